This design comes from an exercise in tuning for small area, a short achievable clock period and few clock cycles per item on the open sky130 flow, not from production work.
Where RTL was checked, it was by simulation tests only, not by an equivalence proof against the original.
The runs stand in the order in which they began. Some may have run side by side, so a run need not build on the results above it, and the first need not be the original design.
The series may have gaps, and a smaller design here may also do less where the tests do not look.
The RTL of runs 4 to 7 and 16 was laid out without a check of its function.

===== flow/design.v =====
module NoekeonGammaSbox(
	input wire	[3:0] inData,
	output wire	[3:0]	outData
);
assign outData =
	(inData == 4'h0) ? 4'h7:
	(inData == 4'h1) ? 4'hA:
	(inData == 4'h2) ? 4'h2:
	(inData == 4'h3) ? 4'hC:
	(inData == 4'h4) ? 4'h4:
	(inData == 4'h5) ? 4'h8:
	(inData == 4'h6) ? 4'hF:
	(inData == 4'h7) ? 4'h0:
	(inData == 4'h8) ? 4'h5:
	(inData == 4'h9) ? 4'h9:
	(inData == 4'hA) ? 4'h1:
	(inData == 4'hB) ? 4'hE:
	(inData == 4'hC) ? 4'h3:
	(inData == 4'hD) ? 4'hD:
	(inData == 4'hE) ? 4'hB:
	4'h6;	
endmodule
module NoekeonGamma(
	input wire	[127:0]	inData,
	output wire	[127:0]	outData
);
NoekeonGammaSbox sbox00(.inData({inData[096], inData[064], inData[032], inData[000]}), .outData({outData[096], outData[064], outData[032], outData[000]}));
NoekeonGammaSbox sbox01(.inData({inData[097], inData[065], inData[033], inData[001]}), .outData({outData[097], outData[065], outData[033], outData[001]}));
NoekeonGammaSbox sbox02(.inData({inData[098], inData[066], inData[034], inData[002]}), .outData({outData[098], outData[066], outData[034], outData[002]}));
NoekeonGammaSbox sbox03(.inData({inData[099], inData[067], inData[035], inData[003]}), .outData({outData[099], outData[067], outData[035], outData[003]}));
NoekeonGammaSbox sbox04(.inData({inData[100], inData[068], inData[036], inData[004]}), .outData({outData[100], outData[068], outData[036], outData[004]}));
NoekeonGammaSbox sbox05(.inData({inData[101], inData[069], inData[037], inData[005]}), .outData({outData[101], outData[069], outData[037], outData[005]}));
NoekeonGammaSbox sbox06(.inData({inData[102], inData[070], inData[038], inData[006]}), .outData({outData[102], outData[070], outData[038], outData[006]}));
NoekeonGammaSbox sbox07(.inData({inData[103], inData[071], inData[039], inData[007]}), .outData({outData[103], outData[071], outData[039], outData[007]}));
NoekeonGammaSbox sbox08(.inData({inData[104], inData[072], inData[040], inData[008]}), .outData({outData[104], outData[072], outData[040], outData[008]}));
NoekeonGammaSbox sbox09(.inData({inData[105], inData[073], inData[041], inData[009]}), .outData({outData[105], outData[073], outData[041], outData[009]}));
NoekeonGammaSbox sbox10(.inData({inData[106], inData[074], inData[042], inData[010]}), .outData({outData[106], outData[074], outData[042], outData[010]}));
NoekeonGammaSbox sbox11(.inData({inData[107], inData[075], inData[043], inData[011]}), .outData({outData[107], outData[075], outData[043], outData[011]}));
NoekeonGammaSbox sbox12(.inData({inData[108], inData[076], inData[044], inData[012]}), .outData({outData[108], outData[076], outData[044], outData[012]}));
NoekeonGammaSbox sbox13(.inData({inData[109], inData[077], inData[045], inData[013]}), .outData({outData[109], outData[077], outData[045], outData[013]}));
NoekeonGammaSbox sbox14(.inData({inData[110], inData[078], inData[046], inData[014]}), .outData({outData[110], outData[078], outData[046], outData[014]}));
NoekeonGammaSbox sbox15(.inData({inData[111], inData[079], inData[047], inData[015]}), .outData({outData[111], outData[079], outData[047], outData[015]}));
NoekeonGammaSbox sbox16(.inData({inData[112], inData[080], inData[048], inData[016]}), .outData({outData[112], outData[080], outData[048], outData[016]}));
NoekeonGammaSbox sbox17(.inData({inData[113], inData[081], inData[049], inData[017]}), .outData({outData[113], outData[081], outData[049], outData[017]}));
NoekeonGammaSbox sbox18(.inData({inData[114], inData[082], inData[050], inData[018]}), .outData({outData[114], outData[082], outData[050], outData[018]}));
NoekeonGammaSbox sbox19(.inData({inData[115], inData[083], inData[051], inData[019]}), .outData({outData[115], outData[083], outData[051], outData[019]}));
NoekeonGammaSbox sbox20(.inData({inData[116], inData[084], inData[052], inData[020]}), .outData({outData[116], outData[084], outData[052], outData[020]}));
NoekeonGammaSbox sbox21(.inData({inData[117], inData[085], inData[053], inData[021]}), .outData({outData[117], outData[085], outData[053], outData[021]}));
NoekeonGammaSbox sbox22(.inData({inData[118], inData[086], inData[054], inData[022]}), .outData({outData[118], outData[086], outData[054], outData[022]}));
NoekeonGammaSbox sbox23(.inData({inData[119], inData[087], inData[055], inData[023]}), .outData({outData[119], outData[087], outData[055], outData[023]}));
NoekeonGammaSbox sbox24(.inData({inData[120], inData[088], inData[056], inData[024]}), .outData({outData[120], outData[088], outData[056], outData[024]}));
NoekeonGammaSbox sbox25(.inData({inData[121], inData[089], inData[057], inData[025]}), .outData({outData[121], outData[089], outData[057], outData[025]}));
NoekeonGammaSbox sbox26(.inData({inData[122], inData[090], inData[058], inData[026]}), .outData({outData[122], outData[090], outData[058], outData[026]}));
NoekeonGammaSbox sbox27(.inData({inData[123], inData[091], inData[059], inData[027]}), .outData({outData[123], outData[091], outData[059], outData[027]}));
NoekeonGammaSbox sbox28(.inData({inData[124], inData[092], inData[060], inData[028]}), .outData({outData[124], outData[092], outData[060], outData[028]}));
NoekeonGammaSbox sbox29(.inData({inData[125], inData[093], inData[061], inData[029]}), .outData({outData[125], outData[093], outData[061], outData[029]}));
NoekeonGammaSbox sbox30(.inData({inData[126], inData[094], inData[062], inData[030]}), .outData({outData[126], outData[094], outData[062], outData[030]}));
NoekeonGammaSbox sbox31(.inData({inData[127], inData[095], inData[063], inData[031]}), .outData({outData[127], outData[095], outData[063], outData[031]}));
endmodule
module NoekeonPi1(
	input wire	[127:0]	inData,
	output wire	[127:0]	outData
);
assign outData[31:0]		= inData[31:0];
assign outData[63:32]	= {inData[62:32],inData[63]};
assign outData[95:64]	= {inData[90:64],inData[95:91]};
assign outData[127:96]	= {inData[125:96],inData[127:126]};
endmodule
module NoekeonPi2(
	input wire	[127:0]	inData,
	output wire	[127:0]	outData
);
assign outData[31:0]		= inData[31:0];
assign outData[63:32]	= {inData[32],inData[63:33]};
assign outData[95:64]	= {inData[68:64],inData[95:69]};
assign outData[127:96]	= {inData[97:96],inData[127:98]};
endmodule
module NoekeonTheta(
	input wire	[127:0]	inData,
	input wire	[127:0]	inKey,
	output wire	[127:0]	outData
);
assign outData[007:000] = inKey[007:000] ^ inData[039:032] ^ inKey[039:032] ^ inData[103:096] ^ inKey[103:096] ^ inData[047:040] ^ inKey[047:040] ^ inData[111:104] ^ inKey[111:104] ^ inData[063:056] ^ inKey[063:056] ^ inData[127:120] ^ inData[007:000] ^ inKey[127:120];
assign outData[015:008] = inKey[015:008] ^ inData[047:040] ^ inKey[047:040] ^ inData[111:104] ^ inKey[111:104] ^ inData[055:048] ^ inKey[055:048] ^ inData[119:112] ^ inKey[119:112] ^ inData[039:032] ^ inKey[039:032] ^ inData[103:096] ^ inData[015:008] ^ inKey[103:096];
assign outData[023:016] = inKey[023:016] ^ inData[055:048] ^ inKey[055:048] ^ inData[119:112] ^ inKey[119:112] ^ inData[063:056] ^ inKey[063:056] ^ inData[127:120] ^ inKey[127:120] ^ inData[047:040] ^ inKey[047:040] ^ inData[111:104] ^ inData[023:016] ^ inKey[111:104];
assign outData[031:024] = inKey[031:024] ^ inData[063:056] ^ inKey[063:056] ^ inData[127:120] ^ inKey[127:120] ^ inData[039:032] ^ inKey[039:032] ^ inData[103:096] ^ inKey[103:096] ^ inData[055:048] ^ inKey[055:048] ^ inData[119:112] ^ inData[031:024] ^ inKey[119:112];
assign outData[039:032] = inData[039:032] ^ inData[007:000] ^ inData[071:064] ^ inData[015:008] ^ inData[079:072] ^ inData[031:024] ^ inData[095:088] ^ inKey[039:032];
assign outData[047:040] = inData[047:040] ^ inData[015:008] ^ inData[079:072] ^ inData[023:016] ^ inData[087:080] ^ inData[007:000] ^ inData[071:064] ^ inKey[047:040];
assign outData[055:048] = inData[055:048] ^ inData[023:016] ^ inData[087:080] ^ inData[031:024] ^ inData[095:088] ^ inData[015:008] ^ inData[079:072] ^ inKey[055:048];
assign outData[063:056] = inData[063:056] ^ inData[031:024] ^ inData[095:088] ^ inData[007:000] ^ inData[071:064] ^ inData[023:016] ^ inData[087:080] ^ inKey[063:056];
assign outData[071:064] = inKey[071:064] ^ inData[039:032] ^ inKey[039:032] ^ inData[103:096] ^ inKey[103:096] ^ inData[047:040] ^ inKey[047:040] ^ inData[111:104] ^ inKey[111:104] ^ inData[063:056] ^ inKey[063:056] ^ inData[127:120] ^ inData[071:064] ^ inKey[127:120];
assign outData[079:072] = inKey[079:072] ^ inData[047:040] ^ inKey[047:040] ^ inData[111:104] ^ inKey[111:104] ^ inData[055:048] ^ inKey[055:048] ^ inData[119:112] ^ inKey[119:112] ^ inData[039:032] ^ inKey[039:032] ^ inData[103:096] ^ inData[079:072] ^ inKey[103:096];
assign outData[087:080] = inKey[087:080] ^ inData[055:048] ^ inKey[055:048] ^ inData[119:112] ^ inKey[119:112] ^ inData[063:056] ^ inKey[063:056] ^ inData[127:120] ^ inKey[127:120] ^ inData[047:040] ^ inKey[047:040] ^ inData[111:104] ^ inData[087:080] ^ inKey[111:104];
assign outData[095:088] = inKey[095:088] ^ inData[063:056] ^ inKey[063:056] ^ inData[127:120] ^ inKey[127:120] ^ inData[039:032] ^ inKey[039:032] ^ inData[103:096] ^ inKey[103:096] ^ inData[055:048] ^ inKey[055:048] ^ inData[119:112] ^ inData[095:088] ^ inKey[119:112];
assign outData[103:096] = inData[103:096] ^ inData[007:000] ^ inData[071:064] ^ inData[015:008] ^ inData[079:072] ^ inData[031:024] ^ inData[095:088] ^ inKey[103:096];
assign outData[111:104] = inData[111:104] ^ inData[015:008] ^ inData[079:072] ^ inData[023:016] ^ inData[087:080] ^ inData[007:000] ^ inData[071:064] ^ inKey[111:104];
assign outData[119:112] = inData[119:112] ^ inData[023:016] ^ inData[087:080] ^ inData[031:024] ^ inData[095:088] ^ inData[015:008] ^ inData[079:072] ^ inKey[119:112];
assign outData[127:120] = inData[127:120] ^ inData[031:024] ^ inData[095:088] ^ inData[007:000] ^ inData[071:064] ^ inData[023:016] ^ inData[087:080] ^ inKey[127:120];
endmodule
module NoekeonKeyTheta(
	input wire	[127:0]	inKey,
	input wire				inDecipher,  
	output wire	[127:0]	outKey
);
wire	[127:0]	outTheta;
NoekeonTheta noekeon_Theta(
		.inData(inKey),
		.inKey(128'h0),
		.outData(outTheta)
);
assign outKey = (inDecipher == 1'b1) ? outTheta : inKey;
endmodule
module NoekeonRoundSh(
	input wire	[127:0]	inData,
	input wire	[127:0]	inKey,
	input wire	[7:0]		inRoundconst,
	input wire				inDecipher,			 
	output wire	[127:0]	outData
);
wire	[127:0]	temp1;
wire	[127:0]	temp2;
wire	[127:0]	temp3;
wire	[127:0]	temp4;
wire	[127:0]	temp5;
assign temp1 = (inDecipher == 1'b1) ? inData: {inData[127:8],inData[7:0]^inRoundconst};
NoekeonTheta noekeon_theta(.inKey(inKey), .inData(temp1), .outData(temp2));
assign temp3 = (inDecipher == 1'b0) ? temp2: {temp2[127:8],temp2[7:0]^inRoundconst};
NoekeonPi1 noekeon_Pi1(.inData(temp3), .outData(temp4));
NoekeonGamma noekeon_gamma(.inData(temp4), .outData(temp5));
NoekeonPi2 noekeon_Pi2(.inData(temp5), .outData(outData));
endmodule
module NoekeonLastRoundSh(
	input wire	[127:0]	inData,
	input wire	[127:0]	inKey,
	input wire	[7:0]		inRoundconst,
	input wire				inDecipher,		 
	output wire	[127:0]	outData
);
wire	[127:0]	temp1;
wire	[127:0]	temp2;
assign temp1 = (inDecipher == 1'b1) ? inData: {inData[127:8],inData[7:0]^inRoundconst};
NoekeonTheta noekeon_theta(.inKey(inKey), .inData(temp1), .outData(temp2));
assign outData = (inDecipher == 1'b0) ? temp2: {temp2[127:8],temp2[7:0]^inRoundconst};
endmodule
module NoekeonConstatBox(
	input wire	[4:0]		inRoundNum,
	output wire	[7:0]		outRoundConst
);
assign outRoundConst =
	(inRoundNum == 5'd00) ? 8'h80:
	(inRoundNum == 5'd01) ? 8'h1B:
	(inRoundNum == 5'd02) ? 8'h36:
	(inRoundNum == 5'd03) ? 8'h6C:
	(inRoundNum == 5'd04) ? 8'hD8:
	(inRoundNum == 5'd05) ? 8'hAB:
	(inRoundNum == 5'd06) ? 8'h4D:
	(inRoundNum == 5'd07) ? 8'h9A:
	(inRoundNum == 5'd08) ? 8'h2F:
	(inRoundNum == 5'd09) ? 8'h5E:
	(inRoundNum == 5'd10) ? 8'hBC:
	(inRoundNum == 5'd11) ? 8'h63:
	(inRoundNum == 5'd12) ? 8'hC6:
	(inRoundNum == 5'd13) ? 8'h97:
	(inRoundNum == 5'd14) ? 8'h35:
	(inRoundNum == 5'd15) ? 8'h6A:
	8'hD4;
endmodule
module NoekeonDataReg(
	input wire				inClk,
	input wire				inReset,
	input wire				inDataWrKey,		 
	input wire	[127:0]	inDataDataKey,
	input wire				inDataWrExt,		 
	input wire	[127:0]	inDataDataExt,
	input wire	 			inDatawrInt,		 
	input wire	[127:0]	inDataDataInt,
	output wire	[127:0]	outData
);
reg [127:0]		DataReg;
always @(posedge(inClk) or posedge(inReset))
begin
	if(inReset == 1'b1) begin
		DataReg <= 128'b0;
	end else begin
		if(inDataWrKey == 1'b1) begin
			DataReg <= inDataDataKey;
		end else begin
			if (inDataWrExt == 1'b1) begin
				DataReg <= inDataDataExt;
			end else begin
				if (inDatawrInt == 1'b1) begin
					DataReg <= inDataDataInt;
				end
			end
		end
	end
end
assign outData = DataReg;
endmodule
module NoekeonDataOutReg(
	input wire 				inClk,
	input wire				inReset,
	input wire	[127:0]	inData,
	input wire				inWr,
	output wire [127:0]	outData
);
reg [127:0]		DataOutReg;
always @(posedge(inClk) or posedge(inReset))
begin
	if(inReset == 1'b1) begin
		DataOutReg <= 128'b0;
	end else begin
		if(inWr == 1'b1) begin
			DataOutReg <= inData;
		end
	end
end
assign outData = DataOutReg;
endmodule
module NoekeonKeyReg(
	input wire				inClk,
	input wire				inReset,
	input wire				inClear,		 
	input wire				inKeyWrExt,		 
	input wire	[127:0]	inKeyDataExt,
	input wire	 			inKeywrInt,		 
	input wire	[127:0]	inKeyDataInt,
	output wire	[127:0]	outKey
);
reg [127:0]		KeyReg;
always @(posedge(inClk) or posedge(inReset))
begin
	if(inReset == 1'b1) begin
		KeyReg <= 128'b0;
	end else begin
		if(inClear == 1'b1) begin
			KeyReg <= 128'b0;
		end else if(inKeyWrExt == 1'b1) begin
			KeyReg <= inKeyDataExt;
		end else begin
			if (inKeywrInt == 1'b1) begin
				KeyReg <= inKeyDataInt;
			end
		end
	end
end
assign outKey = KeyReg;
endmodule
module NoekeonControl(
	input wire				inClk,
	input wire				inReset,
	input wire				inMode,			 
	input wire				inDecipher,		 
	input wire				inDataWr,
	input wire				inKeyWr,
	output wire				outBusy,
	output wire				outKeyWrCipher,	 
	output wire				outKeyWrExt,		 
	output wire				outDataWrKey,		 
	output wire				outDataWrExt,		 
	output wire 			outDatawrInt,		 
	output wire	[4:0]		outRoundNumber,	 
	output wire				outRegOutDataWr,	 
	output wire				outIntDecipher,
	output wire				outResetKey			 
);
reg	[4:0]		regRoundNum; 
reg	[2:0]		regState;
reg				regMode;
reg				regDecipher;
always @(posedge(inClk) or posedge(inReset)) begin
	if(inReset == 1'b1) begin
		regRoundNum <= 5'b0; 
		regState <= 3'd0;
		regMode <= 1'd0;
		regDecipher <= 1'd0;
	end else begin
		case(regState)
			3'd0 :	begin
							if((inKeyWr == 1'b1) & (inMode == 1'b1)) begin
								regState <= 3'd1;
								regRoundNum <= 5'b0;
								regDecipher <= 1'b0;
								regMode <= 1'b1;
							end else begin
								if(inDataWr == 1'b1) begin
									regMode <= 1'b0;
									if(inDecipher == 1'b0) begin
										regState <= 3'd1;
										regDecipher <= 1'b0;
										regRoundNum <= 5'b0;
									end else begin
										regState <= 3'd4;
										regDecipher <= 1'b1;
										regRoundNum <= 5'd16;
									end
								end
							end
						end
			3'd1 :	begin
							if(regRoundNum < 5'd15) begin
								regRoundNum <= regRoundNum + 5'd1;
							end else begin
								if(regMode == 1'b1) begin
									regState <= 3'd2;
									regRoundNum <= regRoundNum + 5'd1;
								end else begin
									regState <= 3'd3;
									regRoundNum <= regRoundNum + 5'd1;
								end
							end
						end
			3'd2 :	begin
							regState <= 3'd0;
						end
			3'd3 :	begin
							regState <= 3'd0;
						end
			3'd4 :	begin
							if(regRoundNum > 5'd1) begin
								regRoundNum <= regRoundNum - 5'd1;
							end else begin
								regState <= 3'd5;
								regRoundNum <= regRoundNum - 5'd1;
							end
						end
			3'd5 :	begin
							regState <= 3'd0;
						end
		endcase
	end
end
assign outRoundNumber = regRoundNum;
assign outKeyWrExt = ((regState == 3'd0) & (inKeyWr==1'b1) & (inMode==1'b0)) ? 1'b1 : 1'b0;
assign outDataWrKey = ((regState == 3'd0) & (inKeyWr==1'b1) & (inMode==1'b1)) ? 1'b1 : 1'b0;
assign outKeyWrCipher = (regState == 3'd2) ? 1'b1 : 1'b0;
assign outRegOutDataWr = ((regState == 3'd3) | (regState == 3'd5)) ? 1'b1 : 1'b0;
assign outDatawrInt = ((regState == 3'd1) | (regState == 3'd4)) ? 1'b1 : 1'b0;
assign outIntDecipher = regDecipher;
assign outDataWrExt = ((regState == 3'd0) & (inDataWr==1'b1)) ? 1'b1 : 1'b0;
assign outBusy = (regState == 3'd0) ? 1'b0 : 1'b1;
assign outResetKey = ((regState == 3'd0) & (inKeyWr == 1'b1) & (inMode == 1'b1)) ? 1'b1 : 1'b0;
endmodule
module Noekeon(
	input wire				inClk,
	input wire				inReset,
	input wire				inMode,			 
	input wire				inDecipher,		 
	input wire				inDataWr,
	input wire	[127:0]	inDataData,
	input wire				inKeyWr,
	input wire	[127:0]	inKeyData,
	output wire				outBusy,
	output wire	[127:0]	outData
);
wire			controlOutKeyWrCipher;	 
wire			controlOutKeyWrExt;		 
wire			controlOutDataWrKey;		 
wire			controlOutDataWrExt;		 
wire			controlOutDatawrInt;		 
wire			controlOutRegOutDataWr;	 
wire			controlOutResetKey;		 
wire				controlOutIntDecipher;
wire	[127:0]	keyBeforeTheta;
wire	[127:0]	keyAfterTheta;
wire	[4:0]		controlOutRoundNumber;   
wire	[7:0]		roundConstant;
wire	[127:0]	regDataData;
wire	[127:0]	LastRoundData;
wire	[127:0]	RoundData;
NoekeonControl noekeon_Control(
	.inClk(inClk),
	.inReset(inReset),
	.inMode(inMode),
	.inDecipher(inDecipher),
	.inDataWr(inDataWr),
	.inKeyWr(inKeyWr),
	.outBusy(outBusy),
	.outKeyWrCipher(controlOutKeyWrCipher),	
	.outKeyWrExt(controlOutKeyWrExt),		
	.outDataWrKey(controlOutDataWrKey),
	.outDataWrExt(controlOutDataWrExt),
	.outDatawrInt(controlOutDatawrInt),
	.outRoundNumber(controlOutRoundNumber),
	.outRegOutDataWr(controlOutRegOutDataWr),
	.outIntDecipher(controlOutIntDecipher),
	.outResetKey(controlOutResetKey)
);
NoekeonKeyReg noekeon_KeyReg(
 	.inClk(inClk),
 	.inReset(inReset),
 	.inClear(controlOutResetKey),
 	.inKeyWrExt(controlOutKeyWrExt),
 	.inKeyDataExt(inKeyData),
  	.inKeywrInt(controlOutKeyWrCipher),
 	.inKeyDataInt(LastRoundData),
 	.outKey(keyBeforeTheta)
);
NoekeonDataReg noekeon_DataReg(
 	.inClk(inClk),
 	.inReset(inReset),
 	.inDataWrKey(controlOutDataWrKey),
 	.inDataDataKey(inKeyData),
 	.inDataWrExt(controlOutDataWrExt),
 	.inDataDataExt(inDataData),
  	.inDatawrInt(controlOutDatawrInt),
 	.inDataDataInt(RoundData),
 	.outData(regDataData)
);
NoekeonRoundSh noekeon_RoundSh(
 	.inData(regDataData),
 	.inKey(keyAfterTheta),
 	.inRoundconst(roundConstant),
 	.inDecipher(controlOutIntDecipher),
 	.outData(RoundData)
);
NoekeonLastRoundSh noekeon_LastRoundSh(
 	.inData(regDataData),
 	.inKey(keyAfterTheta),
 	.inRoundconst(roundConstant),
 	.inDecipher(controlOutIntDecipher),
 	.outData(LastRoundData)
);
NoekeonDataOutReg noekeon_DataOutReg(
	.inClk(inClk),
 	.inReset(inReset),
 	.inData(LastRoundData),
 	.inWr(controlOutRegOutDataWr),
	.outData(outData)
);
NoekeonConstatBox noekeon_ConstatBox(
 	.inRoundNum(controlOutRoundNumber),
	.outRoundConst(roundConstant)
);
NoekeonKeyTheta noekeon_KeyTheta(
 	.inKey(keyBeforeTheta),
 	.inDecipher(controlOutIntDecipher),
 	.outKey(keyAfterTheta)
);
endmodule

===== flow/run.sh =====
#!/bin/bash
# synth_recipe.tcl (not shown) runs the flow's synth.tcl, then flattens the netlist and writes it again
# the make line also repeats each setting of config.mk as NAME=value (left out here)
make -C /OpenROAD-flow-scripts/flow DESIGN_CONFIG=/design/flow/config.mk WORK_HOME=/design/flow/orfs CLKGATE_MAP_FILE= SYNTH_SCRIPT=/design/flow/synth_recipe.tcl finish

===== flow/config.mk =====
export PLATFORM = sky130hd
export DESIGN_NAME = Noekeon
export DESIGN_NICKNAME = Noekeon
export VERILOG_FILES = /design/flow/design.v
export SDC_FILE = /design/flow/constraint.sdc
export NUM_CORES = 4
export LEC_CHECK = 0
export CAP_MARGIN = 20
export CORE_MARGIN = 2
export CORE_UTILIZATION = 40
export SLEW_MARGIN = 20

===== flow/constraint.sdc =====
create_clock -name core_clock -period 5.0 [get_ports {inClk}]
set_input_delay 1.0000 -clock core_clock [delete_from_list [all_inputs] [get_ports {inClk}]]
set_output_delay 1.0000 -clock core_clock [all_outputs]
set_load 0.01 [all_outputs]

==> flow_metrics.tcl, run 1 <==
set metrics [dict create \
    hold_viol 0 \
    die_w_um 271 \
    worstSetupStartpoint "noekeon_Control.regRoundNum[1]$_DFFE_PP0P_" \
    maxCapViolCount 0 \
    netlist_area_mm2 0.0285 \
    cts_num_sinks 394 \
    rows 97 \
    slew_violations 0 \
    startpoint_type "register" \
    cts_tree "yes" \
    dieHeight_um 271 \
    root_buffer "clkbuf_16" \
    status "no timing/DRC/antenna violations" \
    cts.reportedPaths.clkPinSlew_ns 0.06 \
    clock_latency_ns 0.61 \
    ios 391 \
    yosysUniqueCellTypes 84 \
    hold_path_startpoint "noekeon_DataOutReg.DataOutReg[0]$_DFFE_PP0P_" \
    routabilityCongestion 0.967 \
    cp.arrival_ns 5.10 \
    vias 26200 \
    vias_per_cell 5.80 \
    postCtsHoldBufs 0 \
    min_period_over_period_pct 91.7 \
    post_dp_cell_area_mm2 0.0341 \
    min_path_type "register to register" \
    final_cell_count_no_fill 4518 \
    dieArea_mm2 0.0734 \
    max_freq_mhz 218 \
    post-route-cell-area_mm2 0.0356 \
    whs_ns 0.478 \
    ys_seq_elements 394 \
    fin_setup_tns_ns 0 \
    yosysWarnings 4 \
    io_buffers 390 \
    ys_seq_area_share_pct 34.6 \
    syn_avg_cell_area_um2 9.00 \
    critical_path_class "register to register" \
    dp_cells 4432 \
    drive_gt1_share_pct 7.80 \
    synth_top_area_share_pct 34.6 \
    slew_headroom_pct 26.2 \
    critPathSlowestCell "xnor2_1" \
    crit_required_ns 5.52 \
    grt_max_degree 135 \
    cts.repair.resized 0 \
    crit_chain "inv_1, ha_1, nor2_1, a2111oi_0, or4_1, nand3_1, xnor2_1, xnor2_1, nor2_1, xor2_1, nand2_1, a21oi_1" \
    initial_utilization_pct 40.6 \
    synthFlopType "dfrtp_1" \
    grt_usage_pct 32.5 \
    drtAntennaViolNets 0 \
    first_global_vias 24600 \
    seq_area_mm2 0.00986 \
    yosys.area.top_type "dfrtp_1" \
    yosys-top-cells-count "xnor2_1 (512), dfrtp_1 (394), nand2_1 (380)" \
    layout_min_cycle_time_ns 4.58 \
    cts_buffers 47 \
    worstMarginPinSlew_ns 1.10 \
    antenna_found_initial 3 \
    drt-initial-drc-count 2973 \
    grt_pass1_wl_mm 176 \
    yosys-top-cells-area "dfrtp_1 (35%), xnor2_1 (16%), o21ai_0 (6.1%), xnor3_1 (5.3%), xor2_1 (5.0%)" \
    async_reset_ff_share_pct 100 \
    antenna_cells 0 \
    wl_per_cell_um 27.0 \
    post-synth-top-count-cell "xnor2_1" \
    rsz0062_at_grt "no" \
    routed_wl_mm 122 \
    postCtsSetupBuffers 0 \
    cp.buffers_inverters 1 \
    multi_input_area_mm2 0.0180 \
    htreeDepth 2 \
    syn_nets 3437 \
    slowest_delay_ns 0.74 \
    hpwl_mm 92.1 \
    setup_violations 0 \
    r2r_start "noekeon_Control.regRoundNum[1]$_DFFE_PP0P_" \
    crit_path_max_fanout 18 \
    dr.pass1.iters 6 \
    synth_edf_count 0 \
    fill_cells 6645 \
    syn_to_final_growth_pct 25.0 \
    overflow 0 \
    critPathTopFamily "XOR/XNOR gates" \
    fin_skew_ns 0.0239 \
    drc 0 \
    end_kind "register" \
    cts_buffer_depth 3 \
    core_area_mm2 0.0703 \
    netlist_instances 3169 \
    nNetsFinal 3809 \
]
==> logic make-up (layout without fill, tap and decap cells) <==
group	count (synthesis)	count (layout)	share of synthesized area [%]
fa+ha+maj	6	6	0.263
buf+inv	204	613	2.76
compound gates	874	874	18.4
simple gates	821	821	12.2
flops	394	394	34.6
mux	99	99	3.62
xor+xnor	771	771	28.2
==> worst min-delay path: cells and delay by family, from the launching register on <==
kind,cells,cell delay (ns)
AND/OR/NAND/NOR,1,0.05
flip-flops,1,0.33
AO/OA/AOI/OAI,1,0.06
==> registers in the layout, indices dropped and copies added, names as in the netlist <==
signal / cells
noekeon_Control.regDecipher: 1
noekeon_Control.regMode: 1
noekeon_Control.regRoundNum: 5
noekeon_Control.regState: 3
noekeon_DataOutReg.DataOutReg: 128
noekeon_DataReg.DataReg: 128
noekeon_KeyReg.KeyReg: 128
==> final timing paths <==
kind	slack [ns]	cells past startpoint	to
max	0.42	12	noekeon_DataReg.DataReg[101]$_DFFE_PP0P_
min	0.48	2	noekeon_DataOutReg.DataOutReg[0]$_DFFE_PP0P_
max reg2reg	0.42	12	noekeon_DataReg.DataReg[101]$_DFFE_PP0P_
min reg2reg	0.48	2	noekeon_DataOutReg.DataOutReg[0]$_DFFE_PP0P_
max in group asynchronous	3.05	3	noekeon_DataOutReg.DataOutReg[75]$_DFFE_PP0P_
min in group asynchronous	0.86	2	noekeon_DataOutReg.DataOutReg[3]$_DFFE_PP0P_
==> cell type report <==
class,instances,area share (%)
clock buffer,75,4.00
clock inverter,11,0.337
inverter,23,0.253
multi-input combinational,2571,50.4
sequential,394,27.7
tap,940,3.30
timing repair buffer,504,14.0
==> per-layer routing <==
layer / track usage (%) / share of wire, % / vias to the layer above / wire [um]
met5: 0 / 0 / - / 0
met4: 13.9 / 4.8 / 0 / 5860
met3: 4.57 / 8.3 / 200 / 10100
met2: 49.9 / 45 / 1381 / 54300
met1: 45.5 / 42 / 12900 / 51600
li1: - / - / 11700 / -
==> through the flow <==
stage,util (%),setup slack (ns)
after CTS,50.7,0.608
after global routing,50.7,0.195
after floorplan,-,-1.30
after detailed placement,48.5,0.639
after global placement,48.5,0.644
final,50.7,0.415
==> layout by cell type, fill, tap and decap left out, types with 30 or more instances in the layout <==
| cell type | synthesis | final |
|---|---|---|
| nor2_1 | 284 | 278 |
| buf_4 | 1 | 95 |
| xnor2_1 | 512 | 512 |
| mux2i_1 | 66 | 66 |
| a21oi_1 | 222 | 221 |
| nand2_1 | 380 | 376 |
| a221oi_1 | 58 | 58 |
| o21ai_0 | 350 | 350 |
| o22ai_1 | 70 | 70 |
| nand2b_1 | 30 | 30 |
| xor2_1 | 163 | 163 |
| dfrtp_1 | 394 | 393 |
| clkdlybuf4s50_1 | 0 | 390 |
| clkbuf_16 | 0 | 49 |
| mux2_2 | 33 | 33 |
| xnor3_1 | 67 | 67 |
Testbench counts, summed over its fixed seeds: cycles 6,912, items 368.
Power of run 1 is left out: the tool's default activity adds up to more than one toggle a clock period on the data nets, which glitch-free logic cannot reach.
==> run 2, diff against run 1 <==
==> flow/design.v (replaced) <==
module NoekeonGammaSbox(
	input wire	[3:0]	inData,
	output reg	[3:0]	outData
);
always @(*) begin
	case (inData)
		4'h0: outData = 4'h7;
		4'h1: outData = 4'hA;
		4'h2: outData = 4'h2;
		4'h3: outData = 4'hC;
		4'h4: outData = 4'h4;
		4'h5: outData = 4'h8;
		4'h6: outData = 4'hF;
		4'h7: outData = 4'h0;
		4'h8: outData = 4'h5;
		4'h9: outData = 4'h9;
		4'hA: outData = 4'h1;
		4'hB: outData = 4'hE;
		4'hC: outData = 4'h3;
		4'hD: outData = 4'hD;
		4'hE: outData = 4'hB;
		default: outData = 4'h6;
	endcase
end
endmodule
module NoekeonGamma(
	input wire	[127:0]	inData,
	output wire	[127:0]	outData
);
genvar i;
generate
	for (i = 0; i < 32; i = i + 1) begin : sbox
		NoekeonGammaSbox s(
			.inData({inData[96+i], inData[64+i], inData[32+i], inData[i]}),
			.outData({outData[96+i], outData[64+i], outData[32+i], outData[i]})
		);
	end
endgenerate
endmodule
module NoekeonPi1(
	input wire	[127:0]	inData,
	output wire	[127:0]	outData
);
assign outData[31:0]		= inData[31:0];
assign outData[63:32]	= {inData[62:32],inData[63]};
assign outData[95:64]	= {inData[90:64],inData[95:91]};
assign outData[127:96]	= {inData[125:96],inData[127:126]};
endmodule
module NoekeonPi2(
	input wire	[127:0]	inData,
	output wire	[127:0]	outData
);
assign outData[31:0]		= inData[31:0];
assign outData[63:32]	= {inData[32],inData[63:33]};
assign outData[95:64]	= {inData[68:64],inData[95:69]};
assign outData[127:96]	= {inData[97:96],inData[127:98]};
endmodule
module NoekeonTheta(
	input wire	[127:0]	inData,
	output wire	[127:0]	outData
);
wire	[31:0]	m02;
wire	[31:0]	m13;
NoekeonMix mix02(.inData(inData[31:0] ^ inData[95:64]), .outData(m02));
NoekeonMix mix13(.inData(inData[63:32] ^ inData[127:96]), .outData(m13));
assign outData[31:0]   = inData[31:0]   ^ m13;
assign outData[63:32]  = inData[63:32]  ^ m02;
assign outData[95:64]  = inData[95:64]  ^ m13;
assign outData[127:96] = inData[127:96] ^ m02;
endmodule
module NoekeonKeyTheta(
	input wire	[127:0]	inKey,
	input wire				inUseK,
	input wire				inUseU,
	input wire				inUseT,
	output wire	[127:0]	outKey
);
wire	[31:0]	u;
wire	[31:0]	t;
NoekeonMix mixU(.inData(inKey[63:32] ^ inKey[127:96]), .outData(u));
NoekeonMix mixT(.inData(inKey[31:0] ^ inKey[95:64]), .outData(t));
wire	[31:0]	uu = u & {32{inUseU}};
wire	[31:0]	tt = t & {32{inUseT}};
wire	[127:0]	kk = inKey & {128{inUseK}};
assign outKey = kk ^ {tt, uu, tt, uu};
endmodule
module NoekeonRoundSh(
	input wire	[127:0]	inData,
	input wire				inFirst,
	input wire				inZero,
	input wire	[127:0]	inVec,
	output wire	[127:0]	outData
);
wire	[127:0]	p1;
wire	[127:0]	g;
wire	[127:0]	p2;
wire	[127:0]	src;
wire	[127:0]	th;
NoekeonPi1 noekeon_Pi1(.inData(inData), .outData(p1));
NoekeonGamma noekeon_Gamma(.inData(p1), .outData(g));
NoekeonPi2 noekeon_Pi2(.inData(g), .outData(p2));
assign src = inFirst ? (inData & {128{~inZero}}) : p2;
NoekeonTheta noekeon_Theta(.inData(src), .outData(th));
assign outData = th ^ inVec;
endmodule
module NoekeonMix(
	input wire	[31:0]	inData,
	output wire	[31:0]	outData
);
assign outData = inData ^ {inData[23:0], inData[31:24]} ^ {inData[7:0], inData[31:8]};
endmodule
module NoekeonConstatBox(
	input wire	[7:0]		inRc,
	input wire				inDecipher,
	output wire	[7:0]		outRcNext,
	output wire	[127:0]	outConst
);
wire	[7:0]	fwd = {inRc[6:0], 1'b0} ^ (inRc[7] ? 8'h1B : 8'h00);
wire	[7:0]	rc1 = inRc ^ (inRc[0] ? 8'h1B : 8'h00);
wire	[7:0]	bwd = {inRc[0], rc1[7:1]};
assign outRcNext = inDecipher ? bwd : fwd;
wire	[7:0]	e = inDecipher ? 8'h00 : inRc;
wire	[31:0]	w13 = {e, 8'h00, e, e};
assign outConst = {w13, 32'h0, w13, 24'h0, inRc};
endmodule
module NoekeonDataReg(
	input wire				inClk,
	input wire				inBusy,
	input wire				inLoad,
	input wire	[127:0]	inDataExt,
	input wire	[127:0]	inDataInt,
	output wire	[127:0]	outData
);
reg [127:0]		DataReg;
always @(posedge inClk) begin
	if (inBusy == 1'b1)
		DataReg <= inDataInt;
	else if (inLoad == 1'b1)
		DataReg <= inDataExt;
end
assign outData = DataReg;
endmodule
module NoekeonDataOutReg(
	input wire	[127:0]	inData,
	output wire	[127:0]	outData
);
assign outData = inData;
endmodule
module NoekeonKeyReg(
	input wire				inClk,
	input wire				inReset,
	input wire				inKeyWrExt,
	input wire	[127:0]	inKeyDataExt,
	input wire				inKeyWrInt,
	input wire	[127:0]	inKeyDataInt,
	output wire	[127:0]	outKey
);
reg [127:0]		KeyReg;
always @(posedge inClk or posedge inReset) begin
	if (inReset == 1'b1)
		KeyReg <= 128'b0;
	else if (inKeyWrExt == 1'b1)
		KeyReg <= inKeyDataExt;
	else if (inKeyWrInt == 1'b1)
		KeyReg <= inKeyDataInt;
end
assign outKey = KeyReg;
endmodule
module NoekeonControl(
	input wire				inClk,
	input wire				inReset,
	input wire				inMode,
	input wire				inDecipher,
	input wire				inDataWr,
	input wire				inKeyWr,
	input wire	[7:0]		inRcNext,
	output wire				outBusy,
	output wire				outFirst,
	output wire				outMode,
	output wire				outDecipher,
	output wire	[7:0]		outRc,
	output wire				outDataLoad,	 
	output wire				outKeyWrExt,	 
	output wire				outKeyWrInt,	 
	output wire				outUseK,
	output wire				outUseU,
	output wire				outUseT
);
reg				regBusy;
reg				regFirst;
reg				regMode;
reg				regDecipher;
reg	[7:0]		regRc;
wire	startKey  = ~regBusy & inKeyWr & inMode;
wire	startData = ~regBusy & inDataWr & ~(inKeyWr & inMode);
wire	last      = ~regFirst & (regRc == (regDecipher ? 8'h80 : 8'hD4));
always @(posedge inClk or posedge inReset) begin
	if (inReset == 1'b1)
		regBusy <= 1'b0;
	else if (regBusy == 1'b0)
		regBusy <= startKey | startData;
	else if (last == 1'b1)
		regBusy <= 1'b0;
end
always @(posedge inClk) begin
	regFirst <= ~regBusy;
	if (regBusy == 1'b0) begin
		regMode <= inKeyWr & inMode;
		regDecipher <= inDecipher & ~(inKeyWr & inMode);
		regRc <= (inDecipher & ~(inKeyWr & inMode)) ? 8'hD4 : 8'h80;
	end else begin
		regRc <= inRcNext;
	end
end
assign outBusy = regBusy;
assign outFirst = regFirst;
assign outMode = regMode;
assign outDecipher = regDecipher;
assign outRc = regRc;
assign outDataLoad = startData;
assign outKeyWrExt = ~regBusy & inKeyWr;
assign outKeyWrInt = regBusy & regMode & last;
assign outUseK = ~regMode | regFirst;
assign outUseU = ~regDecipher & (~regMode | regFirst);
assign outUseT = regDecipher | (regMode & regFirst);
endmodule
module Noekeon(
	input wire				inClk,
	input wire				inReset,
	input wire				inMode,			 
	input wire				inDecipher,		 
	input wire				inDataWr,
	input wire	[127:0]	inDataData,
	input wire				inKeyWr,
	input wire	[127:0]	inKeyData,
	output wire				outBusy,
	output wire	[127:0]	outData
);
wire			busy;
wire			first;
wire			mode;
wire			decipher;
wire	[7:0]	rc;
wire	[7:0]	rcNext;
wire			dataLoad;
wire			keyWrExt;
wire			keyWrInt;
wire			useK;
wire			useU;
wire			useT;
wire	[127:0]	key;
wire	[127:0]	keyVec;
wire	[127:0]	constVec;
wire	[127:0]	state;
wire	[127:0]	roundData;
NoekeonControl noekeon_Control(
	.inClk(inClk),
	.inReset(inReset),
	.inMode(inMode),
	.inDecipher(inDecipher),
	.inDataWr(inDataWr),
	.inKeyWr(inKeyWr),
	.inRcNext(rcNext),
	.outBusy(busy),
	.outFirst(first),
	.outMode(mode),
	.outDecipher(decipher),
	.outRc(rc),
	.outDataLoad(dataLoad),
	.outKeyWrExt(keyWrExt),
	.outKeyWrInt(keyWrInt),
	.outUseK(useK),
	.outUseU(useU),
	.outUseT(useT)
);
NoekeonKeyReg noekeon_KeyReg(
	.inClk(inClk),
	.inReset(inReset),
	.inKeyWrExt(keyWrExt),
	.inKeyDataExt(inKeyData),
	.inKeyWrInt(keyWrInt),
	.inKeyDataInt(roundData),
	.outKey(key)
);
NoekeonKeyTheta noekeon_KeyTheta(
	.inKey(key),
	.inUseK(useK),
	.inUseU(useU),
	.inUseT(useT),
	.outKey(keyVec)
);
NoekeonConstatBox noekeon_ConstatBox(
	.inRc(rc),
	.inDecipher(decipher),
	.outRcNext(rcNext),
	.outConst(constVec)
);
NoekeonRoundSh noekeon_RoundSh(
	.inData(state),
	.inFirst(first),
	.inZero(mode),
	.inVec(keyVec ^ constVec),
	.outData(roundData)
);
NoekeonDataReg noekeon_DataReg(
	.inClk(inClk),
	.inBusy(busy),
	.inLoad(dataLoad),
	.inDataExt(inDataData),
	.inDataInt(roundData),
	.outData(state)
);
NoekeonDataOutReg noekeon_DataOutReg(
	.inData(state),
	.outData(outData)
);
assign outBusy = busy;
endmodule
==> flow_metrics.tcl, run 2 <==
set metrics [dict create \
    crit_path_max_fanout 24 \
    post-route-cell-area_mm2 0.0393 \
    overflow 0 \
    dieHeight_um 290 \
    post_dp_cell_area_mm2 0.0377 \
    yosysWarnings 4 \
    hold_viol 0 \
    cts_num_sinks 396 \
    yosys-top-cells-area "edfxtp_1 (12%), xnor2_1 (10%), dfrtp_1 (9.9%), dfxtp_1 (8.4%), mux2i_1 (6.5%)" \
    cts.repair.resized 0 \
    root_buffer "clkbuf_16" \
    dr.pass1.iters 6 \
    ys_seq_area_share_pct 30.2 \
    dp_cells 4731 \
    final_cell_mix "clkdlybuf4s50_1 (390), xnor2_1 (383), nand2_1 (302)" \
    drtAntennaViolNets 0 \
    layout_min_cycle_time_ns 3.99 \
    critical_path_class "register to register" \
    drive_gt1_share_pct 10.8 \
    slew_headroom_pct 28.0 \
    rows 104 \
    initial_utilization_pct 40.5 \
    synth_top_area_share_pct 11.9 \
    yosysUniqueCellTypes 76 \
    vias_per_cell 5.84 \
    hpwl_mm 102 \
    slew_violations 0 \
    io_buffers 390 \
    cts_tree "yes" \
    worstMarginPinSlew_ns 1.08 \
    fin_setup_tns_ns 0 \
    synthFlopType "dfxtp_1" \
    maxCapViolCount 0 \
    min_path_cells 2 \
    end_kind "register" \
    grt_usage_pct 31.1 \
    fin_skew_ns 0.0217 \
    first_global_vias 26600 \
    netlist_instances 3397 \
    vias 28200 \
    antenna_found_initial 4 \
    status "no timing/DRC/antenna violations" \
    ios 391 \
    routabilityCongestion 0.996 \
    rsz0062_at_grt "no" \
    critPathSlowestCell "xnor3_1" \
    cts.reportedPaths.clkPinSlew_ns 0.06 \
    dieArea_mm2 0.0841 \
    slowest_delay_ns 0.49 \
    postCtsHoldBufs 0 \
    netlist_area_mm2 0.0327 \
    min_period_over_period_pct 79.7 \
    nNetsFinal 4089 \
    syn_to_final_growth_pct 20.2 \
    crit_chain "nand2b_4, buf_12, o22ai_2, xor2_2, xnor3_1, xnor2_1, nand2_1, o21ai_2, inv_1, ha_1, o311ai_0, o21ai_0" \
    startpoint_type "register" \
    async_reset_ff_share_pct 32.6 \
    whs_ns 0.558 \
    routed_wl_mm 135 \
    final_cell_count_no_fill 4830 \
    die_w_um 290 \
    drc 0 \
    ys_seq_elements 396 \
    postCtsSetupBuffers 0 \
    synth_edf_count 130 \
    min_path_type "register to register" \
    grt_pass1_wl_mm 192 \
    cts_buffers 51 \
    crit_required_ns 5.50 \
    drt-initial-drc-count 3237 \
    wl_per_cell_um 27.9 \
    cp.arrival_ns 4.49 \
    yosys.area.top_type "edfxtp_1" \
    yosys-top-cells-count "xnor2_1 (383), nand2_1 (305), nor2_1 (274)" \
    syn_avg_cell_area_um2 9.63 \
    max_freq_mhz 251 \
    final_common_cell "clkdlybuf4s50_1" \
    syn_nets 3761 \
    reg2reg_depth 12 \
    setup_violations 0 \
    clock_latency_ns 0.63 \
    core_area_mm2 0.0808 \
    cts_buffer_depth 3 \
    htreeDepth 2 \
    fill_cells 7515 \
    grt_max_degree 147 \
    post-synth-top-count-cell "xnor2_1" \
]
-- run 2: cell count changes after synthesis, sizes merged, moves of 89 or more --
| cell | delta |
|---|---|
| a21oi | -95 |
| edfxtp | +130 |
| xnor2 | -137 |
| dfrtp | -265 |
| a22oi | +174 |
| mux2i | +146 |
| inv | +89 |
| o21ai | -100 |
| dfxtp | +137 |
| ha | +96 |
-- run 2: cells by family (layout without fill, tap and decap cells) --
family | Yosys count | after routing | share of synthesized area (%)
compound gates | 830 | 830 | 18.2
xor+xnor | 634 | 634 | 21.9
fa+ha+maj | 102 | 102 | 3.90
buf+inv | 304 | 675 | 4.53
flops | 396 | 396 | 30.2
mux | 316 | 316 | 10.1
other cells | 0 | 2 | 0
simple gates | 815 | 815 | 11.3
-- run 2: path summary, 6_finish.rpt --
path / startpoint / to / slack (ns)
max: noekeon_Control.regMode$_DFFE_PN_ / noekeon_RoundSh.noekeon_Gamma.sbox[5].s.outData[2]$_DFF_P_ / 1.01
max reg2reg: noekeon_Control.regMode$_DFFE_PN_ / noekeon_RoundSh.noekeon_Gamma.sbox[5].s.outData[2]$_DFF_P_ / 1.01
min in group asynchronous: inReset / noekeon_KeyReg.KeyReg[51]$_DFFE_PP0P_ / 0.93
min: noekeon_Control.regRc[2]$_DFF_P_ / noekeon_Control.regRc[1]$_SDFF_PN0_ / 0.56
min reg2reg: noekeon_Control.regRc[2]$_DFF_P_ / noekeon_Control.regRc[1]$_SDFF_PN0_ / 0.56
max in group asynchronous: inReset / noekeon_Control.regBusy$_DFF_PP0_ / 3.04
-- run 2: final cells by class --
class                   count  area [um2]  area share [%]
clock inverters             8        55.1           0.140
repair buffers            467        4650            11.8
clock buffers              88        1560            3.96
flip-flops and latches    396        9880            25.1
diodes                      2        5.00          0.0127
multi-input cells        2697       21400            54.5
well taps                1060        1330            3.37
inverters                 112         427            1.08
-- run 2: critical path: cells and delay by family (launching register included) --
family | cells | cell delay [ns]
simple gates | 2 | 0.61
fa+ha+maj | 1 | 0.20
compound gates | 4 | 1.09
buf+inv | 2 | 0.40
flops | 1 | 0.45
xor+xnor | 3 | 1.08
-- run 2: through the flow --
stage                     setup WS (ns)  utilization [%]
after floorplan                   0.559                -
after detailed placement          0.955             46.6
after CTS                          1.06             48.6
after global placement            0.972             46.6
after global routing              0.828             48.7
final                              1.01             48.7
-- run 2: routing by layer --
layer  track usage [%]  vias up  part of all wire (%)
li1                  -    12700                     -
met1              42.8    13800                    42
met2              47.4     1473                    44
met3              7.25      219                    10
met4              11.7        4                   4.0
met5                 0        -                 0.019
Testbench counts for the RTL of run 2, summed over its fixed seeds: cycles 6,912, items 368.
Power of run 2 is left out for the same reason.
==> run 3, diff against run 2 <==
--- a/flow/design.v
+++ b/flow/design.v
@@ -1,27 +1,15 @@
 module NoekeonGammaSbox(
 	input wire	[3:0]	inData,
-	output reg	[3:0]	outData
+	output wire	[3:0]	outData
 );
-always @(*) begin
-	case (inData)
-		4'h0: outData = 4'h7;
-		4'h1: outData = 4'hA;
-		4'h2: outData = 4'h2;
-		4'h3: outData = 4'hC;
-		4'h4: outData = 4'h4;
-		4'h5: outData = 4'h8;
-		4'h6: outData = 4'hF;
-		4'h7: outData = 4'h0;
-		4'h8: outData = 4'h5;
-		4'h9: outData = 4'h9;
-		4'hA: outData = 4'h1;
-		4'hB: outData = 4'hE;
-		4'hC: outData = 4'h3;
-		4'hD: outData = 4'hD;
-		4'hE: outData = 4'hB;
-		default: outData = 4'h6;
-	endcase
-end
+wire	a1a = inData[1] ^ (~inData[3] & ~inData[2]);
+wire	a0a = inData[0] ^ (inData[2] & a1a);
+wire	b0  = inData[3];
+wire	b3  = a0a;
+wire	b2  = inData[2] ^ b0 ^ a1a ^ b3;
+wire	b1  = a1a ^ (~b3 & ~b2);
+wire	c0  = b0 ^ (b2 & b1);
+assign outData = {b3, b2, b1, c0};
 endmodule
 module NoekeonGamma(
 	input wire	[127:0]	inData,
==> flow_metrics.tcl, run 3 <==
set metrics [dict create \
    cts.reportedPaths.clkPinSlew_ns 0.06 \
    hold_path_startpoint "noekeon_Control.regRc[2]$_DFF_P_" \
    postCtsSetupBuffers 0 \
    yosys.area.top_type "xnor2_1" \
    end_kind "register" \
    io_buffers 390 \
    hpwl_mm 86.1 \
    final_cell_count_no_fill 4216 \
    post-synth-top-count-cell "xnor2_1" \
    vias 24500 \
    maxCapViolCount 0 \
    cts_tree "yes" \
    grt_pass1_wl_mm 163 \
    seq_area_mm2 0.00732 \
    nNetsFinal 3639 \
    reg2reg_depth 11 \
    grt_max_degree 90 \
    yosysUniqueCellTypes 76 \
    worstMarginPinSlew_ns 1.14 \
    min_period_over_period_pct 83.9 \
    vias_per_cell 5.80 \
    r2r_start "noekeon_DataReg.DataReg[84]$_DFFE_PP_" \
    fin_skew_ns 0.0152 \
    slew_headroom_pct 23.5 \
    finalWorstSetupSlack_ns 0.803 \
    antenna_found_initial 0 \
    final_common_cell "xnor2_1" \
    fin_setup_tns_ns 0 \
    final_cell_mix "xnor2_1 (557), clkdlybuf4s50_1 (390), nor2_1 (353)" \
    syn_to_final_growth_pct 26.7 \
    ios 391 \
    multi_input_area_mm2 0.0170 \
    syn_avg_cell_area_um2 8.56 \
    grt_usage_pct 33.9 \
    antenna_cells 0 \
    ys_seq_elements 268 \
    dieArea_mm2 0.0653 \
    netlist_instances 2957 \
    dr.pass1.iters 6 \
    routed_wl_mm 115 \
    die_w_um 256 \
    wl_met1_mm 47.7 \
    overflow 0 \
    htreeDepth 2 \
    critical_path_class "register to register" \
    dr.max_layer_used "met4" \
    worstHoldEndpoint "noekeon_Control.regRc[1]$_SDFF_PN0_" \
    postCtsHoldBufs 0 \
    synthFlopType "edfxtp_1" \
    hold_viol 0 \
    rows 92 \
    cts_num_sinks 268 \
    async_reset_ff_share_pct 48.1 \
    dpl_worst_slack_ns 0.886 \
    synth_top_area_share_pct 19.3 \
    routabilityCongestion 0.974 \
    wl_met2_mm 51.2 \
    cts.repair.resized 0 \
    yosysWarnings 3 \
    crit_path_max_fanout 6 \
    initial_utilization_pct 40.3 \
    wl_per_cell_um 27.2 \
    cts_buffers 37 \
    max_freq_mhz 238 \
    drt-initial-drc-count 2515 \
    drc 0 \
    dp_cells 4147 \
    min_path_cells 2 \
    synth_edf_count 130 \
    fill_cells 5915 \
    first_global_vias 23600 \
    layout_min_cycle_time_ns 4.20 \
    clock_latency_ns 0.57 \
    syn_nets 3255 \
    wl_met3_mm 9.59 \
    status "no timing/DRC/antenna violations" \
    netlist_area_mm2 0.0253 \
    rr_endpoint "noekeon_DataReg.DataReg[121]$_DFFE_PP_" \
    yosys-top-cells-count "xnor2_1 (557), nor2_1 (356), a21oi_1 (264)" \
    reg2reg_setup_slack_ns 0.80 \
    startpoint_type "register" \
    crit_required_ns 5.32 \
    ys_seq_area_share_pct 28.9 \
    drive_gt1_share_pct 7.66 \
    setup_violations 0 \
    root_buffer "clkbuf_16" \
    yosys-top-cells-area "xnor2_1 (19%), edfxtp_1 (15%), dfrtp_1 (13%), xor2_1 (7.5%), nor2_1 (5.3%)" \
    min_path_type "register to register" \
    drtAntennaViolNets 0 \
    cts_buffer_depth 3 \
    cp.arrival_ns 4.51 \
    core_area_mm2 0.0629 \
    dieHeight_um 256 \
    slew_violations 0 \
    rsz0062_at_grt "no" \
]
==> run 3: cell types whose count changed in the layout (fill, tap and decap cells not counted), moves of 44 or more <==
cell      before  now
mux2_2       101   23
a22oi_1      182   68
a221oi_1      57   10
buf_4         64  123
xnor3_1       93   32
nor2b_1       50    6
ha_1         102   36
xor2_1       129  218
nor2_1       273  353
nand2_1      302  193
xnor2_1      383  557
dfxtp_1      136    8
mux2i_1      212   33
a21oi_1      110  263
==> run 3: kinds of logic after synthesis <==
family	count (synthesis)	synth area share, %
buf+inv	278	4.39
flops	268	28.9
compound gates	806	19.3
xor+xnor	834	32.0
fa+ha+maj	36	1.78
mux	56	2.33
simple gates	679	11.3
==> run 3: routing by layer <==
metal | up-vias | global-route usage [%]
li1 | 11000 | -
met1 | 12000 | 45.6
met2 | 1291 | 53.4
met3 | 221 | 5.16
met4 | 0 | 16.4
met5 | - | 0
==> run 3: worst max path at each step <==
| stage | start | endpoint | slack, ns | depth (start not counted) |
|---|---|---|---|---|
| detailed placement | noekeon_DataReg.DataReg[84]$_DFFE_PP_ | noekeon_DataReg.DataReg[121]$_DFFE_PP_ | 0.89 | 11 |
| floorplan | noekeon_Control.regBusy$_DFF_PP0_ | noekeon_DataReg.DataReg[0]$_DFFE_PP_ | 0.52 | 5 |
| CTS | noekeon_DataReg.DataReg[84]$_DFFE_PP_ | noekeon_DataReg.DataReg[121]$_DFFE_PP_ | 0.86 | 11 |
| global placement | noekeon_DataReg.DataReg[119]$_DFFE_PP_ | noekeon_DataReg.DataReg[49]$_DFFE_PP_ | 0.88 | 12 |
| global route | noekeon_DataReg.DataReg[84]$_DFFE_PP_ | noekeon_DataReg.DataReg[33]$_DFFE_PP_ | 0.63 | 12 |
| finish | noekeon_DataReg.DataReg[84]$_DFFE_PP_ | noekeon_DataReg.DataReg[121]$_DFFE_PP_ | 0.80 | 11 |
==> run 3: layout make-up <==
| cell class | instances | area share (%) |
|---|---|---|
| clock inverter | 21 | 0.885 |
| inverter | 99 | 1.19 |
| sequential | 268 | 22.8 |
| clock buffer | 47 | 3.20 |
| tap | 846 | 3.30 |
| timing repair buffer | 524 | 15.8 |
| multi-input combinational | 2411 | 52.9 |
==> run 3: worst max-delay path: stages, from the launching register on <==
cell	delay, ns
edfxtp_1	0.48
inv_1	0.10
ha_1	0.35
xor3_1	0.43
or3_1	0.31
a31oi_1	0.66
xnor2_1	0.33
xnor2_1	0.23
xnor2_1	0.37
buf_4	0.22
xnor2_1	0.15
mux2_2	0.29
==> run 3: through the flow <==
| step | cell area [um2] | hold slack, ns | util [%] |
|---|---|---|---|
| after floorplan | 25300 | 0.494 | - |
| after global placement | 30700 | 0.521 | 48.9 |
| after detailed placement | 30700 | 0.529 | 48.9 |
| after CTS | 32100 | 0.537 | 51.0 |
| after global routing | 32100 | 0.561 | 51.0 |
| final | 32100 | 0.537 | 51.0 |
Testbench counts for the RTL of run 3, summed over its fixed seeds: cycles 6,912, items 368.
Power of run 3 is left out for the same reason.
==> run 4, diff against run 3 <==
--- a/flow/design.v
+++ b/flow/design.v
@@ -56,6 +56,12 @@
 assign outData[95:64]  = inData[95:64]  ^ m13;
 assign outData[127:96] = inData[127:96] ^ m02;
 endmodule
+module NoekeonMix(
+	input wire	[31:0]	inData,
+	output wire	[31:0]	outData
+);
+assign outData = inData ^ {inData[23:0], inData[31:24]} ^ {inData[7:0], inData[31:8]};
+endmodule
 module NoekeonKeyTheta(
 	input wire	[127:0]	inKey,
 	input wire				inUseK,
@@ -74,28 +80,28 @@
 endmodule
 module NoekeonRoundSh(
 	input wire	[127:0]	inData,
-	input wire				inFirst,
-	input wire				inZero,
 	input wire	[127:0]	inVec,
 	output wire	[127:0]	outData
 );
 wire	[127:0]	p1;
 wire	[127:0]	g;
 wire	[127:0]	p2;
-wire	[127:0]	src;
 wire	[127:0]	th;
 NoekeonPi1 noekeon_Pi1(.inData(inData), .outData(p1));
 NoekeonGamma noekeon_Gamma(.inData(p1), .outData(g));
 NoekeonPi2 noekeon_Pi2(.inData(g), .outData(p2));
-assign src = inFirst ? (inData & {128{~inZero}}) : p2;
-NoekeonTheta noekeon_Theta(.inData(src), .outData(th));
+NoekeonTheta noekeon_Theta(.inData(p2), .outData(th));
 assign outData = th ^ inVec;
 endmodule
-module NoekeonMix(
-	input wire	[31:0]	inData,
-	output wire	[31:0]	outData
+module NoekeonLastRoundSh(
+	input wire	[127:0]	inData,
+	output wire	[127:0]	outData
 );
-assign outData = inData ^ {inData[23:0], inData[31:24]} ^ {inData[7:0], inData[31:8]};
+wire	[127:0]	p1;
+wire	[127:0]	g;
+NoekeonPi1 noekeon_Pi1(.inData(inData), .outData(p1));
+NoekeonGamma noekeon_Gamma(.inData(p1), .outData(g));
+NoekeonPi2 noekeon_Pi2(.inData(g), .outData(outData));
 endmodule
 module NoekeonConstatBox(
 	input wire	[7:0]		inRc,
@@ -115,16 +121,22 @@
 	input wire				inClk,
 	input wire				inBusy,
 	input wire				inLoad,
+	input wire				inLoadZero,
 	input wire	[127:0]	inDataExt,
 	input wire	[127:0]	inDataInt,
 	output wire	[127:0]	outData
 );
 reg [127:0]		DataReg;
+wire	[127:0]	preRound;
+NoekeonLastRoundSh noekeon_PreRound(.inData(inDataExt), .outData(preRound));
+localparam [127:0] PRE_ZERO = {32'h0, {96{1'b1}}};
 always @(posedge inClk) begin
 	if (inBusy == 1'b1)
 		DataReg <= inDataInt;
 	else if (inLoad == 1'b1)
-		DataReg <= inDataExt;
+		DataReg <= preRound;
+	else if (inLoadZero == 1'b1)
+		DataReg <= PRE_ZERO;
 end
 assign outData = DataReg;
 endmodule
@@ -141,18 +153,25 @@
 	input wire	[127:0]	inKeyDataExt,
 	input wire				inKeyWrInt,
 	input wire	[127:0]	inKeyDataInt,
-	output wire	[127:0]	outKey
+	output wire	[127:0]	outKey,
+	output wire				outValid
 );
 reg [127:0]		KeyReg;
-always @(posedge inClk or posedge inReset) begin
-	if (inReset == 1'b1)
-		KeyReg <= 128'b0;
-	else if (inKeyWrExt == 1'b1)
+reg				regValid;
+always @(posedge inClk) begin
+	if (inKeyWrExt == 1'b1)
 		KeyReg <= inKeyDataExt;
 	else if (inKeyWrInt == 1'b1)
 		KeyReg <= inKeyDataInt;
 end
+always @(posedge inClk or posedge inReset) begin
+	if (inReset == 1'b1)
+		regValid <= 1'b0;
+	else if (inKeyWrExt == 1'b1)
+		regValid <= 1'b1;
+end
 assign outKey = KeyReg;
+assign outValid = regValid;
 endmodule
 module NoekeonControl(
 	input wire				inClk,
@@ -161,13 +180,13 @@
 	input wire				inDecipher,
 	input wire				inDataWr,
 	input wire				inKeyWr,
+	input wire				inKeyValid,
 	input wire	[7:0]		inRcNext,
 	output wire				outBusy,
-	output wire				outFirst,
-	output wire				outMode,
 	output wire				outDecipher,
 	output wire	[7:0]		outRc,
 	output wire				outDataLoad,	 
+	output wire				outZeroLoad,	 
 	output wire				outKeyWrExt,	 
 	output wire				outKeyWrInt,	 
 	output wire				outUseK,
@@ -200,17 +219,17 @@
 		regRc <= inRcNext;
 	end
 end
+wire	useFirstKey = regMode & regFirst;
 assign outBusy = regBusy;
-assign outFirst = regFirst;
-assign outMode = regMode;
 assign outDecipher = regDecipher;
 assign outRc = regRc;
 assign outDataLoad = startData;
+assign outZeroLoad = startKey;
 assign outKeyWrExt = ~regBusy & inKeyWr;
 assign outKeyWrInt = regBusy & regMode & last;
-assign outUseK = ~regMode | regFirst;
-assign outUseU = ~regDecipher & (~regMode | regFirst);
-assign outUseT = regDecipher | (regMode & regFirst);
+assign outUseK = inKeyValid & (~regMode | regFirst);
+assign outUseU = inKeyValid & ((~regDecipher & ~regMode) | useFirstKey);
+assign outUseT = inKeyValid & ((regDecipher & ~regMode) | useFirstKey);
 endmodule
 module Noekeon(
 	input wire				inClk,
@@ -225,14 +244,14 @@
 	output wire	[127:0]	outData
 );
 wire			busy;
-wire			first;
-wire			mode;
 wire			decipher;
 wire	[7:0]	rc;
 wire	[7:0]	rcNext;
 wire			dataLoad;
+wire			zeroLoad;
 wire			keyWrExt;
 wire			keyWrInt;
+wire			keyValid;
 wire			useK;
 wire			useU;
 wire			useT;
@@ -248,13 +267,13 @@
 	.inDecipher(inDecipher),
 	.inDataWr(inDataWr),
 	.inKeyWr(inKeyWr),
+	.inKeyValid(keyValid),
 	.inRcNext(rcNext),
 	.outBusy(busy),
-	.outFirst(first),
-	.outMode(mode),
 	.outDecipher(decipher),
 	.outRc(rc),
 	.outDataLoad(dataLoad),
+	.outZeroLoad(zeroLoad),
 	.outKeyWrExt(keyWrExt),
 	.outKeyWrInt(keyWrInt),
 	.outUseK(useK),
@@ -268,7 +287,8 @@
 	.inKeyDataExt(inKeyData),
 	.inKeyWrInt(keyWrInt),
 	.inKeyDataInt(roundData),
-	.outKey(key)
+	.outKey(key),
+	.outValid(keyValid)
 );
 NoekeonKeyTheta noekeon_KeyTheta(
 	.inKey(key),
@@ -285,8 +305,6 @@
 );
 NoekeonRoundSh noekeon_RoundSh(
 	.inData(state),
-	.inFirst(first),
-	.inZero(mode),
 	.inVec(keyVec ^ constVec),
 	.outData(roundData)
 );
@@ -294,6 +312,7 @@
 	.inClk(inClk),
 	.inBusy(busy),
 	.inLoad(dataLoad),
+	.inLoadZero(zeroLoad),
 	.inDataExt(inDataData),
 	.inDataInt(roundData),
 	.outData(state)
--- a/flow/config.mk
+++ b/flow/config.mk
@@ -8,4 +8,5 @@
 export CAP_MARGIN = 20
 export CORE_MARGIN = 2
 export CORE_UTILIZATION = 40
+export SETUP_SLACK_MARGIN = 1.5
 export SLEW_MARGIN = 20
==> flow_metrics.tcl, run 4 <==
set metrics [dict create \
    crit_required_ns 5.29 \
    status "no timing/DRC/antenna violations" \
    cp.arrival_ns 3.72 \
    dp_cells 3834 \
    min_path_type "register to register" \
    antenna_found_initial 0 \
    netlist_area_mm2 0.0273 \
    post-synth-top-count-cell "xnor2_1" \
    rsz0062_at_grt "yes" \
    dieHeight_um 265 \
    post_dp_cell_area_mm2 0.0322 \
    synthXorXnorAreaFrac_pct 42.6 \
    cts_num_sinks 269 \
    vias 21100 \
    netlist_instances 2647 \
    yosys.area.top_type "edfxtp_1" \
    setup_violations 0 \
    cts.reportedPaths.clkPinSlew_ns 0.06 \
    hold_viol 0 \
    yosys-top-cells-count "xnor2_1 (537), nand2_1 (274), edfxtp_1 (258)" \
    max_freq_mhz 291 \
    critical_path_class "register to register" \
    synth-compound-area-share_pct 8.75 \
    fin_skew_ns 0.0388 \
    core_area_mm2 0.0674 \
    grt_max_degree 141 \
    vias_per_cell 5.40 \
    end_kind "register" \
    syn_to_final_growth_pct 23.8 \
    fin_setup_tns_ns 0 \
    drt-initial-drc-count 1677 \
    wl_per_cell_um 25.7 \
    drtAntennaViolNets 0 \
    cts_buffer_depth 3 \
    fill_cells 5975 \
    antenna_cells 0 \
    synth-simple-area-share_pct 8.56 \
    yosysWarnings 3 \
    finalWorstSetupSlack_ns 1.57 \
    dpl_worst_slack_ns 0.982 \
    post-route-cell-area_mm2 0.0338 \
    ios 391 \
    final_cell_mix "xnor2_1 (499), clkdlybuf4s50_1 (390), nand2_1 (270)" \
    io_buffers 390 \
    startpoint_type "register" \
    syn_nets 2977 \
    rows 95 \
    yosys-top-cells-area "edfxtp_1 (28%), xnor2_1 (17%), xnor3_1 (13%), xor2_1 (6.6%), nand2_1 (3.8%)" \
    nNetsFinal 3332 \
    drc 0 \
    routabilityCongestion 0.953 \
    final_cell_count_no_fill 3903 \
    die_w_um 265 \
    worstMarginPinSlew_ns 1.09 \
    drive_gt1_share_pct 7.10 \
    synth_top_area_share_pct 28.3 \
    reg2reg_setup_slack_ns 1.57 \
    htreeDepth 2 \
    slew_headroom_pct 26.8 \
    synthAdderAreaFrac_pct 3.11 \
    cts_buffers 36 \
    min_period_over_period_pct 68.7 \
    ys_seq_elements 269 \
    synth_top_family_by_area "XOR/XNOR gates" \
    synthFlopType "edfxtp_1" \
    routed_wl_mm 100 \
    initial_utilization_pct 40.6 \
    dr.pass1.iters 5 \
    cts_tree "yes" \
    grt_pass1_wl_mm 142 \
    final_common_cell "xnor2_1" \
    layout_min_cycle_time_ns 3.43 \
    clock_latency_ns 0.58 \
    synth_edf_count 258 \
    first_global_vias 21300 \
    crit_path_max_fanout 5 \
    yosysUniqueCellTypes 44 \
    synth.area.mux_share_pct 4.33 \
    slew_violations 0 \
    maxCapViolCount 0 \
    ys_seq_area_share_pct 29.2 \
    root_buffer "clkbuf_16" \
    syn_avg_cell_area_um2 10.3 \
    dieArea_mm2 0.0704 \
    hpwl_mm 79.6 \
    overflow 0 \
    async_reset_ff_share_pct 0.743 \
    grt_usage_pct 27.8 \
]
## run 4: metrics by stage
step / hold slack, ns / utilization (%)
floorplan: 0.472 / -
global placement: 0.582 / 47.8
detailed placement: 0.599 / 47.8
CTS: 0.585 / 49.7
global route: 0.605 / 50.2
finish: 0.602 / 50.2
## run 4: final cells by class
cell class | count | area (um2) | share of cell area [%]
clock buffers | 48 | 988 | 2.92
clock inverters | 18 | 204 | 0.603
inverters | 145 | 544 | 1.61
multi-input cells | 2134 | 18900 | 55.8
flip-flops and latches | 269 | 7980 | 23.6
well taps | 873 | 1090 | 3.23
repair buffers | 416 | 4160 | 12.3
## run 4: cell families (layout without fill, tap and decap cells)
group | count (synthesis) | after routing
xor+xnor | 980 | 980
simple gates | 574 | 574
compound gates | 397 | 397
flops | 269 | 269
buf+inv | 244 | 627
mux | 115 | 115
fa+ha+maj | 68 | 68
## run 4: metal layers
layer,wire length (um),GRT usage [%],vias up
li1,-,-,9708
met1,40700,35.4,10500
met2,49900,48.9,759
met3,6560,3.97,123
met4,3000,8.41,0
met5,0,0,-
## run 4: worst max-delay path, cell delays in order, from the launching register on
cell and delay (ns):
edfxtp_1 0.45, inv_1 0.10, ha_1 0.22, xor2_1 0.40
nand2_1 0.18, xor3_1 0.57, xnor2_1 0.22, xnor2_1 0.56
xnor2_1 0.33, o21ai_0 0.13
## run 4: worst paths after layout
kind	start	endpoint	depth (start not counted)
max	noekeon_DataReg.DataReg[70]$_DFFE_PP_	noekeon_KeyReg.KeyReg[1]$_DFFE_PP_	9
min	noekeon_Control.regRc[6]$_DFF_P_	noekeon_Control.regRc[5]$_SDFF_PN0_	2
max reg2reg	noekeon_DataReg.DataReg[70]$_DFFE_PP_	noekeon_KeyReg.KeyReg[1]$_DFFE_PP_	9
min reg2reg	noekeon_Control.regRc[6]$_DFF_P_	noekeon_Control.regRc[5]$_SDFF_PN0_	2
max in group asynchronous	inReset	noekeon_Control.regBusy$_DFF_PP0_	2
min in group asynchronous	inReset	noekeon_KeyReg.regValid$_DFFE_PP0P_	2
## run 4: what timing repair did
action                     CTS  global route
hold buffers                 0             0
gates resized for setup     13            36
setup buffers                2             0
pin swaps                    0             2
setup endpoints to repair   67            75
Power of run 4 is left out for the same reason.
==> run 5, diff against run 4 <==
--- a/flow/config.mk
+++ b/flow/config.mk
@@ -8,5 +8,5 @@
 export CAP_MARGIN = 20
 export CORE_MARGIN = 2
 export CORE_UTILIZATION = 40
-export SETUP_SLACK_MARGIN = 1.5
+export SETUP_SLACK_MARGIN = 2.2
 export SLEW_MARGIN = 20
==> flow_metrics.tcl, run 5 <==
set metrics [dict create \
    grt_usage_pct 29.9 \
    critPathSlowestCell "xor3_2" \
    reg2reg_setup_slack_ns 2.00 \
    dieArea_mm2 0.0704 \
    cpMostUsedCell "xor2_4" \
    layout_min_cycle_time_ns 3.00 \
    drt-initial-drc-count 1780 \
    drive_gt1_share_pct 37.0 \
    synth_top_area_share_pct 28.3 \
    crit_required_ns 5.28 \
    reg2reg_depth 9 \
    yosys.area.top_type "edfxtp_1" \
    overflow 0 \
    startpoint_type "register" \
    rows 95 \
    syn_avg_cell_area_um2 10.3 \
    max_freq_mhz 333 \
    cts_buffers 35 \
    endpoint "noekeon_DataReg.DataReg[79]$_DFFE_PP_" \
    dieHeight_um 265 \
    final_util_pct 64.2 \
    hpwl_mm 78.1 \
    fin_setup_tns_ns 0 \
    yosys-top-cells-area "edfxtp_1 (28%), xnor2_1 (17%), xnor3_1 (13%), xor2_1 (6.6%), nand2_1 (3.8%)" \
    maxCapViolCount 0 \
    vias_per_cell 5.43 \
    min_period_over_period_pct 60.0 \
    cts_num_sinks 269 \
    vias 23400 \
    ios 391 \
    min_path_type "register to register" \
    crit_chain "inv_2, ha_4, xor2_4, nand2_2, xnor2_4, xor3_2, xor2_4, xor2_2, a22oi_2" \
    drtAntennaViolNets 0 \
    crit_path_max_fanout 6 \
    ys_seq_area_share_pct 29.2 \
    cts_buffer_depth 3 \
    ys_seq_elements 269 \
    setup_violations 0 \
    slew_headroom_pct 41.4 \
    routabilityCongestion 0.957 \
    routed_wl_mm 111 \
    clock_latency_ns 0.57 \
    io_buffers 390 \
    cts_tree "yes" \
    rsz0062_at_grt "yes" \
    drc 0 \
    hold_viol 0 \
    synthFlopType "edfxtp_1" \
    dr.pass1.iters 5 \
    end_kind "register" \
    status "no timing/DRC/antenna violations" \
    rr_endpoint "noekeon_DataReg.DataReg[79]$_DFFE_PP_" \
    slew_violations 0 \
    critical_path_class "register to register" \
    syn_nets 2977 \
    first_global_vias 23600 \
    htreeDepth 2 \
    initial_utilization_pct 40.6 \
    post-synth-top-count-cell "xnor2_1" \
    final_common_cell "clkdlybuf4s50_1" \
    syn_to_final_growth_pct 58.3 \
    root_buffer "clkbuf_16" \
    async_reset_ff_share_pct 0.743 \
    yosysUniqueCellTypes 44 \
    postCtsHoldBufs 0 \
    worstMarginPinSlew_ns 0.879 \
    die_w_um 265 \
    slowest_delay_ns 0.60 \
    r2r_start "noekeon_DataReg.DataReg[68]$_DFFE_PP_" \
    nNetsFinal 3753 \
    yosys-top-cells-count "xnor2_1 (537), nand2_1 (274), edfxtp_1 (258)" \
    netlist_instances 2647 \
    grt_max_degree 129 \
    cp.arrival_ns 3.28 \
    cts.reportedPaths.clkPinSlew_ns 0.06 \
    synth_edf_count 258 \
    wl_per_cell_um 25.6 \
    worstSetupStartpoint "noekeon_DataReg.DataReg[68]$_DFFE_PP_" \
    yosysWarnings 3 \
    fin_skew_ns 0.0219 \
    netlist_area_mm2 0.0273 \
    antenna_found_initial 1 \
    core_area_mm2 0.0674 \
    final_cell_mix "clkdlybuf4s50_1 (386), buf_4 (354), xnor2_1 (298)" \
    grt_pass1_wl_mm 153 \
]
==> run 5: area by class of cell <==
cell class	count	area, um2
Tap cell	873	1090
Fill cell	4894	24100
Multi-Input combinational cell	2137	24600
Sequential cell	269	7980
Clock inverter	20	188
Timing Repair Buffer	835	7970
Clock buffer	41	898
Antenna cell	1	2.50
Inverter	145	547
==> run 5: kinds of logic (layout without fill, tap and decap cells) <==
group / count (synthesis) / count (layout) / share of synthesized area (%)
simple gates: 574 / 576 / 8.56
compound gates: 397 / 398 / 8.75
other cells: 0 / 1 / 0
buf+inv: 244 / 1041 / 3.50
flops: 269 / 269 / 29.2
fa+ha+maj: 68 / 68 / 3.11
mux: 115 / 115 / 4.33
xor+xnor: 980 / 980 / 42.6
==> run 5: per-stage QoR <==
| step | std cells | hold WS (ns) | instance area, um2 | worst slack (ns) |
|---|---|---|---|---|
| global placement | 3831 | 0.527 | 32400 | 1.42 |
| CTS | 4147 | 0.539 | 40000 | 2.01 |
| global route | 4321 | 0.591 | 43300 | 1.92 |
| detailed placement | 3831 | 0.534 | 32400 | 1.36 |
| floorplan | 2647 | 0.472 | 27600 | 2.15 |
| finish | 4321 | 0.534 | 43300 | 2.00 |
==> run 5: worst max-delay path, delay by kind of cell, from the launching register on <==
| family | cells | cell delay [ns] |
|---|---|---|
| AOI/OAI and AO/OA | 1 | 0.12 |
| xor gates and xnor gates | 5 | 1.74 |
| buffers and inverters | 1 | 0.11 |
| and+or+nand+nor | 1 | 0.15 |
| adders and majority gates | 1 | 0.17 |
| DFF | 1 | 0.42 |
==> run 5: timing repair <==
| action | in CTS | in global routing |
|---|---|---|
| setup endpoints to repair | 510 | 381 |
| cloned | 6 | 0 |
| pin swaps | 253 | 267 |
| buffers inserted | 249 | 172 |
| gates resized for setup | 665 | 321 |
==> run 5: how the worst min path moves through the flow <==
| stage | depth (start not counted) | startpoint | end | slack, ns |
|---|---|---|---|---|
| 6_report | 2 | noekeon_Control.regRc[2]$_DFF_P_ | noekeon_Control.regRc[1]$_SDFF_PN0_ | 0.53 |
| 5_1_grt | 2 | noekeon_Control.regRc[2]$_DFF_P_ | noekeon_Control.regRc[1]$_SDFF_PN0_ | 0.59 |
| 3_3_place_gp | 2 | noekeon_Control.regRc[2]$_DFF_P_ | noekeon_Control.regRc[1]$_SDFF_PN0_ | 0.53 |
| 2_1_floorplan | 1 | noekeon_KeyReg.regValid$_DFFE_PP0P_ | noekeon_KeyReg.regValid$_DFFE_PP0P_ | 0.47 |
| 3_5_place_dp | 2 | noekeon_Control.regRc[2]$_DFF_P_ | noekeon_Control.regRc[1]$_SDFF_PN0_ | 0.53 |
| 4_1_cts | 2 | noekeon_Control.regRc[2]$_DFF_P_ | noekeon_Control.regRc[1]$_SDFF_PN0_ | 0.54 |
==> run 5: metal layers <==
layer	vias to the layer above	global-route usage, %	part of all wire, %
li1	10500	-	-
met5	-	0	0
met2	964	52.5	50
met1	11800	36.3	38
met4	0	11.8	4.7
met3	215	5.27	7.5
Power of run 5 is left out for the same reason.
==> run 6, diff against run 5 <==
--- a/flow/design.v
+++ b/flow/design.v
@@ -45,16 +45,18 @@
 endmodule
 module NoekeonTheta(
 	input wire	[127:0]	inData,
+	input wire	[127:0]	inVec,
 	output wire	[127:0]	outData
 );
 wire	[31:0]	m02;
 wire	[31:0]	m13;
 NoekeonMix mix02(.inData(inData[31:0] ^ inData[95:64]), .outData(m02));
 NoekeonMix mix13(.inData(inData[63:32] ^ inData[127:96]), .outData(m13));
-assign outData[31:0]   = inData[31:0]   ^ m13;
-assign outData[63:32]  = inData[63:32]  ^ m02;
-assign outData[95:64]  = inData[95:64]  ^ m13;
-assign outData[127:96] = inData[127:96] ^ m02;
+wire	[127:0]	a = inData ^ inVec;
+assign outData[31:0]   = a[31:0]   ^ m13;
+assign outData[63:32]  = a[63:32]  ^ m02;
+assign outData[95:64]  = a[95:64]  ^ m13;
+assign outData[127:96] = a[127:96] ^ m02;
 endmodule
 module NoekeonMix(
 	input wire	[31:0]	inData,
@@ -86,12 +88,10 @@
 wire	[127:0]	p1;
 wire	[127:0]	g;
 wire	[127:0]	p2;
-wire	[127:0]	th;
 NoekeonPi1 noekeon_Pi1(.inData(inData), .outData(p1));
 NoekeonGamma noekeon_Gamma(.inData(p1), .outData(g));
 NoekeonPi2 noekeon_Pi2(.inData(g), .outData(p2));
-NoekeonTheta noekeon_Theta(.inData(p2), .outData(th));
-assign outData = th ^ inVec;
+NoekeonTheta noekeon_Theta(.inData(p2), .inVec(inVec), .outData(outData));
 endmodule
 module NoekeonLastRoundSh(
 	input wire	[127:0]	inData,
==> flow/flow/run.sh (new file) <==
#!/bin/bash
# The standard ORFS layout, with each port's buffer made with the
# smallest buffer cell instead of the one buffer_ports picks by default.
# Every input and output port still gets its own buffer.
set -euo pipefail
export BUFFER_PORTS_ARGS="-buffer_cell sky130_fd_sc_hd__buf_1"
bash standard.sh finish > flow_standard.log 2>&1
==> flow/standard.sh (new file) <==
#!/bin/bash
# synth_recipe.tcl (not shown) runs the flow's synth.tcl, then flattens the netlist and writes it again
# the make line also repeats each setting of config.mk as NAME=value (left out here)
make -C /OpenROAD-flow-scripts/flow DESIGN_CONFIG=/design/flow/config.mk WORK_HOME=/design/flow/orfs CLKGATE_MAP_FILE= SYNTH_SCRIPT=/design/flow/synth_recipe.tcl "${@:-finish}"
--- a/flow/config.mk
+++ b/flow/config.mk
@@ -8,5 +8,4 @@
 export CAP_MARGIN = 20
 export CORE_MARGIN = 2
 export CORE_UTILIZATION = 40
-export SETUP_SLACK_MARGIN = 2.2
 export SLEW_MARGIN = 20
removed: flow/run.sh
==> flow_metrics.tcl, run 6 <==
set metrics [dict create \
    yosys-top-cells-count "xnor2_1 (559), nand2_1 (284), edfxtp_1 (258)" \
    crit_required_ns 5.31 \
    slew_headroom_pct 24.6 \
    drc 0 \
    end_kind "register" \
    dr.max_layer_used "met4" \
    core_area_mm2 0.0672 \
    netlist_instances 2652 \
    critPathSlowestCell "xnor2_1" \
    yosys-top-cells-area "edfxtp_1 (29%), xnor2_1 (18%), xnor3_1 (14%), xor2_1 (6.9%), nand2_1 (3.9%)" \
    drtAntennaViolNets 0 \
    cts.repair.resized 0 \
    fin_setup_tns_ns 0 \
    maxCapViolCount 0 \
    yosysWarnings 3 \
    vias_per_cell 5.44 \
    critical_path_class "register to register" \
    reg2reg_depth 9 \
    min_path_type "input pin to async pin" \
    initial_utilization_pct 40.3 \
    ys_seq_elements 269 \
    startpoint_type "register" \
    overflow 0 \
    syn_avg_cell_area_um2 10.2 \
    routabilityCongestion 0.974 \
    io_buffers 390 \
    drt-initial-drc-count 1963 \
    slew_violations 0 \
    critPathTopFamily "XOR/XNOR gates" \
    ys_seq_area_share_pct 29.5 \
    cp.arrival_ns 4.17 \
    wl_met1_mm 41.1 \
    dieArea_mm2 0.0698 \
    rsz0062_at_grt "no" \
    max_freq_mhz 259 \
    dieHeight_um 264 \
    routed_wl_mm 99.6 \
    grt_usage_pct 27.9 \
    clock_latency_ns 0.56 \
    status "no timing/DRC/antenna violations" \
    wl_per_cell_um 25.5 \
    die_w_um 264 \
    cts_buffers 35 \
    netlist_area_mm2 0.0271 \
    final_util_pct 45.7 \
    syn_to_final_growth_pct 13.4 \
    crit_chain "inv_1, ha_1, xor2_1, nand2_1, xnor2_1, xnor2_1, xnor3_1, xor2_1, mux2_2" \
    wl_met2_mm 48.3 \
    worstMarginPinSlew_ns 1.12 \
    cts_num_sinks 269 \
    cts_tree "yes" \
    synthFlopType "edfxtp_1" \
    fin_skew_ns 0.0178 \
    rows 95 \
    root_buffer "clkbuf_16" \
    post-synth-top-count-cell "xnor2_1" \
    wl_met3_mm 6.49 \
    hold_viol 0 \
    antenna_found_initial 1 \
    final_common_cell "xnor2_1" \
    postCtsSetupBuffers 0 \
    htreeDepth 2 \
    min_period_over_period_pct 77.2 \
    hpwl_mm 80.2 \
    slowest_delay_ns 0.89 \
    syn_nets 2982 \
    yosysUniqueCellTypes 41 \
    cp.buffers_inverters 1 \
    grt_pass1_wl_mm 143 \
    yosys.area.top_type "edfxtp_1" \
    ios 391 \
    postCtsHoldBufs 0 \
    grt_max_degree 140 \
    layout_min_cycle_time_ns 3.86 \
    cts.reportedPaths.clkPinSlew_ns 0.06 \
    final_cell_mix "xnor2_1 (558), buf_1 (390), nand2_1 (280)" \
    dr.pass1.iters 5 \
    crit_path_max_fanout 5 \
    async_reset_ff_share_pct 0.743 \
    path_depth 9 \
    nNetsFinal 3335 \
    setup_violations 0 \
    synth_edf_count 258 \
    drive_gt1_share_pct 4.32 \
    first_global_vias 21400 \
    cts_buffer_depth 3 \
    synth_top_area_share_pct 28.6 \
    vias 21200 \
]
[run 6: final cells by class]
| type | count | area [um2] |
|---|---|---|
| Antenna cell | 1 | 2.50 |
| Clock buffer | 48 | 977 |
| Clock inverter | 13 | 165 |
| Fill cell | 6303 | 36400 |
| Inverter | 148 | 556 |
| Multi-Input combinational cell | 2136 | 18200 |
| Sequential cell | 269 | 7980 |
| Tap cell | 873 | 1090 |
| Timing Repair Buffer | 415 | 1710 |
[run 6: logic make-up after synthesis]
family          count (synthesis)  synth area share, %
compound gates                397                 8.82
xor+xnor                      981                 42.1
mux                           116                 4.40
simple gates                  574                 8.56
flops                         269                 29.5
fa+ha+maj                      68                 3.14
buf+inv                       247                 3.53
[run 6: routing by layer]
layer | GRT usage (%) | vias to the layer above
met5 | 0 | -
met4 | 10.0 | 0
met3 | 3.94 | 140
met2 | 47.4 | 875
met1 | 36.2 | 10500
li1 | - | 9719
[run 6: final timing paths]
| path | start | endpoint | slack [ns] |
|---|---|---|---|
| worst min register to register | noekeon_Control.regRc[2]$_DFF_P_ | noekeon_Control.regRc[1]$_SDFF_PN0_ | 0.57 |
| worst max-delay path | noekeon_DataReg.DataReg[83]$_DFFE_PP_ | noekeon_KeyReg.KeyReg[123]$_DFFE_PP_ | 1.14 |
| min in group core_clock | noekeon_Control.regRc[2]$_DFF_P_ | noekeon_Control.regRc[1]$_SDFF_PN0_ | 0.57 |
| worst max register to register | noekeon_DataReg.DataReg[83]$_DFFE_PP_ | noekeon_KeyReg.KeyReg[123]$_DFFE_PP_ | 1.14 |
| max in group asynchronous | inReset | noekeon_Control.regBusy$_DFF_PP0_ | 4.54 |
| worst min-delay path | inReset | noekeon_Control.regBusy$_DFF_PP0_ | 0.29 |
[run 6: per-stage QoR]
step	area, um2	setup slack [ns]	hold WS [ns]	cells
final	30700	1.14	0.295	3903
after global routing	30700	1.05	0.296	3903
after CTS	30700	1.21	0.276	3902
after detailed placement	29600	1.23	0.552	3841
after global placement	29600	1.28	0.543	3841
after floorplan	27100	0.411	0.472	2652
[run 6: worst register-to-register path: stages (launching register included)]
cell,delay (ns)
edfxtp_1,0.47
inv_1,0.10
ha_1,0.22
xor2_1,0.31
nand2_1,0.12
xnor2_1,0.28
xnor2_1,0.89
xnor3_1,0.70
xor2_1,0.24
mux2_2,0.28
Power of run 6 is left out for the same reason.
==> run 7, diff against run 6 <==
==> flow/run.sh (new file) <==
#!/bin/bash
# synth_recipe.tcl (not shown) runs the flow's synth.tcl, then flattens the netlist and writes it again
# the make line also repeats each setting of config.mk as NAME=value (left out here)
make -C /OpenROAD-flow-scripts/flow DESIGN_CONFIG=/design/flow/config.mk WORK_HOME=/design/flow/orfs CLKGATE_MAP_FILE= SYNTH_SCRIPT=/design/flow/synth_recipe.tcl finish
--- a/flow/config.mk
+++ b/flow/config.mk
@@ -7,5 +7,6 @@
 export LEC_CHECK = 0
 export CAP_MARGIN = 20
 export CORE_MARGIN = 2
-export CORE_UTILIZATION = 40
+export CORE_UTILIZATION = 60
+export SETUP_SLACK_MARGIN = 1.5
 export SLEW_MARGIN = 20
removed: flow/flow/run.sh
removed: flow/standard.sh
==> flow_metrics.tcl, run 7 <==
set metrics [dict create \
    synthFlopType "edfxtp_1" \
    rr_endpoint "noekeon_DataReg.DataReg[96]$_DFFE_PP_" \
    core_area_mm2 0.0444 \
    dieHeight_um 216 \
    end_kind "register" \
    io_buffers 390 \
    cts.reportedPaths.clkPinSlew_ns 0.06 \
    slew_headroom_pct 17.6 \
    synth_top_family_by_area "XOR/XNOR gates" \
    rsz0062_at_grt "yes" \
    synthAdderAreaFrac_pct 3.14 \
    min_path_cells 2 \
    finalWorstSetupSlack_ns 1.54 \
    drtAntennaViolNets 0 \
    antenna_cells 0 \
    yosys.area.top_type "edfxtp_1" \
    reg2reg_depth 9 \
    r2r_start "noekeon_DataReg.DataReg[83]$_DFFE_PP_" \
    hold_path_startpoint "noekeon_Control.regRc[2]$_DFF_P_" \
    syn_nets 2982 \
    worstSetupStartpoint "noekeon_DataReg.DataReg[83]$_DFFE_PP_" \
    min_path_type "register to register" \
    final_cell_mix "xnor2_1 (523), clkdlybuf4s50_1 (390), nand2_1 (280)" \
    cts_buffers 34 \
    setup_violations 0 \
    nNetsFinal 3332 \
    antenna_found_initial 0 \
    routed_wl_mm 91.3 \
    fin_skew_ns 0.0145 \
    layout_min_cycle_time_ns 3.46 \
    drc 0 \
    hpwl_mm 71.7 \
    cts_buffer_depth 3 \
    final_common_cell "xnor2_1" \
    rows 77 \
    fin_setup_tns_ns 0 \
    clock_latency_ns 0.56 \
    ios 391 \
    overflow 0 \
    status "no timing/DRC/antenna violations" \
    yosysWarnings 3 \
    first_global_vias 21500 \
    syn_avg_cell_area_um2 10.2 \
    critical_path_class "register to register" \
    seq_area_mm2 0.00798 \
    syn_to_final_growth_pct 22.8 \
    worstMarginPinSlew_ns 1.23 \
    yosys-top-cells-area "edfxtp_1 (29%), xnor2_1 (18%), xnor3_1 (14%), xor2_1 (6.9%), nand2_1 (3.9%)" \
    worstHoldEndpoint "noekeon_Control.regRc[1]$_SDFF_PN0_" \
    reg2reg_setup_slack_ns 1.54 \
    max_freq_mhz 289 \
    startpoint_type "register" \
    synth-compound-area-share_pct 8.82 \
    synth_edf_count 258 \
    postCtsHoldBufs 0 \
    async_reset_ff_share_pct 0.743 \
    synth.area.mux_share_pct 4.40 \
    htreeDepth 2 \
    hold_viol 0 \
    slew_violations 0 \
    root_buffer "clkbuf_16" \
    dpl_worst_slack_ns 1.09 \
    die_w_um 216 \
    wl_per_cell_um 25.2 \
    netlist_instances 2652 \
    yosys-top-cells-count "xnor2_1 (559), nand2_1 (284), edfxtp_1 (258)" \
    crit_path_max_fanout 5 \
    whs_ns 0.558 \
    vias_per_cell 6.03 \
    netlist_area_mm2 0.0271 \
    maxCapViolCount 0 \
    post-synth-top-count-cell "xnor2_1" \
    drt-initial-drc-count 2623 \
    multi_input_area_mm2 0.0187 \
    dieArea_mm2 0.0469 \
    synth-simple-area-share_pct 8.56 \
    final_util_pct 74.9 \
    cp.arrival_ns 3.73 \
    cts_tree "yes" \
    grt_usage_pct 38.3 \
    yosysUniqueCellTypes 41 \
    cts_num_sinks 269 \
    synth_top_area_share_pct 28.6 \
    fill_cells 3101 \
    grt_pass1_wl_mm 133 \
    min_period_over_period_pct 69.2 \
    initial_utilization_pct 61.0 \
    vias 21800 \
    ys_seq_area_share_pct 29.5 \
    crit_required_ns 5.27 \
    ys_seq_elements 269 \
    synthXorXnorAreaFrac_pct 42.1 \
    grt_max_degree 129 \
    dr.pass1.iters 7 \
    drive_gt1_share_pct 5.98 \
    routabilityCongestion 0.967 \
]
==> run 7: cell counts after synthesis <==
No cell type changed its count.
==> run 7: per-layer routing <==
metal	GRT usage, %	share of wire, %
met5	0	0
met4	15.7	4.5
met3	5.96	9.6
met2	63.6	47
met1	50.4	38
==> run 7: worst max path at each step <==
stage,end,slack [ns],depth (start not counted)
final,noekeon_DataReg.DataReg[96]$_DFFE_PP_,1.54,9
after global routing,noekeon_DataReg.DataReg[126]$_DFFE_PP_,1.45,9
after CTS,noekeon_KeyReg.KeyReg[37]$_DFFE_PP_,1.37,9
after detailed placement,noekeon_KeyReg.KeyReg[37]$_DFFE_PP_,1.09,9
after global placement,noekeon_KeyReg.KeyReg[37]$_DFFE_PP_,1.14,9
after floorplan,noekeon_DataReg.DataReg[0]$_DFFE_PP_,1.70,3
==> run 7: cell type report <==
| type | count | area share, % |
|---|---|---|
| Clock buffer | 44 | 2.86 |
| Clock inverter | 16 | 0.636 |
| Inverter | 148 | 1.67 |
| Multi-Input combinational cell | 2136 | 56.1 |
| Sequential cell | 269 | 24.0 |
| Tap cell | 592 | 2.23 |
| Timing Repair Buffer | 413 | 12.5 |
==> run 7: critical path, cell delays in order, from the launching register on <==
cell and delay, ns:
edfxtp_1 0.49, inv_1 0.12, ha_1 0.37, xnor3_1 0.39, nand2_1 0.06, xnor2_1 0.20
xnor2_2 0.60, xnor3_1 0.53, xnor2_1 0.28, o22ai_1 0.12
==> run 7: logic make-up after synthesis <==
| family | after synthesis |
|---|---|
| muxes | 116 |
| buffers and inverters | 247 |
| and+or+nand+nor | 574 |
| xor gates and xnor gates | 981 |
| AOI/OAI and AO/OA | 397 |
| adders and majority gates | 68 |
| DFF | 269 |
==> run 7: through the flow <==
stage               instance area [um2]  std cells
finish                            33300       3618
global route                      33300       3618
CTS                               32900       3614
detailed placement                31600       3551
global placement                  31600       3551
floorplan                         27100       2652
==> run 7: what timing repair did <==
| item | in CTS | in global routing |
|---|---|---|
| gates resized for setup | 17 | 40 |
| endpoints found under the setup margin | 172 | 110 |
| pin swaps | 0 | 4 |
| buffers inserted | 3 | 4 |
Power of run 7 is left out for the same reason.
==> run 8, diff against run 7 <==
--- a/flow/design.v
+++ b/flow/design.v
@@ -48,15 +48,17 @@
 	input wire	[127:0]	inVec,
 	output wire	[127:0]	outData
 );
-wire	[31:0]	m02;
-wire	[31:0]	m13;
-NoekeonMix mix02(.inData(inData[31:0] ^ inData[95:64]), .outData(m02));
-NoekeonMix mix13(.inData(inData[63:32] ^ inData[127:96]), .outData(m13));
+wire	[31:0]	p02 = inData[31:0] ^ inData[95:64];
+wire	[31:0]	p13 = inData[63:32] ^ inData[127:96];
+wire	[31:0]	q02 = p02 ^ {p02[23:0], p02[31:24]};
+wire	[31:0]	q13 = p13 ^ {p13[23:0], p13[31:24]};
+wire	[31:0]	r02 = {p02[7:0], p02[31:8]};
+wire	[31:0]	r13 = {p13[7:0], p13[31:8]};
 wire	[127:0]	a = inData ^ inVec;
-assign outData[31:0]   = a[31:0]   ^ m13;
-assign outData[63:32]  = a[63:32]  ^ m02;
-assign outData[95:64]  = a[95:64]  ^ m13;
-assign outData[127:96] = a[127:96] ^ m02;
+assign outData[31:0]   = (a[31:0]   ^ r13) ^ q13;
+assign outData[63:32]  = (a[63:32]  ^ r02) ^ q02;
+assign outData[95:64]  = (a[95:64]  ^ r13) ^ q13;
+assign outData[127:96] = (a[127:96] ^ r02) ^ q02;
 endmodule
 module NoekeonMix(
 	input wire	[31:0]	inData,
==> flow/flow/run.sh (new file) <==
#!/bin/bash
# The standard ORFS layout, with each port's buffer made with the
# smallest buffer cell instead of the one buffer_ports picks by default.
# Every input and output port still gets its own buffer.
set -euo pipefail
export BUFFER_PORTS_ARGS="-buffer_cell sky130_fd_sc_hd__buf_1"
bash standard.sh finish > flow_standard.log 2>&1
==> flow/standard.sh (new file) <==
#!/bin/bash
# synth_recipe.tcl (not shown) runs the flow's synth.tcl, then flattens the netlist and writes it again
# the make line also repeats each setting of config.mk as NAME=value (left out here)
make -C /OpenROAD-flow-scripts/flow DESIGN_CONFIG=/design/flow/config.mk WORK_HOME=/design/flow/orfs CLKGATE_MAP_FILE= SYNTH_SCRIPT=/design/flow/synth_recipe.tcl "${@:-finish}"
--- a/flow/config.mk
+++ b/flow/config.mk
@@ -7,6 +7,6 @@
 export LEC_CHECK = 0
 export CAP_MARGIN = 20
 export CORE_MARGIN = 2
-export CORE_UTILIZATION = 60
+export CORE_UTILIZATION = 40
 export SETUP_SLACK_MARGIN = 1.5
 export SLEW_MARGIN = 20
removed: flow/run.sh
==> flow_metrics.tcl, run 8 <==
set metrics [dict create \
    grt_usage_pct 27.6 \
    drt-initial-drc-count 1817 \
    routabilityCongestion 0.951 \
    layout_min_cycle_time_ns 3.56 \
    antenna_found_initial 1 \
    synthFlopType "edfxtp_1" \
    cpMostUsedCell "xnor2_2" \
    slowest_delay_ns 0.54 \
    critPathSlowestCell "xor3_2" \
    hpwl_mm 78.8 \
    maxCapViolCount 0 \
    critical_path_class "register to register" \
    post-synth-top-count-cell "xnor2_1" \
    clock_latency_ns 0.57 \
    nNetsFinal 3318 \
    htreeDepth 2 \
    ys_seq_area_share_pct 29.4 \
    crit_path_max_fanout 4 \
    cts_buffer_depth 3 \
    crit_required_ns 5.36 \
    status "no timing/DRC/antenna violations" \
    cp.arrival_ns 3.91 \
    yosys.area.top_type "edfxtp_1" \
    dr.pass1.iters 5 \
    root_buffer "clkbuf_16" \
    dieHeight_um 265 \
    grt_max_degree 129 \
    netlist_instances 2642 \
    vias_per_cell 5.43 \
    ys_seq_elements 269 \
    multi_input_area_mm2 0.0188 \
    netlist_area_mm2 0.0272 \
    drc 0 \
    min_period_over_period_pct 71.1 \
    syn_avg_cell_area_um2 10.3 \
    cts_buffers 37 \
    syn_to_final_growth_pct 15.4 \
    cts_tree "yes" \
    startpoint_type "register" \
    routed_wl_mm 99.5 \
    yosysUniqueCellTypes 38 \
    slew_violations 0 \
    cts.reportedPaths.clkPinSlew_ns 0.06 \
    setup_violations 0 \
    final_common_cell "xnor2_1" \
    worstMarginPinSlew_ns 1.01 \
    rows 95 \
    fin_setup_tns_ns 0 \
    cts_num_sinks 269 \
    fill_cells 6259 \
    hold_viol 0 \
    slew_headroom_pct 32.4 \
    seq_area_mm2 0.00798 \
    min_path_type "input pin to async pin" \
    core_area_mm2 0.0672 \
    die_w_um 265 \
    final_cell_mix "xnor2_1 (502), buf_1 (390), nand2_1 (274)" \
    yosys-top-cells-count "xnor2_1 (537), nand2_1 (278), edfxtp_1 (258)" \
    synth_edf_count 258 \
    overflow 0 \
    vias 21100 \
    dieArea_mm2 0.0700 \
    grt_pass1_wl_mm 141 \
    synth_top_area_share_pct 28.5 \
    initial_utilization_pct 40.5 \
    ios 391 \
    rsz0062_at_grt "yes" \
    async_reset_ff_share_pct 0.743 \
    wl_per_cell_um 25.6 \
    first_global_vias 21100 \
    drtAntennaViolNets 0 \
    drive_gt1_share_pct 6.43 \
    yosysWarnings 3 \
    yosys-top-cells-area "edfxtp_1 (29%), xnor2_1 (17%), xnor3_1 (14%), xor2_1 (7.2%), nand2_1 (3.8%)" \
    max_freq_mhz 281 \
    crit_chain "inv_1, ha_1, nor2_1, o2bb2ai_1, xor3_2, xnor3_2, xnor2_2, xnor2_2, a21oi_1" \
    io_buffers 390 \
    syn_nets 2972 \
    fin_skew_ns 0.0217 \
    end_kind "register" \
]
[run 8: cell count changes after synthesis, sizes merged, moves of 3 or more]
| cell | previous run | this run |
|---|---|---|
| mux2i | 95 | 88 |
| a21oi | 142 | 138 |
| o22ai | 19 | 14 |
| nand2 | 284 | 280 |
| xnor3 | 164 | 168 |
| inv | 148 | 137 |
| buf | 28 | 36 |
| o2bb2ai | 41 | 44 |
| a21boi | 4 | 1 |
| xnor2 | 581 | 564 |
| and2 | 7 | 20 |
| a22oi | 38 | 34 |
| xor2 | 213 | 228 |
[run 8: final cells by class]
| type | instances | area share (%) |
|---|---|---|
| clock buffer | 44 | 3.24 |
| timing repair buffer | 414 | 5.53 |
| inverter | 137 | 1.64 |
| antenna | 1 | 0.00798 |
| tap | 873 | 3.48 |
| sequential | 269 | 25.5 |
| clock inverter | 23 | 0.694 |
| multi-input combinational | 2129 | 60.0 |
[run 8: layer usage]
layer | global-route usage, % | share of wire [%]
met5 | 0 | 0
met4 | 9.15 | 3.2
met3 | 4.25 | 7.2
met2 | 47.3 | 49
met1 | 35.7 | 41
[run 8: cell families after synthesis]
family                   after synthesis  synth area share, %
buffers and inverters                245                 3.52
adder cells (fa/ha/maj)               68                 3.13
multiplexers                         108                 4.07
AO/OA/AOI/OAI                        382                 8.47
XOR/XNOR                             985                 42.6
flip-flops                           269                 29.4
AND/OR/NAND/NOR                      585                 8.81
[run 8: what timing repair did]
item                                   in CTS  in global routing
resized for setup                          25                 34
hold buffers                                0                  0
gates cloned                                0                  1
setup buffers                               4                  4
endpoints found under the hold margin       0                  0
setup endpoints to repair                 188                 70
pin swaps                                   0                  3
[run 8: path summary, 6_finish.rpt]
kind                                                       end  cells after the start                                    from  slack, ns
hold reg to reg            noekeon_Control.regRc[7]$_SDFF_PN1_                      2        noekeon_Control.regRc[6]$_DFF_P_       0.59
setup / recovery           noekeon_KeyReg.KeyReg[31]$_DFFE_PP_                      9  noekeon_DataReg.DataReg[126]$_DFFE_PP_       1.44
hold / removal             noekeon_KeyReg.regValid$_DFFE_PP0P_                      2                                 inReset       0.26
setup reg to reg           noekeon_KeyReg.KeyReg[31]$_DFFE_PP_                      9  noekeon_DataReg.DataReg[126]$_DFFE_PP_       1.44
max in group asynchronous    noekeon_Control.regBusy$_DFF_PP0_                      2                                 inReset       4.60
min in group core_clock    noekeon_Control.regRc[7]$_SDFF_PN1_                      2        noekeon_Control.regRc[6]$_DFF_P_       0.59
[run 8: critical path: cells and delay by family (launching register included)]
kind | cells | cell delay (ns)
adder cells (fa/ha/maj) | 1 | 0.37
AND/OR/NAND/NOR | 1 | 0.06
AO/OA/AOI/OAI | 2 | 0.64
buffers and inverters | 1 | 0.13
flip-flops | 1 | 0.45
XOR/XNOR | 4 | 1.69
[run 8: through the flow]
stage / util, % / setup slack [ns] / cells / hold slack, ns / area (um2)
floorplan: - / 1.70 / 2642 / 0.472 / 27200
global placement: 44.0 / 1.22 / 3812 / 0.589 / 29600
detailed placement: 44.0 / 1.24 / 3812 / 0.577 / 29600
CTS: 46.2 / 1.51 / 3883 / 0.239 / 31000
global route: 46.7 / 1.47 / 3890 / 0.277 / 31400
finish: 46.7 / 1.44 / 3890 / 0.260 / 31400
Testbench counts for the RTL of run 8, summed over its fixed seeds: cycles 6,912, items 368.
Power of run 8 is left out for the same reason.
==> run 9, diff against run 8 <==
--- a/flow/config.mk
+++ b/flow/config.mk
@@ -8,5 +8,6 @@
 export CAP_MARGIN = 20
 export CORE_MARGIN = 2
 export CORE_UTILIZATION = 40
+export PLACE_DENSITY = 0.85
 export SETUP_SLACK_MARGIN = 1.5
 export SLEW_MARGIN = 20
==> flow_metrics.tcl, run 9 <==
set metrics [dict create \
    grt_usage_pct 26.0 \
    slew_headroom_pct 26.1 \
    crit_path_max_fanout 5 \
    status "no timing/DRC/antenna violations" \
    yosysUniqueCellTypes 38 \
    wl_met2_mm 44.0 \
    layout_min_cycle_time_ns 3.50 \
    setup_violations 0 \
    end_kind "register" \
    slew_violations 0 \
    nNetsFinal 3310 \
    first_global_vias 20400 \
    drt-initial-drc-count 2353 \
    fin_skew_ns 0.0303 \
    dieArea_mm2 0.0700 \
    antenna_found_initial 5 \
    cts_buffers 31 \
    dieHeight_um 265 \
    synthFlopType "edfxtp_1" \
    drive_gt1_share_pct 5.03 \
    rows 95 \
    dr.max_layer_used "met4" \
    post-synth-top-count-cell "xnor2_1" \
    root_buffer "clkbuf_16" \
    hold_viol 0 \
    seq_area_mm2 0.00798 \
    synth_edf_count 258 \
    netlist_area_mm2 0.0272 \
    grt_pass1_wl_mm 133 \
    grt_max_degree 139 \
    core_area_mm2 0.0672 \
    netlist_instances 2642 \
    critical_path_class "register to register" \
    wl_met3_mm 9.97 \
    drtAntennaViolNets 0 \
    htreeDepth 1 \
    max_freq_mhz 286 \
    routed_wl_mm 94.6 \
    postCtsHoldBufs 0 \
    syn_to_final_growth_pct 13.3 \
    hpwl_mm 76.0 \
    initial_utilization_pct 40.5 \
    die_w_um 265 \
    cts.reportedPaths.clkPinSlew_ns 0.06 \
    io_buffers 390 \
    dr.pass1.iters 6 \
    routabilityCongestion 1.03 \
    wl_met1_mm 35.3 \
    ys_seq_elements 269 \
    final_cell_mix "xnor2_1 (521), buf_1 (390), nand2_1 (274)" \
    async_reset_ff_share_pct 0.743 \
    startpoint_type "register" \
    yosysWarnings 3 \
    drc 0 \
    clock_latency_ns 0.60 \
    rsz0062_at_grt "yes" \
    ys_seq_area_share_pct 29.4 \
    wl_per_cell_um 24.4 \
    cts_tree "yes" \
    syn_nets 2972 \
    syn_avg_cell_area_um2 10.3 \
    crit_required_ns 5.39 \
    worstMarginPinSlew_ns 1.11 \
    vias_per_cell 5.52 \
    overflow 0 \
    cts_buffer_depth 3 \
    cts_num_sinks 269 \
    fin_setup_tns_ns 0 \
    multi_input_area_mm2 0.0185 \
    ios 391 \
    vias 21400 \
    yosys.area.top_type "edfxtp_1" \
    min_path_type "input pin to async pin" \
    min_period_over_period_pct 70.0 \
    cp.arrival_ns 3.89 \
    yosys-top-cells-area "edfxtp_1 (29%), xnor2_1 (17%), xnor3_1 (14%), xor2_1 (7.2%), nand2_1 (3.8%)" \
    fill_cells 6118 \
    final_common_cell "xnor2_1" \
    synth_top_area_share_pct 28.5 \
    yosys-top-cells-count "xnor2_1 (537), nand2_1 (278), edfxtp_1 (258)" \
    maxCapViolCount 0 \
]
==> run 9: worst max-delay path: stages, from the launching register on <==
cell and delay [ns]:
edfxtp_1 0.44, inv_1 0.08, ha_1 0.36, xnor3_1 0.39, nand2_1 0.07, xnor2_1 0.53
xor2_1 0.21, xnor2_2 0.53, xnor3_1 0.51, o22ai_1 0.17
==> run 9: per-layer routing <==
layer,vias up,track usage (%)
met4,0,13.3
met5,-,0
met2,1287,42.4
li1,9637,-
met1,10300,32.9
met3,227,5.03
==> run 9: worst paths after layout <==
path,start,endpoint,slack (ns),cells after the start
min in group core_clock,noekeon_Control.regRc[2]$_DFF_P_,noekeon_Control.regRc[1]$_SDFF_PN0_,0.57,2
min reg2reg,noekeon_Control.regRc[2]$_DFF_P_,noekeon_Control.regRc[1]$_SDFF_PN0_,0.57,2
max,noekeon_DataReg.DataReg[91]$_DFFE_PP_,noekeon_DataReg.DataReg[120]$_DFFE_PP_,1.50,9
max reg2reg,noekeon_DataReg.DataReg[91]$_DFFE_PP_,noekeon_DataReg.DataReg[120]$_DFFE_PP_,1.50,9
max in group asynchronous,inReset,noekeon_Control.regBusy$_DFF_PP0_,4.62,2
min,inReset,noekeon_Control.regBusy$_DFF_PP0_,0.23,2
==> run 9: final cells by class <==
| cell class | instances | area share (%) |
|---|---|---|
| multi-input combinational | 2128 | 60.2 |
| sequential | 269 | 25.9 |
| timing repair buffer | 413 | 5.57 |
| tap | 873 | 3.55 |
| clock buffer | 51 | 2.96 |
| inverter | 137 | 1.67 |
| clock inverter | 6 | 0.102 |
| antenna | 5 | 0.0406 |
==> run 9: logic make-up (layout without fill, tap and decap cells) <==
family	Yosys count	count (layout)	synth area share, %
buffers and inverters	245	607	3.52
adder cells (fa/ha/maj)	68	68	3.13
AO/OA/AOI/OAI	382	382	8.47
flip-flops	269	269	29.4
other	0	5	0
XOR/XNOR	985	985	42.6
AND/OR/NAND/NOR	585	585	8.81
multiplexers	108	108	4.07
==> run 9: timing repair <==
| item | in CTS | in global routing |
|---|---|---|
| gates resized for setup | 8 | 21 |
| setup endpoints to repair | 38 | 144 |
| buffers inserted | 0 | 5 |
| pin swaps | 0 | 1 |
==> run 9: through the flow <==
stage / setup slack, ns / hold slack [ns] / util (%) / cells / instance area [um2]
4_1_cts: 1.50 / 0.228 / 45.5 / 3872 / 30600
5_1_grt: 1.44 / 0.235 / 45.9 / 3882 / 30800
6_report: 1.50 / 0.230 / 45.9 / 3882 / 30800
2_1_floorplan: 1.70 / 0.472 / - / 2642 / 27200
3_5_place_dp: 1.31 / 0.562 / 44.0 / 3815 / 29600
3_3_place_gp: 1.39 / 0.553 / 44.0 / 3815 / 29600
Power of run 9 is left out for the same reason.
==> run 10, diff against run 9 <==
--- a/flow/config.mk
+++ b/flow/config.mk
@@ -8,6 +8,5 @@
 export CAP_MARGIN = 20
 export CORE_MARGIN = 2
 export CORE_UTILIZATION = 40
-export PLACE_DENSITY = 0.85
-export SETUP_SLACK_MARGIN = 1.5
+export SETUP_SLACK_MARGIN = 1.8
 export SLEW_MARGIN = 20
==> flow_metrics.tcl, run 10 <==
set metrics [dict create \
    cts_tree "yes" \
    overflow 0 \
    setup_violations 0 \
    dr.pass1.iters 6 \
    status "no timing/DRC/antenna violations" \
    clock_latency_ns 0.57 \
    dp_cells 3813 \
    yosysWarnings 3 \
    drtAntennaViolNets 0 \
    yosysUniqueCellTypes 38 \
    worstMarginPinSlew_ns 1.03 \
    yosys.area.top_type "edfxtp_1" \
    slew_violations 0 \
    syn_to_final_growth_pct 24.8 \
    max_freq_mhz 313 \
    reg2reg_depth 10 \
    maxCapViolCount 0 \
    fin_setup_tns_ns 0 \
    postCtsHoldBufs 0 \
    final_common_cell "xnor2_1" \
    min_path_type "input pin to async pin" \
    routed_wl_mm 102 \
    async_reset_ff_share_pct 0.743 \
    grt_usage_pct 28.3 \
    cts.reportedPaths.clkPinSlew_ns 0.06 \
    vias 21600 \
    cts_buffers 35 \
    layout_min_cycle_time_ns 3.19 \
    post-synth-top-count-cell "xnor2_1" \
    reg2reg_setup_slack_ns 1.81 \
    initial_utilization_pct 40.5 \
    yosys-top-cells-count "xnor2_1 (537), nand2_1 (278), edfxtp_1 (258)" \
    cts_num_sinks 269 \
    antenna_found_initial 0 \
    netlist_area_mm2 0.0272 \
    syn_nets 2972 \
    synth_edf_count 258 \
    r2r_start "noekeon_DataReg.DataReg[88]$_DFFE_PP_" \
    netlist_instances 2642 \
    wl_per_cell_um 25.7 \
    hpwl_mm 79.1 \
    crit_required_ns 5.28 \
    final_cell_count_no_fill 3979 \
    root_buffer "clkbuf_16" \
    nNetsFinal 3412 \
    syn_avg_cell_area_um2 10.3 \
    drt-initial-drc-count 1910 \
    synthFlopType "edfxtp_1" \
    cp.arrival_ns 3.48 \
    rows 95 \
    synth_top_area_share_pct 28.5 \
    end_kind "register" \
    post_dp_cell_area_mm2 0.0296 \
    dieArea_mm2 0.0700 \
    drive_gt1_share_pct 16.3 \
    crit_path_max_fanout 5 \
    worstSetupStartpoint "noekeon_DataReg.DataReg[88]$_DFFE_PP_" \
    grt_pass1_wl_mm 144 \
    post-route-cell-area_mm2 0.0339 \
    grt_max_degree 140 \
    vias_per_cell 5.44 \
    htreeDepth 2 \
    ios 391 \
    core_area_mm2 0.0672 \
    routabilityCongestion 0.938 \
    slew_headroom_pct 31.1 \
    cts_buffer_depth 3 \
    ys_seq_area_share_pct 29.4 \
    io_buffers 390 \
    dieHeight_um 265 \
    min_period_over_period_pct 63.9 \
    drc 0 \
    hold_viol 0 \
    antenna_cells 0 \
    final_util_pct 50.5 \
    startpoint_type "register" \
    yosys-top-cells-area "edfxtp_1 (29%), xnor2_1 (17%), xnor3_1 (14%), xor2_1 (7.2%), nand2_1 (3.8%)" \
    rsz0062_at_grt "yes" \
    critical_path_class "register to register" \
    ys_seq_elements 269 \
    endpoint "noekeon_DataReg.DataReg[83]$_DFFE_PP_" \
    final_cell_mix "xnor2_1 (406), buf_1 (390), nand2_1 (272)" \
    die_w_um 265 \
    fin_skew_ns 0.0220 \
    first_global_vias 21500 \
    rr_endpoint "noekeon_DataReg.DataReg[83]$_DFFE_PP_" \
]
==> run 10: through the flow <==
stage                     setup WS, ns  hold slack (ns)
after floorplan                   2.01            0.472
after global placement            1.22            0.570
after detailed placement          1.16            0.566
after CTS                         1.67            0.260
after global routing              1.68            0.277
final                             1.81            0.269
==> run 10: routing by layer <==
metal  share of wire (%)  up-vias  track usage, %
li1                    -     9809               -
met1                  40    10800            36.4
met2                  49      884            48.5
met3                 7.4      155            4.12
met4                 4.1        0            10.4
met5                   0        -               0
==> run 10: logic make-up after synthesis <==
group / count (synthesis) / share of synthesized area (%)
buf+inv: 245 / 3.52
mux: 108 / 4.07
xor+xnor: 985 / 42.6
compound gates: 382 / 8.47
simple gates: 585 / 8.81
fa+ha+maj: 68 / 3.13
flops: 269 / 29.4
==> run 10: timing repair <==
| action | in CTS | in global routing |
|---|---|---|
| hold endpoints to repair | 0 | 0 |
| gates resized for setup | 156 | 190 |
| pin swaps | 31 | 71 |
| setup buffers | 33 | 71 |
| cloned | 1 | 0 |
| setup endpoints to repair | 325 | 207 |
==> run 10: final cells by class <==
class / count / area, um2
inverter: 137 / 514
clock buffer: 46 / 981
timing repair buffer: 510 / 2540
clock inverter: 15 / 143
tap: 873 / 1090
multi-input combinational: 2129 / 20600
sequential: 269 / 7980
fill: 6059 / 33300
==> run 10: worst max-delay path, cell delays in order, from the launching register on <==
cell and delay, ns:
edfxtp_1 0.47, inv_1 0.13, ha_2 0.20, xor2_2 0.23, and2_1 0.24, xor3_2 0.43
xor3_2 0.53, xnor2_4 0.21, buf_12 0.15, xor2_4 0.21, a22oi_1 0.12
==> run 10: worst min-delay path by stage <==
stage	start	endpoint	slack [ns]	cells past startpoint
after floorplan	noekeon_KeyReg.regValid$_DFFE_PP0P_	noekeon_KeyReg.regValid$_DFFE_PP0P_	0.47	1
after global placement	noekeon_Control.regRc[2]$_DFF_P_	noekeon_Control.regRc[1]$_SDFF_PN0_	0.57	2
after detailed placement	noekeon_Control.regRc[2]$_DFF_P_	noekeon_Control.regRc[1]$_SDFF_PN0_	0.57	2
after CTS	inReset	noekeon_Control.regBusy$_DFF_PP0_	0.26	2
after global routing	inReset	noekeon_Control.regBusy$_DFF_PP0_	0.28	2
final	inReset	noekeon_KeyReg.regValid$_DFFE_PP0P_	0.27	2
Power of run 10 is left out for the same reason.
==> run 11, diff against run 10 <==
--- a/flow/config.mk
+++ b/flow/config.mk
@@ -8,5 +8,6 @@
 export CAP_MARGIN = 20
 export CORE_MARGIN = 2
 export CORE_UTILIZATION = 40
-export SETUP_SLACK_MARGIN = 1.8
+export PLACE_DENSITY = 0.95
+export SETUP_SLACK_MARGIN = 1.5
 export SLEW_MARGIN = 20
==> flow_metrics.tcl, run 11 <==
set metrics [dict create \
    cts.reportedPaths.clkPinSlew_ns 0.06 \
    ios 391 \
    drtAntennaViolNets 0 \
    drive_gt1_share_pct 5.72 \
    nNetsFinal 3314 \
    overflow 0 \
    setup_violations 0 \
    slowest_delay_ns 0.48 \
    status "no timing/DRC/antenna violations" \
    startpoint_type "register" \
    hold_viol 0 \
    syn_avg_cell_area_um2 10.3 \
    synth_edf_count 258 \
    root_buffer "clkbuf_16" \
    crit_path_max_fanout 5 \
    slew_violations 0 \
    final_util_pct 46.2 \
    ys_seq_elements 269 \
    hpwl_mm 78.1 \
    dieHeight_um 265 \
    rows 95 \
    cts_tree "yes" \
    critPathSlowestCell "xnor2_1" \
    wl_per_cell_um 25.2 \
    crit_required_ns 5.27 \
    vias 21900 \
    rsz0062_at_grt "yes" \
    grt_usage_pct 27.3 \
    routed_wl_mm 98.0 \
    crit_chain "inv_1, ha_1, nor2_1, o2bb2ai_1, xor3_1, xor2_1, xnor2_1, xnor2_1, o21ai_1" \
    end_kind "register" \
    fin_setup_tns_ns 0 \
    max_freq_mhz 289 \
    maxCapViolCount 0 \
    synthFlopType "edfxtp_1" \
    dp_cells 3812 \
    yosys.area.top_type "edfxtp_1" \
    cp.buffers_inverters 1 \
    layout_min_cycle_time_ns 3.46 \
    cts_buffer_depth 3 \
    cts_num_sinks 269 \
    antenna_found_initial 10 \
    drc 0 \
    syn_nets 2972 \
    yosysWarnings 3 \
    slew_headroom_pct 35.3 \
    async_reset_ff_share_pct 0.743 \
    cts_buffers 34 \
    dieArea_mm2 0.0700 \
    grt_pass1_wl_mm 140 \
    min_period_over_period_pct 69.2 \
    netlist_instances 2642 \
    vias_per_cell 5.65 \
    io_buffers 390 \
    critPathTopFamily "XOR/XNOR gates" \
    clock_latency_ns 0.56 \
    critical_path_class "register to register" \
    final_common_cell "xnor2_1" \
    initial_utilization_pct 40.5 \
    netlist_area_mm2 0.0272 \
    yosys-top-cells-count "xnor2_1 (537), nand2_1 (278), edfxtp_1 (258)" \
    dr.pass1.iters 6 \
    drt-initial-drc-count 2548 \
    final_cell_mix "xnor2_1 (511), buf_1 (390), nand2_1 (274)" \
    final_cell_count_no_fill 3886 \
    worstMarginPinSlew_ns 0.964 \
    first_global_vias 21700 \
    grt_max_degree 139 \
    cpMostUsedCell "xnor2_1" \
    die_w_um 265 \
    core_area_mm2 0.0672 \
    yosysUniqueCellTypes 38 \
    whs_ns 0.278 \
    path_depth 9 \
    post-synth-top-count-cell "xnor2_1" \
    syn_to_final_growth_pct 14.2 \
    ys_seq_area_share_pct 29.4 \
    reg2reg_depth 9 \
    fin_skew_ns 0.0158 \
    htreeDepth 2 \
    min_path_type "input pin to async pin" \
    cp.arrival_ns 3.73 \
    routabilityCongestion 1.02 \
    synth_top_area_share_pct 28.5 \
    yosys-top-cells-area "edfxtp_1 (29%), xnor2_1 (17%), xnor3_1 (14%), xor2_1 (7.2%), nand2_1 (3.8%)" \
]
==> run 11: cell type report <==
| class | count | area (um2) |
|---|---|---|
| repair buffers | 414 | 1700 |
| well taps | 873 | 1090 |
| inverters | 137 | 514 |
| clock inverters | 16 | 161 |
| flip-flops and latches | 269 | 7980 |
| diodes | 7 | 17.5 |
| clock buffers | 42 | 902 |
| fillers | 5986 | 36100 |
| multi-input cells | 2128 | 18700 |
==> run 11: per-stage QoR <==
stage / instance area, um2 / worst slack, ns
2_1_floorplan: 27200 / 1.70
3_3_place_gp: 29500 / 1.31
3_5_place_dp: 29500 / 1.29
4_1_cts: 30700 / 1.51
5_1_grt: 31000 / 1.45
6_report: 31000 / 1.54
==> run 11: kinds of logic after synthesis <==
kind of cell               count (synthesis)  synth area share, %
AOI/OAI and AO/OA                        382                 8.47
xor gates and xnor gates                 985                 42.6
adders and majority gates                 68                 3.13
buffers and inverters                    245                 3.52
DFF                                      269                 29.4
muxes                                    108                 4.07
and+or+nand+nor                          585                 8.81
==> run 11: timing repair <==
action,4_1_cts,5_1_grt
hold buffers,0,0
setup buffers,2,6
resized for setup,9,35
endpoints found under the setup margin,80,169
pin swaps,1,2
==> run 11: final timing paths <==
check                                                            from  slack, ns                             endpoint
worst max-delay path            noekeon_DataReg.DataReg[67]$_DFFE_PP_       1.54   noekeon_KeyReg.KeyReg[7]$_DFFE_PP_
worst min-delay path                                          inReset       0.28    noekeon_Control.regBusy$_DFF_PP0_
worst max register to register  noekeon_DataReg.DataReg[67]$_DFFE_PP_       1.54   noekeon_KeyReg.KeyReg[7]$_DFFE_PP_
worst min register to register       noekeon_Control.regRc[2]$_DFF_P_       0.57  noekeon_Control.regRc[1]$_SDFF_PN0_
max in group asynchronous                                     inReset       4.60    noekeon_Control.regBusy$_DFF_PP0_
min in group core_clock              noekeon_Control.regRc[2]$_DFF_P_       0.57  noekeon_Control.regRc[1]$_SDFF_PN0_
==> run 11: routing by layer <==
layer	vias to the layer above	GRT usage (%)	part of all wire [%]
met5	-	0	0.048
met4	6	16.3	6.7
met3	313	6.72	12
met2	1444	44.2	46
met1	10500	33.0	36
li1	9647	-	-
Power of run 11 is left out for the same reason.
==> run 12, diff against run 11 <==
--- a/flow/config.mk
+++ b/flow/config.mk
@@ -8,6 +8,6 @@
 export CAP_MARGIN = 20
 export CORE_MARGIN = 2
 export CORE_UTILIZATION = 40
-export PLACE_DENSITY = 0.95
-export SETUP_SLACK_MARGIN = 1.5
+export PLACE_DENSITY = 0.9
+export SETUP_SLACK_MARGIN = 1.8
 export SLEW_MARGIN = 20
==> flow_metrics.tcl, run 12 <==
set metrics [dict create \
    antenna_found_initial 4 \
    critPathTopFamily "XOR/XNOR gates" \
    yosysUniqueCellTypes 38 \
    grt_max_degree 129 \
    final_cell_count_no_fill 3956 \
    dieHeight_um 265 \
    ios 391 \
    syn_avg_cell_area_um2 10.3 \
    netlist_instances 2642 \
    final_util_pct 49.4 \
    cp.buffers_inverters 0 \
    cp.arrival_ns 3.98 \
    clock_latency_ns 0.57 \
    drtAntennaViolNets 0 \
    nNetsFinal 3387 \
    htreeDepth 2 \
    slowest_delay_ns 0.94 \
    io_buffers 390 \
    end_kind "register" \
    post_dp_cell_area_mm2 0.0295 \
    layout_min_cycle_time_ns 3.70 \
    drc 0 \
    seq_area_mm2 0.00798 \
    routabilityCongestion 1.05 \
    postCtsHoldBufs 0 \
    fin_skew_ns 0.0216 \
    routed_wl_mm 105 \
    post-route-cell-area_mm2 0.0332 \
    cpMostUsedCell "xnor3_1" \
    crit_required_ns 5.27 \
    yosys.area.top_type "edfxtp_1" \
    cts_buffers 34 \
    max_freq_mhz 270 \
    async_reset_ff_share_pct 0.743 \
    yosysWarnings 3 \
    overflow 0 \
    dr.pass1.iters 6 \
    fin_setup_tns_ns 0 \
    maxCapViolCount 0 \
    final_common_cell "xnor2_1" \
    min_path_type "input pin to async pin" \
    cts_buffer_depth 3 \
    wl_per_cell_um 26.5 \
    synthFlopType "edfxtp_1" \
    crit_chain "xnor2_1, xnor3_1, nor2_1, xnor3_1, xnor2_2, a22oi_1" \
    grt_usage_pct 26.9 \
    grt_pass1_wl_mm 138 \
    vias_per_cell 5.79 \
    cts_num_sinks 269 \
    ys_seq_area_share_pct 29.4 \
    synth_edf_count 258 \
    slew_headroom_pct 10.1 \
    dp_cells 3814 \
    final_cell_mix "xnor2_1 (422), buf_1 (390), nand2_1 (274)" \
    cts.reportedPaths.clkPinSlew_ns 0.07 \
    critical_path_class "register to register" \
    critPathSlowestCell "xnor2_1" \
    slew_violations 0 \
    setup_violations 0 \
    dieArea_mm2 0.0700 \
    worstMarginPinSlew_ns 1.34 \
    synth_top_area_share_pct 28.5 \
    syn_to_final_growth_pct 22.0 \
    netlist_area_mm2 0.0272 \
    status "no timing/DRC/antenna violations" \
    yosys-top-cells-count "xnor2_1 (537), nand2_1 (278), edfxtp_1 (258)" \
    vias 22900 \
    rows 95 \
    hpwl_mm 77.1 \
    die_w_um 265 \
    root_buffer "clkbuf_16" \
    first_global_vias 21600 \
    ys_seq_elements 269 \
    core_area_mm2 0.0672 \
    initial_utilization_pct 40.5 \
    drt-initial-drc-count 2889 \
    yosys-top-cells-area "edfxtp_1 (29%), xnor2_1 (17%), xnor3_1 (14%), xor2_1 (7.2%), nand2_1 (3.8%)" \
    hold_viol 0 \
    cts_tree "yes" \
    drive_gt1_share_pct 14.3 \
    crit_path_max_fanout 3 \
    fill_cells 5549 \
    multi_input_area_mm2 0.0202 \
    post-synth-top-count-cell "xnor2_1" \
    syn_nets 2972 \
    startpoint_type "register" \
    min_period_over_period_pct 74.1 \
    rsz0062_at_grt "yes" \
]
-- run 12: cell counts after synthesis --
No cell type changed its count.
-- run 12: worst reg2reg max path: cells and delay by family (launching register included) --
kind / cells / cell delay, ns
and+or+nand+nor: 1 / 0.63
AOI/OAI and AO/OA: 1 / 0.14
DFF: 1 / 0.44
xor gates and xnor gates: 4 / 2.22
-- run 12: area by class of cell --
type	count	area share, %
tap	873	3.29
sequential	269	24.1
timing repair buffer	487	6.73
clock inverter	18	0.509
inverter	137	1.55
multi-input combinational	2128	61.0
clock buffer	42	2.85
antenna	2	0.0151
-- run 12: final timing paths --
path | from | to | slack, ns | cells past startpoint
setup / recovery | noekeon_KeyReg.KeyReg[52]$_DFFE_PP_ | noekeon_DataReg.DataReg[84]$_DFFE_PP_ | 1.30 | 6
hold / removal | inReset | noekeon_Control.regBusy$_DFF_PP0_ | 0.27 | 2
setup reg to reg | noekeon_KeyReg.KeyReg[52]$_DFFE_PP_ | noekeon_DataReg.DataReg[84]$_DFFE_PP_ | 1.30 | 6
hold reg to reg | noekeon_Control.regRc[2]$_DFF_P_ | noekeon_Control.regRc[1]$_SDFF_PN0_ | 0.54 | 2
max in group asynchronous | inReset | noekeon_Control.regBusy$_DFF_PP0_ | 4.59 | 2
min in group core_clock | noekeon_Control.regRc[2]$_DFF_P_ | noekeon_Control.regRc[1]$_SDFF_PN0_ | 0.54 | 2
-- run 12: per-stage QoR --
stage | setup slack, ns | hold WS (ns)
6_report | 1.30 | 0.269
5_1_grt | 1.29 | 0.260
4_1_cts | 1.74 | 0.255
3_5_place_dp | 1.39 | 0.535
3_3_place_gp | 1.44 | 0.531
2_1_floorplan | 2.01 | 0.472
-- run 12: logic make-up (layout without fill, tap and decap cells) --
logic type	count (synthesis)	count (layout)	share of synthesized area, %
flip-flops	269	269	29.4
AND/OR/NAND/NOR	585	585	8.81
multiplexers	108	108	4.07
XOR/XNOR	985	985	42.6
buffers and inverters	245	684	3.52
adder cells (fa/ha/maj)	68	68	3.13
AO/OA/AOI/OAI	382	382	8.47
other	0	2	0
-- run 12: routing by layer --
| metal | GRT usage [%] | wire [um] | vias up |
|---|---|---|---|
| li1 | - | - | 9750 |
| met5 | 0 | 27 | - |
| met1 | 32.0 | 34800 | 11000 |
| met3 | 7.83 | 14300 | 416 |
| met2 | 43.4 | 47500 | 1784 |
| met4 | 15.5 | 8020 | 4 |
-- run 12: timing repair --
item | in CTS | in global routing
setup endpoints to repair | 261 | 227
buffers inserted | 25 | 55
gates resized for setup | 85 | 197
pin swaps | 19 | 53
Power of run 12 is left out for the same reason.
==> run 13, diff against run 12 <==
==> flow/flow/run.sh (replaced) <==
#!/bin/bash
# The standard ORFS layout, with each port's buffer made with the
# smallest buffer cell instead of the one buffer_ports picks by default
# (every input and output port still gets its own buffer), and with the
# power recovery step after global routing, which downsizes cells on
# paths that have slack to spare.
set -euo pipefail
export BUFFER_PORTS_ARGS="-buffer_cell sky130_fd_sc_hd__buf_1"
export RECOVER_POWER=100
bash standard.sh finish > flow_standard.log 2>&1
--- a/flow/config.mk
+++ b/flow/config.mk
@@ -8,6 +8,6 @@
 export CAP_MARGIN = 20
 export CORE_MARGIN = 2
 export CORE_UTILIZATION = 40
-export PLACE_DENSITY = 0.9
-export SETUP_SLACK_MARGIN = 1.8
+export PLACE_DENSITY = 0.85
+export SETUP_SLACK_MARGIN = 1.5
 export SLEW_MARGIN = 20
==> flow_metrics.tcl, run 13 <==
set metrics [dict create \
    grt_pass1_wl_mm 133 \
    min_period_over_period_pct 81.3 \
    drtAntennaViolNets 0 \
    cts_buffers 31 \
    synth_top_family_by_area "XOR/XNOR gates" \
    dr.pass1.iters 5 \
    drc 0 \
    netlist_area_mm2 0.0272 \
    critPathSlowestCell "xor2_1" \
    io_buffers 390 \
    yosys-top-cells-area "edfxtp_1 (29%), xnor2_1 (17%), xnor3_1 (14%), xor2_1 (7.2%), nand2_1 (3.8%)" \
    crit_required_ns 5.36 \
    cts_buffer_depth 3 \
    syn_to_final_growth_pct 12.2 \
    worstSetupStartpoint "noekeon_DataReg.DataReg[95]$_DFFE_PP_" \
    dp_cells 3815 \
    failed_checks "max-capacitance violations, max-slew violations" \
    ios 391 \
    cpMostUsedCell "xor2_1" \
    rr_endpoint "noekeon_KeyReg.KeyReg[100]$_DFFE_PP_" \
    post-synth-top-count-cell "xnor2_1" \
    synth-compound-area-share_pct 8.47 \
    final_cell_count_no_fill 3882 \
    rsz0062_at_grt "yes" \
    endpoint "noekeon_KeyReg.KeyReg[100]$_DFFE_PP_" \
    vias_per_cell 5.53 \
    syn_nets 2972 \
    grt_usage_pct 26.0 \
    reg2reg_setup_slack_ns 0.94 \
    ys_seq_elements 269 \
    layout_min_cycle_time_ns 4.06 \
    netlist_instances 2642 \
    htreeDepth 1 \
    setup_violations 0 \
    max_freq_mhz 246 \
    reg2reg_depth 9 \
    slew_headroom_pct -101 \
    crit_chain "inv_1, ha_1, xnor3_1, nand2_1, xnor2_1, xor2_1, xor2_1, xor3_1, mux2_2" \
    synthXorXnorAreaFrac_pct 42.6 \
    end_kind "register" \
    dieArea_mm2 0.0700 \
    dr.max_layer_used "met4" \
    wl_met2_mm 44.0 \
    hold_viol 0 \
    root_buffer "clkbuf_16" \
    grt_max_degree 139 \
    drt-initial-drc-count 2303 \
    ys_seq_area_share_pct 29.4 \
    wl_per_cell_um 24.4 \
    clock_latency_ns 0.61 \
    vias 21500 \
    startpoint_type "register" \
    critical_path_class "register to register" \
    postCtsHoldBufs 0 \
    wl_met1_mm 35.2 \
    synth-simple-area-share_pct 8.81 \
    routed_wl_mm 94.7 \
    worstMarginPinSlew_ns 3.02 \
    rows 95 \
    slew_violations 213 \
    overflow 0 \
    antenna_found_initial 5 \
    yosys-top-cells-count "xnor2_1 (537), nand2_1 (278), edfxtp_1 (258)" \
    synth_top_area_share_pct 28.5 \
    cp.arrival_ns 4.42 \
    synth_edf_count 258 \
    fin_setup_tns_ns 0 \
    r2r_start "noekeon_DataReg.DataReg[95]$_DFFE_PP_" \
    yosys.area.top_type "edfxtp_1" \
    dieHeight_um 265 \
    fin_skew_ns 0.0301 \
    final_common_cell "xnor2_1" \
    min_path_type "input pin to async pin" \
    cts.reportedPaths.clkPinSlew_ns 0.06 \
    final_cell_mix "xnor2_1 (542), buf_1 (386), nand2_1 (275)" \
    syn_avg_cell_area_um2 10.3 \
    maxCapViolCount 3 \
    routabilityCongestion 1.03 \
    synthAdderAreaFrac_pct 3.13 \
    wl_met3_mm 10.1 \
    yosysUniqueCellTypes 38 \
    synth.area.mux_share_pct 4.07 \
    cts_tree "yes" \
    slowest_delay_ns 0.78 \
    async_reset_ff_share_pct 0.743 \
    initial_utilization_pct 40.5 \
    nNetsFinal 3310 \
    hpwl_mm 76.0 \
    die_w_um 265 \
    drive_gt1_share_pct 3.76 \
    synthFlopType "edfxtp_1" \
    status "failed layout checks" \
    first_global_vias 20400 \
    crit_path_max_fanout 5 \
    cts_num_sinks 269 \
    yosysWarnings 3 \
    core_area_mm2 0.0672 \
]
-- run 13: layer usage --
metal  track usage (%)  vias to the layer above
met5                 0                        -
met4              13.3                        0
met3              5.03                      239
met2              42.4                     1281
met1              32.9                    10300
li1                  -                     9641
-- run 13: how the worst min path moves through the flow --
| stage | startpoint | end | slack, ns | depth (start not counted) |
|---|---|---|---|---|
| after global routing | inReset | noekeon_KeyReg.regValid$_DFFE_PP0P_ | 0.24 | 2 |
| final | inReset | noekeon_KeyReg.regValid$_DFFE_PP0P_ | 0.23 | 2 |
| after detailed placement | noekeon_Control.regRc[2]$_DFF_P_ | noekeon_Control.regRc[1]$_SDFF_PN0_ | 0.56 | 2 |
| after CTS | inReset | noekeon_Control.regBusy$_DFF_PP0_ | 0.23 | 2 |
| after global placement | noekeon_Control.regRc[2]$_DFF_P_ | noekeon_Control.regRc[1]$_SDFF_PN0_ | 0.55 | 2 |
| after floorplan | noekeon_KeyReg.regValid$_DFFE_PP0P_ | noekeon_KeyReg.regValid$_DFFE_PP0P_ | 0.47 | 1 |
-- run 13: cell type report --
class                      instances  area, um2
antenna                            5       12.5
tap                              873       1090
fill                            6177      36700
clock inverter                     6       31.3
multi-input combinational       2128      18200
clock buffer                      51        912
sequential                       269       7980
inverter                         137        514
timing repair buffer             413       1700
-- run 13: cell families (layout without fill, tap and decap cells) --
| group | Yosys count | in the layout |
|---|---|---|
| mux | 108 | 108 |
| simple gates | 585 | 585 |
| other cells | 0 | 5 |
| fa+ha+maj | 68 | 68 |
| compound gates | 382 | 382 |
| buf+inv | 245 | 607 |
| flops | 269 | 269 |
| xor+xnor | 985 | 985 |
-- run 13: what timing repair did --
action	4_1_cts	5_1_grt
pin swaps	0	1
buffers inserted	0	5
gates resized for setup	8	21
hold endpoints to repair	0	0
setup endpoints to repair	38	144
-- run 13: per-stage QoR --
step	hold slack [ns]	cell area (um2)	utilization [%]	setup WS, ns
4_1_cts	0.228	30600	45.5	1.50
5_1_grt	0.235	30500	45.4	0.943
3_5_place_dp	0.562	29600	44.0	1.31
6_report	0.235	30500	45.4	0.937
2_1_floorplan	0.472	27200	-	1.70
3_3_place_gp	0.553	29600	44.0	1.39
-- run 13: critical path: cells and delay by family (launching register included) --
family / cells / cell delay [ns]
buf+inv: 1 / 0.10
fa+ha+maj: 1 / 0.38
simple gates: 1 / 0.07
xor+xnor: 5 / 2.53
mux: 1 / 0.31
flops: 1 / 0.43
Power of run 13 is left out for the same reason.
==> run 14, diff against run 13 <==
--- a/flow/design.v
+++ b/flow/design.v
@@ -196,6 +196,7 @@
 	output wire				outUseT
 );
 reg				regBusy;
+reg				regWb;
 reg				regFirst;
 reg				regMode;
 reg				regDecipher;
@@ -208,16 +209,20 @@
 		regBusy <= 1'b0;
 	else if (regBusy == 1'b0)
 		regBusy <= startKey | startData;
-	else if (last == 1'b1)
+	else if (regWb == 1'b1)
+		regBusy <= 1'b0;
+	else if ((last == 1'b1) && (regMode == 1'b0))
 		regBusy <= 1'b0;
 end
 always @(posedge inClk) begin
 	regFirst <= ~regBusy;
 	if (regBusy == 1'b0) begin
+		regWb <= 1'b0;
 		regMode <= inKeyWr & inMode;
 		regDecipher <= inDecipher & ~(inKeyWr & inMode);
 		regRc <= (inDecipher & ~(inKeyWr & inMode)) ? 8'hD4 : 8'h80;
 	end else begin
+		regWb <= last & regMode;
 		regRc <= inRcNext;
 	end
 end
@@ -228,7 +233,7 @@
 assign outDataLoad = startData;
 assign outZeroLoad = startKey;
 assign outKeyWrExt = ~regBusy & inKeyWr;
-assign outKeyWrInt = regBusy & regMode & last;
+assign outKeyWrInt = regBusy & regWb;
 assign outUseK = inKeyValid & (~regMode | regFirst);
 assign outUseU = inKeyValid & ((~regDecipher & ~regMode) | useFirstKey);
 assign outUseT = inKeyValid & ((regDecipher & ~regMode) | useFirstKey);
@@ -288,7 +293,7 @@
 	.inKeyWrExt(keyWrExt),
 	.inKeyDataExt(inKeyData),
 	.inKeyWrInt(keyWrInt),
-	.inKeyDataInt(roundData),
+	.inKeyDataInt(state),
 	.outKey(key),
 	.outValid(keyValid)
 );
==> flow/flow/run.sh (replaced) <==
#!/bin/bash
# The standard ORFS layout, with each port's buffer made with the
# smallest buffer cell instead of the one buffer_ports picks by default.
# Every input and output port still gets its own buffer.
set -euo pipefail
export BUFFER_PORTS_ARGS="-buffer_cell sky130_fd_sc_hd__buf_1"
bash standard.sh finish > flow_standard.log 2>&1
--- a/flow/config.mk
+++ b/flow/config.mk
@@ -8,6 +8,6 @@
 export CAP_MARGIN = 20
 export CORE_MARGIN = 2
 export CORE_UTILIZATION = 40
-export PLACE_DENSITY = 0.85
+export PLACE_DENSITY = 0.95
 export SETUP_SLACK_MARGIN = 1.5
 export SLEW_MARGIN = 20
==> flow_metrics.tcl, run 14 <==
set metrics [dict create \
    slew_violations 0 \
    reg2reg_depth 8 \
    core_area_mm2 0.0673 \
    dr.max_layer_used "met5" \
    nNetsFinal 3260 \
    synth_edf_count 258 \
    routabilityCongestion 1.02 \
    first_global_vias 21000 \
    startpoint_type "register" \
    vias 21600 \
    maxCapViolCount 0 \
    overflow 0 \
    routed_wl_mm 96.3 \
    setup_violations 0 \
    worstMarginPinSlew_ns 1.06 \
    cts_buffers 30 \
    wl_met1_mm 35.2 \
    end_kind "register" \
    rows 95 \
    clock_latency_ns 0.60 \
    ys_seq_elements 270 \
    crit_required_ns 5.30 \
    drt-initial-drc-count 2673 \
    cp.arrival_ns 3.77 \
    post-synth-top-count-cell "xnor2_1" \
    status "no timing/DRC/antenna violations" \
    whs_ns 0.259 \
    vias_per_cell 5.64 \
    final_common_cell "xnor2_1" \
    yosys-top-cells-area "edfxtp_1 (28%), xnor2_1 (18%), xnor3_1 (12%), xor2_1 (7.2%), nand2_1 (4.4%)" \
    drc 0 \
    cts_tree "yes" \
    cts_num_sinks 270 \
    grt_max_degree 129 \
    antenna_found_initial 6 \
    io_buffers 390 \
    ys_seq_area_share_pct 29.3 \
    synth_top_area_share_pct 28.4 \
    cts_buffer_depth 3 \
    min_period_over_period_pct 69.5 \
    grt_usage_pct 26.4 \
    max_freq_mhz 288 \
    netlist_area_mm2 0.0273 \
    hold_viol 0 \
    yosysUniqueCellTypes 50 \
    synthFlopType "edfxtp_1" \
    rsz0062_at_grt "no" \
    ios 391 \
    min_path_type "input pin to async pin" \
    syn_nets 2930 \
    final_cell_mix "xnor2_1 (543), buf_1 (390), nand2_1 (316)" \
    yosys-top-cells-count "xnor2_1 (548), nand2_1 (318), edfxtp_1 (258)" \
    dieHeight_um 265 \
    wl_met2_mm 43.9 \
    wl_met3_mm 10.7 \
    dieArea_mm2 0.0703 \
    fin_setup_tns_ns 0 \
    drtAntennaViolNets 0 \
    yosysWarnings 3 \
    crit_path_max_fanout 5 \
    hpwl_mm 77.0 \
    postCtsSetupBuffers 0 \
    netlist_instances 2600 \
    async_reset_ff_share_pct 0.741 \
    syn_to_final_growth_pct 12.5 \
    grt_pass1_wl_mm 136 \
    critical_path_class "register to register" \
    die_w_um 265 \
    yosys.area.top_type "edfxtp_1" \
    htreeDepth 1 \
    cts.reportedPaths.clkPinSlew_ns 0.07 \
    syn_avg_cell_area_um2 10.5 \
    fin_skew_ns 0.0144 \
    slew_headroom_pct 29.6 \
    drive_gt1_share_pct 6.36 \
    wl_per_cell_um 25.2 \
    layout_min_cycle_time_ns 3.47 \
    root_buffer "clkbuf_16" \
    initial_utilization_pct 40.5 \
    dr.pass1.iters 6 \
]
-- run 14: worst max-delay path, cell delays in order (launching register included) --
cell and delay [ns]:
edfxtp_1 0.48, inv_1 0.12, ha_1 0.37, xnor2_1 0.36
xnor3_1 0.46, xor2_4 0.26, xor2_2 0.47, xnor3_1 0.52
o2bb2ai_1 0.14
-- run 14: what timing repair did --
item	4_1_cts	5_1_grt
pin swaps	0	1
endpoints found under the setup margin	2	11
hold buffers	0	0
gates resized for setup	1	6
endpoints found under the hold margin	0	0
-- run 14: per-layer routing --
layer / GRT usage [%] / vias up
li1: - / 9494
met1: 32.2 / 10300
met2: 42.8 / 1442
met3: 6.24 / 291
met4: 15.5 / 10
met5: 0 / -
-- run 14: path summary, 6_finish.rpt --
| check | slack [ns] | endpoint | startpoint |
|---|---|---|---|
| worst min-delay path | 0.26 | noekeon_Control.regBusy$_DFF_PP0_ | inReset |
| min in group core_clock | 0.53 | noekeon_Control.regBusy$_DFF_PP0_ | noekeon_Control.regWb$_SDFF_PN0_ |
| worst min register to register | 0.53 | noekeon_Control.regBusy$_DFF_PP0_ | noekeon_Control.regWb$_SDFF_PN0_ |
| max in group asynchronous | 4.58 | noekeon_Control.regBusy$_DFF_PP0_ | inReset |
| worst max-delay path | 1.53 | noekeon_DataReg.DataReg[126]$_DFFE_PP_ | noekeon_DataReg.DataReg[70]$_DFFE_PP_ |
| worst max register to register | 1.53 | noekeon_DataReg.DataReg[126]$_DFFE_PP_ | noekeon_DataReg.DataReg[70]$_DFFE_PP_ |
-- run 14: area by class of cell --
class | count | area, um2
timing repair buffer | 403 | 1620
multi-input combinational | 2088 | 18400
antenna | 1 | 2.50
clock inverter | 21 | 224
clock buffer | 35 | 791
fill | 6070 | 36600
sequential | 270 | 8000
inverter | 137 | 514
tap | 873 | 1090
-- run 14: cell families (layout without fill, tap and decap cells) --
kind of cell	after synthesis	after routing	synth area share (%)
buffers and inverters	242	596	3.56
XOR/XNOR	993	993	42.6
multiplexers	138	138	5.37
other	0	1	0
flip-flops	270	270	29.3
adder cells (fa/ha/maj)	68	68	3.12
AND/OR/NAND/NOR	546	546	8.24
AO/OA/AOI/OAI	343	343	7.76
-- run 14: through the flow --
step	worst slack (ns)	utilization [%]	area, um2	std cells
5_1_grt	1.51	45.6	30700	3828
2_1_floorplan	1.51	-	27300	2600
3_3_place_gp	1.53	44.0	29600	3771
4_1_cts	1.51	45.5	30600	3827
3_5_place_dp	1.46	44.0	29600	3771
6_report	1.53	45.6	30700	3828
Testbench counts for the RTL of run 14, summed over its fixed seeds: cycles 6,928, items 368.
Power of run 14 is left out for the same reason.
==> run 15, diff against run 14 <==
--- a/flow/config.mk
+++ b/flow/config.mk
@@ -9,5 +9,5 @@
 export CORE_MARGIN = 2
 export CORE_UTILIZATION = 40
 export PLACE_DENSITY = 0.95
-export SETUP_SLACK_MARGIN = 1.5
+export SETUP_SLACK_MARGIN = 1.7
 export SLEW_MARGIN = 20
==> flow_metrics.tcl, run 15 <==
set metrics [dict create \
    io_buffers 390 \
    core_area_mm2 0.0673 \
    antenna_found_initial 2 \
    routed_wl_mm 99.9 \
    routabilityCongestion 1.03 \
    overflow 0 \
    grt_max_degree 129 \
    dieArea_mm2 0.0703 \
    worstMarginPinSlew_ns 1.06 \
    dieHeight_um 265 \
    final_util_pct 46.8 \
    startpoint_type "register" \
    netlist_area_mm2 0.0273 \
    drtAntennaViolNets 0 \
    max_freq_mhz 297 \
    cts_tree "yes" \
    syn_nets 2930 \
    slew_violations 0 \
    ys_seq_elements 270 \
    cts_buffer_depth 3 \
    first_global_vias 21200 \
    post-synth-top-count-cell "xnor2_1" \
    end_kind "register" \
    setup_violations 0 \
    syn_to_final_growth_pct 15.6 \
    fin_setup_tns_ns 0 \
    grt_pass1_wl_mm 139 \
    dr.pass1.iters 6 \
    fin_skew_ns 0.0210 \
    netlist_instances 2600 \
    final_cell_mix "xnor2_1 (501), buf_1 (390), nand2_1 (316)" \
    crit_required_ns 5.25 \
    die_w_um 265 \
    syn_avg_cell_area_um2 10.5 \
    final_common_cell "xnor2_1" \
    vias 22100 \
    cts.reportedPaths.clkPinSlew_ns 0.06 \
    wl_per_cell_um 25.9 \
    layout_min_cycle_time_ns 3.36 \
    yosys-top-cells-area "edfxtp_1 (28%), xnor2_1 (18%), xnor3_1 (12%), xor2_1 (7.2%), nand2_1 (4.4%)" \
    min_period_over_period_pct 67.2 \
    critPathTopFamily "XOR/XNOR gates" \
    crit_chain "inv_1, ha_1, xor2_1, nand2_1, xor3_1, xor2_1, xnor2_1, xnor2_1, a22oi_1" \
    critPathSlowestCell "xnor2_1" \
    cts_buffers 34 \
    nNetsFinal 3282 \
    ios 391 \
    yosys.area.top_type "edfxtp_1" \
    drt-initial-drc-count 2892 \
    synthFlopType "edfxtp_1" \
    async_reset_ff_share_pct 0.741 \
    cp.arrival_ns 3.61 \
    hold_viol 0 \
    yosysUniqueCellTypes 50 \
    grt_usage_pct 27.0 \
    slew_headroom_pct 29.1 \
    cp.buffers_inverters 1 \
    htreeDepth 2 \
    slowest_delay_ns 0.62 \
    critical_path_class "register to register" \
    min_path_type "input pin to async pin" \
    cts_num_sinks 270 \
    drive_gt1_share_pct 8.94 \
    yosysWarnings 3 \
    initial_utilization_pct 40.5 \
    hpwl_mm 77.5 \
    yosys-top-cells-count "xnor2_1 (548), nand2_1 (318), edfxtp_1 (258)" \
    rsz0062_at_grt "yes" \
    vias_per_cell 5.73 \
    drc 0 \
    synth_edf_count 258 \
    status "no timing/DRC/antenna violations" \
    crit_path_max_fanout 5 \
    maxCapViolCount 0 \
    ys_seq_area_share_pct 29.3 \
    clock_latency_ns 0.56 \
    root_buffer "clkbuf_16" \
    synth_top_area_share_pct 28.4 \
    rows 95 \
]
run 15: cell types whose count changed in the layout (fill, tap and decap cells not counted), sizes merged:
| cell | previous run | this run |
|---|---|---|
| o21ai | 133 | 134 |
| clkinv | 16 | 14 |
| bufinv | 5 | 3 |
| clkbuf | 35 | 43 |
| buf | 403 | 420 |
| clkinvlp | 0 | 1 |
run 15: layout make-up:
cell class	count	area, um2
diodes	1	2.50
clock buffers	43	948
fillers	5985	35800
well taps	873	1090
repair buffers	420	1760
clock inverters	18	166
inverters	137	514
multi-input cells	2089	19000
flip-flops and latches	270	8000
run 15: repair_timing:
action                                  CTS  global route
buffers inserted                          1            16
gates cloned                              0             1
pin swaps                                 1             4
endpoints found under the hold margin     0             0
gates resized for setup                  20            62
hold buffers                              0             0
endpoints found under the setup margin   33            74
run 15: routing by layer:
| metal | vias up | wire length [um] | global-route usage, % |
|---|---|---|---|
| li1 | 9536 | - | - |
| met1 | 10600 | 35600 | 33.1 |
| met2 | 1561 | 46100 | 43.7 |
| met3 | 336 | 11600 | 6.42 |
| met4 | 2 | 6590 | 15.3 |
| met5 | - | 16 | 0 |
run 15: final timing paths:
path                                                        end  depth (start not counted)                             startpoint  slack [ns]
setup reg to reg           noekeon_DataReg.DataReg[2]$_DFFE_PP_                          9  noekeon_DataReg.DataReg[95]$_DFFE_PP_        1.64
hold reg to reg               noekeon_Control.regBusy$_DFF_PP0_                          1       noekeon_Control.regWb$_SDFF_PN0_        0.53
setup / recovery           noekeon_DataReg.DataReg[2]$_DFFE_PP_                          9  noekeon_DataReg.DataReg[95]$_DFFE_PP_        1.64
min in group core_clock       noekeon_Control.regBusy$_DFF_PP0_                          1       noekeon_Control.regWb$_SDFF_PN0_        0.53
hold / removal              noekeon_KeyReg.regValid$_DFFE_PP0P_                          2                                inReset        0.30
max in group asynchronous     noekeon_Control.regBusy$_DFF_PP0_                          2                                inReset        4.52
run 15: logic make-up (layout without fill, tap and decap cells):
| family | Yosys count | after routing | share of synthesized area, % |
|---|---|---|---|
| mux | 138 | 138 | 5.37 |
| flops | 270 | 270 | 29.3 |
| fa+ha+maj | 68 | 68 | 3.12 |
| compound gates | 343 | 344 | 7.76 |
| simple gates | 546 | 546 | 8.24 |
| xor+xnor | 993 | 993 | 42.6 |
| other cells | 0 | 1 | 0 |
| buf+inv | 242 | 618 | 3.56 |
run 15: stage by stage:
step	setup slack, ns	hold WS (ns)	std cells	instance area [um2]
floorplan	2.19	0.466	2600	27300
detailed placement	1.39	0.502	3770	29600
global route	1.58	0.319	3851	31500
CTS	1.64	0.295	3832	30900
finish	1.64	0.301	3851	31500
global placement	1.40	0.494	3770	29600
Power of run 15 is left out for the same reason.
==> run 16, diff against run 15 <==
--- a/flow/design.v
+++ b/flow/design.v
@@ -2,14 +2,23 @@
 	input wire	[3:0]	inData,
 	output wire	[3:0]	outData
 );
-wire	a1a = inData[1] ^ (~inData[3] & ~inData[2]);
-wire	a0a = inData[0] ^ (inData[2] & a1a);
-wire	b0  = inData[3];
-wire	b3  = a0a;
-wire	b2  = inData[2] ^ b0 ^ a1a ^ b3;
-wire	b1  = a1a ^ (~b3 & ~b2);
-wire	c0  = b0 ^ (b2 & b1);
-assign outData = {b3, b2, b1, c0};
+assign outData =
+	(inData == 4'h0) ? 4'h7:
+	(inData == 4'h1) ? 4'hA:
+	(inData == 4'h2) ? 4'h2:
+	(inData == 4'h3) ? 4'hC:
+	(inData == 4'h4) ? 4'h4:
+	(inData == 4'h5) ? 4'h8:
+	(inData == 4'h6) ? 4'hF:
+	(inData == 4'h7) ? 4'h0:
+	(inData == 4'h8) ? 4'h5:
+	(inData == 4'h9) ? 4'h9:
+	(inData == 4'hA) ? 4'h1:
+	(inData == 4'hB) ? 4'hE:
+	(inData == 4'hC) ? 4'h3:
+	(inData == 4'hD) ? 4'hD:
+	(inData == 4'hE) ? 4'hB:
+	4'h6;
 endmodule
 module NoekeonGamma(
 	input wire	[127:0]	inData,
--- a/flow/config.mk
+++ b/flow/config.mk
@@ -9,5 +9,5 @@
 export CORE_MARGIN = 2
 export CORE_UTILIZATION = 40
 export PLACE_DENSITY = 0.95
-export SETUP_SLACK_MARGIN = 1.7
+export SETUP_SLACK_MARGIN = 1.5
 export SLEW_MARGIN = 20
==> flow_metrics.tcl, run 16 <==
set metrics [dict create \
    end_kind "register" \
    cp.buffers_inverters 1 \
    min_path_type "input pin to async pin" \
    slowest_delay_ns 0.69 \
    synthFlopType "edfxtp_1" \
    dieHeight_um 255 \
    antenna_found_initial 1 \
    yosys-top-cells-count "xnor2_1 (440), edfxtp_1 (258), xor2_1 (224)" \
    maxCapViolCount 0 \
    yosys-top-cells-area "edfxtp_1 (31%), xnor2_1 (15%), xor2_1 (7.8%), xnor3_1 (7.8%), mux2i_1 (6.1%)" \
    ios 391 \
    startpoint_type "register" \
    drc 0 \
    status "no timing/DRC/antenna violations" \
    routabilityCongestion 1.04 \
    critical_path_class "register to register" \
    overflow 0 \
    fill_cells 5720 \
    dieArea_mm2 0.0651 \
    drive_gt1_share_pct 10.2 \
    root_buffer "clkbuf_16" \
    cts_tree "yes" \
    grt_pass1_wl_mm 125 \
    yosysWarnings 3 \
    min_period_over_period_pct 67.7 \
    slew_headroom_pct 19.8 \
    routed_wl_mm 89.2 \
    drt-initial-drc-count 2553 \
    first_global_vias 18700 \
    critPathTopFamily "XOR/XNOR gates" \
    synth_top_area_share_pct 30.7 \
    initial_utilization_pct 40.2 \
    final_common_cell "xnor2_1" \
    layout_min_cycle_time_ns 3.39 \
    cts.repair.resized 0 \
    io_buffers 390 \
    grt_usage_pct 26.3 \
    fin_skew_ns 0.0350 \
    synth_edf_count 258 \
    critPathSlowestCell "edfxtp_1" \
    syn_nets 2669 \
    hpwl_mm 70.3 \
    yosys.area.top_type "edfxtp_1" \
    rsz0062_at_grt "no" \
    crit_chain "inv_1, ha_1, xnor3_1, xnor2_1, xor2_1, xnor2_1, xnor2_1, o22ai_1" \
    cts_buffer_depth 3 \
    postCtsHoldBufs 0 \
    slew_violations 0 \
    async_reset_ff_share_pct 0.741 \
    cp.arrival_ns 3.69 \
    vias 20100 \
    netlist_instances 2403 \
    netlist_area_mm2 0.0252 \
    ys_seq_elements 270 \
    dr.pass1.iters 8 \
    grt_max_degree 73 \
    drtAntennaViolNets 0 \
    post-synth-top-count-cell "xnor2_1" \
    die_w_um 255 \
    wl_per_cell_um 25.2 \
    hold_viol 0 \
    worstMarginPinSlew_ns 1.20 \
    cts_num_sinks 270 \
    syn_to_final_growth_pct 11.7 \
    max_freq_mhz 295 \
    fin_setup_tns_ns 0 \
    setup_violations 0 \
    antenna_cells 0 \
    rows 92 \
    cpMostUsedCell "xnor2_1" \
    cts_buffers 31 \
    vias_per_cell 5.68 \
    yosysUniqueCellTypes 54 \
    ys_seq_area_share_pct 31.7 \
    cts.reportedPaths.clkPinSlew_ns 0.06 \
    postCtsSetupBuffers 0 \
    clock_latency_ns 0.61 \
    crit_required_ns 5.30 \
    htreeDepth 1 \
    nNetsFinal 2936 \
    crit_path_max_fanout 16 \
    syn_avg_cell_area_um2 10.5 \
    final_cell_mix "xnor2_1 (440), buf_1 (390), edfxtp_1 (258)" \
    core_area_mm2 0.0627 \
]
## run 16: logic make-up after synthesis
kind of cell | synth area share, %
muxes | 12.1
xor gates and xnor gates | 33.0
and+or+nand+nor | 7.76
DFF | 31.7
buffers and inverters | 3.52
AOI/OAI and AO/OA | 11.7
adders and majority gates | 0.198
## run 16: layer usage
layer	GRT usage, %	up-vias	routed length [um]
met5	0	-	10
li1	-	8960	-
met1	33.4	9783	34200
met3	5.22	206	8770
met2	42.2	1151	41000
met4	14.2	2	5270
## run 16: final timing paths
kind,start,to,slack [ns],cells past startpoint
worst max register to register,noekeon_Control.regDecipher$_DFFE_PN_,noekeon_DataReg.DataReg[108]$_DFFE_PP_,1.61,8
max in group asynchronous,inReset,noekeon_Control.regBusy$_DFF_PP0_,4.54,2
min in group core_clock,noekeon_Control.regWb$_SDFF_PN0_,noekeon_Control.regBusy$_DFF_PP0_,0.51,1
worst min-delay path,inReset,noekeon_KeyReg.regValid$_DFFE_PP0P_,0.26,2
worst max-delay path,noekeon_Control.regDecipher$_DFFE_PN_,noekeon_DataReg.DataReg[108]$_DFFE_PP_,1.61,8
worst min register to register,noekeon_Control.regWb$_SDFF_PN0_,noekeon_Control.regBusy$_DFF_PP0_,0.51,1
## run 16: metrics by stage
| step | instances | cell area (um2) | hold WS (ns) | setup WS [ns] | utilization (%) |
|---|---|---|---|---|---|
| final | 3541 | 28200 | 0.264 | 1.61 | 44.9 |
| after global routing | 3541 | 28200 | 0.267 | 1.54 | 44.9 |
| after CTS | 3541 | 28200 | 0.255 | 1.72 | 44.9 |
| after detailed placement | 3483 | 27200 | 0.501 | 1.69 | 43.4 |
| after global placement | 3483 | 27200 | 0.496 | 1.75 | 43.4 |
| after floorplan | 2403 | 25300 | 0.453 | 1.72 | - |
## run 16: final cells by class
type	count	area (um2)	area share [%]
inverter	40	150	0.533
timing repair buffer	402	1590	5.65
clock inverter	14	163	0.577
clock buffer	44	825	2.93
multi-input combinational	1925	16400	58.2
tap	846	1060	3.76
sequential	270	8000	28.4
Power of run 16 is left out for the same reason.
==> run 17, diff against run 16 <==
--- a/flow/design.v
+++ b/flow/design.v
@@ -57,17 +57,15 @@
 	input wire	[127:0]	inVec,
 	output wire	[127:0]	outData
 );
-wire	[31:0]	p02 = inData[31:0] ^ inData[95:64];
-wire	[31:0]	p13 = inData[63:32] ^ inData[127:96];
-wire	[31:0]	q02 = p02 ^ {p02[23:0], p02[31:24]};
-wire	[31:0]	q13 = p13 ^ {p13[23:0], p13[31:24]};
-wire	[31:0]	r02 = {p02[7:0], p02[31:8]};
-wire	[31:0]	r13 = {p13[7:0], p13[31:8]};
+wire	[31:0]	m02;
+wire	[31:0]	m13;
+NoekeonMix mix02(.inData(inData[31:0] ^ inData[95:64]), .outData(m02));
+NoekeonMix mix13(.inData(inData[63:32] ^ inData[127:96]), .outData(m13));
 wire	[127:0]	a = inData ^ inVec;
-assign outData[31:0]   = (a[31:0]   ^ r13) ^ q13;
-assign outData[63:32]  = (a[63:32]  ^ r02) ^ q02;
-assign outData[95:64]  = (a[95:64]  ^ r13) ^ q13;
-assign outData[127:96] = (a[127:96] ^ r02) ^ q02;
+assign outData[31:0]   = a[31:0]   ^ m13;
+assign outData[63:32]  = a[63:32]  ^ m02;
+assign outData[95:64]  = a[95:64]  ^ m13;
+assign outData[127:96] = a[127:96] ^ m02;
 endmodule
 module NoekeonMix(
 	input wire	[31:0]	inData,
==> flow_metrics.tcl, run 17 <==
set metrics [dict create \
    dpl_worst_slack_ns 1.81 \
    first_global_vias 19500 \
    cts_buffer_depth 3 \
    vias_per_cell 5.80 \
    synth-simple-area-share_pct 8.92 \
    grt_pass1_wl_mm 127 \
    reg2reg_depth 7 \
    worstMarginPinSlew_ns 0.960 \
    routabilityCongestion 1.02 \
    initial_utilization_pct 40.2 \
    die_w_um 252 \
    synth_top_area_share_pct 31.4 \
    cp.arrival_ns 3.52 \
    netlist_instances 2363 \
    synth-compound-area-share_pct 11.5 \
    status "no timing/DRC/antenna violations" \
    async_reset_ff_share_pct 0.741 \
    dieArea_mm2 0.0637 \
    ys_seq_elements 270 \
    post-synth-top-count-cell "xnor2_1" \
    cts_num_sinks 270 \
    maxCapViolCount 0 \
    cts.reportedPaths.clkPinSlew_ns 0.06 \
    grt_max_degree 130 \
    final_common_cell "xnor2_1" \
    end_kind "register" \
    drc 0 \
    max_freq_mhz 307 \
    synth_edf_count 258 \
    synth_top_family_by_area "XOR/XNOR gates" \
    postCtsHoldBufs 0 \
    synthAdderAreaFrac_pct 0.203 \
    reg2reg_setup_slack_ns 1.74 \
    antenna_found_initial 3 \
    routed_wl_mm 89.1 \
    fin_skew_ns 0.0128 \
    syn_to_final_growth_pct 12.4 \
    rr_endpoint "noekeon_DataReg.DataReg[83]$_DFFE_PP_" \
    synthXorXnorAreaFrac_pct 33.2 \
    yosys.area.top_type "edfxtp_1" \
    min_path_type "input pin to async pin" \
    syn_nets 2629 \
    cts_buffers 35 \
    netlist_area_mm2 0.0247 \
    dieHeight_um 252 \
    cts_tree "yes" \
    setup_violations 0 \
    core_area_mm2 0.0614 \
    rsz0062_at_grt "no" \
    slew_headroom_pct 35.5 \
    rows 91 \
    io_buffers 390 \
    startpoint_type "register" \
    syn_avg_cell_area_um2 10.4 \
    dr.pass1.iters 5 \
    wl_per_cell_um 25.6 \
    min_period_over_period_pct 65.1 \
    drive_gt1_share_pct 8.79 \
    nNetsFinal 2925 \
    synthFlopType "edfxtp_1" \
    root_buffer "clkbuf_16" \
    fin_setup_tns_ns 0 \
    slew_violations 0 \
    crit_required_ns 5.26 \
    crit_path_max_fanout 8 \
    layout_min_cycle_time_ns 3.26 \
    vias 20200 \
    drt-initial-drc-count 2608 \
    yosys-top-cells-area "edfxtp_1 (31%), xnor2_1 (17%), xnor3_1 (7.4%), xor2_1 (7.1%), mux2_2 (6.0%)" \
    synth.area.mux_share_pct 10.9 \
    yosys-top-cells-count "xnor2_1 (490), edfxtp_1 (258), nand2_1 (236)" \
    postCtsSetupBuffers 0 \
    critical_path_class "register to register" \
    grt_usage_pct 27.2 \
    yosysUniqueCellTypes 61 \
    drtAntennaViolNets 0 \
    ys_seq_area_share_pct 32.4 \
    r2r_start "noekeon_DataReg.DataReg[20]$_DFFE_PP_" \
    final_cell_mix "xnor2_1 (490), buf_1 (390), edfxtp_1 (258)" \
    ios 391 \
    hold_viol 0 \
    clock_latency_ns 0.56 \
    htreeDepth 2 \
    worstSetupStartpoint "noekeon_DataReg.DataReg[20]$_DFFE_PP_" \
    cts.repair.resized 0 \
    hpwl_mm 69.8 \
    yosysWarnings 3 \
    finalWorstSetupSlack_ns 1.74 \
    overflow 0 \
]
run 17: through the flow:
| step | cells | instance area [um2] | util [%] | hold WS (ns) |
|---|---|---|---|---|
| floorplan | 2363 | 24700 | - | 0.439 |
| CTS | 3474 | 27700 | 45.2 | 0.279 |
| global placement | 3412 | 26700 | 43.4 | 0.485 |
| detailed placement | 3412 | 26700 | 43.4 | 0.487 |
| finish | 3475 | 27700 | 45.2 | 0.293 |
| global route | 3475 | 27700 | 45.2 | 0.299 |
run 17: how the worst max path moves through the flow:
stage and to:
6_report noekeon_DataReg.DataReg[83]$_DFFE_PP_, 5_1_grt noekeon_DataReg.DataReg[6]$_DFFE_PP_, 4_1_cts noekeon_DataReg.DataReg[83]$_DFFE_PP_, 3_5_place_dp noekeon_DataReg.DataReg[113]$_DFFE_PP_
3_3_place_gp noekeon_DataReg.DataReg[70]$_DFFE_PP_, 2_1_floorplan noekeon_KeyReg.KeyReg[0]$_DFFE_PP_
run 17: routing by layer:
metal | wire (um) | GRT usage (%) | vias to the layer above
met3 | 10300 | 7.28 | 227
met2 | 40900 | 43.4 | 1287
met4 | 4990 | 14.1 | 4
met5 | 26 | 0 | -
li1 | - | - | 8934
met1 | 32900 | 33.7 | 9714
run 17: kinds of logic after synthesis:
logic type,Yosys count
buffers and inverters,165
multiplexers,251
XOR/XNOR,788
AO/OA/AOI/OAI,386
adder cells (fa/ha/maj),4
flip-flops,270
AND/OR/NAND/NOR,499
run 17: cell type report:
cell class                      count  area, um2
Clock buffer                       50       1010
Timing Repair Buffer              406       1620
Sequential cell                   270       8000
Tap cell                          790        988
Clock inverter                     12       55.1
Multi-Input combinational cell   1928      16000
Inverter                           18       67.6
Fill cell                        5617      33600
Antenna cell                        1       2.50
run 17: critical path: stages (launching register included):
cell and delay [ns]:
edfxtp_1 0.58, and3b_2 0.26, a211oi_1 0.43, xnor2_1 0.43, xnor3_1 0.61, xnor2_1 0.17
xnor2_1 0.37, a22oi_1 0.11
Testbench counts for the RTL of run 17, summed over its fixed seeds: cycles 6,928, items 368.
Power of run 17 is left out for the same reason.
==> run 18, diff against run 17 <==
--- a/flow/config.mk
+++ b/flow/config.mk
@@ -9,5 +9,5 @@
 export CORE_MARGIN = 2
 export CORE_UTILIZATION = 40
 export PLACE_DENSITY = 0.95
-export SETUP_SLACK_MARGIN = 1.5
+export SETUP_SLACK_MARGIN = 1.8
 export SLEW_MARGIN = 20
==> flow_metrics.tcl, run 18 <==
set metrics [dict create \
    synth_top_area_share_pct 31.4 \
    min_period_over_period_pct 63.7 \
    dp_cells 3412 \
    post-synth-top-count-cell "xnor2_1" \
    core_area_mm2 0.0614 \
    syn_nets 2629 \
    async_reset_ff_share_pct 0.741 \
    htreeDepth 2 \
    cts_num_sinks 270 \
    min_path_type "input pin to async pin" \
    critPathSlowestCell "xnor2_1" \
    grt_usage_pct 27.2 \
    overflow 0 \
    hold_viol 0 \
    setup_violations 0 \
    synthFlopType "edfxtp_1" \
    wl_per_cell_um 25.6 \
    rsz0062_at_grt "no" \
    first_global_vias 19500 \
    slew_violations 0 \
    cts.reportedPaths.clkPinSlew_ns 0.06 \
    reg2reg_depth 7 \
    crit_path_max_fanout 3 \
    vias_per_cell 5.80 \
    final_common_cell "xnor2_1" \
    dr.pass1.iters 6 \
    syn_avg_cell_area_um2 10.4 \
    die_w_um 252 \
    layout_min_cycle_time_ns 3.18 \
    ys_seq_area_share_pct 32.4 \
    yosys.area.top_type "edfxtp_1" \
    ys_seq_elements 270 \
    rows 91 \
    cts_tree "yes" \
    multi_input_area_mm2 0.0161 \
    rr_endpoint "noekeon_DataReg.DataReg[4]$_DFFE_PP_" \
    drt-initial-drc-count 2537 \
    synth_edf_count 258 \
    postCtsSetupBuffers 0 \
    dieArea_mm2 0.0637 \
    cts_buffers 35 \
    grt_max_degree 130 \
    antenna_found_initial 3 \
    netlist_area_mm2 0.0247 \
    dieHeight_um 252 \
    maxCapViolCount 0 \
    initial_utilization_pct 40.2 \
    cp.arrival_ns 3.46 \
    yosysWarnings 3 \
    startpoint_type "register" \
    max_freq_mhz 314 \
    worstMarginPinSlew_ns 0.983 \
    netlist_instances 2363 \
    fill_cells 5602 \
    drive_gt1_share_pct 9.13 \
    cpMostUsedCell "xnor2_1" \
    fin_setup_tns_ns 0 \
    yosys-top-cells-count "xnor2_1 (490), edfxtp_1 (258), nand2_1 (236)" \
    slowest_delay_ns 0.81 \
    root_buffer "clkbuf_16" \
    final_cell_count_no_fill 3475 \
    drc 0 \
    ios 391 \
    hpwl_mm 69.8 \
    vias 20200 \
    io_buffers 390 \
    final_cell_mix "xnor2_1 (484), buf_1 (390), edfxtp_1 (258)" \
    clock_latency_ns 0.56 \
    drtAntennaViolNets 0 \
    yosysUniqueCellTypes 61 \
    postCtsHoldBufs 0 \
    slew_headroom_pct 34.0 \
    r2r_start "noekeon_KeyReg.KeyReg[36]$_DFFE_PP_" \
    status "no timing/DRC/antenna violations" \
    syn_to_final_growth_pct 12.7 \
    seq_area_mm2 0.00800 \
    routed_wl_mm 89.1 \
    cts_buffer_depth 3 \
    critical_path_class "register to register" \
    yosys-top-cells-area "edfxtp_1 (31%), xnor2_1 (17%), xnor3_1 (7.4%), xor2_1 (7.1%), mux2_2 (6.0%)" \
    grt_pass1_wl_mm 127 \
    crit_chain "xnor2_1, xnor3_1, nor2_1, xnor2_1, xnor2_1, xnor2_1, a21oi_1" \
    nNetsFinal 2925 \
    fin_skew_ns 0.0153 \
    end_kind "register" \
    reg2reg_setup_slack_ns 1.82 \
    routabilityCongestion 1.02 \
    crit_required_ns 5.28 \
]
==> run 18: cell types whose count changed in the layout (fill, tap and decap cells not counted) <==
cell	delta
xnor2_2	+6
xor2_2	+3
xnor2_1	-6
xor2_1	-3
==> run 18: cell families after synthesis <==
family                   count (synthesis)  synth area share [%]
multiplexers                           251                  10.9
adder cells (fa/ha/maj)                  4                 0.203
flip-flops                             270                  32.4
XOR/XNOR                               788                  33.2
AO/OA/AOI/OAI                          386                  11.5
AND/OR/NAND/NOR                        499                  8.92
buffers and inverters                  165                  2.91
==> run 18: metrics by stage <==
stage,setup slack (ns),util (%),instance area [um2],hold WS [ns]
after floorplan,1.86,-,24700,0.439
after detailed placement,1.81,43.4,26700,0.487
after CTS,1.80,45.2,27700,0.279
final,1.82,45.3,27800,0.289
after global placement,1.87,43.4,26700,0.485
after global routing,1.80,45.3,27800,0.299
==> run 18: worst max-delay path by stage <==
| stage | startpoint | end | slack [ns] | cells after the start |
|---|---|---|---|---|
| global placement | noekeon_KeyReg.KeyReg[102]$_DFFE_PP_ | noekeon_DataReg.DataReg[70]$_DFFE_PP_ | 1.87 | 7 |
| finish | noekeon_KeyReg.KeyReg[36]$_DFFE_PP_ | noekeon_DataReg.DataReg[4]$_DFFE_PP_ | 1.82 | 7 |
| CTS | noekeon_DataReg.DataReg[81]$_DFFE_PP_ | noekeon_DataReg.DataReg[113]$_DFFE_PP_ | 1.80 | 7 |
| detailed placement | noekeon_DataReg.DataReg[81]$_DFFE_PP_ | noekeon_DataReg.DataReg[113]$_DFFE_PP_ | 1.81 | 7 |
| global route | noekeon_Control.regDecipher$_DFFE_PN_ | noekeon_DataReg.DataReg[97]$_DFFE_PP_ | 1.80 | 7 |
| floorplan | inKeyWr | noekeon_KeyReg.KeyReg[0]$_DFFE_PP_ | 1.86 | 4 |
==> run 18: cell type report <==
class	count	share of cell area (%)
timing repair buffer	406	5.83
clock buffer	50	3.62
tap	790	3.56
clock inverter	12	0.198
antenna	1	0.00900
inverter	18	0.243
multi-input combinational	1928	57.8
sequential	270	28.8
==> run 18: critical path, delay by kind of cell (launching register included) <==
family | cells | cell delay [ns]
xor gates and xnor gates | 5 | 2.18
and+or+nand+nor | 1 | 0.12
AOI/OAI and AO/OA | 1 | 0.11
DFF | 1 | 0.48
==> run 18: what timing repair did <==
action	in CTS	in global routing
gates cloned	0	0
gates resized for setup	1	8
endpoints found under the setup margin	1	9
endpoints found under the hold margin	0	0
==> run 18: per-layer routing <==
layer / GRT usage (%) / wire length [um] / vias to the layer above
li1: - / - / 8927
met2: 43.4 / 40900 / 1270
met3: 7.11 / 10000 / 229
met4: 13.9 / 5020 / 4
met5: 0 / 26 / -
met1: 33.8 / 33200 / 9733
Power of run 18 is left out for the same reason.
==> run 19, diff against run 18 <==
--- a/flow/config.mk
+++ b/flow/config.mk
@@ -9,5 +9,5 @@
 export CORE_MARGIN = 2
 export CORE_UTILIZATION = 40
 export PLACE_DENSITY = 0.95
-export SETUP_SLACK_MARGIN = 1.8
+export SETUP_SLACK_MARGIN = 2.1
 export SLEW_MARGIN = 20
==> flow_metrics.tcl, run 19 <==
set metrics [dict create \
    dp_cells 3413 \
    drt-initial-drc-count 2676 \
    cts_num_sinks 270 \
    fin_skew_ns 0.0224 \
    critPathTopFamily "XOR/XNOR gates" \
    crit_path_max_fanout 8 \
    slowest_delay_ns 0.62 \
    cts_buffer_depth 3 \
    rows 91 \
    layout_min_cycle_time_ns 2.96 \
    routed_wl_mm 90.4 \
    netlist_area_mm2 0.0247 \
    yosysWarnings 3 \
    fill_cells 5484 \
    drtAntennaViolNets 0 \
    final_cell_mix "xnor2_1 (420), buf_1 (390), edfxtp_1 (258)" \
    yosysUniqueCellTypes 61 \
    dieArea_mm2 0.0637 \
    first_global_vias 19600 \
    core_area_mm2 0.0614 \
    routabilityCongestion 1.04 \
    rsz0062_at_grt "yes" \
    hpwl_mm 69.7 \
    cpMostUsedCell "xnor2_1" \
    syn_avg_cell_area_um2 10.4 \
    grt_usage_pct 27.3 \
    rr_endpoint "noekeon_DataReg.DataReg[35]$_DFFE_PP_" \
    synth_top_area_share_pct 31.4 \
    cts_tree "yes" \
    cp.buffers_inverters 0 \
    hold_viol 0 \
    path_depth 7 \
    postCtsHoldBufs 0 \
    ios 391 \
    worstSetupStartpoint "noekeon_DataReg.DataReg[121]$_DFFE_PP_" \
    final_cell_count_no_fill 3492 \
    slew_headroom_pct 38.9 \
    worstMarginPinSlew_ns 0.911 \
    reg2reg_depth 7 \
    crit_chain "o21ba_1, o22a_1, xnor2_1, xor2_1, xnor2_1, xnor2_1, a22oi_1" \
    setup_violations 0 \
    grt_pass1_wl_mm 128 \
    synthFlopType "edfxtp_1" \
    dpl_worst_slack_ns 1.83 \
    cts.reportedPaths.clkPinSlew_ns 0.06 \
    die_w_um 252 \
    syn_to_final_growth_pct 16.6 \
    yosys.area.top_type "edfxtp_1" \
    antenna_found_initial 6 \
    final_common_cell "xnor2_1" \
    dr.pass1.iters 8 \
    ys_seq_elements 270 \
    r2r_start "noekeon_DataReg.DataReg[121]$_DFFE_PP_" \
    grt_max_degree 76 \
    ys_seq_area_share_pct 32.4 \
    seq_area_mm2 0.00800 \
    vias_per_cell 5.87 \
    maxCapViolCount 0 \
    startpoint_type "register" \
    vias 20500 \
    post-synth-top-count-cell "xnor2_1" \
    drive_gt1_share_pct 13.4 \
    htreeDepth 2 \
    syn_nets 2629 \
    fin_setup_tns_ns 0 \
    initial_utilization_pct 40.2 \
    dieHeight_um 252 \
    min_path_type "input pin to async pin" \
    critPathSlowestCell "xnor2_1" \
    netlist_instances 2363 \
    nNetsFinal 2940 \
    wl_per_cell_um 25.9 \
    crit_required_ns 5.27 \
    reg2reg_setup_slack_ns 2.04 \
    clock_latency_ns 0.56 \
    cts_buffers 35 \
    slew_violations 0 \
    yosys-top-cells-area "edfxtp_1 (31%), xnor2_1 (17%), xnor3_1 (7.4%), xor2_1 (7.1%), mux2_2 (6.0%)" \
    yosys-top-cells-count "xnor2_1 (490), edfxtp_1 (258), nand2_1 (236)" \
    overflow 0 \
    min_period_over_period_pct 59.3 \
    synth_edf_count 258 \
    async_reset_ff_share_pct 0.741 \
    drc 0 \
    multi_input_area_mm2 0.0168 \
    critical_path_class "register to register" \
    root_buffer "clkbuf_16" \
    max_freq_mhz 337 \
    io_buffers 390 \
    end_kind "register" \
    finalWorstSetupSlack_ns 2.04 \
    cp.arrival_ns 3.24 \
    status "no timing/DRC/antenna violations" \
]
## run 19: per-stage QoR
stage / util (%) / hold slack [ns] / instance area (um2)
3_3_place_gp: 43.5 / 0.478 / 26700
4_1_cts: 46.0 / 0.341 / 28200
6_report: 46.9 / 0.362 / 28800
2_1_floorplan: - / 0.439 / 24700
3_5_place_dp: 43.5 / 0.496 / 26700
5_1_grt: 46.8 / 0.384 / 28800
## run 19: repair_timing
item                                    in CTS  in global routing
setup buffers                                5                  9
pin swaps                                    1                  4
cloned                                       0                  0
endpoints found under the setup margin      70                 72
gates resized for setup                     48                 64
## run 19: area by class of cell
class / instances / area share, %
clock buffers: 46 / 3.44
diodes: 4 / 0.0348
multi-input cells: 1928 / 58.5
flip-flops and latches: 270 / 27.8
inverters: 18 / 0.235
well taps: 790 / 3.44
repair buffers: 421 / 6.16
clock inverters: 15 / 0.405
## run 19: layer usage
| metal | wire length, um | share of wire [%] | GRT usage [%] |
|---|---|---|---|
| met1 | 32800 | 36 | 34.3 |
| met2 | 41200 | 46 | 43.4 |
| met3 | 10500 | 12 | 6.29 |
| met4 | 5860 | 6.5 | 15.2 |
| met5 | 34 | 0.038 | 0 |
## run 19: worst max path at each step
stage,to,slack (ns)
floorplan,noekeon_KeyReg.KeyReg[0]$_DFFE_PP_,2.11
finish,noekeon_DataReg.DataReg[35]$_DFFE_PP_,2.04
CTS,noekeon_DataReg.DataReg[4]$_DFFE_PP_,2.03
global placement,noekeon_DataReg.DataReg[118]$_DFFE_PP_,1.75
detailed placement,noekeon_DataReg.DataReg[37]$_DFFE_PP_,1.83
global route,noekeon_DataReg.DataReg[94]$_DFFE_PP_,1.99
## run 19: logic make-up (layout without fill, tap and decap cells)
family	after synthesis	after routing	share of synthesized area [%]
compound gates	386	386	11.5
xor+xnor	788	788	33.2
fa+ha+maj	4	4	0.203
buf+inv	165	500	2.91
flops	270	270	32.4
mux	251	251	10.9
other cells	0	4	0
simple gates	499	499	8.92
Power of run 19 is left out for the same reason.
==> run 20, diff against run 19 <==
--- a/flow/config.mk
+++ b/flow/config.mk
@@ -8,6 +8,6 @@
 export CAP_MARGIN = 20
 export CORE_MARGIN = 2
 export CORE_UTILIZATION = 40
-export PLACE_DENSITY = 0.95
-export SETUP_SLACK_MARGIN = 2.1
+export PLACE_DENSITY = 0.8
+export SETUP_SLACK_MARGIN = 2.0
 export SLEW_MARGIN = 20
==> flow_metrics.tcl, run 20 <==
set metrics [dict create \
    status "no timing/DRC/antenna violations" \
    die_w_um 252 \
    fill_cells 5660 \
    yosys.area.top_type "edfxtp_1" \
    cts_tree "yes" \
    layout_min_cycle_time_ns 2.99 \
    yosysWarnings 3 \
    critical_path_class "register to register" \
    vias_per_cell 5.64 \
    grt_max_degree 130 \
    maxCapViolCount 0 \
    yosys-top-cells-count "xnor2_1 (490), edfxtp_1 (258), nand2_1 (236)" \
    core_area_mm2 0.0614 \
    netlist_area_mm2 0.0247 \
    hold_viol 0 \
    initial_utilization_pct 40.2 \
    nNetsFinal 2928 \
    min_path_type "input pin to async pin" \
    postCtsHoldBufs 0 \
    vias 19600 \
    clock_latency_ns 0.55 \
    worstMarginPinSlew_ns 0.951 \
    drt-initial-drc-count 1971 \
    ys_seq_elements 270 \
    wl_per_cell_um 25.1 \
    dieHeight_um 252 \
    yosysUniqueCellTypes 61 \
    syn_avg_cell_area_um2 10.4 \
    grt_usage_pct 26.6 \
    drive_gt1_share_pct 11.4 \
    routabilityCongestion 0.999 \
    dieArea_mm2 0.0637 \
    synth_edf_count 258 \
    reg2reg_setup_slack_ns 2.01 \
    final_common_cell "xnor2_1" \
    fin_skew_ns 0.0125 \
    synth_top_area_share_pct 31.4 \
    cts_buffers 36 \
    syn_to_final_growth_pct 14.7 \
    cp.arrival_ns 3.24 \
    synthFlopType "edfxtp_1" \
    root_buffer "clkbuf_16" \
    cts_num_sinks 270 \
    setup_violations 0 \
    min_period_over_period_pct 59.8 \
    dr.pass1.iters 6 \
    max_freq_mhz 335 \
    slew_headroom_pct 36.4 \
    overflow 0 \
    cts.reportedPaths.clkPinSlew_ns 0.06 \
    hpwl_mm 67.2 \
    async_reset_ff_share_pct 0.741 \
    antenna_found_initial 3 \
    drtAntennaViolNets 0 \
    crit_required_ns 5.25 \
    htreeDepth 2 \
    cts_buffer_depth 3 \
    crit_path_max_fanout 8 \
    netlist_instances 2363 \
    rsz0062_at_grt "yes" \
    grt_pass1_wl_mm 123 \
    crit_chain "nor3_1, a211oi_2, xnor2_1, xnor2_1, xnor2_1, xnor2_1, a22oi_1" \
    first_global_vias 18100 \
    routed_wl_mm 87.2 \
    end_kind "register" \
    slowest_delay_ns 0.62 \
    ios 391 \
    drc 0 \
    fin_setup_tns_ns 0 \
    rows 91 \
    io_buffers 390 \
    cpMostUsedCell "xnor2_1" \
    slew_violations 0 \
    yosys-top-cells-area "edfxtp_1 (31%), xnor2_1 (17%), xnor3_1 (7.4%), xor2_1 (7.1%), mux2_2 (6.0%)" \
    final_cell_mix "xnor2_1 (445), buf_1 (390), edfxtp_1 (258)" \
    syn_nets 2629 \
    post-synth-top-count-cell "xnor2_1" \
    critPathSlowestCell "xnor2_1" \
    startpoint_type "register" \
    ys_seq_area_share_pct 32.4 \
]
[run 20: cell counts after synthesis]
Identical to the previous run, type by type.
[run 20: per-stage QoR]
step / instance area, um2 / instances / setup slack, ns / hold slack, ns / util, %
6_report: 28300 / 3473 / 2.01 / 0.293 / 46.1
5_1_grt: 28300 / 3472 / 1.92 / 0.318 / 46.1
4_1_cts: 27900 / 3468 / 1.86 / 0.275 / 45.5
3_5_place_dp: 26700 / 3410 / 1.71 / 0.504 / 43.5
3_3_place_gp: 26700 / 3409 / 1.32 / 0.504 / 43.5
2_1_floorplan: 24700 / 2363 / 2.07 / 0.439 / -
[run 20: layout make-up]
cell class	instances	area, um2	area share (%)
Multi-Input combinational cell	1928	16500	58.3
Sequential cell	270	8000	28.3
Timing Repair Buffer	408	1680	5.94
Clock buffer	50	1020	3.59
Tap cell	790	988	3.49
Inverter	18	67.6	0.239
Clock inverter	8	36.3	0.128
Antenna cell	1	2.50	0.00885
[run 20: critical path: cells and delay by family (launching register included)]
kind,cells,cell delay (ns)
flops,1,0.55
simple gates,1,0.28
xor+xnor,4,1.64
compound gates,2,0.22
[run 20: final timing paths]
path,end,cells after the start,start
max reg2reg,noekeon_DataReg.DataReg[70]$_DFFE_PP_,7,noekeon_DataReg.DataReg[109]$_DFFE_PP_
min reg2reg,noekeon_Control.regWb$_SDFF_PN0_,1,noekeon_Control.regFirst$_DFF_P_
min,noekeon_KeyReg.regValid$_DFFE_PP0P_,2,inReset
max,noekeon_DataReg.DataReg[70]$_DFFE_PP_,7,noekeon_DataReg.DataReg[109]$_DFFE_PP_
min in group core_clock,noekeon_Control.regWb$_SDFF_PN0_,1,noekeon_Control.regFirst$_DFF_P_
max in group asynchronous,noekeon_Control.regBusy$_DFF_PP0_,2,inReset
[run 20: timing repair]
action	4_1_cts	5_1_grt
gates resized for setup	24	44
cloned	0	0
setup buffers	0	4
endpoints found under the setup margin	29	54
pin swaps	0	2
[run 20: metal layers]
metal / track usage [%] / share of wire (%)
met4: 9.55 / 3.7
met2: 43.4 / 47
met3: 5.24 / 8.9
met1: 35.0 / 40
met5: 0 / 0.015
[run 20: kinds of logic after synthesis]
| kind of cell | share of synthesized area [%] |
|---|---|
| buffers and inverters | 2.91 |
| and+or+nand+nor | 8.92 |
| xor gates and xnor gates | 33.2 |
| muxes | 10.9 |
| AOI/OAI and AO/OA | 11.5 |
| adders and majority gates | 0.203 |
| DFF | 32.4 |
Power of run 20 is left out for the same reason.
==> run 21, diff against run 20 <==
--- a/flow/config.mk
+++ b/flow/config.mk
@@ -7,7 +7,7 @@
 export LEC_CHECK = 0
 export CAP_MARGIN = 20
 export CORE_MARGIN = 2
-export CORE_UTILIZATION = 40
-export PLACE_DENSITY = 0.8
+export CORE_UTILIZATION = 55
+export PLACE_DENSITY = 0.95
 export SETUP_SLACK_MARGIN = 2.0
 export SLEW_MARGIN = 20
==> flow_metrics.tcl, run 21 <==
set metrics [dict create \
    status "no timing/DRC/antenna violations" \
    synth_top_area_share_pct 31.4 \
    grt_usage_pct 35.8 \
    io_buffers 390 \
    dieArea_mm2 0.0466 \
    worstMarginPinSlew_ns 1.03 \
    worstSetupStartpoint "noekeon_DataReg.DataReg[36]$_DFFE_PP_" \
    fin_skew_ns 0.00898 \
    cts_tree "yes" \
    drc 0 \
    cts.reportedPaths.clkPinSlew_ns 0.06 \
    max_freq_mhz 319 \
    cp.arrival_ns 3.43 \
    cts_buffer_depth 3 \
    final_cell_count_no_fill 3281 \
    dp_cells 3214 \
    ys_seq_elements 270 \
    async_reset_ff_share_pct 0.741 \
    ios 391 \
    critical_path_class "register to register" \
    grt_pass1_wl_mm 125 \
    dpl_worst_slack_ns 1.77 \
    crit_chain "xor2_1, a221oi_1, xnor2_1, xor2_1, xnor2_1, xnor2_1, a21oi_1" \
    rsz0062_at_grt "yes" \
    root_buffer "clkbuf_16" \
    netlist_instances 2363 \
    dieHeight_um 216 \
    min_path_type "input pin to async pin" \
    endpoint "noekeon_DataReg.DataReg[4]$_DFFE_PP_" \
    grt_max_degree 130 \
    fill_cells 3366 \
    overflow 0 \
    slowest_delay_ns 0.63 \
    core_area_mm2 0.0442 \
    hpwl_mm 64.5 \
    multi_input_area_mm2 0.0165 \
    vias_per_cell 6.32 \
    crit_required_ns 5.29 \
    rows 77 \
    drt-initial-drc-count 2745 \
    htreeDepth 1 \
    ys_seq_area_share_pct 32.4 \
    syn_avg_cell_area_um2 10.4 \
    post_dp_cell_area_mm2 0.0264 \
    syn_to_final_growth_pct 14.4 \
    routabilityCongestion 1.05 \
    die_w_um 216 \
    reg2reg_setup_slack_ns 1.86 \
    final_cell_mix "xnor2_1 (447), buf_1 (390), edfxtp_1 (258)" \
    nNetsFinal 2931 \
    cts_buffers 31 \
    first_global_vias 20000 \
    antenna_found_initial 2 \
    synthFlopType "edfxtp_1" \
    finalWorstSetupSlack_ns 1.86 \
    reg2reg_depth 7 \
    slew_violations 0 \
    end_kind "register" \
    drtAntennaViolNets 0 \
    dr.pass1.iters 5 \
    wl_per_cell_um 26.4 \
    layout_min_cycle_time_ns 3.14 \
    fin_setup_tns_ns 0 \
    post-route-cell-area_mm2 0.0282 \
    r2r_start "noekeon_DataReg.DataReg[36]$_DFFE_PP_" \
    yosys-top-cells-count "xnor2_1 (490), edfxtp_1 (258), nand2_1 (236)" \
    clock_latency_ns 0.59 \
    critPathSlowestCell "xnor2_1" \
    startpoint_type "register" \
    routed_wl_mm 86.5 \
    syn_nets 2629 \
    initial_utilization_pct 55.8 \
    yosysUniqueCellTypes 61 \
    min_period_over_period_pct 62.8 \
    setup_violations 0 \
    postCtsHoldBufs 0 \
    hold_viol 0 \
    crit_path_max_fanout 8 \
    seq_area_mm2 0.00800 \
    synth_edf_count 258 \
    vias 20700 \
    rr_endpoint "noekeon_DataReg.DataReg[4]$_DFFE_PP_" \
    post-synth-top-count-cell "xnor2_1" \
    cts_num_sinks 270 \
    slew_headroom_pct 31.6 \
    final_common_cell "xnor2_1" \
    yosys.area.top_type "edfxtp_1" \
    drive_gt1_share_pct 12.2 \
    netlist_area_mm2 0.0247 \
    yosys-top-cells-area "edfxtp_1 (31%), xnor2_1 (17%), xnor3_1 (7.4%), xor2_1 (7.1%), mux2_2 (6.0%)" \
    yosysWarnings 3 \
    cpMostUsedCell "xnor2_1" \
    maxCapViolCount 0 \
    antenna_cells 0 \
]
-- run 21: worst min-delay path by stage --
stage / slack (ns) / start / end
floorplan: 0.44 / noekeon_Control.regFirst$_DFF_P_ / noekeon_Control.regWb$_SDFF_PN0_
global placement: 0.50 / noekeon_Control.regFirst$_DFF_P_ / noekeon_Control.regWb$_SDFF_PN0_
detailed placement: 0.52 / noekeon_Control.regWb$_SDFF_PN0_ / noekeon_Control.regBusy$_DFF_PP0_
CTS: 0.22 / inReset / noekeon_Control.regBusy$_DFF_PP0_
global route: 0.23 / inReset / noekeon_Control.regBusy$_DFF_PP0_
finish: 0.22 / inReset / noekeon_Control.regBusy$_DFF_PP0_
-- run 21: worst max-delay path, delay by kind of cell (launching register included) --
family / cells / cell delay [ns]
AOI/OAI and AO/OA: 2 / 0.59
DFF: 1 / 0.53
xor gates and xnor gates: 5 / 1.73
-- run 21: timing repair --
action,CTS,global route
endpoints found under the setup margin,37,52
pin swaps,0,6
gates resized for setup,28,43
buffers inserted,3,7
gates cloned,0,0
-- run 21: through the flow --
stage / util [%] / hold WS (ns)
4_1_cts: 63.0 / 0.219
3_5_place_dp: 59.7 / 0.521
2_1_floorplan: - / 0.439
5_1_grt: 63.8 / 0.233
3_3_place_gp: 59.7 / 0.504
6_report: 63.8 / 0.224
-- run 21: cell type report --
type                    count  share of cell area, %
well taps                 592                   2.62
repair buffers            416                   6.01
inverters                  18                  0.239
clock inverters            24                   1.52
flip-flops and latches    270                   28.4
clock buffers              33                   2.81
multi-input cells        1928                   58.4
-- run 21: routing by layer --
layer  vias up  global-route usage [%]  routed length [um]
met5         -                       0                   0
met4         0                    19.6                5710
met3       316                    6.82                9220
met2      1443                    58.0               40000
met1     10000                    45.2               31600
li1       8929                       -                   -
-- run 21: cell families after synthesis --
logic type	after synthesis	share of synthesized area, %
and+or+nand+nor	499	8.92
AOI/OAI and AO/OA	386	11.5
xor gates and xnor gates	788	33.2
DFF	270	32.4
buffers and inverters	165	2.91
adders and majority gates	4	0.203
muxes	251	10.9
Power of run 21 is left out for the same reason.

[static timing again, ports no longer ideal]
How much do the figures lean on ideal ports? The routed layouts below were timed once more, with nothing changed but the port constraints.
Step 1 (the two cells are an assumption about what drives the block):
set clk [get_ports {inClk}]
set_driving_cell -lib_cell sky130_fd_sc_hd__clkbuf_16 $clk
set_driving_cell -lib_cell sky130_fd_sc_hd__buf_2 [delete_from_list [all_inputs] $clk]
Step 2, shift: input delay + t, output delay - t, t = (earliest + latest rising clock arrival at the registers) / 2. This alone moves slack from input paths to output paths.
a / b / c = ideal / step 1 / step 2; a / b = the first two.
run	t (ns)	slack for setup (ns)	worst setup path at the end
run 1	0.666	0.415 / 0.415 / 0.415	register to register
run 2	0.685	1.013 / 1.013 / 0.862	input to register
run 3	0.630	0.803 / 0.803 / 0.803	register to register
run 4	0.627	1.567 / 1.567 / 1.385	input to register
run 5	0.621	1.998 / 1.998 / 1.711	input to register
run 6	0.613	1.140 / 1.140 / 1.140	register to register
run 7	0.615	1.539 / 1.539 / 1.158	input to register
run 8	0.619	1.443 / 1.443 / 1.443	register to register
run 9	0.653	1.499 / 1.499 / 1.499	register to register
run 10	0.628	1.805 / 1.805 / 1.486	input to register
run 11	0.615	1.538 / 1.538 / 1.538	register to register
run 12	0.624	1.297 / 1.297 / 1.297	register to register
run 13	0.657	0.937 / 0.937 / 0.937	register to register
run 14	0.649	1.526 / 1.526 / 1.442	input to register
run 15	0.615	1.638 / 1.638 / 1.598	input to register
run 16	0.647	1.613 / 1.613 / 1.613	register to register
run 17	0.609	1.743 / 1.743 / 1.743	register to register
run 18	0.612	1.817 / 1.817 / 1.817	register to register
run 19	0.615	2.035 / 2.035 / 1.855	input to register
run 20	0.607	2.011 / 2.011 / 1.758	input to register
run 21	0.641	1.860 / 1.860 / 1.860	register to register
The setup slack of run 7, which loses most, moves by 0.000 ns with the drivers and by -0.381 ns with both steps.
